What follows belongs to an exercise in optimizing a design on an open flow for small area, a short achievable clock period and few clock cycles; a production flow would make more cautious choices. The RTL was checked by simulation tests, not by an equivalence proof against the original design. Order is by start time. A run may have started before the one above it ended, and the first run may already hold edits. The series may have gaps, and a smaller design here may also do less where the tests do not look.

`flow/run.sh`:
```
#!/bin/bash
# synth_recipe.tcl (not shown) runs the flow's synth.tcl, then flattens the netlist and writes it again
# the make line also repeats each setting of config.mk as NAME=value (left out here)
make -C /OpenROAD-flow-scripts/flow DESIGN_CONFIG=/design/flow/config.mk WORK_HOME=/design/flow/orfs CLKGATE_MAP_FILE= SYNTH_SCRIPT=/design/flow/synth_recipe.tcl finish
```
`flow/config.mk`:
```
export PLATFORM = sky130hd
export DESIGN_NAME = softmax
export DESIGN_NICKNAME = softmax
export VERILOG_FILES = /design/flow/design.v
export SDC_FILE = /design/flow/constraint.sdc
export NUM_CORES = 4
export LEC_CHECK = 0
export CAP_MARGIN = 20
export CORE_MARGIN = 2
export CORE_UTILIZATION = 40
export PLACE_DENSITY = 0.6
export SLEW_MARGIN = 20
```
`flow/constraint.sdc`:
```
create_clock -name core_clock -period 15.0 [get_ports {clk}]
set_input_delay 3.0000 -clock core_clock [delete_from_list [all_inputs] [get_ports {clk}]]
set_output_delay 3.0000 -clock core_clock [all_outputs]
set_load 0.01 [all_outputs]
```
`flow/design.v`:
```
module softmax #(parameter
	ARITH_TYPE = 1,
	DATA_WIDTH = 32,
	INTEGER = 10,
	FRACTION = 22,
    E=8,
    M=23 )
    (
input  wire                  clk,
input  wire                  reset,
input  wire                  softmax_enable,
input  wire [DATA_WIDTH-1:0] in1,
input  wire [DATA_WIDTH-1:0] in2,
input  wire [DATA_WIDTH-1:0] in3,
input  wire [DATA_WIDTH-1:0] in4,
input  wire [DATA_WIDTH-1:0] max_input,
output wire [DATA_WIDTH-1:0] softmax_out_1,
output wire [DATA_WIDTH-1:0] softmax_out_2,
output wire [DATA_WIDTH-1:0] softmax_out_3,
output wire [DATA_WIDTH-1:0] softmax_out_4,
output reg                   softmax_output_ready
    );
localparam [2:0] LAST = 3'd6;
reg [2:0] cnt;    
always @(posedge clk or posedge reset) begin
    if (reset) begin
        cnt <= 3'd0;
        softmax_output_ready <= 1'b0;
    end else begin
        if (softmax_enable)
            cnt <= 3'd1;
        else if (cnt != 3'd0 && cnt != LAST)
            cnt <= cnt + 3'd1;
        else
            cnt <= 3'd0;
        softmax_output_ready <= (cnt == LAST);
    end
end
reg [30:0] xin;
always @(*) begin
    case (cnt[1:0])
    2'd0: xin = in1[30:0];
    2'd1: xin = in2[30:0];
    2'd2: xin = in3[30:0];
    default: xin = in4[30:0];
    endcase
end
wire [30:0] x = max_input[30:0] - xin;
reg        s1_sat;
reg [6:0]  s1_idx;
reg [18:0] s1_r;
always @(posedge clk) begin
    s1_sat <= |x[30:26];
    s1_idx <= x[25:19];
    s1_r   <= x[18:0];
end
wire [37:0] sq_full = s1_r * s1_r;
reg        s2_sat;
reg [6:0]  s2_idx;
reg [18:0] s2_r;
reg [15:0] s2_sq;
always @(posedge clk) begin
    s2_sat <= s1_sat;
    s2_idx <= s1_idx;
    s2_r   <= s1_r;
    s2_sq  <= sq_full[37:22];
end
wire [34:0] cu_full = s2_r * s2_sq;
wire [12:0] cu = cu_full[34:22];
wire [15:0] cu5 = {cu, 2'b00} + cu;                  
wire [18:0] d = s2_r - {4'd0, s2_sq[15:1]} + {8'd0, cu5[15:5]};
reg        s3_sat;
reg [6:0]  s3_idx;
reg [18:0] s3_d;
always @(posedge clk) begin
    s3_sat <= s2_sat;
    s3_idx <= s2_idx;
    s3_d   <= d;
end
reg [22:0] p12;
always @(*) begin
    case ({s3_sat, s3_idx})
    8'd0: p12 = 23'h400000;
    8'd1: p12 = 23'h387ad4;
    8'd2: p12 = 23'h31d7df;
    8'd3: p12 = 23'h2bfc8c;
    8'd4: p12 = 23'h26d165;
    8'd5: p12 = 23'h2241b9;
    8'd6: p12 = 23'h1e3b40;
    8'd7: p12 = 23'h1aadde;
    8'd8: p12 = 23'h178b56;
    8'd9: p12 = 23'h14c71a;
    8'd10: p12 = 23'h125617;
    8'd11: p12 = 23'h102e85;
    8'd12: p12 = 23'h0e47c3;
    8'd13: p12 = 23'h0c9a33;
    8'd14: p12 = 23'h0b1f1c;
    8'd15: p12 = 23'h09d091;
    8'd16: p12 = 23'h08a955;
    8'd17: p12 = 23'h07a4c9;
    8'd18: p12 = 23'h06bedc;
    8'd19: p12 = 23'h05f3f2;
    8'd20: p12 = 23'h0540e1;
    8'd21: p12 = 23'h04a2da;
    8'd22: p12 = 23'h041764;
    8'd23: p12 = 23'h039c52;
    8'd24: p12 = 23'h032fb6;
    8'd25: p12 = 23'h02cfdc;
    8'd26: p12 = 23'h027b46;
    8'd27: p12 = 23'h0230a1;
    8'd28: p12 = 23'h01eec0;
    8'd29: p12 = 23'h01b49e;
    8'd30: p12 = 23'h018150;
    8'd31: p12 = 23'h015409;
    8'd32: p12 = 23'h012c15;
    8'd33: p12 = 23'h0108d2;
    8'd34: p12 = 23'h00e9b4;
    8'd35: p12 = 23'h00ce3e;
    8'd36: p12 = 23'h00b602;
    8'd37: p12 = 23'h00a09f;
    8'd38: p12 = 23'h008dbf;
    8'd39: p12 = 23'h007d17;
    8'd40: p12 = 23'h006e64;
    8'd41: p12 = 23'h00616b;
    8'd42: p12 = 23'h0055f8;
    8'd43: p12 = 23'h004bde;
    8'd44: p12 = 23'h0042f4;
    8'd45: p12 = 23'h003b16;
    8'd46: p12 = 23'h003425;
    8'd47: p12 = 23'h002e04;
    8'd48: p12 = 23'h00289c;
    8'd49: p12 = 23'h0023d6;
    8'd50: p12 = 23'h001fa0;
    8'd51: p12 = 23'h001be9;
    8'd52: p12 = 23'h0018a1;
    8'd53: p12 = 23'h0015bc;
    8'd54: p12 = 23'h00132e;
    8'd55: p12 = 23'h0010ed;
    8'd56: p12 = 23'h000ef0;
    8'd57: p12 = 23'h000d2e;
    8'd58: p12 = 23'h000ba2;
    8'd59: p12 = 23'h000a44;
    8'd60: p12 = 23'h00090f;
    8'd61: p12 = 23'h0007fe;
    8'd62: p12 = 23'h00070e;
    8'd63: p12 = 23'h00063a;
    8'd64: p12 = 23'h00057f;
    8'd65: p12 = 23'h0004d9;
    8'd66: p12 = 23'h000447;
    8'd67: p12 = 23'h0003c7;
    8'd68: p12 = 23'h000355;
    8'd69: p12 = 23'h0002f1;
    8'd70: p12 = 23'h000298;
    8'd71: p12 = 23'h00024a;
    8'd72: p12 = 23'h000205;
    8'd73: p12 = 23'h0001c8;
    8'd74: p12 = 23'h000192;
    8'd75: p12 = 23'h000163;
    8'd76: p12 = 23'h000139;
    8'd77: p12 = 23'h000114;
    8'd78: p12 = 23'h0000f4;
    8'd79: p12 = 23'h0000d7;
    8'd80: p12 = 23'h0000be;
    8'd81: p12 = 23'h0000a7;
    8'd82: p12 = 23'h000093;
    8'd83: p12 = 23'h000082;
    8'd84: p12 = 23'h000073;
    8'd85: p12 = 23'h000065;
    8'd86: p12 = 23'h000059;
    8'd87: p12 = 23'h00004f;
    8'd88: p12 = 23'h000046;
    8'd89: p12 = 23'h00003d;
    8'd90: p12 = 23'h000036;
    8'd91: p12 = 23'h000030;
    8'd92: p12 = 23'h00002a;
    8'd93: p12 = 23'h000025;
    8'd94: p12 = 23'h000021;
    8'd95: p12 = 23'h00001d;
    8'd96: p12 = 23'h000019;
    8'd97: p12 = 23'h000016;
    8'd98: p12 = 23'h000013;
    8'd99: p12 = 23'h000011;
    8'd100: p12 = 23'h00000f;
    8'd101: p12 = 23'h00000d;
    8'd102: p12 = 23'h00000b;
    8'd103: p12 = 23'h00000a;
    8'd104: p12 = 23'h000009;
    8'd105: p12 = 23'h000007;
    8'd106: p12 = 23'h000007;
    8'd107: p12 = 23'h000006;
    8'd108: p12 = 23'h000005;
    8'd109: p12 = 23'h000004;
    8'd110: p12 = 23'h000004;
    8'd111: p12 = 23'h000003;
    8'd112: p12 = 23'h000003;
    8'd113: p12 = 23'h000002;
    8'd114: p12 = 23'h000002;
    8'd115: p12 = 23'h000002;
    8'd116: p12 = 23'h000001;
    8'd117: p12 = 23'h000001;
    8'd118: p12 = 23'h000001;
    8'd119: p12 = 23'h000001;
    8'd120: p12 = 23'h000001;
    8'd121: p12 = 23'h000000;
    8'd122: p12 = 23'h000000;
    8'd123: p12 = 23'h000000;
    8'd124: p12 = 23'h000000;
    8'd125: p12 = 23'h000000;
    8'd126: p12 = 23'h000000;
    8'd127: p12 = 23'h000000;
    default: p12 = 23'd0;
    endcase
end
wire [22:0] oi = 23'h400000 - {4'd0, s3_d};
wire [45:0] res_full = p12 * oi;
reg [22:0] o1, o2, o3, o4;
always @(posedge clk) begin
    o4 <= res_full[44:22];
    o3 <= o4;
    o2 <= o3;
    o1 <= o2;
end
assign softmax_out_1 = {9'd0, o1};
assign softmax_out_2 = {9'd0, o2};
assign softmax_out_3 = {9'd0, o3};
assign softmax_out_4 = {9'd0, o4};
endmodule
```
==> results by group, run 1 <==
Yosys
  – Synth async-reset ratio: 0.0191
  – Post-synth EDFFs: 0
  – Avg Cell Area, Syn: 8.82 sq um
  – FF+latch count, synth: 209
  – Distinct cells, synth: 80
  – Yosys warning total: 1
  – Sequential area share after synthesis: 0.0912
  – Synth Flop Type: dfxtp_1
  – Mapped Cells: 5223
  – Mapped Area: 46100 sq um

STA
  – Final period util: 0.740
  – Max-slew headroom at the worst pin: 0.259
  – Unrepaired setup endpoints after global routing: false
  – TNS Setup: 0 ns
  – Final hold violation count: 0
  – Fmax: 90.1 MHz
  – Clk_skew: 0.0440 ns
  – Final Worst Setup Slack: 3.90 ns
  – Final setup vio count: 0
  – Post-layout min period: 11.10 ns
  – Worst hold slack: 0.320 ns
  – Max-slew violation count: 0
  – Worst-margin pin slew: 1.11 ns

Final layout
  – Final #Nets: 6926
  – Fraction of layout cells with a size suffix above 1: 0.0322
  – Area Growth Syn to Fin: 10.6%
  – Final core occ: 0.446

Worst setup path
  – FF-to-FF Start: s2_r[11]
  – Setup crit start kind: flip-flop
  – Worst path most repeated cell: fa_1
  – Crit-path slowest cell: dfxtp_1
  – Critical Path RT: 15.49 ns
  – Largest stage delay on the critical path: 0.99 ns
  – Crit end category: flip-flop
  – R2r endpoint: s3_d[18]
  – Crit path kind: reg2reg
  – R2R depth: 39
  – Worst-path maximum fanout: 17
  – Critical Path AT: 11.59 ns
  – R2R setup slack: 3.90 ns

Worst hold path
  – Hold Path Depth: 0
  – Hold Path Sink: s2_idx[5]
  – Hold_sp: s1_idx[5]
  – Min-Delay Path Class: reg2reg

GRT
  – Global-route wire length before repair: 200000 um
  – Initial antenna violation count: 2
  – Grt total ovfl: 0
  – Pin count of the biggest net entering global routing: 93
  – Vias in the first global route: 37300
  – Total Routing Usage GR: 0.214

Placement
  – IO buf count: 250
  – Setup WS pre-CTS: 4.05 ns
  – Detailed placer's ending HPWL: 96800 um
  – Gpl congestion: 0.914

Floorplanning
  – DIE HEIGHT: 343 um
  – # IOs: 292
  – Rows: 124
  – Core box area: 114000 sq um
  – Die span in x: 343 um
  – Die area: 118000 sq um
  – Initial Utilization: 0.403

Clocking
  – Hold_buf cts: 0
  – Skew-Pair Late Insertion Delay: 0.58 ns
  – CTS-repair resized insts: 0
  – Inserted Clock Buffers: 24
  – CTS HTree Levels: 1
  – Clk buf depth: 3
  – TritonCTS clock tree: done
  – CTS root buf: clkbuf_16
  – Postcts setup bufs: 0
  – Clk sinks: 209
  – Worst-path clk slew: 0.08 ns

Drt
  – Pre-Repair DR Iteration Count: 6
  – Vias post-DR: 34900
  – DRC: 0
  – Final wirelength: 124000 um
  – Routed wire length per instance: 18.0 um
  – Final ANT Viol Nets: 0
  – Via/cell ratio: 5.07
  – DR iter-0 viols: 2242

Flow run
  – Maxcap violations: 0

Outcome
  – Status: finished clean
[worst max-delay path, delay by kind of cell, from the launching register on]
family                     cells  cell delay, ns
xor gates and xnor gates       3            0.69
buffers and inverters          4            0.21
and+or+nand+nor                5            0.54
adders and majority gates     10            4.40
DFF                            1            0.99
AOI/OAI and AO/OA             17            4.20
[placed cells by master (no fill, tap or decap), types with 8 or more instances in the layout]
master / netlist / final
nand4_1: 13 / 13
a21o_1: 33 / 33
and3_1: 15 / 15
nor2b_1: 48 / 42
a21boi_0: 10 / 10
o31ai_1: 9 / 9
buf_4: 36 / 81
dfxtp_1: 205 / 202
o21ai_0: 139 / 139
o211ai_1: 20 / 20
nor3_1: 39 / 39
nand2_1: 702 / 702
nor4_1: 8 / 8
a311oi_1: 9 / 9
clkbuf_16: 0 / 25
fa_1: 930 / 930
conb_1: 1 / 36
nand3_1: 34 / 34
ha_1: 484 / 484
inv_1: 1150 / 1150
a31oi_1: 22 / 22
o21bai_1: 13 / 13
or2_2: 13 / 13
o21a_1: 24 / 24
a222oi_1: 32 / 32
xor2_1: 48 / 47
xnor2_1: 91 / 84
and2_1: 217 / 217
xnor2_2: 2 / 8
nor2_1: 295 / 295
a211oi_1: 31 / 31
a21oi_1: 137 / 137
clkdlybuf4s50_1: 0 / 250
nand2b_1: 49 / 49
[worst max path at each step]
| stage | slack [ns] | to | cells past startpoint | from |
|---|---|---|---|---|
| 2_1_floorplan | 5.53 | s3_d[18] | 43 | s2_sq[1] |
| 3_3_place_gp | 4.13 | s3_d[18] | 39 | s2_r[11] |
| 3_5_place_dp | 4.05 | s3_d[18] | 41 | s2_r[11] |
| 4_1_cts | 4.00 | s3_d[18] | 41 | s2_r[11] |
| 5_1_grt | 3.08 | s3_d[18] | 41 | s2_r[11] |
| 6_report | 3.90 | s3_d[18] | 39 | s2_r[11] |
[metrics by stage]
stage | cells | area (sq um)
2_1_floorplan | 5258 | 46200
3_3_place_gp | 6835 | 50200
3_5_place_dp | 6835 | 50200
4_1_cts | 6879 | 51000
5_1_grt | 6879 | 51000
6_report | 6881 | 51000
[final cells by class]
class / instances / area (sq um)
Antenna cell: 2 / 5.00
Sequential cell: 209 / 4210
Clock buffer: 29 / 661
Multi-Input combinational cell: 3626 / 36600
Inverter: 1157 / 4340
Timing Repair Buffer: 331 / 3110
Fill cell: 11200 / 63400
Clock inverter: 15 / 130
Tap cell: 1512 / 1890
[cells by family after synthesis]
logic type                 synth area share
and+or+nand+nor                       0.144
buffers and inverters                 0.119
adders and majority gates             0.535
AOI/OAI and AO/OA                    0.0796
DFF                                  0.0912
xor gates and xnor gates             0.0277
muxes                               0.00277
other                             0.0000814
[cell usage after synthesis (all sizes together), types with 49 or more instances]
| cell | count | area share |
|---|---|---|
| buf | 56 | 0.0078 |
| xor2 | 49 | 0.0097 |
| xnor2 | 93 | 0.018 |
| o21ai | 141 | 0.015 |
| and2 | 217 | 0.029 |
| dfxtp | 205 | 0.089 |
| clkbuf | 210 | 0.017 |
| a21oi | 137 | 0.015 |
| ha | 484 | 0.13 |
| fa | 930 | 0.40 |
| inv | 1151 | 0.094 |
| nor2 | 295 | 0.024 |
| nand2b | 49 | 0.0067 |
| nand2 | 702 | 0.057 |
[per-layer routing]
metal / vias to the layer above / track usage / wire length [um]
li1: 16100 / - / -
met5: - / 0 / 0
met3: 230 / 0.0298 / 8190
met2: 1253 / 0.360 / 58300
met1: 17300 / 0.288 / 53400
met4: 0 / 0.0582 / 3660
Testbench counts, summed over its fixed seeds: cycles 16,808.
Power of run 1 is not shown: default switching activity piles up to over one toggle a cycle in this logic, so the estimate is an artifact.
--- run 2: outline of the changes from run 1 ---
flow/design.v: 227 -> 2109 lines; modules unchanged: 0
  softmax: edited, 227 -> 2109 lines, shown in part
==> module softmax, changes in run 2, first 64 of 1987 lines <==
@@ -21,17 +21,17 @@
 output reg                   softmax_output_ready
     );
-localparam [2:0] LAST = 3'd6;
-reg [2:0] cnt;    
+localparam [3:0] LAST = 4'd6;
+reg [3:0] cnt;    
 always @(posedge clk or posedge reset) begin
     if (reset) begin
-        cnt <= 3'd0;
+        cnt <= 4'd0;
         softmax_output_ready <= 1'b0;
     end else begin
         if (softmax_enable)
-            cnt <= 3'd1;
-        else if (cnt != 3'd0 && cnt != LAST)
-            cnt <= cnt + 3'd1;
+            cnt <= 4'd1;
+        else if (cnt != 4'd0 && cnt != LAST)
+            cnt <= cnt + 4'd1;
         else
-            cnt <= 3'd0;
+            cnt <= 4'd0;
         softmax_output_ready <= (cnt == LAST);
     end
@@ -46,39 +46,1145 @@
     endcase
 end
-wire [30:0] x = max_input[30:0] - xin;
-reg        s1_sat;
+wire [26:0] x26 = {1'b0, max_input[25:0]} - {1'b0, xin[25:0]};
+reg        s1_bw;
+reg [4:0]  s1_xh;
 reg [6:0]  s1_idx;
 reg [18:0] s1_r;
 always @(posedge clk) begin
-    s1_sat <= |x[30:26];
-    s1_idx <= x[25:19];
-    s1_r   <= x[18:0];
+    s1_bw  <= x26[26];
+    s1_xh  <= max_input[30:26] - xin[30:26];
+    s1_idx <= x26[25:19];
+    s1_r   <= x26[18:0];
 end
-wire [37:0] sq_full = s1_r * s1_r;
-reg        s2_sat;
-reg [6:0]  s2_idx;
-reg [18:0] s2_r;
+wire s1_sat = (s1_xh != {4'd0, s1_bw});
+wire gp0 = s1_r[0] & s1_r[1];
+wire gp1 = s1_r[0] & s1_r[2];
+wire gp2 = s1_r[0] & s1_r[3];
+wire gp3 = s1_r[0] & s1_r[4];
+wire gp4 = s1_r[0] & s1_r[5];
+wire gp5 = s1_r[0] & s1_r[6];
+wire gp6 = s1_r[0] & s1_r[7];
+wire gp7 = s1_r[0] & s1_r[8];
+wire gp8 = s1_r[0] & s1_r[9];
+wire gp9 = s1_r[0] & s1_r[10];
+wire gp10 = s1_r[0] & s1_r[11];
+wire gp11 = s1_r[0] & s1_r[12];
+wire gp12 = s1_r[0] & s1_r[13];
+wire gp13 = s1_r[0] & s1_r[14];
+wire gp14 = s1_r[0] & s1_r[15];
==> run 2 against run 1 <==
First-iteration DRC count is 27% higher. Sequential share of layout area is 5.1 points higher. Clock skew fell by 0.015 ns. Die area fell by 21%. Non-clock buffer count shrank 2. Critical path depth decreased by 16. Maximum frequency increased by 38%. Critical endpoint is now s3_d[13]. Largest cell class unchanged.
==> results by group, run 2 <==
Flow run
  – Maxcap violations: 0 (unchanged)

Final layout
  – Area Growth Syn to Fin: 12.5%
  – Finished Cell Area: 41100 sq um (-19%)
  – Ant diodes: 0 (-2)
  – Fin cells: 5383 (-22%)
  – Final #Nets: 5109 (-26%)
  – Fraction of layout cells with a size suffix above 1: 0.0468 (+0.0146)
  – Commonest non-fill, non-tap cell in the layout: inv_1
  – Most frequent cells in the layout: inv_1 (644), fa_1 (495), xnor2_1 (414)

Placement
  – Setup WS pre-CTS: 6.92 ns (+2.87 ns)
  – Detailed placer's ending HPWL: 77200 um (-20%)
  – DP Area: 39800 sq um (-21%)
  – Placed Cells: 5318 (-22%)
  – IO buf count: 250 (unchanged)
  – Gpl congestion: 0.904 (-1.1%)

Worst setup path
  – Setup crit start kind: flip-flop
  – Critical Path AT: 8.52 ns (-3.07 ns)
  – Crit end category: flip-flop
  – Worst-path maximum fanout: 21 (+4)
  – Critical Path RT: 15.45 ns (-0.04 ns)
  – Crit path kind: reg2reg

STA
  – Unrepaired setup endpoints after global routing: false
  – Worst-margin pin slew: 1.22 ns (+0.109 ns)
  – Max-slew headroom at the worst pin: 0.185 (-0.0740)
  – Final hold violation count: 0 (unchanged)
  – Max-slew violation count: 0 (unchanged)
  – Final period util: 0.538 (-0.202)
  – Post-layout min period: 8.07 ns (-3.03 ns)
  – Final Worst Setup Slack: 6.93 ns (+3.03 ns)
  – Clk_skew: 0.0293 ns (-0.0147 ns)
  – Fmax: 124 MHz (+38%)
  – TNS Setup: 0 ns (unchanged)
  – Final setup vio count: 0 (unchanged)

Clocking
  – Worst-path clk slew: 0.06 ns (-0.02 ns)
  – CTS-repair resized insts: 0 (unchanged)
  – Clk buf depth: 3 (unchanged)
  – Skew-Pair Late Insertion Delay: 0.58 ns (about the same)
  – Clk sinks: 272 (+30%)
  – CTS HTree Levels: 2 (+1)
  – TritonCTS clock tree: done
  – CTS root buf: clkbuf_16
  – Hold_buf cts: 0 (unchanged)
  – Inserted Clock Buffers: 36 (+50%)
  – Postcts setup bufs: 0 (unchanged)

GRT
  – Initial antenna violation count: 0 (-2)
  – Vias in the first global route: 30000 (-20%)
  – Grt total ovfl: 0 (unchanged)
  – Total Routing Usage GR: 0.226 (+0.0121)
  – Global-route wire length before repair: 169000 um (-16%)
  – Pin count of the biggest net entering global routing: 90 (-3.2%)

Yosys
  – Most area-consuming cells after synthesis: fa_1 (27%), dfxtp_1 (15%), xnor2_1 (9.9%)
  – Post-synth top area share: 0.272 (-0.132)
  – FF+latch count, synth: 272 (+30%)
  – Top cell type by total area after synthesis: fa_1
  – Yosys warning total: 1 (unchanged)
  – Mapped Cells: 4108 (-21%)
  – Synth Flop Type: dfxtp_1
  – Mapped Area: 36500 sq um (-21%)
  – Sequential area share after synthesis: 0.150 (+0.0587)
  – Avg Cell Area, Syn: 8.88 sq um (+0.65%)
  – Most common cell in the netlist: inv_1
  – Synth async-reset ratio: 0.0184 (-0.000756)
  – Post-synth EDFFs: 0 (unchanged)
  – Distinct cells, synth: 86 (+7.5%)
  – Top cells by count, synth: inv_1 (644), fa_1 (495), xnor2_1 (414)

Floorplanning
  – Die area: 93600 sq um (-21%)
  – Die span in x: 306 um (-11%)
  – Initial Utilization: 0.405 (+0.00164)
  – Core box area: 90100 sq um (-21%)
  – DIE HEIGHT: 306 um (-11%)
  – Rows: 110 (-11%)
  – # IOs: 292 (unchanged)

Drt
  – Routed wire length per instance: 19.7 um (+9.9%)
  – Final ANT Viol Nets: 0 (unchanged)
  – Via/cell ratio: 5.44 (+7.2%)
  – Pre-Repair DR Iteration Count: 7 (+1)
  – Final wirelength: 106000 um (-14%)
  – DR iter-0 viols: 2844 (+27%)
  – Vias post-DR: 29300 (-16%)
  – DRC: 0 (unchanged)

Outcome
  – Status: finished clean

Worst hold path
  – Min-Delay Path Class: reg2reg
## run 2: changes by cell type in the layout (fill, tap and decap cells not counted), sizes merged, moves of 140 or more
| cell | previous run | this run |
|---|---|---|
| nor2 | 295 | 155 |
| ha | 484 | 270 |
| nand2 | 702 | 256 |
| inv | 1158 | 659 |
| xnor2 | 93 | 414 |
| a22oi | 5 | 343 |
| fa | 930 | 495 |
## run 2: layout make-up
cell class              count  area, sq um
clock buffers              42          963
clock inverters            22          279
fillers                  8725        49100
inverters                 661         2480
multi-input cells        2881        27300
flip-flops and latches    272         5470
well taps                1176         1470
repair buffers            329         3100
## run 2: through the flow
step           utilization  hold slack, ns
6_report             0.455           0.343
5_1_grt              0.455           0.351
4_1_cts              0.455           0.346
3_5_place_dp         0.441           0.335
3_3_place_gp         0.441           0.333
2_1_floorplan            -           0.354
## run 2: kinds of logic (layout without fill, tap and decap cells)
kind of cell	count (synthesis)	in the layout	synth area share
other cells	1	36	0.000103
mux	12	12	0.00370
buf+inv	990	1054	0.106
compound gates	910	910	0.175
fa+ha+maj	765	765	0.364
xor+xnor	458	458	0.110
flops	272	272	0.150
simple gates	700	700	0.0911
## run 2: worst max-delay path, stage by stage (launching register included)
cell and delay, ns:
dfxtp_1 1.01, a22oi_1 0.24, xnor2_1 0.21, fa_1 0.58, fa_1 0.55, inv_1 0.05
fa_1 0.48, fa_1 0.57, inv_1 0.05, ha_1 0.30, a21o_1 0.24, a211oi_1 0.22
nor4b_1 0.36, a31oi_1 0.34, or2_2 0.41, fa_1 0.49, ha_1 0.22, or3_1 0.34
o21ba_2 0.24, a211oi_4 0.36, a21oi_4 0.14, a21oi_1 0.28, o21ai_1 0.13, xor2_1 0.16
## run 2: final timing paths
kind / end / from / depth (start not counted) / slack (ns)
worst max-delay path: s3_d[13] / s2_sq[9] / 23 / 6.93
worst min-delay path: o2[2] / o3[2] / 0 / 0.34
worst max register to register: s3_d[13] / s2_sq[9] / 23 / 6.93
worst min register to register: o2[2] / o3[2] / 0 / 0.34
max in group asynchronous: cnt[1] / reset / 2 / 12.18
min in group asynchronous: cnt[2] / reset / 2 / 2.63
## run 2: metal layers
layer | routed length, um | global-route usage
met1 | 44500 | 0.294
met2 | 51100 | 0.385
met3 | 7390 | 0.0328
met4 | 3190 | 0.0725
met5 | 0 | 0
Testbench counts for the RTL of run 2, summed over its fixed seeds: cycles 16,808.
Power of run 2 is left out for the same reason.
==> run 3, diff against run 2 <==
--- a/flow/config.mk
+++ b/flow/config.mk
@@ -6,4 +6,5 @@
 export NUM_CORES = 4
 export LEC_CHECK = 0
+export ABC_AREA = 1
 export CAP_MARGIN = 20
 export CORE_MARGIN = 2
==> run 3 against run 2 <==
Global-route usage is 1.6 points higher. Synthesized cell count up 18%. Via count is 13% higher. Cell area increased by 3.9%. Critical endpoint is now s3_d[12]. Highest routed layer unchanged. Clock skew shrank 0.0095 ns.
==> results by group, run 3 <==
Worst setup path
  – R2R setup slack: 7.96 ns (+1.03 ns)
  – FF-to-FF Start: s2_sq[1]
  – Critical Path RT: 15.46 ns (about the same)
  – Critical Path AT: 7.49 ns (-1.03 ns)
  – Setup crit start kind: flip-flop
  – Crit end category: flip-flop
  – Worst-path maximum fanout: 19 (-9.5%)
  – Crit path kind: reg2reg
  – R2r endpoint: s3_d[12]
  – R2R depth: 26 (+13%)
  – Worst setup endpoint: s3_d[12]
  – Setup crit start: s2_sq[1]

STA
  – Worst-margin pin slew: 1.24 ns (+0.0196 ns)
  – Post-layout min period: 7.04 ns (-1.03 ns)
  – Final hold violation count: 0 (unchanged)
  – Max-slew headroom at the worst pin: 0.172 (-0.0129)
  – Fmax: 142 MHz (+15%)
  – Unrepaired setup endpoints after global routing: false
  – Clk_skew: 0.0198 ns (-0.00945 ns)
  – Max-slew violation count: 0 (unchanged)
  – Final setup vio count: 0 (unchanged)
  – Final period util: 0.469 (-0.0686)
  – TNS Setup: 0 ns (unchanged)

Clocking
  – Worst-path clk slew: 0.06 ns (about the same)
  – Clk sinks: 272 (unchanged)
  – TritonCTS clock tree: done
  – CTS-repair resized insts: 0 (unchanged)
  – Postcts setup bufs: 0 (unchanged)
  – Hold_buf cts: 0 (unchanged)
  – Clk buf depth: 3 (unchanged)
  – Inserted Clock Buffers: 30 (-17%)
  – CTS root buf: clkbuf_16
  – CTS HTree Levels: 1 (-1)
  – Skew-Pair Late Insertion Delay: 0.60 ns (+0.02 ns)

GRT
  – M1 GR Usage: 0.315 (+0.0215)
  – Total Routing Usage GR: 0.241 (+0.0156)
  – Met3 Use GR: 0.0409 (+0.00811)
  – GRT busiest layer: met2
  – Pin count of the biggest net entering global routing: 61 (-32%)
  – Met2 GRT Util: 0.402 (+0.0172)
  – Global-route wire length before repair: 188000 um (+12%)
  – Grt total ovfl: 0 (unchanged)
  – Initial antenna violation count: 0 (unchanged)
  – Vias in the first global route: 34000 (+13%)

Yosys
  – Post-synth top area share: 0.260 (-0.0112)
  – Distinct cells, synth: 62 (-28%)
  – FF+latch count, synth: 272 (unchanged)
  – Top cell type by total area after synthesis: fa_1
  – Post-synth EDFFs: 0 (unchanged)
  – Synth Flop Type: dfxtp_1
  – Avg Cell Area, Syn: 7.88 sq um (-11%)
  – Mapped Area: 38100 sq um (+4.3%)
  – Sequential area share after synthesis: 0.144 (-0.00620)
  – Mapped Cells: 4829 (+18%)
  – Yosys warning total: 1 (unchanged)
  – Synth async-reset ratio: 0.0184 (unchanged)
  – Most common cell in the netlist: inv_1
  – Top cells by count, synth: inv_1 (1007), nand2_1 (668), fa_1 (495)
  – Most area-consuming cells after synthesis: fa_1 (26%), dfxtp_1 (14%), xor2_1 (10%)

Floorplanning
  – DIE HEIGHT: 312 um (+2.1%)
  – # IOs: 292 (unchanged)
  – Die area: 97600 sq um (+4.3%)
  – Initial Utilization: 0.402 (-0.00235)
  – Die span in x: 312 um (+2.1%)
  – Core box area: 94600 sq um (+4.9%)
  – Rows: 113 (+2.7%)

Drt
  – Routed wire length per instance: 19.1 um (-3.4%)
  – Pre-Repair DR Iteration Count: 6 (-1)
  – Final wirelength: 119000 um (+12%)
  – Final ANT Viol Nets: 0 (unchanged)
  – DR iter-0 viols: 2714 (-4.6%)
  – Via/cell ratio: 5.30 (-2.6%)
  – DRC: 0 (unchanged)
  – Vias post-DR: 33000 (+13%)

Flow run
  – Maxcap violations: 0 (unchanged)

Placement
  – Detailed placer's ending HPWL: 91200 um (+18%)
  – Gpl congestion: 0.959 (+6.0%)
  – IO buf count: 250 (unchanged)

Outcome
  – Status: finished clean

Worst hold path
  – Min-Delay Path Class: reg2reg

Final layout
  – Commonest non-fill, non-tap cell in the layout: inv_1
  – Ant diodes: 0 (unchanged)
  – Most frequent cells in the layout: inv_1 (1007), nand2_1 (668), fa_1 (495)
  – Fraction of layout cells with a size suffix above 1: 0.0385 (-0.00837)
  – Final #Nets: 5873 (+15%)
  – Area Growth Syn to Fin: 12.1%
-- run 3: worst min-delay path by stage --
stage | from | cells past startpoint | end
after floorplan | s1_r[0] | 0 | s2_r[0]
after global placement | o4[2] | 0 | o3[2]
after detailed placement | o2[4] | 0 | o1[4]
after CTS | o2[4] | 0 | o1[4]
after global routing | o4[3] | 0 | o3[3]
final | o2[4] | 0 | o1[4]
-- run 3: logic make-up (layout without fill, tap and decap cells) --
kind of cell,after synthesis,count (layout),synth area share
simple gates,1101,1101,0.118
xor+xnor,454,454,0.104
other cells,1,36,0.0000985
buf+inv,1317,1420,0.135
compound gates,919,919,0.149
fa+ha+maj,765,765,0.349
flops,272,272,0.144
-- run 3: cell type report --
class	instances	area [sq um]
Clock buffer	37	838
Clock inverter	17	270
Fill cell	9465	51900
Inverter	1056	3970
Multi-Input combinational cell	3275	27600
Sequential cell	272	5470
Tap cell	1265	1580
Timing Repair Buffer	310	2950
-- run 3: metal layers --
metal  part of all wire  wire length [um]
met5                  0                 0
met2               0.46             54500
met4              0.039              4610
met3              0.086             10200
met1               0.42             49600
-- run 3: metrics by stage --
step           instances  utilization  setup slack, ns  instance area (sq um)  hold slack [ns]
2_1_floorplan       4864            -             9.09                  38200            0.346
3_3_place_gp        6178        0.439             8.08                  41500            0.333
3_5_place_dp        6178        0.439             8.01                  41500            0.334
4_1_cts             6232        0.451             7.96                  42700            0.348
5_1_grt             6232        0.451             7.57                  42700            0.352
6_report            6232        0.451             7.96                  42700            0.347
-- run 3: worst max-delay path, stage by stage (launching register included) --
cell	delay, ns
dfxtp_1	0.54
clkinv_1	0.63
o22ai_1	0.54
inv_1	0.11
fa_1	0.55
inv_1	0.06
fa_1	0.53
inv_1	0.05
fa_1	0.53
inv_1	0.05
fa_1	0.48
ha_1	0.33
nand2_1	0.11
inv_1	0.05
nand2_1	0.06
nand2_1	0.06
a21oi_1	0.15
nand3_2	0.20
fa_1	0.53
ha_1	0.36
a21oi_1	0.25
nor2_1	0.06
nor2_1	0.16
o21ai_0	0.10
a21oi_1	0.13
o21ai_0	0.11
xor2_1	0.17
Power of run 3 is left out for the same reason.
==> run 4, diff against run 3 <==
==> flow/flow/run.sh (new file) <==
#!/bin/bash
# Layout flow: the standard ORFS flow, unchanged, with its timing repair
# asked to leave extra setup slack (the design is signed off at the design's
# clock period as usual; the margin only makes repair_timing work harder on
# the critical register-to-register paths).
set -euo pipefail
MARGIN=$(cat flow/margin.txt 2>/dev/null || echo 8)
bash standard.sh SETUP_SLACK_MARGIN=$MARGIN finish > flow_make.log 2>&1
==> flow/flow/margin.txt (new file) <==
8
==> flow/standard.sh (new file) <==
#!/bin/bash
# synth_recipe.tcl (not shown) runs the flow's synth.tcl, then flattens the netlist and writes it again
# the make line also repeats each setting of config.mk as NAME=value (left out here)
make -C /OpenROAD-flow-scripts/flow DESIGN_CONFIG=/design/flow/config.mk WORK_HOME=/design/flow/orfs CLKGATE_MAP_FILE= SYNTH_SCRIPT=/design/flow/synth_recipe.tcl "${@:-finish}"
removed: flow/run.sh
==> run 4 against run 3 <==
Cell area grew 0.25%. Clock-buffer cell count is the same. First-iteration DRC count shrank 2.4%. Non-clock buffer count grew 12. Cell count grew 0.19%. Maximum frequency grew 5.3%. Via count is essentially flat.
==> results by group, run 4 <==
STA
  – Worst-margin pin slew: 1.21 ns (-0.0255 ns)
  – Final hold violation count: 0 (unchanged)
  – Final period util: 0.445 (-0.0238)
  – Fmax: 150 MHz (+5.3%)
  – Max-slew violation count: 0 (unchanged)
  – Max-slew headroom at the worst pin: 0.189 (+0.0171)
  – Unrepaired setup endpoints after global routing: false
  – Post-layout min period: 6.68 ns (-0.357 ns)
  – Final setup vio count: 0 (unchanged)
  – TNS Setup: 0 ns (unchanged)
  – Clk_skew: 0.0212 ns (+0.00136 ns)

Yosys
  – Avg Cell Area, Syn: 7.88 sq um (unchanged)
  – Most area-consuming cells after synthesis: fa_1 (26%), dfxtp_1 (14%), xor2_1 (10%)
  – Top cells by count, synth: inv_1 (1007), nand2_1 (668), fa_1 (495)
  – Distinct cells, synth: 62 (unchanged)
  – FF+latch count, synth: 272 (unchanged)
  – Most common cell in the netlist: inv_1
  – Mapped Area: 38100 sq um (unchanged)
  – Synth Flop Type: dfxtp_1
  – Post-synth top area share: 0.260 (unchanged)
  – Synth async-reset ratio: 0.0184 (unchanged)
  – Yosys warning total: 1 (unchanged)
  – Top cell type by total area after synthesis: fa_1
  – Mapped Cells: 4829 (unchanged)
  – Post-synth EDFFs: 0 (unchanged)
  – Sequential area share after synthesis: 0.144 (unchanged)

Worst setup path
  – Crit path kind: reg2reg
  – Critical Path RT: 15.48 ns (+0.02 ns)
  – Worst-path maximum fanout: 11 (-8)
  – Crit end category: flip-flop
  – R2R setup slack: 8.32 ns (+0.36 ns)
  – Setup crit start kind: flip-flop
  – Critical Path AT: 7.16 ns (-0.33 ns)

Floorplanning
  – # IOs: 292 (unchanged)
  – Rows: 113 (unchanged)
  – Die area: 97600 sq um (unchanged)
  – Core box area: 94600 sq um (unchanged)
  – Die span in x: 312 um (unchanged)
  – DIE HEIGHT: 312 um (unchanged)
  – Initial Utilization: 0.402 (unchanged)

Placement
  – IO buf count: 250 (unchanged)
  – Gpl congestion: 0.959 (unchanged)
  – Detailed placer's ending HPWL: 91200 um (unchanged)
  – Placed Cells: 6178 (unchanged)

Final layout
  – Final #Nets: 5885 (+0.20%)
  – Multi-input logic area: 27600 sq um (unchanged)
  – Sequential Area: 5470 sq um (about the same)
  – Fraction of layout cells with a size suffix above 1: 0.0420 (+0.00352)
  – Area Growth Syn to Fin: 12.3%
  – Filler instances: 9454 (-0.12%)
  – Ant diodes: 0 (unchanged)
  – Fin cells: 6244 (+0.19%)
  – Commonest non-fill, non-tap cell in the layout: inv_1
  – Most frequent cells in the layout: inv_1 (1005), nand2_1 (668), fa_1 (495)

GRT
  – Grt total ovfl: 0 (unchanged)
  – Global-route wire length before repair: 188000 um (unchanged)
  – Pin count of the biggest net entering global routing: 61 (unchanged)
  – Total Routing Usage GR: 0.241 (unchanged)
  – Initial antenna violation count: 0 (unchanged)
  – Vias in the first global route: 34000 (unchanged)

Clocking
  – Clk buf depth: 3 (unchanged)
  – Clk sinks: 272 (unchanged)
  – TritonCTS clock tree: done
  – Inserted Clock Buffers: 30 (unchanged)
  – Skew-Pair Late Insertion Delay: 0.60 ns (about the same)
  – CTS root buf: clkbuf_16
  – CTS HTree Levels: 1 (unchanged)
  – Worst-path clk slew: 0.06 ns (about the same)
  – Hold_buf cts: 0 (unchanged)

Drt
  – Routed wire length per instance: 19.1 um (-0.12%)
  – Via/cell ratio: 5.29 (-0.16%)
  – Final wirelength: 119000 um (about the same)
  – DR iter-0 viols: 2650 (-2.4%)
  – Vias post-DR: 33000 (+0.033%)
  – DRC: 0 (unchanged)
  – Pre-Repair DR Iteration Count: 5 (-1)
  – Final ANT Viol Nets: 0 (unchanged)

Flow run
  – Maxcap violations: 0 (unchanged)

Outcome
  – Status: finished clean

Worst hold path
  – Min-Delay Path Class: reg2reg
[run 4: through the flow]
step / cell area (sq um) / util / hold slack, ns / setup WS (ns)
global placement: 41500 / 0.439 / 0.333 / 8.08
detailed placement: 41500 / 0.439 / 0.334 / 8.01
floorplan: 38200 / - / 0.346 / 9.09
CTS: 42700 / 0.451 / 0.348 / 8.12
finish: 42800 / 0.452 / 0.347 / 8.32
global route: 42800 / 0.452 / 0.352 / 8.01
[run 4: final cells by class]
cell class | count | share of cell area
Inverter | 1056 | 0.0931
Clock buffer | 37 | 0.0196
Sequential cell | 272 | 0.128
Multi-Input combinational cell | 3275 | 0.645
Timing Repair Buffer | 322 | 0.0712
Clock inverter | 17 | 0.00632
Tap cell | 1265 | 0.0370
[run 4: what timing repair did]
action | 4_1_cts | 5_1_grt
setup endpoints to repair | 1 | 9
cloned | 0 | 0
resized for setup | 1 | 6
buffers inserted | 0 | 12
[run 4: logic make-up after synthesis]
family                     after synthesis  share of synthesized area
adders and majority gates              765                      0.349
and+or+nand+nor                       1101                      0.118
DFF                                    272                      0.144
other                                    1                  0.0000985
xor gates and xnor gates               454                      0.104
buffers and inverters                 1317                      0.135
AOI/OAI and AO/OA                      919                      0.149
[run 4: final timing paths]
kind,cells after the start,endpoint,startpoint
max,24,s3_d[18],s2_sq[15]
min,0,o1[4],o2[4]
max reg2reg,24,s3_d[18],s2_sq[15]
min reg2reg,0,o1[4],o2[4]
max in group asynchronous,2,cnt[0],reset
min in group asynchronous,2,cnt[1],reset
[run 4: worst max-delay path, stage by stage, from the launching register on]
cell	delay [ns]
dfxtp_1	0.61
clkinvlp_4	0.28
buf_4	0.20
o22ai_1	0.20
xor2_1	0.12
fa_1	0.51
inv_1	0.05
fa_1	0.45
fa_1	0.55
inv_1	0.05
fa_1	0.46
fa_1	0.39
inv_1	0.09
fa_1	0.41
fa_1	0.54
inv_1	0.04
ha_1	0.34
a21oi_1	0.17
inv_1	0.07
a31oi_1	0.32
o21ai_0	0.20
a31oi_1	0.30
nand2_1	0.09
nand2_1	0.06
nand2_1	0.05
[run 4: routing by layer]
| layer | share of wire | wire [um] | global-route usage |
|---|---|---|---|
| met1 | 0.42 | 49800 | 0.315 |
| met2 | 0.46 | 54700 | 0.402 |
| met3 | 0.082 | 9810 | 0.0409 |
| met4 | 0.038 | 4560 | 0.0849 |
| met5 | 0 | 0 | 0 |
Power of run 4 is left out for the same reason.
==> run 5, diff against run 4 <==
==> flow/flow/margin.txt (replaced) <==
10
==> run 5 against run 4 <==
Clock-buffer cell count grew 3. Via count grew 2.5%. Setup slack improved by 0.84 ns. Cell area up 4.8%. Sequential cell count unchanged. Global-route usage up 0.91 points. Cell count increased by 1.4%. Maximum frequency increased by 14%. Worst hold slack lost 0.00059 ns.
==> results by group, run 5 <==
Outcome
  – Status: finished clean

Yosys
  – Top cells by count, synth: inv_1 (1007), nand2_1 (668), fa_1 (495)
  – Yosys warning total: 1 (unchanged)
  – Synth async-reset ratio: 0.0184 (unchanged)
  – Post-synth top area share: 0.260 (unchanged)
  – Synth Flop Type: dfxtp_1
  – FF+latch count, synth: 272 (unchanged)
  – Top cell type by total area after synthesis: fa_1
  – Mapped Area: 38100 sq um (unchanged)
  – Mapped Cells: 4829 (unchanged)
  – Avg Cell Area, Syn: 7.88 sq um (unchanged)
  – Most area-consuming cells after synthesis: fa_1 (26%), dfxtp_1 (14%), xor2_1 (10%)
  – Post-synth EDFFs: 0 (unchanged)
  – Most common cell in the netlist: inv_1
  – Distinct cells, synth: 62 (unchanged)
  – Sequential area share after synthesis: 0.144 (unchanged)

Floorplanning
  – Initial Utilization: 0.402 (unchanged)
  – # IOs: 292 (unchanged)
  – Die span in x: 312 um (unchanged)
  – Core box area: 94600 sq um (unchanged)
  – Rows: 113 (unchanged)
  – Die area: 97600 sq um (unchanged)
  – DIE HEIGHT: 312 um (unchanged)

Clocking
  – CTS HTree Levels: 1 (unchanged)
  – Inserted Clock Buffers: 31 (+3.3%)
  – Worst-path clk slew: 0.06 ns (about the same)
  – TritonCTS clock tree: done
  – Clk sinks: 272 (unchanged)
  – CTS root buf: clkbuf_16
  – Skew-Pair Late Insertion Delay: 0.59 ns (about the same)
  – Clk buf depth: 3 (unchanged)

GRT
  – Pin count of the biggest net entering global routing: 61 (unchanged)
  – Global-route wire length before repair: 195000 um (+3.6%)
  – Total Routing Usage GR: 0.250 (+0.00906)
  – Initial antenna violation count: 0 (unchanged)
  – Grt total ovfl: 0 (unchanged)
  – Vias in the first global route: 34800 (+2.4%)

Drt
  – Routed wire length per instance: 19.6 um (+3.0%)
  – Pre-Repair DR Iteration Count: 6 (+1)
  – Final ANT Viol Nets: 0 (unchanged)
  – Final wirelength: 124000 um (+4.5%)
  – DR iter-0 viols: 2920 (+10%)
  – Vias post-DR: 33900 (+2.5%)
  – Via/cell ratio: 5.35 (+1.1%)
  – DRC: 0 (unchanged)

Final layout
  – Final #Nets: 5972 (+1.5%)
  – Area Growth Syn to Fin: 17.7%
  – Most frequent cells in the layout: inv_1 (962), nand2_1 (640), fa_1 (478)
  – Final core occ: 0.474 (+0.0215)
  – Commonest non-fill, non-tap cell in the layout: inv_1
  – Ant diodes: 0 (unchanged)
  – Fraction of layout cells with a size suffix above 1: 0.110 (+0.0675)

Worst setup path
  – Crit path kind: reg2reg
  – Worst path most repeated cell: fa_1
  – Setup crit start kind: flip-flop
  – Largest stage delay on the critical path: 0.56 ns (-0.05 ns)
  – Crit end category: flip-flop
  – Worst-path maximum fanout: 8 (-3)
  – Critical Path RT: 15.48 ns (about the same)
  – R2r endpoint: s3_d[18]
  – Crit-path slowest cell: fa_1
  – R2R depth: 30 (+25%)
  – FF-to-FF Start: s2_sq[13]
  – R2R setup slack: 9.16 ns (+0.84 ns)
  – Critical Path AT: 6.31 ns (-0.85 ns)

STA
  – Final period util: 0.389 (-0.0562)
  – Post-layout min period: 5.84 ns (-0.843 ns)
  – Fmax: 171 MHz (+14%)
  – TNS Setup: 0 ns (unchanged)
  – Max-slew violation count: 0 (unchanged)
  – Final setup vio count: 0 (unchanged)
  – Max-slew headroom at the worst pin: 0.382 (+0.193)
  – Final hold violation count: 0 (unchanged)
  – Worst-margin pin slew: 0.925 ns (-0.289 ns)
  – Unrepaired setup endpoints after global routing: true
  – Clk_skew: 0.0207 ns (-0.000459 ns)

Placement
  – Gpl congestion: 0.921 (-3.9%)
  – Detailed placer's ending HPWL: 92100 um (+0.97%)
  – IO buf count: 250 (unchanged)

Worst hold path
  – Hold Path Depth: 0 (unchanged)
  – Hold_sp: o2[0]
  – Min-Delay Path Class: reg2reg
  – Hold Path Sink: o1[0]

Flow run
  – Maxcap violations: 0 (unchanged)
run 5: cell counts after synthesis:
No cell type changed its count.
run 5: logic make-up (layout without fill, tap and decap cells):
kind of cell	Yosys count	in the layout	share of synthesized area
buffers and inverters	1317	1521	0.135
and+or+nand+nor	1101	1101	0.118
AOI/OAI and AO/OA	919	919	0.149
adders and majority gates	765	765	0.349
xor gates and xnor gates	454	454	0.104
DFF	272	272	0.144
other	1	36	0.0000985
run 5: worst max-delay path, delay by kind of cell, from the launching register on:
family / cells / cell delay (ns)
compound gates: 3 / 0.39
xor+xnor: 1 / 0.10
buf+inv: 7 / 0.85
fa+ha+maj: 7 / 3.07
simple gates: 12 / 0.96
flops: 1 / 0.37
run 5: stage by stage:
step / instances / setup WS, ns / hold WS, ns / cell area, sq um
final: 6333 / 9.16 / 0.347 / 44800
after detailed placement: 6171 / 8.49 / 0.335 / 41800
after CTS: 6302 / 9.27 / 0.349 / 44100
after global placement: 6171 / 8.50 / 0.332 / 41800
after floorplan: 4864 / 9.75 / 0.340 / 38900
after global routing: 6333 / 8.94 / 0.353 / 44800
run 5: layer usage:
metal  track usage  wire length [um]  vias up
met2         0.408             56100     1720
li1              -                 -    15600
met5             0                 0        -
met3        0.0449             11300      343
met4         0.104              5950        0
met1         0.328             50900    16200
run 5: worst max path at each step:
stage	from	to	slack (ns)
2_1_floorplan	s2_sq[1]	s3_d[12]	9.75
3_3_place_gp	s2_r[11]	s3_d[13]	8.50
3_5_place_dp	s2_r[11]	s3_d[12]	8.49
4_1_cts	s2_sq[9]	s3_d[12]	9.27
5_1_grt	s2_sq[13]	s3_d[12]	8.94
6_report	s2_sq[13]	s3_d[18]	9.16
run 5: final cells by class:
type                            count  area [sq um]
Fill cell                        9324         49800
Multi-Input combinational cell   3275         28500
Sequential cell                   272          5580
Inverter                         1056          4140
Timing Repair Buffer              398          3800
Tap cell                         1265          1580
Clock buffer                       40           900
Clock inverter                     17           243
Timing Repair inverter             10          70.1
run 5: timing repair:
item / in CTS / in global routing
endpoints found under the setup margin: 70 / 56
buffers inserted: 65 / 28
gates cloned: 9 / 3
hold buffers: 0 / 0
resized for setup: 174 / 109
pin swaps: 30 / 47
Power of run 5 is left out for the same reason.
--- run 6: outline of the changes from run 5 ---
flow/design.v: 2109 -> 2697 lines; modules unchanged: 0
  softmax: edited, 2109 -> 2689 lines, shown in part
  sm_fa: new, 4 lines
  sm_ha: new, 4 lines
==> module softmax as of run 6, first 66 of 2689 lines <==
module softmax #(parameter
	ARITH_TYPE = 1,
	DATA_WIDTH = 32,
	INTEGER = 10,
	FRACTION = 22,
    E=8,
    M=23 )
    (
input  wire                  clk,
input  wire                  reset,
input  wire                  softmax_enable,
input  wire [DATA_WIDTH-1:0] in1,
input  wire [DATA_WIDTH-1:0] in2,
input  wire [DATA_WIDTH-1:0] in3,
input  wire [DATA_WIDTH-1:0] in4,
input  wire [DATA_WIDTH-1:0] max_input,
output wire [DATA_WIDTH-1:0] softmax_out_1,
output wire [DATA_WIDTH-1:0] softmax_out_2,
output wire [DATA_WIDTH-1:0] softmax_out_3,
output wire [DATA_WIDTH-1:0] softmax_out_4,
output reg                   softmax_output_ready
    );
localparam [3:0] LAST = 4'd6;
reg [3:0] cnt;    
always @(posedge clk or posedge reset) begin
    if (reset) begin
        cnt <= 4'd0;
        softmax_output_ready <= 1'b0;
    end else begin
        if (softmax_enable)
            cnt <= 4'd1;
        else if (cnt != 4'd0 && cnt != LAST)
            cnt <= cnt + 4'd1;
        else
            cnt <= 4'd0;
        softmax_output_ready <= (cnt == LAST);
    end
end
reg [30:0] xin;
always @(*) begin
    case (cnt[1:0])
    2'd0: xin = in1[30:0];
    2'd1: xin = in2[30:0];
    2'd2: xin = in3[30:0];
    default: xin = in4[30:0];
    endcase
end
wire [26:0] x26 = {1'b0, max_input[25:0]} - {1'b0, xin[25:0]};
reg        s1_bw;
reg [4:0]  s1_xh;
reg [6:0]  s1_idx;
reg [18:0] s1_r;
always @(posedge clk) begin
    s1_bw  <= x26[26];
    s1_xh  <= max_input[30:26] - xin[30:26];
    s1_idx <= x26[25:19];
    s1_r   <= x26[18:0];
end
wire s1_sat = (s1_xh != {4'd0, s1_bw});
wire gp0 = s1_r[0] & s1_r[1];
wire gp1 = s1_r[0] & s1_r[2];
wire gp2 = s1_r[0] & s1_r[3];
wire gp3 = s1_r[0] & s1_r[4];
wire gp4 = s1_r[0] & s1_r[5];
wire gp5 = s1_r[0] & s1_r[6];
wire gp6 = s1_r[0] & s1_r[7];
==> module sm_fa as of run 6 <==
module sm_fa (input wire a, input wire b, input wire c, output wire s, output wire co);
assign s = a ^ b ^ c;
assign co = (a & b) | (c & (a ^ b));
endmodule
==> module sm_ha as of run 6 <==
module sm_ha (input wire a, input wire b, output wire s, output wire co);
assign s = a ^ b;
assign co = a & b;
endmodule
==> flow/flow/run.sh (replaced) <==
#!/bin/bash
# Layout flow: the standard ORFS flow (standard.sh, unchanged) with two
# settings passed on to make:
#  - BUFFER_PORTS_ARGS: every input and output port still gets its buffer, a
#    buf_1 (the smallest buffer) instead of the cell buffer_ports picks.
# make's full output goes to flow_make.log; ORFS keeps each step's log under
# orfs/logs.
set -euo pipefail
MARGIN=$(cat flow/margin.txt)
bash standard.sh "SETUP_SLACK_MARGIN=$MARGIN" \
  "BUFFER_PORTS_ARGS=-buffer_cell sky130_fd_sc_hd__buf_1" finish > flow_make.log 2>&1
--- a/flow/config.mk
+++ b/flow/config.mk
@@ -12,2 +12,4 @@
 export PLACE_DENSITY = 0.6
 export SLEW_MARGIN = 20
+export SYNTH_HIERARCHICAL = 1
+export SYNTH_MINIMUM_KEEP_SIZE = 0
==> run 6 against run 5 <==
Still clean. Maximum frequency up 3.9%. Via count down 3.4%. Synthesized cell count down 12%. Global-route usage up 0.98 points.
==> results by group, run 6 <==
Worst setup path
  – Critical Path AT: 6.07 ns (-0.24 ns)
  – Worst-path maximum fanout: 4 (-4)
  – Crit path kind: reg2reg
  – Setup crit start kind: flip-flop
  – R2R depth: 23 (-23%)
  – Critical Path RT: 15.46 ns (-0.02 ns)
  – Crit end category: flip-flop

Yosys
  – Synth Flop Type: dfxtp_1
  – Top cell type by total area after synthesis: fa_1
  – Mapped Cells: 4249 (-12%)
  – Sequential area share after synthesis: 0.133 (-0.0112)
  – Distinct cells, synth: 61 (-1.6%)
  – Post-synth EDFFs: 0 (unchanged)
  – Mapped Area: 35400 sq um (-7.0%)
  – Synth async-reset ratio: 0.0215 (+0.00308)
  – FF+latch count, synth: 233 (-14%)
  – Post-synth top area share: 0.290 (+0.0293)
  – Yosys warning total: 7 (+6)
  – Avg Cell Area, Syn: 8.33 sq um (+5.7%)
  – Most common cell in the netlist: nand2_1
  – Top cells by count, synth: nand2_1 (685), fa_1 (512), inv_1 (481)
  – Most area-consuming cells after synthesis: fa_1 (29%), dfxtp_1 (13%), xor2_1 (10%)

Drt
  – Pre-Repair DR Iteration Count: 8 (+2)
  – Via/cell ratio: 5.58 (+4.3%)
  – DR iter-0 viols: 3126 (+7.1%)
  – DRC: 0 (unchanged)
  – Final wirelength: 121000 um (-2.4%)
  – Vias post-DR: 32700 (-3.4%)
  – Routed wire length per instance: 20.7 um (+5.3%)
  – Final ANT Viol Nets: 0 (unchanged)

STA
  – Clk_skew: 0.0212 ns (+0.000470 ns)
  – Final period util: 0.375 (-0.0145)
  – Max-slew headroom at the worst pin: 0.402 (+0.0198)
  – Worst-margin pin slew: 0.893 ns (-0.0317 ns)
  – Unrepaired setup endpoints after global routing: true
  – Final hold violation count: 0 (unchanged)
  – Max-slew violation count: 0 (unchanged)
  – Fmax: 178 MHz (+3.9%)
  – Final setup vio count: 0 (unchanged)
  – Post-layout min period: 5.62 ns (-0.218 ns)
  – TNS Setup: 0 ns (unchanged)

Floorplanning
  – DIE HEIGHT: 301 um (-3.5%)
  – Die span in x: 301 um (-3.5%)
  – Core box area: 88000 sq um (-7.0%)
  – Initial Utilization: 0.402 (about the same)
  – Die area: 90900 sq um (-6.9%)
  – # IOs: 292 (unchanged)
  – Rows: 109 (-3.5%)

Placement
  – Detailed placer's ending HPWL: 85000 um (-7.7%)
  – IO buf count: 250 (unchanged)
  – DP Area: 37400 sq um (-11%)
  – Placed Cells: 5519 (-11%)
  – Gpl congestion: 0.930 (+1.0%)

GRT
  – Initial antenna violation count: 0 (unchanged)
  – Global-route wire length before repair: 186000 um (-4.6%)
  – Pin count of the biggest net entering global routing: 61 (unchanged)
  – Total Routing Usage GR: 0.260 (+0.00977)
  – Grt total ovfl: 0 (unchanged)
  – Vias in the first global route: 33100 (-5.0%)

Clocking
  – CTS HTree Levels: 1 (unchanged)
  – Clk buf depth: 3 (unchanged)
  – Hold_buf cts: 0 (unchanged)
  – Clk sinks: 233 (-14%)
  – Worst-path clk slew: 0.06 ns (about the same)
  – TritonCTS clock tree: done
  – Inserted Clock Buffers: 28 (-9.7%)
  – CTS root buf: clkbuf_16
  – Skew-Pair Late Insertion Delay: 0.59 ns (about the same)

Final layout
  – Finished Cell Area: 42900 sq um (-4.2%)
  – Most frequent cells in the layout: nand2_1 (646), fa_1 (468), inv_1 (422)
  – Multi-input logic area: 29700 sq um (+4.3%)
  – Commonest non-fill, non-tap cell in the layout: nand2_1
  – Area Growth Syn to Fin: 21.3%
  – Final #Nets: 5619 (-5.9%)
  – Filler instances: 8402 (-9.9%)
  – Sequential Area: 4830 sq um (-13%)
  – Final core occ: 0.488 (+0.0144)
  – Fraction of layout cells with a size suffix above 1: 0.186 (+0.0761)
  – Fin cells: 5869 (-7.3%)

Outcome
  – Status: finished clean

Worst hold path
  – Hold Path Depth: 0 (unchanged)
  – Min-Delay Path Class: reg2reg

Flow run
  – Maxcap violations: 0 (unchanged)
[run 6: changes by cell type in the layout (fill, tap and decap cells not counted), sizes merged, moves of 33 or more]
cell | before | now
buf | 146 | 572
clkdlybuf4s50 | 246 | 0
conb | 36 | 72
dfxtp | 267 | 228
inv | 1012 | 478
o21ai | 159 | 126
[run 6: area by class of cell]
class,count,share of cell area
diodes,1,0.0000583
clock inverters,19,0.00592
multi-input cells,3310,0.692
well taps,1165,0.0340
inverters,516,0.0501
repair inverters,20,0.00332
flip-flops and latches,233,0.113
repair buffers,572,0.0846
clock buffers,33,0.0175
[run 6: what timing repair did]
item / CTS / global route
buffers inserted: 179 / 97
endpoints found under the setup margin: 54 / 51
gates cloned: 20 / 1
gates resized for setup: 383 / 216
pin swaps: 93 / 126
[run 6: per-stage QoR]
| stage | setup slack [ns] | hold slack, ns |
|---|---|---|
| 5_1_grt | 9.13 | 0.333 |
| 3_5_place_dp | 8.44 | 0.313 |
| 4_1_cts | 9.33 | 0.327 |
| 6_report | 9.38 | 0.327 |
| 2_1_floorplan | 9.88 | 0.310 |
| 3_3_place_gp | 8.46 | 0.312 |
[run 6: kinds of logic after synthesis]
group	Yosys count	synth area share
compound gates	901	0.158
xor+xnor	444	0.110
fa+ha+maj	775	0.383
buf+inv	777	0.0898
flops	233	0.133
other cells	2	0.000212
simple gates	1117	0.126
[run 6: worst max-delay path, cell delays in order (launching register included)]
cell and delay, ns:
dfxtp_4 0.36, buf_4 0.13, nand2_1 0.14, xor2_2 0.19
fa_1 0.57, fa_1 0.45, fa_2 0.35, fa_1 0.51
fa_1 0.42, ha_1 0.32, a21oi_1 0.13, o21ai_1 0.09
nor2_2 0.16, nand3_4 0.12, fa_2 0.56, ha_4 0.22
a21oi_4 0.15, nor2_2 0.05, nor2_2 0.11, buf_4 0.13
o21ai_4 0.07, nand3_2 0.08, nand2_2 0.05, xor2_1 0.14
[run 6: path summary, 6_finish.rpt]
kind | slack, ns | startpoint | endpoint
max | 9.38 | s2_sq[15] | s3_d[16]
min reg2reg | 0.33 | s1_idx[5] | s2_si[5]
max reg2reg | 9.38 | s2_sq[15] | s3_d[16]
min | 0.33 | s1_idx[5] | s2_si[5]
max in group asynchronous | 12.46 | reset | cnt[1]
min in group asynchronous | 2.37 | reset | cnt[3]
[run 6: per-module statistics from Yosys (local to each module, per instance)]
module   flops+latches  cells  times used
softmax            233   3651           1
sm_ha                0      1          88
sm_fa                0      1         510
[run 6: metal layers]
| metal | up-vias | global-route usage | share of wire |
|---|---|---|---|
| li1 | 14800 | - | - |
| met1 | 15800 | 0.338 | 0.40 |
| met2 | 1753 | 0.424 | 0.46 |
| met3 | 404 | 0.0443 | 0.089 |
| met4 | 0 | 0.118 | 0.055 |
| met5 | - | 0 | 0 |
Testbench counts for the RTL of run 6, summed over its fixed seeds: cycles 16,808.
Power of run 6 is left out for the same reason.
==> run 7, diff against run 6 <==
==> flow/flow/margin.txt (replaced) <==
12
==> run 7 against run 6 <==
Still clean on timing, DRC and antenna. Global-route usage grew 0.82 points. Setup slack got worse by 0.061 ns. Clock-buffer cell count shrank 1. Critical path depth shrank 3. Routed wire length is 3.0% higher. Clock skew decreased by 0.00077 ns. Via count up 0.51%. Register-to-register slack got worse by 0.06 ns. Area after synthesis is the same. Sequential cell count did not move. Sequential share of layout area down 0.39 points. First-iteration DRC count shrank 13%. Critical endpoint is now s3_d[13].
==> results by group, run 7 <==
Worst setup path
  – Crit-path cells: clkinvlp_4 > buf_4 > buf_6 > o22ai_2 > xor2_1 > fa_1 > fa_2 > fa_1 > fa_2 > fa_2 > fa_2 > fa_2 > ha_4 > nand2_1 > nor2_1 > inv_1 > o21bai_1 > a21oi_2 > o21bai_1 > xor2_1
  – Worst path bufs/invs: 4 (+2)
  – Delay-heaviest family, CP: adder cells
  – FF-to-FF Start: s2_sq[15]
  – Critical Path RT: 15.49 ns (+0.03 ns)
  – Worst path most repeated cell: fa_2
  – Critical Path AT: 6.17 ns (+0.10 ns)
  – R2R setup slack: 9.32 ns (-0.06 ns)
  – Worst-path maximum fanout: 7 (+3)
  – Setup crit start kind: flip-flop
  – Largest stage delay on the critical path: 0.53 ns (-0.04 ns)
  – Crit end category: flip-flop
  – Crit-path slowest cell: fa_2
  – Crit path kind: reg2reg
  – R2R depth: 20 (-13%)
  – R2r endpoint: s3_d[13]

Floorplanning
  – Die area: 90900 sq um (unchanged)
  – # IOs: 292 (unchanged)
  – Rows: 109 (unchanged)
  – Die span in x: 301 um (unchanged)
  – Initial Utilization: 0.402 (unchanged)
  – Core box area: 88000 sq um (unchanged)
  – DIE HEIGHT: 301 um (unchanged)

STA
  – Worst hold slack: 0.323 ns (-0.00375 ns)
  – Final setup vio count: 0 (unchanged)
  – TNS Setup: 0 ns (unchanged)
  – Final hold violation count: 0 (unchanged)
  – Fmax: 176 MHz (-1.1%)
  – Max-slew headroom at the worst pin: 0.294 (-0.108)
  – Final period util: 0.379 (+0.00404)
  – Clk_skew: 0.0204 ns (-0.000770 ns)
  – Max-slew violation count: 0 (unchanged)
  – Worst-margin pin slew: 1.05 ns (+0.161 ns)
  – Unrepaired setup endpoints after global routing: true
  – Post-layout min period: 5.68 ns (+0.0605 ns)

Clocking
  – Hold_buf cts: 0 (unchanged)
  – Skew-Pair Late Insertion Delay: 0.58 ns (about the same)
  – TritonCTS clock tree: done
  – Clk buf depth: 3 (unchanged)
  – Worst-path clk slew: 0.07 ns (about the same)
  – Inserted Clock Buffers: 27 (-3.6%)
  – Clk sinks: 233 (unchanged)
  – CTS HTree Levels: 1 (unchanged)
  – CTS root buf: clkbuf_16

Yosys
  – Top cell type by total area after synthesis: fa_1
  – Most common cell in the netlist: nand2_1
  – Distinct cells, synth: 61 (unchanged)
  – Avg Cell Area, Syn: 8.33 sq um (unchanged)
  – Sequential area share after synthesis: 0.133 (unchanged)
  – Most area-consuming cells after synthesis: fa_1 (29%), dfxtp_1 (13%), xor2_1 (10%)
  – FF+latch count, synth: 233 (unchanged)
  – Top cells by count, synth: nand2_1 (685), fa_1 (512), inv_1 (481)
  – Post-synth top area share: 0.290 (unchanged)
  – Post-synth EDFFs: 0 (unchanged)
  – Mapped Cells: 4249 (unchanged)
  – Synth Flop Type: dfxtp_1
  – Synth async-reset ratio: 0.0215 (unchanged)
  – Yosys warning total: 7 (unchanged)
  – Mapped Area: 35400 sq um (unchanged)

Placement
  – Detailed placer's ending HPWL: 86000 um (+1.1%)
  – Gpl congestion: 0.940 (+1.1%)
  – IO buf count: 250 (unchanged)

Final layout
  – Final #Nets: 5638 (+0.34%)
  – Fraction of layout cells with a size suffix above 1: 0.276 (+0.0902)
  – Commonest non-fill, non-tap cell in the layout: nand2_1
  – Filler instances: 8040 (-4.3%)
  – Area Growth Syn to Fin: 29.1%
  – Most frequent cells in the layout: nand2_1 (610), fa_1 (440), inv_1 (410)
  – Final core occ: 0.519 (+0.0313)

GRT
  – Total Routing Usage GR: 0.268 (+0.00819)
  – Grt total ovfl: 0 (unchanged)
  – Initial antenna violation count: 0 (unchanged)
  – Pin count of the biggest net entering global routing: 61 (unchanged)
  – Vias in the first global route: 33900 (+2.6%)
  – Global-route wire length before repair: 191000 um (+2.7%)

Drt
  – Final ANT Viol Nets: 0 (unchanged)
  – Metal-1 WL: 49700 um (+2.9%)
  – Via/cell ratio: 5.59 (+0.20%)
  – Pre-Repair DR Iteration Count: 6 (-2)
  – Final wirelength: 125000 um (+3.0%)
  – DR WL met2: 58700 um (+5.7%)
  – Top sig layer: met4
  – DR iter-0 viols: 2730 (-13%)
  – Vias post-DR: 32900 (+0.51%)
  – Routed wire length per instance: 21.2 um (+2.7%)
  – Met3 Wirelength: 10200 um (-5.4%)
  – DRC: 0 (unchanged)

Worst hold path
  – Hold Path Sink: s2_si[4]
  – Min-Delay Path Class: reg2reg
  – Hold Path Depth: 0 (unchanged)
  – Hold_sp: s1_idx[4]

Outcome
  – Status: finished clean

Flow run
  – Maxcap violations: 0 (unchanged)
==> run 7: stage by stage <==
step                      setup WS, ns  std cells  cell area [sq um]
after floorplan                   9.88       4319              37300
after global placement            8.72       5514              38300
after detailed placement          8.70       5514              38300
after CTS                         9.32       5818              43900
after global routing              9.17       5886              45700
final                             9.32       5887              45700
==> run 7: cell families (layout without fill, tap and decap cells) <==
kind of cell | Yosys count | after routing | synth area share
flip-flops | 233 | 233 | 0.133
buffers and inverters | 777 | 1179 | 0.0898
XOR/XNOR | 444 | 444 | 0.110
other | 2 | 73 | 0.000212
adder cells (fa/ha/maj) | 775 | 775 | 0.383
AND/OR/NAND/NOR | 1117 | 1117 | 0.126
AO/OA/AOI/OAI | 901 | 901 | 0.158
==> run 7: final cells by class <==
type / count / area [sq um] / area share
well taps: 1165 / 1460 / 0.0319
diodes: 1 / 2.50 / 0.0000548
inverters: 516 / 2180 / 0.0476
clock inverters: 18 / 221 / 0.00485
repair buffers: 592 / 4850 / 0.106
flip-flops and latches: 233 / 4960 / 0.109
clock buffers: 32 / 714 / 0.0156
repair inverters: 21 / 146 / 0.00320
multi-input cells: 3309 / 31200 / 0.682
==> run 7: how the worst max path moves through the flow <==
| stage | endpoint | slack, ns | start | cells after the start |
|---|---|---|---|---|
| 3_3_place_gp | s3_d[13] | 8.72 | s2_sq[14] | 23 |
| 5_1_grt | s3_d[8] | 9.17 | s2_sq[15] | 24 |
| 4_1_cts | s3_d[12] | 9.32 | s2_rd[4] | 24 |
| 6_report | s3_d[13] | 9.32 | s2_sq[15] | 20 |
| 2_1_floorplan | s3_d[12] | 9.88 | s2_sq[0] | 24 |
| 3_5_place_dp | s3_d[13] | 8.70 | s2_sq[14] | 23 |
==> run 7: routing by layer <==
layer  up-vias  global-route usage
met3       396              0.0469
met2      1661               0.447
met5         -                   0
met4         0               0.117
li1      14800                   -
met1     16000               0.341
==> run 7: per-module statistics from Yosys, one instance, submodules excluded <==
module,flip-flops and latches,cell area (sq um),cells inside
sm_fa,0,20.0,1
sm_ha,0,12.5,1
softmax,233,24100,3651
==> run 7: repair_timing <==
item / 4_1_cts / 5_1_grt
hold endpoints to repair: 0 / 0
gates cloned: 23 / 0
pin swaps: 180 / 170
gates resized for setup: 652 / 280
setup buffers: 231 / 68
endpoints found under the setup margin: 192 / 187
Power of run 7 is left out for the same reason.
==> run 8, diff against run 7 <==
==> flow/flow/margin.txt (replaced) <==
9
==> run 8 against run 7 <==
Synthesized cell count is the same. Maximum frequency shrank 3.8%. Area after synthesis is the same. Highest routed layer is now met5. Global-route usage shrank 2.0 points. Routed wire length shrank 8.3%. Sequential share of layout area grew 1.2 points. Via count shrank 4.8%. First-iteration DRC count grew 6.6%. Largest cell class unchanged. Clock skew grew 0.016 ns. Die area is the same.
==> results by group, run 8 <==
Worst setup path
  – Worst path bufs/invs: 3 (-1)
  – Crit-path cells: clkinvlp_4 > buf_4 > o22ai_1 > xor2_1 > fa_1 > fa_1 > fa_1 > fa_1 > fa_1 > fa_1 > fa_1 > ha_2 > a21oi_1 > inv_1 > a31oi_4 > o21ai_0 > a31oi_1 > nand3b_1 > nand2_1
  – Worst-path maximum fanout: 5 (-2)
  – Critical Path AT: 6.37 ns (+0.20 ns)
  – Critical Path RT: 15.47 ns (-0.02 ns)
  – Worst path most repeated cell: fa_1
  – Crit end category: flip-flop
  – Setup crit start kind: flip-flop
  – Crit path kind: reg2reg
  – Largest stage delay on the critical path: 0.50 ns (-0.03 ns)
  – Delay-heaviest family, CP: adder cells
  – Crit-path slowest cell: fa_1

Final layout
  – Commonest non-fill, non-tap cell in the layout: nand2_1
  – Fin cells: 5668 (-3.7%)
  – Most frequent cells in the layout: nand2_1 (682), fa_1 (508), inv_1 (445)
  – Multi-input logic area: 28000 sq um (-10%)
  – Area Growth Syn to Fin: 11.4%
  – Filler instances: 8791 (+9.3%)
  – Finished Cell Area: 39400 sq um (-14%)
  – Sequential Area: 4760 sq um (-4.1%)
  – Fraction of layout cells with a size suffix above 1: 0.0822 (-0.194)
  – Final #Nets: 5420 (-3.9%)
  – Final core occ: 0.448 (-0.0714)
  – Ant diodes: 0 (-1)

Floorplanning
  – Core box area: 88000 sq um (unchanged)
  – Rows: 109 (unchanged)
  – Die area: 90900 sq um (unchanged)
  – # IOs: 292 (unchanged)
  – DIE HEIGHT: 301 um (unchanged)
  – Die span in x: 301 um (unchanged)
  – Initial Utilization: 0.402 (unchanged)

STA
  – Unrepaired setup endpoints after global routing: true
  – Max-slew violation count: 0 (unchanged)
  – Final period util: 0.394 (+0.0149)
  – Worst-margin pin slew: 1.14 ns (+0.0821 ns)
  – Final setup vio count: 0 (unchanged)
  – Max-slew headroom at the worst pin: 0.241 (-0.0531)
  – Post-layout min period: 5.90 ns (+0.223 ns)
  – Final hold violation count: 0 (unchanged)
  – Fmax: 169 MHz (-3.8%)
  – TNS Setup: 0 ns (unchanged)
  – Clk_skew: 0.0365 ns (+0.0161 ns)

Outcome
  – Status: finished clean

Yosys
  – Most area-consuming cells after synthesis: fa_1 (29%), dfxtp_1 (13%), xor2_1 (10%)
  – Synth Flop Type: dfxtp_1
  – Sequential area share after synthesis: 0.133 (unchanged)
  – Post-synth top area share: 0.290 (unchanged)
  – Yosys warning total: 7 (unchanged)
  – Mapped Cells: 4249 (unchanged)
  – Top cell type by total area after synthesis: fa_1
  – Most common cell in the netlist: nand2_1
  – Synth async-reset ratio: 0.0215 (unchanged)
  – Post-synth EDFFs: 0 (unchanged)
  – Avg Cell Area, Syn: 8.33 sq um (unchanged)
  – FF+latch count, synth: 233 (unchanged)
  – Distinct cells, synth: 61 (unchanged)
  – Top cells by count, synth: nand2_1 (685), fa_1 (512), inv_1 (481)
  – Mapped Area: 35400 sq um (unchanged)

GRT
  – GRT busiest layer: met2
  – Met3 Use GR: 0.0355 (-0.0114)
  – Pin count of the biggest net entering global routing: 61 (unchanged)
  – Grt total ovfl: 0 (unchanged)
  – Total Routing Usage GR: 0.248 (-0.0203)
  – M1 GR Usage: 0.325 (-0.0163)
  – Initial antenna violation count: 1 (+1)
  – Global-route wire length before repair: 179000 um (-6.6%)
  – Met2 GRT Util: 0.416 (-0.0307)
  – Vias in the first global route: 31900 (-6.0%)

Drt
  – Via/cell ratio: 5.53 (-1.1%)
  – Final ANT Viol Nets: 0 (unchanged)
  – Final wirelength: 115000 um (-8.3%)
  – DR iter-0 viols: 2909 (+6.6%)
  – DRC: 0 (unchanged)
  – Pre-Repair DR Iteration Count: 8 (+2)
  – Routed wire length per instance: 20.2 um (-4.8%)
  – Vias post-DR: 31300 (-4.8%)

Clocking
  – TritonCTS clock tree: done
  – Clk buf depth: 3 (unchanged)
  – CTS root buf: clkbuf_16
  – Skew-Pair Late Insertion Delay: 0.59 ns (about the same)
  – Clk sinks: 233 (unchanged)
  – CTS HTree Levels: 1 (unchanged)
  – Inserted Clock Buffers: 27 (unchanged)
  – Hold_buf cts: 0 (unchanged)
  – Worst-path clk slew: 0.06 ns (about the same)

Placement
  – Gpl congestion: 0.940 (unchanged)
  – Placed Cells: 5506 (-0.15%)
  – DP Area: 37100 sq um (-3.2%)
  – Detailed placer's ending HPWL: 85100 um (-1.1%)
  – IO buf count: 250 (unchanged)

Flow run
  – Maxcap violations: 0 (unchanged)

Worst hold path
  – Min-Delay Path Class: reg2reg
==> run 8: cell counts after synthesis <==
Identical to the previous run, type by type.
==> run 8: layer usage <==
metal  up-vias  part of all wire
li1      14400                 -
met1     15000              0.41
met2      1580              0.47
met3       287             0.084
met4         2             0.040
met5         -          0.000079
==> run 8: modules after synthesis (local to each module, per instance) <==
module   cells inside  area [sq um]  times used  flops+latches
sm_fa               1          20.0         510              0
sm_ha               1          12.5          88              0
softmax          3651         24100           1            233
==> run 8: layout make-up <==
type | count | share of cell area
timing repair inverter | 17 | 0.00286
sequential | 233 | 0.121
tap | 1165 | 0.0370
timing repair buffer | 378 | 0.0520
clock buffer | 31 | 0.0178
clock inverter | 19 | 0.00543
multi-input combinational | 3309 | 0.711
inverter | 516 | 0.0534
==> run 8: repair_timing <==
| item | 4_1_cts | 5_1_grt |
|---|---|---|
| setup endpoints to repair | 40 | 39 |
| gates cloned | 14 | 3 |
| pin swaps | 2 | 19 |
| setup buffers | 34 | 61 |
| resized for setup | 55 | 108 |
| hold endpoints to repair | 0 | 0 |
==> run 8: final timing paths <==
kind	start	end	slack [ns]	depth (start not counted)
min reg2reg	s1_idx[1]	s2_si[1]	0.32	0
max in group asynchronous	reset	cnt[3]	12.54	2
max	s2_sq[12]	s3_d[18]	9.10	19
min in group asynchronous	reset	cnt[2]	2.28	2
max reg2reg	s2_sq[12]	s3_d[18]	9.10	19
min	s1_idx[1]	s2_si[1]	0.32	0
==> run 8: cell families (layout without fill, tap and decap cells) <==
| family | after synthesis | count (layout) | synth area share |
|---|---|---|---|
| compound gates | 901 | 901 | 0.158 |
| xor+xnor | 444 | 444 | 0.110 |
| fa+ha+maj | 775 | 775 | 0.383 |
| buf+inv | 777 | 961 | 0.0898 |
| flops | 233 | 233 | 0.133 |
| other cells | 2 | 72 | 0.000212 |
| simple gates | 1117 | 1117 | 0.126 |
==> run 8: through the flow <==
stage,setup WS (ns),hold WS (ns)
floorplan,9.40,0.310
finish,9.10,0.325
global route,8.84,0.328
CTS,8.92,0.327
detailed placement,8.59,0.312
global placement,8.60,0.312
Power of run 8 is left out for the same reason.
==> run 9, diff against run 8 <==
==> flow/flow/margin.txt (replaced) <==
10
--- a/flow/config.mk
+++ b/flow/config.mk
@@ -9,6 +9,6 @@
 export CAP_MARGIN = 20
 export CORE_MARGIN = 2
-export CORE_UTILIZATION = 40
-export PLACE_DENSITY = 0.6
+export CORE_UTILIZATION = 60
+export PLACE_DENSITY = 0.75
 export SLEW_MARGIN = 20
 export SYNTH_HIERARCHICAL = 1
==> run 9 against run 8 <==
Area after synthesis unchanged. Core utilization increased by 27 points. Non-clock buffer count increased by 144. Setup slack got worse by 0.36 ns. First-iteration DRC count increased by 54%. Sequential cell count unchanged. Via count increased by 11%. Critical endpoint is now s3_d[16]. Largest cell class unchanged.
==> results by group, run 9 <==
Final layout
  – Commonest non-fill, non-tap cell in the layout: nand2_1
  – Finished Cell Area: 42400 sq um (+7.5%)
  – Area Growth Syn to Fin: 19.7%
  – Fraction of layout cells with a size suffix above 1: 0.187 (+0.104)
  – Most frequent cells in the layout: nand2_1 (634), fa_1 (472), inv_1 (420)
  – Ant diodes: 0 (unchanged)
  – Final #Nets: 5571 (+2.8%)

STA
  – Max-slew headroom at the worst pin: 0.428 (+0.187)
  – Worst hold slack: 0.326 ns (+0.000578 ns)
  – Worst-margin pin slew: 0.847 ns (-0.290 ns)
  – Final setup vio count: 0 (unchanged)
  – Unrepaired setup endpoints after global routing: true
  – Max-slew violation count: 0 (unchanged)
  – Final hold violation count: 0 (unchanged)
  – Post-layout min period: 6.26 ns (+0.360 ns)
  – Clk_skew: 0.0278 ns (-0.00877 ns)
  – TNS Setup: 0 ns (unchanged)
  – Fmax: 160 MHz (-5.7%)
  – Final period util: 0.418 (+0.0240)

Worst setup path
  – Setup crit start kind: flip-flop
  – Worst-path maximum fanout: 10 (+5)
  – Crit end category: flip-flop
  – Crit path kind: reg2reg
  – R2R depth: 18 (-1)
  – Critical Path AT: 6.71 ns (+0.34 ns)
  – Critical Path RT: 15.44 ns (-0.03 ns)

Yosys
  – Synth Area in XOR/XNOR: 0.110 (unchanged)
  – Sequential area share after synthesis: 0.133 (unchanged)
  – Compound-Gate Fraction of Synth Area: 0.158 (unchanged)
  – Top cell type by total area after synthesis: fa_1
  – Synth async-reset ratio: 0.0215 (unchanged)
  – Mapped Area: 35400 sq um (unchanged)
  – Mapped Cells: 4249 (unchanged)
  – Distinct cells, synth: 61 (unchanged)
  – Post-synth EDFFs: 0 (unchanged)
  – Synth Area in Simple Gates: 0.126 (unchanged)
  – FF+latch count, synth: 233 (unchanged)
  – Yosys warning total: 7 (unchanged)
  – Most area-consuming cells after synthesis: fa_1 (29%), dfxtp_1 (13%), xor2_1 (10%)
  – Synth Flop Type: dfxtp_1
  – Post-Synth Adder-Cell Area: 0.383 (unchanged)
  – Most common cell in the netlist: nand2_1
  – Avg Cell Area, Syn: 8.33 sq um (unchanged)
  – Post-synth top area share: 0.290 (unchanged)
  – Top cells by count, synth: nand2_1 (685), fa_1 (512), inv_1 (481)
  – Largest family of logic cells by synthesized area: adder cells
  – Mux contribution to synthesized area: 0 (unchanged)

Clocking
  – Inserted Clock Buffers: 27 (unchanged)
  – CTS root buf: clkbuf_16
  – Skew-Pair Late Insertion Delay: 0.58 ns (about the same)
  – Clk buf depth: 3 (unchanged)
  – TritonCTS clock tree: done
  – Clk sinks: 233 (unchanged)
  – CTS HTree Levels: 1 (unchanged)
  – Worst-path clk slew: 0.06 ns (about the same)
  – Hold_buf cts: 0 (unchanged)

Drt
  – DR iter-0 viols: 4476 (+54%)
  – Pre-Repair DR Iteration Count: 8 (unchanged)
  – Routed wire length per instance: 24.4 um (+21%)
  – Final wirelength: 132000 um (+15%)
  – Vias post-DR: 34700 (+11%)
  – Final ANT Viol Nets: 0 (unchanged)
  – Via/cell ratio: 6.39 (+16%)
  – DRC: 0 (unchanged)

GRT
  – Global-route wire length before repair: 183000 um (+2.3%)
  – Pin count of the biggest net entering global routing: 61 (unchanged)
  – Total Routing Usage GR: 0.388 (+0.140)
  – Vias in the first global route: 33500 (+5.2%)
  – Grt total ovfl: 0 (unchanged)
  – Initial antenna violation count: 2 (+1)

Placement
  – DP Area: 36900 sq um (-0.52%)
  – Detailed placer's ending HPWL: 82200 um (-3.3%)
  – Gpl congestion: 1.01 (+7.6%)
  – IO buf count: 250 (unchanged)

Floorplanning
  – DIE HEIGHT: 247 um (-18%)
  – # IOs: 292 (unchanged)
  – Die span in x: 247 um (-18%)
  – Rows: 89 (-18%)
  – Die area: 60900 sq um (-33%)
  – Core box area: 58700 sq um (-33%)
  – Initial Utilization: 0.603 (+0.201)

Worst hold path
  – Min-Delay Path Class: reg2reg
  – Hold Path Depth: 0 (unchanged)

Flow run
  – Maxcap violations: 0 (unchanged)

Outcome
  – Status: finished clean
-- run 9: cell count changes in the layout (fill, tap and decap cells not counted), moves of 28 or more --
| cell | delta |
|---|---|
| o22ai_1 | -34 |
| fa_2 | +36 |
| buf_6 | +34 |
| dfxtp_1 | -28 |
| nor2_4 | +34 |
| xor2_1 | -31 |
| buf_4 | +111 |
| nor2_1 | -55 |
| xor2_2 | +28 |
| fa_1 | -36 |
| nand2_1 | -48 |
-- run 9: area by class of cell --
class                      instances  area, sq um
multi-input combinational       3309        30000
fill                            4164        16300
sequential                       233         4820
timing repair buffer             522         3290
inverter                         516         2160
tap                              773          967
clock buffer                      34          742
timing repair inverter            24          174
clock inverter                    16          166
-- run 9: kinds of logic (layout without fill, tap and decap cells) --
| group | after synthesis | in the layout |
|---|---|---|
| simple gates | 1117 | 1117 |
| compound gates | 901 | 901 |
| buf+inv | 777 | 1112 |
| fa+ha+maj | 775 | 775 |
| xor+xnor | 444 | 444 |
| flops | 233 | 233 |
| other cells | 2 | 72 |
-- run 9: path summary, 6_finish.rpt --
path / from / slack, ns / to
max: s2_sq[11] / 8.74 / s3_d[16]
min: s1_idx[5] / 0.33 / s2_si[5]
max reg2reg: s2_sq[11] / 8.74 / s3_d[16]
min reg2reg: s1_idx[5] / 0.33 / s2_si[5]
max in group asynchronous: reset / 12.48 / cnt[0]
min in group asynchronous: reset / 2.34 / softmax_output_ready
-- run 9: metal layers --
metal  global-route usage  wire length [um]  vias up
met1                0.488             45000    16300
met4                0.228             11500        8
met5                    0               147        -
li1                     -                 -    14700
met3                0.103             17900      948
met2                0.603             57700     2739
-- run 9: repair_timing --
action                     4_1_cts  5_1_grt
gates cloned                    22        2
setup endpoints to repair       46       55
setup buffers                  148       86
pin swaps                       68      137
gates resized for setup        304      355
-- run 9: critical path, cell delays in order (launching register included) --
cell,delay (ns)
dfxtp_2,0.43
clkinvlp_4,0.32
o22ai_1,0.30
xor2_1,0.19
ha_1,0.28
fa_1,0.48
fa_1,0.47
fa_1,0.53
fa_1,0.41
fa_1,0.46
fa_1,0.57
ha_4,0.25
a21oi_1,0.41
inv_2,0.17
a31oi_4,0.23
o21ai_0,0.19
a21oi_1,0.18
nand2_1,0.11
xor2_1,0.16
-- run 9: stage by stage --
stage	instances	setup slack [ns]	util
6_report	5427	8.74	0.722
2_1_floorplan	4319	9.88	-
3_3_place_gp	5119	8.52	0.628
4_1_cts	5339	9.32	0.685
5_1_grt	5427	8.67	0.722
3_5_place_dp	5119	8.35	0.628
-- run 9: Yosys stat by module, one instance, submodules excluded --
module,flops+latches,cell area (sq um),cells,times used
sm_fa,0,20.0,1,510
sm_ha,0,12.5,1,88
softmax,233,24100,3651,1
Power of run 9 is left out for the same reason.
==> run 10, diff against run 9 <==
==> flow/flow/margin.txt (replaced) <==
8
--- a/flow/config.mk
+++ b/flow/config.mk
@@ -9,6 +9,6 @@
 export CAP_MARGIN = 20
 export CORE_MARGIN = 2
-export CORE_UTILIZATION = 60
-export PLACE_DENSITY = 0.75
+export CORE_UTILIZATION = 40
+export PLACE_DENSITY = 0.6
 export SLEW_MARGIN = 20
 export SYNTH_HIERARCHICAL = 1
==> run 10 against run 9 <==
Still clean on timing, DRC and antenna. Area after synthesis stayed put. Core utilization is 29 points lower. Cell count is 2.4% higher. Register-to-register slack worse by 0.36 ns.
==> results by group, run 10 <==
Drt
  – DRC: 0 (unchanged)
  – Routed wire length per instance: 19.8 um (-19%)
  – DR iter-0 viols: 2481 (-45%)
  – Final ANT Viol Nets: 0 (unchanged)
  – Via/cell ratio: 5.49 (-14%)
  – Pre-Repair DR Iteration Count: 5 (-3)
  – Vias post-DR: 30500 (-12%)
  – Final wirelength: 110000 um (-17%)

Placement
  – IO buf count: 250 (unchanged)
  – Gpl congestion: 0.940 (-7.1%)
  – Placed Cells: 5506 (+7.6%)
  – Detailed placer's ending HPWL: 85100 um (+3.4%)

Yosys
  – Post-synth top area share: 0.290 (unchanged)
  – Mapped Cells: 4249 (unchanged)
  – Synth Flop Type: dfxtp_1
  – Most common cell in the netlist: nand2_1
  – Most area-consuming cells after synthesis: fa_1 (29%), dfxtp_1 (13%), xor2_1 (10%)
  – Sequential area share after synthesis: 0.133 (unchanged)
  – Top cell type by total area after synthesis: fa_1
  – Mapped Area: 35400 sq um (unchanged)
  – Avg Cell Area, Syn: 8.33 sq um (unchanged)
  – Yosys warning total: 7 (unchanged)
  – Distinct cells, synth: 61 (unchanged)
  – Top cells by count, synth: nand2_1 (685), fa_1 (512), inv_1 (481)
  – FF+latch count, synth: 233 (unchanged)
  – Post-synth EDFFs: 0 (unchanged)
  – Synth async-reset ratio: 0.0215 (unchanged)

Clocking
  – Postcts setup bufs: 0 (-100%)
  – Clk sinks: 233 (unchanged)
  – Skew-Pair Late Insertion Delay: 0.58 ns (about the same)
  – CTS-repair resized insts: 0 (-100%)
  – Worst-path clk slew: 0.06 ns (about the same)
  – Clk buf depth: 3 (unchanged)
  – CTS HTree Levels: 1 (unchanged)
  – CTS root buf: clkbuf_16
  – Hold_buf cts: 0 (unchanged)
  – Inserted Clock Buffers: 27 (unchanged)
  – TritonCTS clock tree: done

Worst setup path
  – Critical Path AT: 7.08 ns (+0.37 ns)
  – Worst path bufs/invs: 1 (-1)
  – Setup crit start kind: flip-flop
  – Crit-path cells: nor2_1 > nor2_1 > clkinv_1 > o22ai_1 > xor2_1 > fa_1 > fa_1 > fa_1 > fa_1 > fa_1 > ha_1 > a21oi_1 > a21boi_0 > o21ai_0 > a221oi_1 > nand3_1 > nor2_1 > nor2_1
  – Largest stage delay on the critical path: 0.70 ns (+0.13 ns)
  – Worst-path maximum fanout: 18 (+8)
  – Worst path most repeated cell: fa_1
  – Critical Path RT: 15.46 ns (+0.02 ns)
  – Crit end category: flip-flop
  – Delay-heaviest family, CP: adder cells
  – Crit-path slowest cell: dfxtp_1
  – Crit path kind: reg2reg

STA
  – Clk_skew: 0.0332 ns (+0.00545 ns)
  – Max-slew violation count: 0 (unchanged)
  – TNS Setup: 0 ns (unchanged)
  – Post-layout min period: 6.62 ns (+0.357 ns)
  – Final hold violation count: 0 (unchanged)
  – Final setup vio count: 0 (unchanged)
  – Fmax: 151 MHz (-5.4%)
  – Unrepaired setup endpoints after global routing: false
  – Final period util: 0.441 (+0.0238)
  – Max-slew headroom at the worst pin: 0.188 (-0.240)
  – Worst-margin pin slew: 1.22 ns (+0.371 ns)

Worst hold path
  – Min-Delay Path Class: reg2reg

Floorplanning
  – Die area: 90900 sq um (+49%)
  – Die span in x: 301 um (+22%)
  – Initial Utilization: 0.402 (-0.201)
  – Core box area: 88000 sq um (+50%)
  – DIE HEIGHT: 301 um (+22%)
  – # IOs: 292 (unchanged)
  – Rows: 109 (+22%)

GRT
  – Total Routing Usage GR: 0.242 (-0.147)
  – Global-route wire length before repair: 175000 um (-4.3%)
  – Vias in the first global route: 31500 (-6.1%)
  – Pin count of the biggest net entering global routing: 61 (unchanged)
  – Initial antenna violation count: 1 (-1)
  – Grt total ovfl: 0 (unchanged)

Final layout
  – Commonest non-fill, non-tap cell in the layout: nand2_1
  – Final core occ: 0.432 (-0.290)
  – Area Growth Syn to Fin: 7.37%
  – Most frequent cells in the layout: nand2_1 (685), fa_1 (512), inv_1 (481)
  – Final #Nets: 5309 (-4.7%)
  – Filler instances: 8915 (+110%)
  – Ant diodes: 0 (unchanged)
  – Fin cells: 5557 (+2.4%)
  – Fraction of layout cells with a size suffix above 1: 0.0335 (-0.153)

Flow run
  – Maxcap violations: 0 (unchanged)

Outcome
  – Status: finished clean
[run 10: cell counts after synthesis]
Identical to the previous run, type by type.
[run 10: worst register-to-register path, cell delays in order (launching register included)]
cell and delay, ns:
dfxtp_1 0.70, nor2_1 0.17, nor2_1 0.19, clkinv_1 0.61, o22ai_1 0.46, xor2_1 0.23
fa_1 0.47, fa_1 0.54, fa_1 0.42, fa_1 0.51, fa_1 0.41, ha_1 0.37
a21oi_1 0.21, a21boi_0 0.34, o21ai_0 0.22, a221oi_1 0.35, nand3_1 0.15, nor2_1 0.11
nor2_1 0.05
[run 10: cells by family after synthesis]
| family | synth area share |
|---|---|
| buffers and inverters | 0.0898 |
| xor gates and xnor gates | 0.110 |
| DFF | 0.133 |
| and+or+nand+nor | 0.126 |
| AOI/OAI and AO/OA | 0.158 |
| adders and majority gates | 0.383 |
| other | 0.000212 |
[run 10: final timing paths]
kind                                 from       end  slack [ns]  depth (start not counted)
worst max-delay path            s3_p12[5]    o4[15]        8.38                         18
worst min-delay path            s1_idx[1]  s2_si[1]        0.32                          0
worst max register to register  s3_p12[5]    o4[15]        8.38                         18
worst min register to register  s1_idx[1]  s2_si[1]        0.32                          0
max in group asynchronous           reset    cnt[3]       12.54                          2
min in group asynchronous           reset    cnt[2]        2.28                          2
[run 10: layout make-up]
type	count	area [sq um]	area share
tap	1165	1460	0.0384
multi-input combinational	3309	27800	0.731
inverter	516	1940	0.0512
sequential	233	4690	0.123
clock inverter	19	214	0.00563
clock buffer	31	701	0.0184
timing repair buffer	284	1200	0.0315
[run 10: metal layers]
metal | up-vias | GRT usage | part of all wire
li1 | 14200 | - | -
met1 | 14800 | 0.322 | 0.43
met2 | 1346 | 0.406 | 0.47
met3 | 206 | 0.0300 | 0.072
met4 | 2 | 0.0790 | 0.033
met5 | - | 0 | 0.000082
[run 10: stage by stage]
stage | hold slack (ns) | setup WS (ns) | instance area, sq um
finish | 0.325 | 8.38 | 38000
global route | 0.328 | 8.06 | 38000
CTS | 0.327 | 8.56 | 38000
detailed placement | 0.312 | 8.59 | 37100
global placement | 0.312 | 8.60 | 37100
floorplan | 0.310 | 9.40 | 35600
[run 10: modules after synthesis, one instance, submodules excluded]
module / cell area [sq um] / copies in the design / flops+latches / cells inside
sm_fa: 20.0 / 510 / 0 / 1
sm_ha: 12.5 / 88 / 0 / 1
softmax: 24100 / 1 / 233 / 3651
Power of run 10 is left out for the same reason.
==> run 11: too many edits to list; what changed since run 10 <==
flow/design.v: 2697 -> 3014 lines; modules unchanged: 2
  softmax: edited, 2689 -> 3006 lines, shown in part
==> module softmax as of run 11, first 66 of 3006 lines <==
module softmax #(parameter
	ARITH_TYPE = 1,
	DATA_WIDTH = 32,
	INTEGER = 10,
	FRACTION = 22,
    E=8,
    M=23 )
    (
input  wire                  clk,
input  wire                  reset,
input  wire                  softmax_enable,
input  wire [DATA_WIDTH-1:0] in1,
input  wire [DATA_WIDTH-1:0] in2,
input  wire [DATA_WIDTH-1:0] in3,
input  wire [DATA_WIDTH-1:0] in4,
input  wire [DATA_WIDTH-1:0] max_input,
output wire [DATA_WIDTH-1:0] softmax_out_1,
output wire [DATA_WIDTH-1:0] softmax_out_2,
output wire [DATA_WIDTH-1:0] softmax_out_3,
output wire [DATA_WIDTH-1:0] softmax_out_4,
output reg                   softmax_output_ready
    );
localparam [3:0] LAST = 4'd6;
reg [3:0] cnt;    
always @(posedge clk or posedge reset) begin
    if (reset) begin
        cnt <= 4'd0;
        softmax_output_ready <= 1'b0;
    end else begin
        if (softmax_enable)
            cnt <= 4'd1;
        else if (cnt != 4'd0 && cnt != LAST)
            cnt <= cnt + 4'd1;
        else
            cnt <= 4'd0;
        softmax_output_ready <= (cnt == LAST);
    end
end
reg [30:0] xin;
always @(*) begin
    case (cnt[1:0])
    2'd0: xin = in1[30:0];
    2'd1: xin = in2[30:0];
    2'd2: xin = in3[30:0];
    default: xin = in4[30:0];
    endcase
end
wire [26:0] x26 = {1'b0, max_input[25:0]} - {1'b0, xin[25:0]};
reg        s1_bw;
reg [4:0]  s1_xh;
reg [6:0]  s1_idx;
reg [18:0] s1_r;
always @(posedge clk) begin
    s1_bw  <= x26[26];
    s1_xh  <= max_input[30:26] - xin[30:26];
    s1_idx <= x26[25:19];
    s1_r   <= x26[18:0];
end
wire s1_sat = (s1_xh != {4'd0, s1_bw});
wire gp0 = s1_r[0] & s1_r[1];
wire gp1 = s1_r[0] & s1_r[2];
wire gp2 = s1_r[0] & s1_r[3];
wire gp3 = s1_r[0] & s1_r[4];
wire gp4 = s1_r[0] & s1_r[5];
wire gp5 = s1_r[0] & s1_r[6];
wire gp6 = s1_r[0] & s1_r[7];
==> flow/flow/margin.txt (replaced) <==
9
==> run 11 against run 10 <==
Synthesized cell count down 6.9%. Global-route usage increased by 0.26 points. Area after synthesis shrank 3.9%. Cell area rose by 0.38%. Die area down 3.9%. Register-to-register slack better by 0.82 ns. Cell count is 4.0% lower. Sequential cell count stayed put. Setup slack gained 0.82 ns. Non-clock buffer count up 96. Critical path type unchanged. Still clean on timing, DRC and antenna. Critical path depth up 1.
==> results by group, run 11 <==
Outcome
  – Status: finished clean

Yosys
  – Top cells by count, synth: nand2_1 (569), fa_1 (516), inv_1 (431)
  – Mapped Cells: 3956 (-6.9%)
  – Avg Cell Area, Syn: 8.59 sq um (+3.2%)
  – Most area-consuming cells after synthesis: fa_1 (30%), dfxtp_1 (13%), xor2_1 (11%)
  – Synth Flop Type: dfxtp_1
  – Synth async-reset ratio: 0.0215 (unchanged)
  – Mapped Area: 34000 sq um (-3.9%)
  – Top cell type by total area after synthesis: fa_1
  – Distinct cells, synth: 68 (+11%)
  – Post-synth EDFFs: 0 (unchanged)
  – Yosys warning total: 7 (unchanged)
  – FF+latch count, synth: 233 (unchanged)
  – Post-synth top area share: 0.304 (+0.0142)
  – Most common cell in the netlist: nand2_1
  – Sequential area share after synthesis: 0.138 (+0.00540)

Final layout
  – Ant diodes: 0 (unchanged)
  – Final #Nets: 5121 (-3.5%)
  – Fraction of layout cells with a size suffix above 1: 0.0876 (+0.0541)
  – Most frequent cells in the layout: nand2_1 (564), fa_1 (510), xor2_1 (410)
  – Area Growth Syn to Fin: 12.2%
  – Commonest non-fill, non-tap cell in the layout: nand2_1

Drt
  – Via/cell ratio: 5.52 (+0.61%)
  – DR iter-0 viols: 2818 (+14%)
  – Final ANT Viol Nets: 0 (unchanged)
  – Top sig layer: met4
  – Pre-Repair DR Iteration Count: 6 (+1)
  – Metal-1 WL: 44400 um (-5.2%)
  – DR WL met2: 50500 um (-2.2%)
  – Routed wire length per instance: 20.4 um (+2.8%)
  – Vias post-DR: 29500 (-3.4%)
  – DRC: 0 (unchanged)
  – Final wirelength: 109000 um (-1.3%)
  – Met3 Wirelength: 9580 um (+21%)

STA
  – Final Worst Setup Slack: 9.20 ns (+0.821 ns)
  – Max-slew headroom at the worst pin: 0.331 (+0.143)
  – Clk_skew: 0.0444 ns (+0.0112 ns)
  – Final setup vio count: 0 (unchanged)
  – Post-layout min period: 5.80 ns (-0.821 ns)
  – Unrepaired setup endpoints after global routing: true
  – Final hold violation count: 0 (unchanged)
  – Worst-margin pin slew: 1.00 ns (-0.216 ns)
  – TNS Setup: 0 ns (unchanged)
  – Fmax: 172 MHz (+14%)
  – Max-slew violation count: 0 (unchanged)
  – Final period util: 0.387 (-0.0547)
  – Worst hold slack: 0.325 ns (+0.000349 ns)

Floorplanning
  – DIE HEIGHT: 296 um (-1.9%)
  – Die span in x: 296 um (-1.9%)
  – Core box area: 84000 sq um (-4.6%)
  – Die area: 87300 sq um (-3.9%)
  – Initial Utilization: 0.405 (+0.00273)
  – # IOs: 292 (unchanged)
  – Rows: 106 (-2.8%)

GRT
  – Initial antenna violation count: 0 (-1)
  – Total Routing Usage GR: 0.244 (+0.00257)
  – Grt total ovfl: 0 (unchanged)
  – Pin count of the biggest net entering global routing: 61 (unchanged)
  – Global-route wire length before repair: 167000 um (-4.4%)
  – Vias in the first global route: 29700 (-5.6%)

Worst setup path
  – Worst path most repeated cell: fa_1
  – Crit path kind: reg2reg
  – Crit end category: flip-flop
  – Critical Path RT: 15.50 ns (+0.04 ns)
  – Crit-path cells: clkinvlp_4 > buf_4 > o22ai_1 > xor2_1 > fa_1 > fa_1 > fa_1 > fa_2 > fa_1 > fa_1 > fa_1 > ha_4 > nand2_1 > o21a_1 > o221a_2 > nor2_1 > a211oi_1 > nand2_1 > xor2_1
  – Worst-path maximum fanout: 10 (-8)
  – Largest stage delay on the critical path: 0.53 ns (-0.17 ns)
  – Setup crit start kind: flip-flop
  – Crit-path slowest cell: fa_1
  – Critical Path AT: 6.30 ns (-0.78 ns)

Clocking
  – Skew-Pair Late Insertion Delay: 0.58 ns (about the same)
  – Clk sinks: 233 (unchanged)
  – CTS HTree Levels: 1 (unchanged)
  – CTS root buf: clkbuf_16
  – Clk buf depth: 3 (unchanged)
  – Worst-path clk slew: 0.07 ns (about the same)
  – Inserted Clock Buffers: 26 (-3.7%)
  – TritonCTS clock tree: done

Placement
  – IO buf count: 250 (unchanged)
  – Gpl congestion: 0.927 (-1.4%)
  – Detailed placer's ending HPWL: 79600 um (-6.4%)
  – Setup WS pre-CTS: 8.27 ns (-0.325 ns)

Worst hold path
  – Min-Delay Path Class: reg2reg

Flow run
  – Maxcap violations: 0 (unchanged)
==> run 11: cell types whose count changed after synthesis, sizes merged, moves of 10 or more <==
cell	before	now
buf	155	101
nor2	278	218
inv	502	449
xor2	424	414
a21oi	196	206
a21o	18	5
nand3	86	59
nand2	690	580
o21ai	126	113
clkbuf	106	172
==> run 11: through the flow <==
stage / util / cells / instance area [sq um]
6_report: 0.454 / 5334 / 38100
5_1_grt: 0.454 / 5334 / 38100
4_1_cts: 0.444 / 5277 / 37300
3_5_place_dp: 0.427 / 5190 / 35900
3_3_place_gp: 0.427 / 5189 / 35800
2_1_floorplan: - / 4026 / 34300
==> run 11: final timing paths <==
path	start	end	slack, ns	depth (start not counted)
worst max-delay path	s2_sq[15]	s3_d[16]	9.20	19
worst min-delay path	s1_idx[4]	s2_si[4]	0.33	0
worst max register to register	s2_sq[15]	s3_d[16]	9.20	19
worst min register to register	s1_idx[4]	s2_si[4]	0.33	0
max in group asynchronous	reset	cnt[2]	12.46	2
min in group asynchronous	reset	softmax_output_ready	2.31	2
==> run 11: layer usage <==
metal | GRT usage | up-vias
met1 | 0.322 | 14200
met4 | 0.0839 | 0
met3 | 0.0380 | 268
met2 | 0.407 | 1494
li1 | - | 13500
met5 | 0 | -
==> run 11: timing repair <==
action,4_1_cts,5_1_grt
endpoints found under the setup margin,42,40
hold buffers,0,0
resized for setup,52,119
setup buffers,28,49
cloned,11,8
pin swaps,7,13
==> run 11: worst max-delay path, delay by kind of cell (launching register included) <==
| kind | cells | cell delay, ns |
|---|---|---|
| adder cells (fa/ha/maj) | 8 | 3.55 |
| AND/OR/NAND/NOR | 3 | 0.36 |
| AO/OA/AOI/OAI | 4 | 0.74 |
| buffers and inverters | 2 | 0.33 |
| flip-flops | 1 | 0.39 |
| XOR/XNOR | 2 | 0.36 |
==> run 11: cells by family after synthesis <==
| kind of cell | after synthesis | share of synthesized area |
|---|---|---|
| AO/OA/AOI/OAI | 862 | 0.156 |
| XOR/XNOR | 433 | 0.112 |
| adder cells (fa/ha/maj) | 778 | 0.400 |
| buffers and inverters | 729 | 0.0849 |
| flip-flops | 233 | 0.138 |
| other | 2 | 0.000221 |
| AND/OR/NAND/NOR | 919 | 0.109 |
==> run 11: layout make-up <==
| class | instances | area, sq um |
|---|---|---|
| fillers | 8283 | 45800 |
| inverters | 456 | 1880 |
| repair buffers | 380 | 2080 |
| repair inverters | 19 | 115 |
| clock inverters | 14 | 151 |
| clock buffers | 34 | 751 |
| flip-flops and latches | 233 | 4750 |
| multi-input cells | 3064 | 27000 |
| well taps | 1134 | 1420 |
==> run 11: modules after synthesis, one instance, submodules excluded <==
module / times used / flip-flops and latches / cell area [sq um] / cells inside
sm_fa: 510 / 0 / 20.0 / 1
softmax: 1 / 233 / 22700 / 3358
sm_ha: 88 / 0 / 12.5 / 1
Testbench counts for the RTL of run 11, summed over its fixed seeds: cycles 16,808.
Power of run 11 is left out for the same reason.
==> run 12: too many edits to list; what changed since run 11 <==
flow/design.v: 3014 -> 2809 lines; modules unchanged: 2
  softmax: edited, 3006 -> 2801 lines, shown in part
==> module softmax as of run 12, first 66 of 2801 lines <==
module softmax #(parameter
	ARITH_TYPE = 1,
	DATA_WIDTH = 32,
	INTEGER = 10,
	FRACTION = 22,
    E=8,
    M=23 )
    (
input  wire                  clk,
input  wire                  reset,
input  wire                  softmax_enable,
input  wire [DATA_WIDTH-1:0] in1,
input  wire [DATA_WIDTH-1:0] in2,
input  wire [DATA_WIDTH-1:0] in3,
input  wire [DATA_WIDTH-1:0] in4,
input  wire [DATA_WIDTH-1:0] max_input,
output wire [DATA_WIDTH-1:0] softmax_out_1,
output wire [DATA_WIDTH-1:0] softmax_out_2,
output wire [DATA_WIDTH-1:0] softmax_out_3,
output wire [DATA_WIDTH-1:0] softmax_out_4,
output reg                   softmax_output_ready
    );
localparam [3:0] LAST = 4'd6;
reg [3:0] cnt;    
always @(posedge clk or posedge reset) begin
    if (reset) begin
        cnt <= 4'd0;
        softmax_output_ready <= 1'b0;
    end else begin
        if (softmax_enable)
            cnt <= 4'd1;
        else if (cnt != 4'd0 && cnt != LAST)
            cnt <= cnt + 4'd1;
        else
            cnt <= 4'd0;
        softmax_output_ready <= (cnt == LAST);
    end
end
reg [30:0] xin;
always @(*) begin
    case (cnt[1:0])
    2'd0: xin = in1[30:0];
    2'd1: xin = in2[30:0];
    2'd2: xin = in3[30:0];
    default: xin = in4[30:0];
    endcase
end
wire [26:0] x26 = {1'b0, max_input[25:0]} - {1'b0, xin[25:0]};
reg        s1_bw;
reg [4:0]  s1_xh;
reg [6:0]  s1_idx;
reg [18:0] s1_r;
always @(posedge clk) begin
    s1_bw  <= x26[26];
    s1_xh  <= max_input[30:26] - xin[30:26];
    s1_idx <= x26[25:19];
    s1_r   <= x26[18:0];
end
wire s1_sat = (s1_xh != {4'd0, s1_bw});
wire gp0 = s1_r[0] & s1_r[1];
wire gp1 = s1_r[0] & s1_r[2];
wire gp2 = s1_r[0] & s1_r[3];
wire gp3 = s1_r[0] & s1_r[4];
wire gp4 = s1_r[0] & s1_r[5];
wire gp5 = s1_r[0] & s1_r[6];
wire gp6 = s1_r[0] & s1_r[7];
==> run 12 against run 11 <==
Die area rose by 2.7%. Global-route usage barely moved. Routed wire length rose by 3.7%. Clock-buffer cell count fell by 5. First-iteration DRC count rose by 9.9%. Register-to-register slack got worse by 0.04 ns. Maximum frequency fell by 0.62%. Critical path type unchanged.
==> results by group, run 12 <==
Clocking
  – Clk buf depth: 3 (unchanged)
  – TritonCTS clock tree: done
  – Skew-Pair Late Insertion Delay: 0.58 ns (about the same)
  – Worst-path clk slew: 0.06 ns (about the same)
  – CTS root buf: clkbuf_16
  – CTS HTree Levels: 1 (unchanged)
  – Clk sinks: 229 (-1.7%)
  – Inserted Clock Buffers: 26 (unchanged)
  – Hold_buf cts: 0 (unchanged)

STA
  – Post-layout min period: 5.83 ns (+0.0360 ns)
  – Final period util: 0.389 (+0.00240)
  – Max-slew headroom at the worst pin: 0.275 (-0.0561)
  – Fmax: 171 MHz (-0.62%)
  – Worst-margin pin slew: 1.09 ns (+0.0837 ns)
  – Max-slew violation count: 0 (unchanged)
  – Unrepaired setup endpoints after global routing: true
  – TNS Setup: 0 ns (unchanged)
  – Clk_skew: 0.0419 ns (-0.00256 ns)
  – Final Worst Setup Slack: 9.17 ns (-0.0360 ns)
  – Final setup vio count: 0 (unchanged)
  – Final hold violation count: 0 (unchanged)

Final layout
  – Fraction of layout cells with a size suffix above 1: 0.0915 (+0.00384)
  – Area Growth Syn to Fin: 12.5%
  – Commonest non-fill, non-tap cell in the layout: nand2_1
  – Final #Nets: 5351 (+4.5%)
  – Most frequent cells in the layout: nand2_1 (642), fa_1 (504), inv_1 (436)
  – Fin cells: 5595 (+4.9%)
  – Finished Cell Area: 39300 sq um (+3.0%)

Yosys
  – Yosys warning total: 7 (unchanged)
  – Top cells by count, synth: nand2_1 (650), fa_1 (517), inv_1 (470)
  – Post-synth EDFFs: 0 (unchanged)
  – Avg Cell Area, Syn: 8.38 sq um (-2.5%)
  – Mapped Area: 34900 sq um (+2.7%)
  – Top cell type by total area after synthesis: fa_1
  – Most common cell in the netlist: nand2_1
  – Post-synth top area share: 0.296 (-0.00739)
  – Distinct cells, synth: 64 (-5.9%)
  – Synth Flop Type: dfxtp_1
  – Sequential area share after synthesis: 0.132 (-0.00591)
  – Synth async-reset ratio: 0.0218 (+0.000375)
  – Mapped Cells: 4168 (+5.4%)
  – FF+latch count, synth: 229 (-1.7%)
  – Most area-consuming cells after synthesis: fa_1 (30%), dfxtp_1 (13%), xor2_1 (11%)

Floorplanning
  – Die span in x: 299 um (+1.3%)
  – Rows: 108 (+1.9%)
  – DIE HEIGHT: 299 um (+1.3%)
  – # IOs: 292 (unchanged)
  – Initial Utilization: 0.403 (-0.00190)
  – Core box area: 86600 sq um (+3.2%)
  – Die area: 89700 sq um (+2.7%)

Worst setup path
  – Worst-path maximum fanout: 5 (-5)
  – Critical Path RT: 15.46 ns (-0.04 ns)
  – Crit path kind: reg2reg
  – Worst path most repeated cell: nand2_1
  – Crit end category: flip-flop
  – Critical Path AT: 6.29 ns (about the same)
  – Crit-path slowest cell: fa_1
  – Setup crit start kind: flip-flop
  – Largest stage delay on the critical path: 0.58 ns (+0.05 ns)

Placement
  – Detailed placer's ending HPWL: 83500 um (+4.9%)
  – Setup WS pre-CTS: 8.50 ns (+0.233 ns)
  – IO buf count: 250 (unchanged)
  – DP Area: 36800 sq um (+2.5%)
  – Gpl congestion: 0.931 (+0.41%)
  – Placed Cells: 5426 (+4.5%)

GRT
  – Total Routing Usage GR: 0.245 (+0.000365)
  – Global-route wire length before repair: 175000 um (+4.9%)
  – Met3 Use GR: 0.0398 (+0.00175)
  – GRT busiest layer: met2
  – Met2 GRT Util: 0.411 (+0.00442)
  – Pin count of the biggest net entering global routing: 61 (unchanged)
  – M1 GR Usage: 0.320 (-0.00217)
  – Initial antenna violation count: 0 (unchanged)
  – Grt total ovfl: 0 (unchanged)
  – Vias in the first global route: 31500 (+6.1%)

Drt
  – DR iter-0 viols: 3097 (+9.9%)
  – DRC: 0 (unchanged)
  – Final wirelength: 113000 um (+3.7%)
  – Routed wire length per instance: 20.1 um (-1.1%)
  – Via/cell ratio: 5.54 (+0.30%)
  – Pre-Repair DR Iteration Count: 6 (unchanged)
  – Final ANT Viol Nets: 0 (unchanged)
  – Vias post-DR: 31000 (+5.2%)

Worst hold path
  – Min-Delay Path Class: reg2reg

Outcome
  – Status: finished clean

Flow run
  – Maxcap violations: 0 (unchanged)
run 12: cell types whose count changed after synthesis, moves of 14 or more:
cell / before / now
o21ai_0: 97 / 120
nand2_1: 569 / 650
nand3_1: 58 / 74
nor3_1: 20 / 35
inv_1: 431 / 470
xor2_1: 414 / 429
clkbuf_1: 172 / 158
nor2_1: 217 / 239
clkinv_1: 7 / 23
a21oi_1: 199 / 216
run 12: final timing paths:
kind | start | depth (start not counted) | slack, ns | endpoint
max | s2_r[8] | 26 | 9.17 | s3_d[12]
min | s1_idx[3] | 0 | 0.33 | s2_si[3]
max reg2reg | s2_r[8] | 26 | 9.17 | s3_d[12]
min reg2reg | s1_idx[3] | 0 | 0.33 | s2_si[3]
max in group asynchronous | reset | 2 | 12.54 | cnt[3]
min in group asynchronous | reset | 2 | 2.28 | softmax_output_ready
run 12: per-module statistics from Yosys, one instance, submodules excluded:
module   flops+latches  area, sq um  times used
softmax            229        23600           1
sm_ha                0         12.5          84
sm_fa                0         20.0         515
run 12: cell families (layout without fill, tap and decap cells):
family	Yosys count	count (layout)	synth area share
AND/OR/NAND/NOR	1051	1051	0.122
AO/OA/AOI/OAI	906	906	0.159
adder cells (fa/ha/maj)	766	766	0.386
buffers and inverters	761	966	0.0863
XOR/XNOR	453	453	0.115
flip-flops	229	229	0.132
other	2	69	0.000215
run 12: metrics by stage:
step,utilization,hold WS [ns]
global placement,0.424,0.310
finish,0.454,0.326
detailed placement,0.424,0.312
floorplan,-,0.310
global route,0.454,0.335
CTS,0.442,0.325
run 12: area by class of cell:
type,count,area (sq um)
well taps,1155,1450
clock buffers,29,672
clock inverters,16,206
repair inverters,11,55.1
inverters,506,2100
fillers,8611,47300
multi-input cells,3244,27900
flip-flops and latches,229,4700
diodes,1,2.50
repair buffers,404,2190
run 12: per-layer routing:
metal,vias up,wire [um]
met4,0,4320
met5,-,0
li1,14200,-
met3,293,9940
met2,1603,52800
met1,14900,45700
run 12: timing repair:
action,4_1_cts,5_1_grt
setup endpoints to repair,41,35
pin swaps,2,27
gates cloned,5,6
gates resized for setup,68,152
buffers inserted,54,58
run 12: critical path: cells and delay by family (launching register included):
| kind | cells | cell delay [ns] |
|---|---|---|
| AOI/OAI and AO/OA | 5 | 0.58 |
| xor gates and xnor gates | 2 | 0.36 |
| adders and majority gates | 7 | 2.89 |
| buffers and inverters | 3 | 0.56 |
| DFF | 1 | 0.38 |
| and+or+nand+nor | 9 | 0.91 |
Testbench counts for the RTL of run 12, summed over its fixed seeds: cycles 16,808.
Power of run 12 is left out for the same reason.
==> run 13, diff against run 12 <==
--- a/flow/design.v
+++ b/flow/design.v
@@ -1769,294 +1769,296 @@
     endcase
 end
+wire gbt1562 = (p12[1] & ~p12[0] & ~1'b0) | (~p12[1] & p12[0] & 1'b0);
+wire gbo1563 = p12[2] ^ p12[1];
+wire gbt1564 = (p12[3] & ~p12[2] & ~p12[1]) | (~p12[3] & p12[2] & p12[1]);
+wire gbo1565 = p12[4] ^ p12[3];
+wire gbt1566 = (p12[5] & ~p12[4] & ~p12[3]) | (~p12[5] & p12[4] & p12[3]);
+wire gbo1567 = p12[6] ^ p12[5];
+wire gbt1568 = (p12[7] & ~p12[6] & ~p12[5]) | (~p12[7] & p12[6] & p12[5]);
+wire gbo1569 = p12[8] ^ p12[7];
+wire gbt1570 = (p12[9] & ~p12[8] & ~p12[7]) | (~p12[9] & p12[8] & p12[7]);
+wire gbo1571 = p12[10] ^ p12[9];
+wire gbt1572 = (p12[11] & ~p12[10] & ~p12[9]) | (~p12[11] & p12[10] & p12[9]);
+wire gbo1573 = p12[12] ^ p12[11];
+wire gbt1574 = (p12[13] & ~p12[12] & ~p12[11]) | (~p12[13] & p12[12] & p12[11]);
+wire gbo1575 = p12[14] ^ p12[13];
+wire gbt1576 = (p12[15] & ~p12[14] & ~p12[13]) | (~p12[15] & p12[14] & p12[13]);
+wire gbo1577 = p12[16] ^ p12[15];
+wire gbt1578 = (p12[17] & ~p12[16] & ~p12[15]) | (~p12[17] & p12[16] & p12[15]);
+wire gbo1579 = p12[18] ^ p12[17];
+wire gbt1580 = (p12[19] & ~p12[18] & ~p12[17]) | (~p12[19] & p12[18] & p12[17]);
+wire gbo1581 = p12[20] ^ p12[19];
+wire gbt1582 = (p12[21] & ~p12[20] & ~p12[19]) | (~p12[21] & p12[20] & p12[19]);
+wire gbo1583 = p12[22] ^ p12[21];
+wire gbt1584 = p12[22] & p12[21];
+reg [35:0] s3_pd;
+always @(posedge clk) s3_pd <= {gbt1584, gbo1583, 1'b0, gbt1582, gbo1581, p12[21], gbt1580, gbo1579, p12[19], gbt1578, gbo1577, p12[17], gbt1576, gbo1575, p12[15], gbt1574, gbo1573, p12[13], gbt1572, gbo1571, p12[11], gbt1570, gbo1569, p12[9], gbt1568, gbo1567, p12[7], gbt1566, gbo1565, p12[5], gbt1564, gbo1563, p12[3], gbt1562, p12[0], p12[1]};
 reg [22:0] s3_p12;
 always @(posedge clk) s3_p12 <= {p12[22], p12[21], p12[20], p12[19], p12[18], p12[17], p12[16], p12[15], p12[14], p12[13], p12[12], p12[11], p12[10], p12[9], p12[8], p12[7], p12[6], p12[5], p12[4], p12[3], p12[2], p12[1], p12[0]};
-wire gbt1562 = (s3_p12[1] & ~s3_p12[0] & ~1'b0) | (~s3_p12[1] & s3_p12[0] & 1'b0);
-wire gbo1563 = s3_p12[2] ^ s3_p12[1];
-wire gbt1564 = (s3_p12[3] & ~s3_p12[2] & ~s3_p12[1]) | (~s3_p12[3] & s3_p12[2] & s3_p12[1]);
-wire gbo1565 = s3_p12[4] ^ s3_p12[3];
-wire gbt1566 = (s3_p12[5] & ~s3_p12[4] & ~s3_p12[3]) | (~s3_p12[5] & s3_p12[4] & s3_p12[3]);
-wire gbo1567 = s3_p12[6] ^ s3_p12[5];
-wire gbt1568 = (s3_p12[7] & ~s3_p12[6] & ~s3_p12[5]) | (~s3_p12[7] & s3_p12[6] & s3_p12[5]);
-wire gbo1569 = s3_p12[8] ^ s3_p12[7];
-wire gbt1570 = (s3_p12[9] & ~s3_p12[8] & ~s3_p12[7]) | (~s3_p12[9] & s3_p12[8] & s3_p12[7]);
-wire gbo1571 = s3_p12[10] ^ s3_p12[9];
-wire gbt1572 = (s3_p12[11] & ~s3_p12[10] & ~s3_p12[9]) | (~s3_p12[11] & s3_p12[10] & s3_p12[9]);
-wire gbo1573 = s3_p12[12] ^ s3_p12[11];
-wire gbt1574 = (s3_p12[13] & ~s3_p12[12] & ~s3_p12[11]) | (~s3_p12[13] & s3_p12[12] & s3_p12[11]);
-wire gbo1575 = s3_p12[14] ^ s3_p12[13];
-wire gbt1576 = (s3_p12[15] & ~s3_p12[14] & ~s3_p12[13]) | (~s3_p12[15] & s3_p12[14] & s3_p12[13]);
-wire gbo1577 = s3_p12[16] ^ s3_p12[15];
-wire gbt1578 = (s3_p12[17] & ~s3_p12[16] & ~s3_p12[15]) | (~s3_p12[17] & s3_p12[16] & s3_p12[15]);
-wire gbo1579 = s3_p12[18] ^ s3_p12[17];
-wire gbt1580 = (s3_p12[19] & ~s3_p12[18] & ~s3_p12[17]) | (~s3_p12[19] & s3_p12[18] & s3_p12[17]);
-wire gbo1581 = s3_p12[20] ^ s3_p12[19];
-wire gbt1582 = (s3_p12[21] & ~s3_p12[20] & ~s3_p12[19]) | (~s3_p12[21] & s3_p12[20] & s3_p12[19]);
-wire gbo1583 = s3_p12[22] ^ s3_p12[21];
-wire gbt1584 = s3_p12[22] & s3_p12[21];
-wire gn1585 = ~s3_p12[1];
-wire gn1586 = ~s3_p12[3];
-wire gn1587 = ~s3_p12[5];
-wire gn1588 = ~s3_p12[7];
-wire gn1589 = ~s3_p12[9];
-wire gn1590 = ~s3_p12[11];
-wire gn1591 = ~s3_p12[13];
-wire gn1592 = ~s3_p12[15];
-wire gn1593 = ~s3_p12[17];
-wire gn1594 = ~s3_p12[19];
-wire gn1595 = ~s3_p12[21];
-wire gp1596 = ((s3_p12[0] & s3_d[0])) ^ gn1585;
-wire gp1597 = ((s3_p12[0] & s3_d[1]) | (gbt1562 & s3_d[0])) ^ gn1585;
-wire gp1598 = ((s3_p12[0] & s3_d[2]) | (gbt1562 & s3_d[1])) ^ gn1585;
-wire gp1599 = ((s3_p12[0] & s3_d[3]) | (gbt1562 & s3_d[2])) ^ gn1585;
-wire gp1600 = ((s3_p12[0] & s3_d[4]) | (gbt1562 & s3_d[3])) ^ gn1585;
-wire gp1601 = ((s3_p12[0] & s3_d[5]) | (gbt1562 & s3_d[4])) ^ gn1585;
-wire gp1602 = ((s3_p12[0] & s3_d[6]) | (gbt1562 & s3_d[5])) ^ gn1585;
-wire gp1603 = ((s3_p12[0] & s3_d[7]) | (gbt1562 & s3_d[6])) ^ gn1585;
-wire gp1604 = ((s3_p12[0] & s3_d[8]) | (gbt1562 & s3_d[7])) ^ gn1585;
-wire gp1605 = ((s3_p12[0] & s3_d[9]) | (gbt1562 & s3_d[8])) ^ gn1585;
-wire gp1606 = ((s3_p12[0] & s3_d[10]) | (gbt1562 & s3_d[9])) ^ gn1585;
-wire gp1607 = ((s3_p12[0] & s3_d[11]) | (gbt1562 & s3_d[10])) ^ gn1585;
-wire gp1608 = ((s3_p12[0] & s3_d[12]) | (gbt1562 & s3_d[11])) ^ gn1585;
-wire gp1609 = ((s3_p12[0] & s3_d[13]) | (gbt1562 & s3_d[12])) ^ gn1585;
-wire gp1610 = ((s3_p12[0] & s3_d[14]) | (gbt1562 & s3_d[13])) ^ gn1585;
-wire gp1611 = ((s3_p12[0] & s3_d[15]) | (gbt1562 & s3_d[14])) ^ gn1585;
-wire gp1612 = ((s3_p12[0] & s3_d[16]) | (gbt1562 & s3_d[15])) ^ gn1585;
-wire gp1613 = ((s3_p12[0] & s3_d[17]) | (gbt1562 & s3_d[16])) ^ gn1585;
-wire gp1614 = ((s3_p12[0] & s3_d[18]) | (gbt1562 & s3_d[17])) ^ gn1585;
-wire gp1615 = ((gbt1562 & s3_d[18])) ^ gn1585;
+wire gn1585 = ~s3_pd[0];
+wire gn1586 = ~s3_pd[3];
+wire gn1587 = ~s3_pd[6];
+wire gn1588 = ~s3_pd[9];
+wire gn1589 = ~s3_pd[12];
+wire gn1590 = ~s3_pd[15];
+wire gn1591 = ~s3_pd[18];
+wire gn1592 = ~s3_pd[21];
+wire gn1593 = ~s3_pd[24];
+wire gn1594 = ~s3_pd[27];
+wire gn1595 = ~s3_pd[30];
+wire gp1596 = ((s3_pd[1] & s3_d[0])) ^ gn1585;
+wire gp1597 = ((s3_pd[1] & s3_d[1]) | (s3_pd[2] & s3_d[0])) ^ gn1585;
+wire gp1598 = ((s3_pd[1] & s3_d[2]) | (s3_pd[2] & s3_d[1])) ^ gn1585;
+wire gp1599 = ((s3_pd[1] & s3_d[3]) | (s3_pd[2] & s3_d[2])) ^ gn1585;
+wire gp1600 = ((s3_pd[1] & s3_d[4]) | (s3_pd[2] & s3_d[3])) ^ gn1585;
+wire gp1601 = ((s3_pd[1] & s3_d[5]) | (s3_pd[2] & s3_d[4])) ^ gn1585;
+wire gp1602 = ((s3_pd[1] & s3_d[6]) | (s3_pd[2] & s3_d[5])) ^ gn1585;
+wire gp1603 = ((s3_pd[1] & s3_d[7]) | (s3_pd[2] & s3_d[6])) ^ gn1585;
+wire gp1604 = ((s3_pd[1] & s3_d[8]) | (s3_pd[2] & s3_d[7])) ^ gn1585;
+wire gp1605 = ((s3_pd[1] & s3_d[9]) | (s3_pd[2] & s3_d[8])) ^ gn1585;
+wire gp1606 = ((s3_pd[1] & s3_d[10]) | (s3_pd[2] & s3_d[9])) ^ gn1585;
+wire gp1607 = ((s3_pd[1] & s3_d[11]) | (s3_pd[2] & s3_d[10])) ^ gn1585;
+wire gp1608 = ((s3_pd[1] & s3_d[12]) | (s3_pd[2] & s3_d[11])) ^ gn1585;
+wire gp1609 = ((s3_pd[1] & s3_d[13]) | (s3_pd[2] & s3_d[12])) ^ gn1585;
+wire gp1610 = ((s3_pd[1] & s3_d[14]) | (s3_pd[2] & s3_d[13])) ^ gn1585;
+wire gp1611 = ((s3_pd[1] & s3_d[15]) | (s3_pd[2] & s3_d[14])) ^ gn1585;
+wire gp1612 = ((s3_pd[1] & s3_d[16]) | (s3_pd[2] & s3_d[15])) ^ gn1585;
+wire gp1613 = ((s3_pd[1] & s3_d[17]) | (s3_pd[2] & s3_d[16])) ^ gn1585;
+wire gp1614 = ((s3_pd[1] & s3_d[18]) | (s3_pd[2] & s3_d[17])) ^ gn1585;
+wire gp1615 = ((s3_pd[2] & s3_d[18])) ^ gn1585;
 wire gn1616 = ~gn1585;
-wire gp1617 = ((gbo1563 & s3_d[0])) ^ gn1586;
-wire gp1618 = ((gbo1563 & s3_d[1]) | (gbt1564 & s3_d[0])) ^ gn1586;
-wire gp1619 = ((gbo1563 & s3_d[2]) | (gbt1564 & s3_d[1])) ^ gn1586;
-wire gp1620 = ((gbo1563 & s3_d[3]) | (gbt1564 & s3_d[2])) ^ gn1586;
-wire gp1621 = ((gbo1563 & s3_d[4]) | (gbt1564 & s3_d[3])) ^ gn1586;
-wire gp1622 = ((gbo1563 & s3_d[5]) | (gbt1564 & s3_d[4])) ^ gn1586;
-wire gp1623 = ((gbo1563 & s3_d[6]) | (gbt1564 & s3_d[5])) ^ gn1586;
-wire gp1624 = ((gbo1563 & s3_d[7]) | (gbt1564 & s3_d[6])) ^ gn1586;
-wire gp1625 = ((gbo1563 & s3_d[8]) | (gbt1564 & s3_d[7])) ^ gn1586;
-wire gp1626 = ((gbo1563 & s3_d[9]) | (gbt1564 & s3_d[8])) ^ gn1586;
-wire gp1627 = ((gbo1563 & s3_d[10]) | (gbt1564 & s3_d[9])) ^ gn1586;
-wire gp1628 = ((gbo1563 & s3_d[11]) | (gbt1564 & s3_d[10])) ^ gn1586;
-wire gp1629 = ((gbo1563 & s3_d[12]) | (gbt1564 & s3_d[11])) ^ gn1586;
-wire gp1630 = ((gbo1563 & s3_d[13]) | (gbt1564 & s3_d[12])) ^ gn1586;
-wire gp1631 = ((gbo1563 & s3_d[14]) | (gbt1564 & s3_d[13])) ^ gn1586;
-wire gp1632 = ((gbo1563 & s3_d[15]) | (gbt1564 & s3_d[14])) ^ gn1586;
-wire gp1633 = ((gbo1563 & s3_d[16]) | (gbt1564 & s3_d[15])) ^ gn1586;
-wire gp1634 = ((gbo1563 & s3_d[17]) | (gbt1564 & s3_d[16])) ^ gn1586;
-wire gp1635 = ((gbo1563 & s3_d[18]) | (gbt1564 & s3_d[17])) ^ gn1586;
-wire gp1636 = ((gbt1564 & s3_d[18])) ^ gn1586;
+wire gp1617 = ((s3_pd[4] & s3_d[0])) ^ gn1586;
+wire gp1618 = ((s3_pd[4] & s3_d[1]) | (s3_pd[5] & s3_d[0])) ^ gn1586;
+wire gp1619 = ((s3_pd[4] & s3_d[2]) | (s3_pd[5] & s3_d[1])) ^ gn1586;
+wire gp1620 = ((s3_pd[4] & s3_d[3]) | (s3_pd[5] & s3_d[2])) ^ gn1586;
+wire gp1621 = ((s3_pd[4] & s3_d[4]) | (s3_pd[5] & s3_d[3])) ^ gn1586;
+wire gp1622 = ((s3_pd[4] & s3_d[5]) | (s3_pd[5] & s3_d[4])) ^ gn1586;
+wire gp1623 = ((s3_pd[4] & s3_d[6]) | (s3_pd[5] & s3_d[5])) ^ gn1586;
+wire gp1624 = ((s3_pd[4] & s3_d[7]) | (s3_pd[5] & s3_d[6])) ^ gn1586;
+wire gp1625 = ((s3_pd[4] & s3_d[8]) | (s3_pd[5] & s3_d[7])) ^ gn1586;
+wire gp1626 = ((s3_pd[4] & s3_d[9]) | (s3_pd[5] & s3_d[8])) ^ gn1586;
+wire gp1627 = ((s3_pd[4] & s3_d[10]) | (s3_pd[5] & s3_d[9])) ^ gn1586;
+wire gp1628 = ((s3_pd[4] & s3_d[11]) | (s3_pd[5] & s3_d[10])) ^ gn1586;
+wire gp1629 = ((s3_pd[4] & s3_d[12]) | (s3_pd[5] & s3_d[11])) ^ gn1586;
+wire gp1630 = ((s3_pd[4] & s3_d[13]) | (s3_pd[5] & s3_d[12])) ^ gn1586;
+wire gp1631 = ((s3_pd[4] & s3_d[14]) | (s3_pd[5] & s3_d[13])) ^ gn1586;
+wire gp1632 = ((s3_pd[4] & s3_d[15]) | (s3_pd[5] & s3_d[14])) ^ gn1586;
+wire gp1633 = ((s3_pd[4] & s3_d[16]) | (s3_pd[5] & s3_d[15])) ^ gn1586;
+wire gp1634 = ((s3_pd[4] & s3_d[17]) | (s3_pd[5] & s3_d[16])) ^ gn1586;
+wire gp1635 = ((s3_pd[4] & s3_d[18]) | (s3_pd[5] & s3_d[17])) ^ gn1586;
+wire gp1636 = ((s3_pd[5] & s3_d[18])) ^ gn1586;
 wire gn1637 = ~gn1586;
-wire gp1638 = ((gbo1565 & s3_d[0])) ^ gn1587;
-wire gp1639 = ((gbo1565 & s3_d[1]) | (gbt1566 & s3_d[0])) ^ gn1587;
-wire gp1640 = ((gbo1565 & s3_d[2]) | (gbt1566 & s3_d[1])) ^ gn1587;
-wire gp1641 = ((gbo1565 & s3_d[3]) | (gbt1566 & s3_d[2])) ^ gn1587;
-wire gp1642 = ((gbo1565 & s3_d[4]) | (gbt1566 & s3_d[3])) ^ gn1587;
-wire gp1643 = ((gbo1565 & s3_d[5]) | (gbt1566 & s3_d[4])) ^ gn1587;
-wire gp1644 = ((gbo1565 & s3_d[6]) | (gbt1566 & s3_d[5])) ^ gn1587;
-wire gp1645 = ((gbo1565 & s3_d[7]) | (gbt1566 & s3_d[6])) ^ gn1587;
-wire gp1646 = ((gbo1565 & s3_d[8]) | (gbt1566 & s3_d[7])) ^ gn1587;
-wire gp1647 = ((gbo1565 & s3_d[9]) | (gbt1566 & s3_d[8])) ^ gn1587;
-wire gp1648 = ((gbo1565 & s3_d[10]) | (gbt1566 & s3_d[9])) ^ gn1587;
-wire gp1649 = ((gbo1565 & s3_d[11]) | (gbt1566 & s3_d[10])) ^ gn1587;
-wire gp1650 = ((gbo1565 & s3_d[12]) | (gbt1566 & s3_d[11])) ^ gn1587;
-wire gp1651 = ((gbo1565 & s3_d[13]) | (gbt1566 & s3_d[12])) ^ gn1587;
-wire gp1652 = ((gbo1565 & s3_d[14]) | (gbt1566 & s3_d[13])) ^ gn1587;
-wire gp1653 = ((gbo1565 & s3_d[15]) | (gbt1566 & s3_d[14])) ^ gn1587;
-wire gp1654 = ((gbo1565 & s3_d[16]) | (gbt1566 & s3_d[15])) ^ gn1587;
-wire gp1655 = ((gbo1565 & s3_d[17]) | (gbt1566 & s3_d[16])) ^ gn1587;
-wire gp1656 = ((gbo1565 & s3_d[18]) | (gbt1566 & s3_d[17])) ^ gn1587;
-wire gp1657 = ((gbt1566 & s3_d[18])) ^ gn1587;
+wire gp1638 = ((s3_pd[7] & s3_d[0])) ^ gn1587;
+wire gp1639 = ((s3_pd[7] & s3_d[1]) | (s3_pd[8] & s3_d[0])) ^ gn1587;
+wire gp1640 = ((s3_pd[7] & s3_d[2]) | (s3_pd[8] & s3_d[1])) ^ gn1587;
+wire gp1641 = ((s3_pd[7] & s3_d[3]) | (s3_pd[8] & s3_d[2])) ^ gn1587;
+wire gp1642 = ((s3_pd[7] & s3_d[4]) | (s3_pd[8] & s3_d[3])) ^ gn1587;
+wire gp1643 = ((s3_pd[7] & s3_d[5]) | (s3_pd[8] & s3_d[4])) ^ gn1587;
+wire gp1644 = ((s3_pd[7] & s3_d[6]) | (s3_pd[8] & s3_d[5])) ^ gn1587;
+wire gp1645 = ((s3_pd[7] & s3_d[7]) | (s3_pd[8] & s3_d[6])) ^ gn1587;
+wire gp1646 = ((s3_pd[7] & s3_d[8]) | (s3_pd[8] & s3_d[7])) ^ gn1587;
+wire gp1647 = ((s3_pd[7] & s3_d[9]) | (s3_pd[8] & s3_d[8])) ^ gn1587;
+wire gp1648 = ((s3_pd[7] & s3_d[10]) | (s3_pd[8] & s3_d[9])) ^ gn1587;
+wire gp1649 = ((s3_pd[7] & s3_d[11]) | (s3_pd[8] & s3_d[10])) ^ gn1587;
+wire gp1650 = ((s3_pd[7] & s3_d[12]) | (s3_pd[8] & s3_d[11])) ^ gn1587;
+wire gp1651 = ((s3_pd[7] & s3_d[13]) | (s3_pd[8] & s3_d[12])) ^ gn1587;
+wire gp1652 = ((s3_pd[7] & s3_d[14]) | (s3_pd[8] & s3_d[13])) ^ gn1587;
+wire gp1653 = ((s3_pd[7] & s3_d[15]) | (s3_pd[8] & s3_d[14])) ^ gn1587;
+wire gp1654 = ((s3_pd[7] & s3_d[16]) | (s3_pd[8] & s3_d[15])) ^ gn1587;
+wire gp1655 = ((s3_pd[7] & s3_d[17]) | (s3_pd[8] & s3_d[16])) ^ gn1587;
+wire gp1656 = ((s3_pd[7] & s3_d[18]) | (s3_pd[8] & s3_d[17])) ^ gn1587;
+wire gp1657 = ((s3_pd[8] & s3_d[18])) ^ gn1587;
 wire gn1658 = ~gn1587;
-wire gp1659 = ((gbo1567 & s3_d[0])) ^ gn1588;
-wire gp1660 = ((gbo1567 & s3_d[1]) | (gbt1568 & s3_d[0])) ^ gn1588;
-wire gp1661 = ((gbo1567 & s3_d[2]) | (gbt1568 & s3_d[1])) ^ gn1588;
-wire gp1662 = ((gbo1567 & s3_d[3]) | (gbt1568 & s3_d[2])) ^ gn1588;
-wire gp1663 = ((gbo1567 & s3_d[4]) | (gbt1568 & s3_d[3])) ^ gn1588;
-wire gp1664 = ((gbo1567 & s3_d[5]) | (gbt1568 & s3_d[4])) ^ gn1588;
-wire gp1665 = ((gbo1567 & s3_d[6]) | (gbt1568 & s3_d[5])) ^ gn1588;
-wire gp1666 = ((gbo1567 & s3_d[7]) | (gbt1568 & s3_d[6])) ^ gn1588;
-wire gp1667 = ((gbo1567 & s3_d[8]) | (gbt1568 & s3_d[7])) ^ gn1588;
-wire gp1668 = ((gbo1567 & s3_d[9]) | (gbt1568 & s3_d[8])) ^ gn1588;
-wire gp1669 = ((gbo1567 & s3_d[10]) | (gbt1568 & s3_d[9])) ^ gn1588;
-wire gp1670 = ((gbo1567 & s3_d[11]) | (gbt1568 & s3_d[10])) ^ gn1588;
-wire gp1671 = ((gbo1567 & s3_d[12]) | (gbt1568 & s3_d[11])) ^ gn1588;
-wire gp1672 = ((gbo1567 & s3_d[13]) | (gbt1568 & s3_d[12])) ^ gn1588;
-wire gp1673 = ((gbo1567 & s3_d[14]) | (gbt1568 & s3_d[13])) ^ gn1588;
-wire gp1674 = ((gbo1567 & s3_d[15]) | (gbt1568 & s3_d[14])) ^ gn1588;
-wire gp1675 = ((gbo1567 & s3_d[16]) | (gbt1568 & s3_d[15])) ^ gn1588;
-wire gp1676 = ((gbo1567 & s3_d[17]) | (gbt1568 & s3_d[16])) ^ gn1588;
-wire gp1677 = ((gbo1567 & s3_d[18]) | (gbt1568 & s3_d[17])) ^ gn1588;
-wire gp1678 = ((gbt1568 & s3_d[18])) ^ gn1588;
+wire gp1659 = ((s3_pd[10] & s3_d[0])) ^ gn1588;
+wire gp1660 = ((s3_pd[10] & s3_d[1]) | (s3_pd[11] & s3_d[0])) ^ gn1588;
+wire gp1661 = ((s3_pd[10] & s3_d[2]) | (s3_pd[11] & s3_d[1])) ^ gn1588;
+wire gp1662 = ((s3_pd[10] & s3_d[3]) | (s3_pd[11] & s3_d[2])) ^ gn1588;
+wire gp1663 = ((s3_pd[10] & s3_d[4]) | (s3_pd[11] & s3_d[3])) ^ gn1588;
+wire gp1664 = ((s3_pd[10] & s3_d[5]) | (s3_pd[11] & s3_d[4])) ^ gn1588;
+wire gp1665 = ((s3_pd[10] & s3_d[6]) | (s3_pd[11] & s3_d[5])) ^ gn1588;
+wire gp1666 = ((s3_pd[10] & s3_d[7]) | (s3_pd[11] & s3_d[6])) ^ gn1588;
+wire gp1667 = ((s3_pd[10] & s3_d[8]) | (s3_pd[11] & s3_d[7])) ^ gn1588;
+wire gp1668 = ((s3_pd[10] & s3_d[9]) | (s3_pd[11] & s3_d[8])) ^ gn1588;
+wire gp1669 = ((s3_pd[10] & s3_d[10]) | (s3_pd[11] & s3_d[9])) ^ gn1588;
+wire gp1670 = ((s3_pd[10] & s3_d[11]) | (s3_pd[11] & s3_d[10])) ^ gn1588;
+wire gp1671 = ((s3_pd[10] & s3_d[12]) | (s3_pd[11] & s3_d[11])) ^ gn1588;
+wire gp1672 = ((s3_pd[10] & s3_d[13]) | (s3_pd[11] & s3_d[12])) ^ gn1588;
+wire gp1673 = ((s3_pd[10] & s3_d[14]) | (s3_pd[11] & s3_d[13])) ^ gn1588;
+wire gp1674 = ((s3_pd[10] & s3_d[15]) | (s3_pd[11] & s3_d[14])) ^ gn1588;
+wire gp1675 = ((s3_pd[10] & s3_d[16]) | (s3_pd[11] & s3_d[15])) ^ gn1588;
+wire gp1676 = ((s3_pd[10] & s3_d[17]) | (s3_pd[11] & s3_d[16])) ^ gn1588;
+wire gp1677 = ((s3_pd[10] & s3_d[18]) | (s3_pd[11] & s3_d[17])) ^ gn1588;
+wire gp1678 = ((s3_pd[11] & s3_d[18])) ^ gn1588;
 wire gn1679 = ~gn1588;
-wire gp1680 = ((gbo1569 & s3_d[0])) ^ gn1589;
-wire gp1681 = ((gbo1569 & s3_d[1]) | (gbt1570 & s3_d[0])) ^ gn1589;
-wire gp1682 = ((gbo1569 & s3_d[2]) | (gbt1570 & s3_d[1])) ^ gn1589;
-wire gp1683 = ((gbo1569 & s3_d[3]) | (gbt1570 & s3_d[2])) ^ gn1589;
-wire gp1684 = ((gbo1569 & s3_d[4]) | (gbt1570 & s3_d[3])) ^ gn1589;
-wire gp1685 = ((gbo1569 & s3_d[5]) | (gbt1570 & s3_d[4])) ^ gn1589;
-wire gp1686 = ((gbo1569 & s3_d[6]) | (gbt1570 & s3_d[5])) ^ gn1589;
-wire gp1687 = ((gbo1569 & s3_d[7]) | (gbt1570 & s3_d[6])) ^ gn1589;
-wire gp1688 = ((gbo1569 & s3_d[8]) | (gbt1570 & s3_d[7])) ^ gn1589;
-wire gp1689 = ((gbo1569 & s3_d[9]) | (gbt1570 & s3_d[8])) ^ gn1589;
-wire gp1690 = ((gbo1569 & s3_d[10]) | (gbt1570 & s3_d[9])) ^ gn1589;
-wire gp1691 = ((gbo1569 & s3_d[11]) | (gbt1570 & s3_d[10])) ^ gn1589;
-wire gp1692 = ((gbo1569 & s3_d[12]) | (gbt1570 & s3_d[11])) ^ gn1589;
-wire gp1693 = ((gbo1569 & s3_d[13]) | (gbt1570 & s3_d[12])) ^ gn1589;
-wire gp1694 = ((gbo1569 & s3_d[14]) | (gbt1570 & s3_d[13])) ^ gn1589;
-wire gp1695 = ((gbo1569 & s3_d[15]) | (gbt1570 & s3_d[14])) ^ gn1589;
-wire gp1696 = ((gbo1569 & s3_d[16]) | (gbt1570 & s3_d[15])) ^ gn1589;
-wire gp1697 = ((gbo1569 & s3_d[17]) | (gbt1570 & s3_d[16])) ^ gn1589;
-wire gp1698 = ((gbo1569 & s3_d[18]) | (gbt1570 & s3_d[17])) ^ gn1589;
-wire gp1699 = ((gbt1570 & s3_d[18])) ^ gn1589;
+wire gp1680 = ((s3_pd[13] & s3_d[0])) ^ gn1589;
+wire gp1681 = ((s3_pd[13] & s3_d[1]) | (s3_pd[14] & s3_d[0])) ^ gn1589;
+wire gp1682 = ((s3_pd[13] & s3_d[2]) | (s3_pd[14] & s3_d[1])) ^ gn1589;
+wire gp1683 = ((s3_pd[13] & s3_d[3]) | (s3_pd[14] & s3_d[2])) ^ gn1589;
+wire gp1684 = ((s3_pd[13] & s3_d[4]) | (s3_pd[14] & s3_d[3])) ^ gn1589;
+wire gp1685 = ((s3_pd[13] & s3_d[5]) | (s3_pd[14] & s3_d[4])) ^ gn1589;
+wire gp1686 = ((s3_pd[13] & s3_d[6]) | (s3_pd[14] & s3_d[5])) ^ gn1589;
+wire gp1687 = ((s3_pd[13] & s3_d[7]) | (s3_pd[14] & s3_d[6])) ^ gn1589;
+wire gp1688 = ((s3_pd[13] & s3_d[8]) | (s3_pd[14] & s3_d[7])) ^ gn1589;
+wire gp1689 = ((s3_pd[13] & s3_d[9]) | (s3_pd[14] & s3_d[8])) ^ gn1589;
+wire gp1690 = ((s3_pd[13] & s3_d[10]) | (s3_pd[14] & s3_d[9])) ^ gn1589;
+wire gp1691 = ((s3_pd[13] & s3_d[11]) | (s3_pd[14] & s3_d[10])) ^ gn1589;
+wire gp1692 = ((s3_pd[13] & s3_d[12]) | (s3_pd[14] & s3_d[11])) ^ gn1589;
+wire gp1693 = ((s3_pd[13] & s3_d[13]) | (s3_pd[14] & s3_d[12])) ^ gn1589;
+wire gp1694 = ((s3_pd[13] & s3_d[14]) | (s3_pd[14] & s3_d[13])) ^ gn1589;
+wire gp1695 = ((s3_pd[13] & s3_d[15]) | (s3_pd[14] & s3_d[14])) ^ gn1589;
+wire gp1696 = ((s3_pd[13] & s3_d[16]) | (s3_pd[14] & s3_d[15])) ^ gn1589;
+wire gp1697 = ((s3_pd[13] & s3_d[17]) | (s3_pd[14] & s3_d[16])) ^ gn1589;
+wire gp1698 = ((s3_pd[13] & s3_d[18]) | (s3_pd[14] & s3_d[17])) ^ gn1589;
+wire gp1699 = ((s3_pd[14] & s3_d[18])) ^ gn1589;
 wire gn1700 = ~gn1589;
-wire gp1701 = ((gbo1571 & s3_d[0])) ^ gn1590;
-wire gp1702 = ((gbo1571 & s3_d[1]) | (gbt1572 & s3_d[0])) ^ gn1590;
-wire gp1703 = ((gbo1571 & s3_d[2]) | (gbt1572 & s3_d[1])) ^ gn1590;
-wire gp1704 = ((gbo1571 & s3_d[3]) | (gbt1572 & s3_d[2])) ^ gn1590;
-wire gp1705 = ((gbo1571 & s3_d[4]) | (gbt1572 & s3_d[3])) ^ gn1590;
-wire gp1706 = ((gbo1571 & s3_d[5]) | (gbt1572 & s3_d[4])) ^ gn1590;
-wire gp1707 = ((gbo1571 & s3_d[6]) | (gbt1572 & s3_d[5])) ^ gn1590;
-wire gp1708 = ((gbo1571 & s3_d[7]) | (gbt1572 & s3_d[6])) ^ gn1590;
-wire gp1709 = ((gbo1571 & s3_d[8]) | (gbt1572 & s3_d[7])) ^ gn1590;
-wire gp1710 = ((gbo1571 & s3_d[9]) | (gbt1572 & s3_d[8])) ^ gn1590;
-wire gp1711 = ((gbo1571 & s3_d[10]) | (gbt1572 & s3_d[9])) ^ gn1590;
-wire gp1712 = ((gbo1571 & s3_d[11]) | (gbt1572 & s3_d[10])) ^ gn1590;
-wire gp1713 = ((gbo1571 & s3_d[12]) | (gbt1572 & s3_d[11])) ^ gn1590;
-wire gp1714 = ((gbo1571 & s3_d[13]) | (gbt1572 & s3_d[12])) ^ gn1590;
-wire gp1715 = ((gbo1571 & s3_d[14]) | (gbt1572 & s3_d[13])) ^ gn1590;
-wire gp1716 = ((gbo1571 & s3_d[15]) | (gbt1572 & s3_d[14])) ^ gn1590;
-wire gp1717 = ((gbo1571 & s3_d[16]) | (gbt1572 & s3_d[15])) ^ gn1590;
-wire gp1718 = ((gbo1571 & s3_d[17]) | (gbt1572 & s3_d[16])) ^ gn1590;
-wire gp1719 = ((gbo1571 & s3_d[18]) | (gbt1572 & s3_d[17])) ^ gn1590;
-wire gp1720 = ((gbt1572 & s3_d[18])) ^ gn1590;
+wire gp1701 = ((s3_pd[16] & s3_d[0])) ^ gn1590;
+wire gp1702 = ((s3_pd[16] & s3_d[1]) | (s3_pd[17] & s3_d[0])) ^ gn1590;
+wire gp1703 = ((s3_pd[16] & s3_d[2]) | (s3_pd[17] & s3_d[1])) ^ gn1590;
+wire gp1704 = ((s3_pd[16] & s3_d[3]) | (s3_pd[17] & s3_d[2])) ^ gn1590;
+wire gp1705 = ((s3_pd[16] & s3_d[4]) | (s3_pd[17] & s3_d[3])) ^ gn1590;
+wire gp1706 = ((s3_pd[16] & s3_d[5]) | (s3_pd[17] & s3_d[4])) ^ gn1590;
+wire gp1707 = ((s3_pd[16] & s3_d[6]) | (s3_pd[17] & s3_d[5])) ^ gn1590;
+wire gp1708 = ((s3_pd[16] & s3_d[7]) | (s3_pd[17] & s3_d[6])) ^ gn1590;
+wire gp1709 = ((s3_pd[16] & s3_d[8]) | (s3_pd[17] & s3_d[7])) ^ gn1590;
+wire gp1710 = ((s3_pd[16] & s3_d[9]) | (s3_pd[17] & s3_d[8])) ^ gn1590;
+wire gp1711 = ((s3_pd[16] & s3_d[10]) | (s3_pd[17] & s3_d[9])) ^ gn1590;
+wire gp1712 = ((s3_pd[16] & s3_d[11]) | (s3_pd[17] & s3_d[10])) ^ gn1590;
+wire gp1713 = ((s3_pd[16] & s3_d[12]) | (s3_pd[17] & s3_d[11])) ^ gn1590;
+wire gp1714 = ((s3_pd[16] & s3_d[13]) | (s3_pd[17] & s3_d[12])) ^ gn1590;
+wire gp1715 = ((s3_pd[16] & s3_d[14]) | (s3_pd[17] & s3_d[13])) ^ gn1590;
+wire gp1716 = ((s3_pd[16] & s3_d[15]) | (s3_pd[17] & s3_d[14])) ^ gn1590;
+wire gp1717 = ((s3_pd[16] & s3_d[16]) | (s3_pd[17] & s3_d[15])) ^ gn1590;
+wire gp1718 = ((s3_pd[16] & s3_d[17]) | (s3_pd[17] & s3_d[16])) ^ gn1590;
+wire gp1719 = ((s3_pd[16] & s3_d[18]) | (s3_pd[17] & s3_d[17])) ^ gn1590;
+wire gp1720 = ((s3_pd[17] & s3_d[18])) ^ gn1590;
 wire gn1721 = ~gn1590;
-wire gp1722 = ((gbo1573 & s3_d[0])) ^ gn1591;
-wire gp1723 = ((gbo1573 & s3_d[1]) | (gbt1574 & s3_d[0])) ^ gn1591;
-wire gp1724 = ((gbo1573 & s3_d[2]) | (gbt1574 & s3_d[1])) ^ gn1591;
-wire gp1725 = ((gbo1573 & s3_d[3]) | (gbt1574 & s3_d[2])) ^ gn1591;
-wire gp1726 = ((gbo1573 & s3_d[4]) | (gbt1574 & s3_d[3])) ^ gn1591;
-wire gp1727 = ((gbo1573 & s3_d[5]) | (gbt1574 & s3_d[4])) ^ gn1591;
-wire gp1728 = ((gbo1573 & s3_d[6]) | (gbt1574 & s3_d[5])) ^ gn1591;
-wire gp1729 = ((gbo1573 & s3_d[7]) | (gbt1574 & s3_d[6])) ^ gn1591;
-wire gp1730 = ((gbo1573 & s3_d[8]) | (gbt1574 & s3_d[7])) ^ gn1591;
-wire gp1731 = ((gbo1573 & s3_d[9]) | (gbt1574 & s3_d[8])) ^ gn1591;
-wire gp1732 = ((gbo1573 & s3_d[10]) | (gbt1574 & s3_d[9])) ^ gn1591;
-wire gp1733 = ((gbo1573 & s3_d[11]) | (gbt1574 & s3_d[10])) ^ gn1591;
-wire gp1734 = ((gbo1573 & s3_d[12]) | (gbt1574 & s3_d[11])) ^ gn1591;
-wire gp1735 = ((gbo1573 & s3_d[13]) | (gbt1574 & s3_d[12])) ^ gn1591;
-wire gp1736 = ((gbo1573 & s3_d[14]) | (gbt1574 & s3_d[13])) ^ gn1591;
-wire gp1737 = ((gbo1573 & s3_d[15]) | (gbt1574 & s3_d[14])) ^ gn1591;
-wire gp1738 = ((gbo1573 & s3_d[16]) | (gbt1574 & s3_d[15])) ^ gn1591;
-wire gp1739 = ((gbo1573 & s3_d[17]) | (gbt1574 & s3_d[16])) ^ gn1591;
-wire gp1740 = ((gbo1573 & s3_d[18]) | (gbt1574 & s3_d[17])) ^ gn1591;
-wire gp1741 = ((gbt1574 & s3_d[18])) ^ gn1591;
+wire gp1722 = ((s3_pd[19] & s3_d[0])) ^ gn1591;
+wire gp1723 = ((s3_pd[19] & s3_d[1]) | (s3_pd[20] & s3_d[0])) ^ gn1591;
+wire gp1724 = ((s3_pd[19] & s3_d[2]) | (s3_pd[20] & s3_d[1])) ^ gn1591;
+wire gp1725 = ((s3_pd[19] & s3_d[3]) | (s3_pd[20] & s3_d[2])) ^ gn1591;
+wire gp1726 = ((s3_pd[19] & s3_d[4]) | (s3_pd[20] & s3_d[3])) ^ gn1591;
+wire gp1727 = ((s3_pd[19] & s3_d[5]) | (s3_pd[20] & s3_d[4])) ^ gn1591;
+wire gp1728 = ((s3_pd[19] & s3_d[6]) | (s3_pd[20] & s3_d[5])) ^ gn1591;
+wire gp1729 = ((s3_pd[19] & s3_d[7]) | (s3_pd[20] & s3_d[6])) ^ gn1591;
+wire gp1730 = ((s3_pd[19] & s3_d[8]) | (s3_pd[20] & s3_d[7])) ^ gn1591;
+wire gp1731 = ((s3_pd[19] & s3_d[9]) | (s3_pd[20] & s3_d[8])) ^ gn1591;
+wire gp1732 = ((s3_pd[19] & s3_d[10]) | (s3_pd[20] & s3_d[9])) ^ gn1591;
+wire gp1733 = ((s3_pd[19] & s3_d[11]) | (s3_pd[20] & s3_d[10])) ^ gn1591;
+wire gp1734 = ((s3_pd[19] & s3_d[12]) | (s3_pd[20] & s3_d[11])) ^ gn1591;
+wire gp1735 = ((s3_pd[19] & s3_d[13]) | (s3_pd[20] & s3_d[12])) ^ gn1591;
+wire gp1736 = ((s3_pd[19] & s3_d[14]) | (s3_pd[20] & s3_d[13])) ^ gn1591;
+wire gp1737 = ((s3_pd[19] & s3_d[15]) | (s3_pd[20] & s3_d[14])) ^ gn1591;
+wire gp1738 = ((s3_pd[19] & s3_d[16]) | (s3_pd[20] & s3_d[15])) ^ gn1591;
+wire gp1739 = ((s3_pd[19] & s3_d[17]) | (s3_pd[20] & s3_d[16])) ^ gn1591;
+wire gp1740 = ((s3_pd[19] & s3_d[18]) | (s3_pd[20] & s3_d[17])) ^ gn1591;
+wire gp1741 = ((s3_pd[20] & s3_d[18])) ^ gn1591;
 wire gn1742 = ~gn1591;
-wire gp1743 = ((gbo1575 & s3_d[0])) ^ gn1592;
-wire gp1744 = ((gbo1575 & s3_d[1]) | (gbt1576 & s3_d[0])) ^ gn1592;
-wire gp1745 = ((gbo1575 & s3_d[2]) | (gbt1576 & s3_d[1])) ^ gn1592;
-wire gp1746 = ((gbo1575 & s3_d[3]) | (gbt1576 & s3_d[2])) ^ gn1592;
-wire gp1747 = ((gbo1575 & s3_d[4]) | (gbt1576 & s3_d[3])) ^ gn1592;
-wire gp1748 = ((gbo1575 & s3_d[5]) | (gbt1576 & s3_d[4])) ^ gn1592;
-wire gp1749 = ((gbo1575 & s3_d[6]) | (gbt1576 & s3_d[5])) ^ gn1592;
-wire gp1750 = ((gbo1575 & s3_d[7]) | (gbt1576 & s3_d[6])) ^ gn1592;
-wire gp1751 = ((gbo1575 & s3_d[8]) | (gbt1576 & s3_d[7])) ^ gn1592;
-wire gp1752 = ((gbo1575 & s3_d[9]) | (gbt1576 & s3_d[8])) ^ gn1592;
-wire gp1753 = ((gbo1575 & s3_d[10]) | (gbt1576 & s3_d[9])) ^ gn1592;
-wire gp1754 = ((gbo1575 & s3_d[11]) | (gbt1576 & s3_d[10])) ^ gn1592;
-wire gp1755 = ((gbo1575 & s3_d[12]) | (gbt1576 & s3_d[11])) ^ gn1592;
-wire gp1756 = ((gbo1575 & s3_d[13]) | (gbt1576 & s3_d[12])) ^ gn1592;
-wire gp1757 = ((gbo1575 & s3_d[14]) | (gbt1576 & s3_d[13])) ^ gn1592;
-wire gp1758 = ((gbo1575 & s3_d[15]) | (gbt1576 & s3_d[14])) ^ gn1592;
-wire gp1759 = ((gbo1575 & s3_d[16]) | (gbt1576 & s3_d[15])) ^ gn1592;
-wire gp1760 = ((gbo1575 & s3_d[17]) | (gbt1576 & s3_d[16])) ^ gn1592;
-wire gp1761 = ((gbo1575 & s3_d[18]) | (gbt1576 & s3_d[17])) ^ gn1592;
-wire gp1762 = ((gbt1576 & s3_d[18])) ^ gn1592;
+wire gp1743 = ((s3_pd[22] & s3_d[0])) ^ gn1592;
+wire gp1744 = ((s3_pd[22] & s3_d[1]) | (s3_pd[23] & s3_d[0])) ^ gn1592;
+wire gp1745 = ((s3_pd[22] & s3_d[2]) | (s3_pd[23] & s3_d[1])) ^ gn1592;
+wire gp1746 = ((s3_pd[22] & s3_d[3]) | (s3_pd[23] & s3_d[2])) ^ gn1592;
+wire gp1747 = ((s3_pd[22] & s3_d[4]) | (s3_pd[23] & s3_d[3])) ^ gn1592;
+wire gp1748 = ((s3_pd[22] & s3_d[5]) | (s3_pd[23] & s3_d[4])) ^ gn1592;
+wire gp1749 = ((s3_pd[22] & s3_d[6]) | (s3_pd[23] & s3_d[5])) ^ gn1592;
+wire gp1750 = ((s3_pd[22] & s3_d[7]) | (s3_pd[23] & s3_d[6])) ^ gn1592;
+wire gp1751 = ((s3_pd[22] & s3_d[8]) | (s3_pd[23] & s3_d[7])) ^ gn1592;
+wire gp1752 = ((s3_pd[22] & s3_d[9]) | (s3_pd[23] & s3_d[8])) ^ gn1592;
+wire gp1753 = ((s3_pd[22] & s3_d[10]) | (s3_pd[23] & s3_d[9])) ^ gn1592;
+wire gp1754 = ((s3_pd[22] & s3_d[11]) | (s3_pd[23] & s3_d[10])) ^ gn1592;
+wire gp1755 = ((s3_pd[22] & s3_d[12]) | (s3_pd[23] & s3_d[11])) ^ gn1592;
+wire gp1756 = ((s3_pd[22] & s3_d[13]) | (s3_pd[23] & s3_d[12])) ^ gn1592;
+wire gp1757 = ((s3_pd[22] & s3_d[14]) | (s3_pd[23] & s3_d[13])) ^ gn1592;
+wire gp1758 = ((s3_pd[22] & s3_d[15]) | (s3_pd[23] & s3_d[14])) ^ gn1592;
+wire gp1759 = ((s3_pd[22] & s3_d[16]) | (s3_pd[23] & s3_d[15])) ^ gn1592;
+wire gp1760 = ((s3_pd[22] & s3_d[17]) | (s3_pd[23] & s3_d[16])) ^ gn1592;
+wire gp1761 = ((s3_pd[22] & s3_d[18]) | (s3_pd[23] & s3_d[17])) ^ gn1592;
+wire gp1762 = ((s3_pd[23] & s3_d[18])) ^ gn1592;
 wire gn1763 = ~gn1592;
-wire gp1764 = ((gbo1577 & s3_d[0])) ^ gn1593;
-wire gp1765 = ((gbo1577 & s3_d[1]) | (gbt1578 & s3_d[0])) ^ gn1593;
-wire gp1766 = ((gbo1577 & s3_d[2]) | (gbt1578 & s3_d[1])) ^ gn1593;
-wire gp1767 = ((gbo1577 & s3_d[3]) | (gbt1578 & s3_d[2])) ^ gn1593;
-wire gp1768 = ((gbo1577 & s3_d[4]) | (gbt1578 & s3_d[3])) ^ gn1593;
-wire gp1769 = ((gbo1577 & s3_d[5]) | (gbt1578 & s3_d[4])) ^ gn1593;
-wire gp1770 = ((gbo1577 & s3_d[6]) | (gbt1578 & s3_d[5])) ^ gn1593;
-wire gp1771 = ((gbo1577 & s3_d[7]) | (gbt1578 & s3_d[6])) ^ gn1593;
-wire gp1772 = ((gbo1577 & s3_d[8]) | (gbt1578 & s3_d[7])) ^ gn1593;
-wire gp1773 = ((gbo1577 & s3_d[9]) | (gbt1578 & s3_d[8])) ^ gn1593;
-wire gp1774 = ((gbo1577 & s3_d[10]) | (gbt1578 & s3_d[9])) ^ gn1593;
-wire gp1775 = ((gbo1577 & s3_d[11]) | (gbt1578 & s3_d[10])) ^ gn1593;
-wire gp1776 = ((gbo1577 & s3_d[12]) | (gbt1578 & s3_d[11])) ^ gn1593;
-wire gp1777 = ((gbo1577 & s3_d[13]) | (gbt1578 & s3_d[12])) ^ gn1593;
-wire gp1778 = ((gbo1577 & s3_d[14]) | (gbt1578 & s3_d[13])) ^ gn1593;
-wire gp1779 = ((gbo1577 & s3_d[15]) | (gbt1578 & s3_d[14])) ^ gn1593;
-wire gp1780 = ((gbo1577 & s3_d[16]) | (gbt1578 & s3_d[15])) ^ gn1593;
-wire gp1781 = ((gbo1577 & s3_d[17]) | (gbt1578 & s3_d[16])) ^ gn1593;
-wire gp1782 = ((gbo1577 & s3_d[18]) | (gbt1578 & s3_d[17])) ^ gn1593;
-wire gp1783 = ((gbt1578 & s3_d[18])) ^ gn1593;
+wire gp1764 = ((s3_pd[25] & s3_d[0])) ^ gn1593;
+wire gp1765 = ((s3_pd[25] & s3_d[1]) | (s3_pd[26] & s3_d[0])) ^ gn1593;
+wire gp1766 = ((s3_pd[25] & s3_d[2]) | (s3_pd[26] & s3_d[1])) ^ gn1593;
+wire gp1767 = ((s3_pd[25] & s3_d[3]) | (s3_pd[26] & s3_d[2])) ^ gn1593;
+wire gp1768 = ((s3_pd[25] & s3_d[4]) | (s3_pd[26] & s3_d[3])) ^ gn1593;
+wire gp1769 = ((s3_pd[25] & s3_d[5]) | (s3_pd[26] & s3_d[4])) ^ gn1593;
+wire gp1770 = ((s3_pd[25] & s3_d[6]) | (s3_pd[26] & s3_d[5])) ^ gn1593;
+wire gp1771 = ((s3_pd[25] & s3_d[7]) | (s3_pd[26] & s3_d[6])) ^ gn1593;
+wire gp1772 = ((s3_pd[25] & s3_d[8]) | (s3_pd[26] & s3_d[7])) ^ gn1593;
+wire gp1773 = ((s3_pd[25] & s3_d[9]) | (s3_pd[26] & s3_d[8])) ^ gn1593;
+wire gp1774 = ((s3_pd[25] & s3_d[10]) | (s3_pd[26] & s3_d[9])) ^ gn1593;
+wire gp1775 = ((s3_pd[25] & s3_d[11]) | (s3_pd[26] & s3_d[10])) ^ gn1593;
+wire gp1776 = ((s3_pd[25] & s3_d[12]) | (s3_pd[26] & s3_d[11])) ^ gn1593;
+wire gp1777 = ((s3_pd[25] & s3_d[13]) | (s3_pd[26] & s3_d[12])) ^ gn1593;
+wire gp1778 = ((s3_pd[25] & s3_d[14]) | (s3_pd[26] & s3_d[13])) ^ gn1593;
+wire gp1779 = ((s3_pd[25] & s3_d[15]) | (s3_pd[26] & s3_d[14])) ^ gn1593;
+wire gp1780 = ((s3_pd[25] & s3_d[16]) | (s3_pd[26] & s3_d[15])) ^ gn1593;
+wire gp1781 = ((s3_pd[25] & s3_d[17]) | (s3_pd[26] & s3_d[16])) ^ gn1593;
+wire gp1782 = ((s3_pd[25] & s3_d[18]) | (s3_pd[26] & s3_d[17])) ^ gn1593;
+wire gp1783 = ((s3_pd[26] & s3_d[18])) ^ gn1593;
 wire gn1784 = ~gn1593;
-wire gp1785 = ((gbo1579 & s3_d[0])) ^ gn1594;
-wire gp1786 = ((gbo1579 & s3_d[1]) | (gbt1580 & s3_d[0])) ^ gn1594;
-wire gp1787 = ((gbo1579 & s3_d[2]) | (gbt1580 & s3_d[1])) ^ gn1594;
-wire gp1788 = ((gbo1579 & s3_d[3]) | (gbt1580 & s3_d[2])) ^ gn1594;
-wire gp1789 = ((gbo1579 & s3_d[4]) | (gbt1580 & s3_d[3])) ^ gn1594;
-wire gp1790 = ((gbo1579 & s3_d[5]) | (gbt1580 & s3_d[4])) ^ gn1594;
-wire gp1791 = ((gbo1579 & s3_d[6]) | (gbt1580 & s3_d[5])) ^ gn1594;
-wire gp1792 = ((gbo1579 & s3_d[7]) | (gbt1580 & s3_d[6])) ^ gn1594;
-wire gp1793 = ((gbo1579 & s3_d[8]) | (gbt1580 & s3_d[7])) ^ gn1594;
-wire gp1794 = ((gbo1579 & s3_d[9]) | (gbt1580 & s3_d[8])) ^ gn1594;
-wire gp1795 = ((gbo1579 & s3_d[10]) | (gbt1580 & s3_d[9])) ^ gn1594;
-wire gp1796 = ((gbo1579 & s3_d[11]) | (gbt1580 & s3_d[10])) ^ gn1594;
-wire gp1797 = ((gbo1579 & s3_d[12]) | (gbt1580 & s3_d[11])) ^ gn1594;
-wire gp1798 = ((gbo1579 & s3_d[13]) | (gbt1580 & s3_d[12])) ^ gn1594;
-wire gp1799 = ((gbo1579 & s3_d[14]) | (gbt1580 & s3_d[13])) ^ gn1594;
-wire gp1800 = ((gbo1579 & s3_d[15]) | (gbt1580 & s3_d[14])) ^ gn1594;
-wire gp1801 = ((gbo1579 & s3_d[16]) | (gbt1580 & s3_d[15])) ^ gn1594;
-wire gp1802 = ((gbo1579 & s3_d[17]) | (gbt1580 & s3_d[16])) ^ gn1594;
-wire gp1803 = ((gbo1579 & s3_d[18]) | (gbt1580 & s3_d[17])) ^ gn1594;
-wire gp1804 = ((gbt1580 & s3_d[18])) ^ gn1594;
+wire gp1785 = ((s3_pd[28] & s3_d[0])) ^ gn1594;
+wire gp1786 = ((s3_pd[28] & s3_d[1]) | (s3_pd[29] & s3_d[0])) ^ gn1594;
+wire gp1787 = ((s3_pd[28] & s3_d[2]) | (s3_pd[29] & s3_d[1])) ^ gn1594;
+wire gp1788 = ((s3_pd[28] & s3_d[3]) | (s3_pd[29] & s3_d[2])) ^ gn1594;
+wire gp1789 = ((s3_pd[28] & s3_d[4]) | (s3_pd[29] & s3_d[3])) ^ gn1594;
+wire gp1790 = ((s3_pd[28] & s3_d[5]) | (s3_pd[29] & s3_d[4])) ^ gn1594;
+wire gp1791 = ((s3_pd[28] & s3_d[6]) | (s3_pd[29] & s3_d[5])) ^ gn1594;
+wire gp1792 = ((s3_pd[28] & s3_d[7]) | (s3_pd[29] & s3_d[6])) ^ gn1594;
+wire gp1793 = ((s3_pd[28] & s3_d[8]) | (s3_pd[29] & s3_d[7])) ^ gn1594;
+wire gp1794 = ((s3_pd[28] & s3_d[9]) | (s3_pd[29] & s3_d[8])) ^ gn1594;
+wire gp1795 = ((s3_pd[28] & s3_d[10]) | (s3_pd[29] & s3_d[9])) ^ gn1594;
+wire gp1796 = ((s3_pd[28] & s3_d[11]) | (s3_pd[29] & s3_d[10])) ^ gn1594;
+wire gp1797 = ((s3_pd[28] & s3_d[12]) | (s3_pd[29] & s3_d[11])) ^ gn1594;
+wire gp1798 = ((s3_pd[28] & s3_d[13]) | (s3_pd[29] & s3_d[12])) ^ gn1594;
+wire gp1799 = ((s3_pd[28] & s3_d[14]) | (s3_pd[29] & s3_d[13])) ^ gn1594;
+wire gp1800 = ((s3_pd[28] & s3_d[15]) | (s3_pd[29] & s3_d[14])) ^ gn1594;
+wire gp1801 = ((s3_pd[28] & s3_d[16]) | (s3_pd[29] & s3_d[15])) ^ gn1594;
+wire gp1802 = ((s3_pd[28] & s3_d[17]) | (s3_pd[29] & s3_d[16])) ^ gn1594;
+wire gp1803 = ((s3_pd[28] & s3_d[18]) | (s3_pd[29] & s3_d[17])) ^ gn1594;
+wire gp1804 = ((s3_pd[29] & s3_d[18])) ^ gn1594;
 wire gn1805 = ~gn1594;
-wire gp1806 = ((gbo1581 & s3_d[0])) ^ gn1595;
-wire gp1807 = ((gbo1581 & s3_d[1]) | (gbt1582 & s3_d[0])) ^ gn1595;
-wire gp1808 = ((gbo1581 & s3_d[2]) | (gbt1582 & s3_d[1])) ^ gn1595;
-wire gp1809 = ((gbo1581 & s3_d[3]) | (gbt1582 & s3_d[2])) ^ gn1595;
-wire gp1810 = ((gbo1581 & s3_d[4]) | (gbt1582 & s3_d[3])) ^ gn1595;
-wire gp1811 = ((gbo1581 & s3_d[5]) | (gbt1582 & s3_d[4])) ^ gn1595;
-wire gp1812 = ((gbo1581 & s3_d[6]) | (gbt1582 & s3_d[5])) ^ gn1595;
-wire gp1813 = ((gbo1581 & s3_d[7]) | (gbt1582 & s3_d[6])) ^ gn1595;
-wire gp1814 = ((gbo1581 & s3_d[8]) | (gbt1582 & s3_d[7])) ^ gn1595;
-wire gp1815 = ((gbo1581 & s3_d[9]) | (gbt1582 & s3_d[8])) ^ gn1595;
-wire gp1816 = ((gbo1581 & s3_d[10]) | (gbt1582 & s3_d[9])) ^ gn1595;
-wire gp1817 = ((gbo1581 & s3_d[11]) | (gbt1582 & s3_d[10])) ^ gn1595;
-wire gp1818 = ((gbo1581 & s3_d[12]) | (gbt1582 & s3_d[11])) ^ gn1595;
-wire gp1819 = ((gbo1581 & s3_d[13]) | (gbt1582 & s3_d[12])) ^ gn1595;
-wire gp1820 = ((gbo1581 & s3_d[14]) | (gbt1582 & s3_d[13])) ^ gn1595;
-wire gp1821 = ((gbo1581 & s3_d[15]) | (gbt1582 & s3_d[14])) ^ gn1595;
-wire gp1822 = ((gbo1581 & s3_d[16]) | (gbt1582 & s3_d[15])) ^ gn1595;
-wire gp1823 = ((gbo1581 & s3_d[17]) | (gbt1582 & s3_d[16])) ^ gn1595;
-wire gp1824 = ((gbo1581 & s3_d[18]) | (gbt1582 & s3_d[17])) ^ gn1595;
-wire gp1825 = ((gbt1582 & s3_d[18])) ^ gn1595;
+wire gp1806 = ((s3_pd[31] & s3_d[0])) ^ gn1595;
+wire gp1807 = ((s3_pd[31] & s3_d[1]) | (s3_pd[32] & s3_d[0])) ^ gn1595;
+wire gp1808 = ((s3_pd[31] & s3_d[2]) | (s3_pd[32] & s3_d[1])) ^ gn1595;
+wire gp1809 = ((s3_pd[31] & s3_d[3]) | (s3_pd[32] & s3_d[2])) ^ gn1595;
+wire gp1810 = ((s3_pd[31] & s3_d[4]) | (s3_pd[32] & s3_d[3])) ^ gn1595;
+wire gp1811 = ((s3_pd[31] & s3_d[5]) | (s3_pd[32] & s3_d[4])) ^ gn1595;
+wire gp1812 = ((s3_pd[31] & s3_d[6]) | (s3_pd[32] & s3_d[5])) ^ gn1595;
+wire gp1813 = ((s3_pd[31] & s3_d[7]) | (s3_pd[32] & s3_d[6])) ^ gn1595;
+wire gp1814 = ((s3_pd[31] & s3_d[8]) | (s3_pd[32] & s3_d[7])) ^ gn1595;
+wire gp1815 = ((s3_pd[31] & s3_d[9]) | (s3_pd[32] & s3_d[8])) ^ gn1595;
+wire gp1816 = ((s3_pd[31] & s3_d[10]) | (s3_pd[32] & s3_d[9])) ^ gn1595;
+wire gp1817 = ((s3_pd[31] & s3_d[11]) | (s3_pd[32] & s3_d[10])) ^ gn1595;
+wire gp1818 = ((s3_pd[31] & s3_d[12]) | (s3_pd[32] & s3_d[11])) ^ gn1595;
+wire gp1819 = ((s3_pd[31] & s3_d[13]) | (s3_pd[32] & s3_d[12])) ^ gn1595;
+wire gp1820 = ((s3_pd[31] & s3_d[14]) | (s3_pd[32] & s3_d[13])) ^ gn1595;
+wire gp1821 = ((s3_pd[31] & s3_d[15]) | (s3_pd[32] & s3_d[14])) ^ gn1595;
+wire gp1822 = ((s3_pd[31] & s3_d[16]) | (s3_pd[32] & s3_d[15])) ^ gn1595;
+wire gp1823 = ((s3_pd[31] & s3_d[17]) | (s3_pd[32] & s3_d[16])) ^ gn1595;
+wire gp1824 = ((s3_pd[31] & s3_d[18]) | (s3_pd[32] & s3_d[17])) ^ gn1595;
+wire gp1825 = ((s3_pd[32] & s3_d[18])) ^ gn1595;
 wire gn1826 = ~gn1595;
-wire gp1827 = ~((gbo1583 & s3_d[0]));
-wire gp1828 = ~((gbo1583 & s3_d[1]) | (gbt1584 & s3_d[0]));
-wire gp1829 = ~((gbo1583 & s3_d[2]) | (gbt1584 & s3_d[1]));
-wire gp1830 = ~((gbo1583 & s3_d[3]) | (gbt1584 & s3_d[2]));
-wire gp1831 = ~((gbo1583 & s3_d[4]) | (gbt1584 & s3_d[3]));
-wire gp1832 = ~((gbo1583 & s3_d[5]) | (gbt1584 & s3_d[4]));
-wire gp1833 = ~((gbo1583 & s3_d[6]) | (gbt1584 & s3_d[5]));
-wire gp1834 = ~((gbo1583 & s3_d[7]) | (gbt1584 & s3_d[6]));
-wire gp1835 = ~((gbo1583 & s3_d[8]) | (gbt1584 & s3_d[7]));
-wire gp1836 = ~((gbo1583 & s3_d[9]) | (gbt1584 & s3_d[8]));
-wire gp1837 = ~((gbo1583 & s3_d[10]) | (gbt1584 & s3_d[9]));
-wire gp1838 = ~((gbo1583 & s3_d[11]) | (gbt1584 & s3_d[10]));
-wire gp1839 = ~((gbo1583 & s3_d[12]) | (gbt1584 & s3_d[11]));
-wire gp1840 = ~((gbo1583 & s3_d[13]) | (gbt1584 & s3_d[12]));
-wire gp1841 = ~((gbo1583 & s3_d[14]) | (gbt1584 & s3_d[13]));
-wire gp1842 = ~((gbo1583 & s3_d[15]) | (gbt1584 & s3_d[14]));
-wire gp1843 = ~((gbo1583 & s3_d[16]) | (gbt1584 & s3_d[15]));
-wire gp1844 = ~((gbo1583 & s3_d[17]) | (gbt1584 & s3_d[16]));
-wire gp1845 = ~((gbo1583 & s3_d[18]) | (gbt1584 & s3_d[17]));
-wire gp1846 = ~((gbt1584 & s3_d[18]));
+wire gp1827 = ~((s3_pd[34] & s3_d[0]));
+wire gp1828 = ~((s3_pd[34] & s3_d[1]) | (s3_pd[35] & s3_d[0]));
+wire gp1829 = ~((s3_pd[34] & s3_d[2]) | (s3_pd[35] & s3_d[1]));
+wire gp1830 = ~((s3_pd[34] & s3_d[3]) | (s3_pd[35] & s3_d[2]));
+wire gp1831 = ~((s3_pd[34] & s3_d[4]) | (s3_pd[35] & s3_d[3]));
+wire gp1832 = ~((s3_pd[34] & s3_d[5]) | (s3_pd[35] & s3_d[4]));
+wire gp1833 = ~((s3_pd[34] & s3_d[6]) | (s3_pd[35] & s3_d[5]));
+wire gp1834 = ~((s3_pd[34] & s3_d[7]) | (s3_pd[35] & s3_d[6]));
+wire gp1835 = ~((s3_pd[34] & s3_d[8]) | (s3_pd[35] & s3_d[7]));
+wire gp1836 = ~((s3_pd[34] & s3_d[9]) | (s3_pd[35] & s3_d[8]));
+wire gp1837 = ~((s3_pd[34] & s3_d[10]) | (s3_pd[35] & s3_d[9]));
+wire gp1838 = ~((s3_pd[34] & s3_d[11]) | (s3_pd[35] & s3_d[10]));
+wire gp1839 = ~((s3_pd[34] & s3_d[12]) | (s3_pd[35] & s3_d[11]));
+wire gp1840 = ~((s3_pd[34] & s3_d[13]) | (s3_pd[35] & s3_d[12]));
+wire gp1841 = ~((s3_pd[34] & s3_d[14]) | (s3_pd[35] & s3_d[13]));
+wire gp1842 = ~((s3_pd[34] & s3_d[15]) | (s3_pd[35] & s3_d[14]));
+wire gp1843 = ~((s3_pd[34] & s3_d[16]) | (s3_pd[35] & s3_d[15]));
+wire gp1844 = ~((s3_pd[34] & s3_d[17]) | (s3_pd[35] & s3_d[16]));
+wire gp1845 = ~((s3_pd[34] & s3_d[18]) | (s3_pd[35] & s3_d[17]));
+wire gp1846 = ~((s3_pd[35] & s3_d[18]));
 wire gs1847;
 wire gco1848;
-sm_ha u1849 (.a(gn1593), .b(gp1764), .s(gs1847), .co(gco1848));
+sm_ha u1849 (.a(gn1593), .b(gp1612), .s(gs1847), .co(gco1848));
 wire gs1850;
 wire gco1851;
@@ -2064,8 +2066,8 @@
 wire gs1853;
 wire gco1854;
-sm_fa u1855 (.a(gn1594), .b(gp1785), .c(gp1614), .s(gs1853), .co(gco1854));
+sm_fa u1855 (.a(gn1594), .b(gp1614), .c(gp1633), .s(gs1853), .co(gco1854));
 wire gs1856;
 wire gco1857;
-sm_ha u1858 (.a(gp1633), .b(gp1652), .s(gs1856), .co(gco1857));
+sm_ha u1858 (.a(gp1652), .b(gp1671), .s(gs1856), .co(gco1857));
 wire gs1859;
 wire gco1860;
@@ -2079,8 +2081,8 @@
 wire gs1868;
 wire gco1869;
-sm_fa u1870 (.a(gp1806), .b(gp1635), .c(gp1654), .s(gs1868), .co(gco1869));
+sm_fa u1870 (.a(gp1635), .b(gp1654), .c(gp1673), .s(gs1868), .co(gco1869));
 wire gs1871;
 wire gco1872;
-sm_fa u1873 (.a(gp1673), .b(gp1692), .c(gp1711), .s(gs1871), .co(gco1872));
+sm_fa u1873 (.a(gp1692), .b(gp1711), .c(gp1730), .s(gs1871), .co(gco1872));
 wire gs1874;
 wire gco1875;
@@ -2154,5 +2156,5 @@
 wire gs1943;
 wire gco1944;
-sm_ha u1945 (.a(gn1590), .b(gp1701), .s(gs1943), .co(gco1944));
+sm_ha u1945 (.a(gn1590), .b(gp1606), .s(gs1943), .co(gco1944));
 wire gs1946;
 wire gco1947;
@@ -2160,8 +2162,8 @@
 wire gs1949;
 wire gco1950;
-sm_fa u1951 (.a(gn1591), .b(gp1722), .c(gp1608), .s(gs1949), .co(gco1950));
+sm_fa u1951 (.a(gn1591), .b(gp1608), .c(gp1627), .s(gs1949), .co(gco1950));
 wire gs1952;
 wire gco1953;
-sm_ha u1954 (.a(gp1627), .b(gp1646), .s(gs1952), .co(gco1953));
+sm_ha u1954 (.a(gp1646), .b(gp1665), .s(gs1952), .co(gco1953));
 wire gs1955;
 wire gco1956;
@@ -2172,11 +2174,11 @@
 wire gs1961;
 wire gco1962;
-sm_fa u1963 (.a(gn1592), .b(gp1743), .c(gp1610), .s(gs1961), .co(gco1962));
+sm_fa u1963 (.a(gn1592), .b(gp1610), .c(gp1629), .s(gs1961), .co(gco1962));
 wire gs1964;
 wire gco1965;
-sm_fa u1966 (.a(gp1629), .b(gp1648), .c(gp1667), .s(gs1964), .co(gco1965));
+sm_fa u1966 (.a(gp1648), .b(gp1667), .c(gp1686), .s(gs1964), .co(gco1965));
 wire gs1967;
 wire gco1968;
-sm_ha u1969 (.a(gp1686), .b(gp1705), .s(gs1967), .co(gco1968));
+sm_ha u1969 (.a(gp1705), .b(gp1724), .s(gs1967), .co(gco1968));
 wire gs1970;
 wire gco1971;
@@ -2190,11 +2192,11 @@
 wire gs1979;
 wire gco1980;
-sm_fa u1981 (.a(gp1612), .b(gp1631), .c(gp1650), .s(gs1979), .co(gco1980));
+sm_fa u1981 (.a(gp1631), .b(gp1650), .c(gp1669), .s(gs1979), .co(gco1980));
 wire gs1982;
 wire gco1983;
-sm_fa u1984 (.a(gp1669), .b(gp1688), .c(gp1707), .s(gs1982), .co(gco1983));
+sm_fa u1984 (.a(gp1688), .b(gp1707), .c(gp1726), .s(gs1982), .co(gco1983));
 wire gs1985;
 wire gco1986;
-sm_fa u1987 (.a(gp1726), .b(gp1745), .c(gs1847), .s(gs1985), .co(gco1986));
+sm_fa u1987 (.a(gp1745), .b(gp1764), .c(gs1847), .s(gs1985), .co(gco1986));
 wire gs1988;
 wire gco1989;
@@ -2208,8 +2210,8 @@
 wire gs1997;
 wire gco1998;
-sm_fa u1999 (.a(gp1671), .b(gp1690), .c(gp1709), .s(gs1997), .co(gco1998));
+sm_fa u1999 (.a(gp1690), .b(gp1709), .c(gp1728), .s(gs1997), .co(gco1998));
 wire gs2000;
 wire gco2001;
-sm_fa u2002 (.a(gp1728), .b(gp1747), .c(gp1766), .s(gs2000), .co(gco2001));
+sm_fa u2002 (.a(gp1747), .b(gp1766), .c(gp1785), .s(gs2000), .co(gco2001));
 wire gs2003;
 wire gco2004;
@@ -2226,8 +2228,8 @@
 wire gs2015;
 wire gco2016;
-sm_fa u2017 (.a(gs1865), .b(gp1730), .c(gp1749), .s(gs2015), .co(gco2016));
+sm_fa u2017 (.a(gp1749), .b(gp1768), .c(gp1787), .s(gs2015), .co(gco2016));
 wire gs2018;
 wire gco2019;
-sm_fa u2020 (.a(gp1768), .b(gp1787), .c(gco1863), .s(gs2018), .co(gco2019));
+sm_fa u2020 (.a(gp1806), .b(gs1865), .c(gco1863), .s(gs2018), .co(gco2019));
 wire gs2021;
 wire gco2022;
@@ -2235,8 +2237,8 @@
 wire gs2024;
 wire gco2025;
-sm_fa u2026 (.a(gco1866), .b(gp1769), .c(gp1788), .s(gs2024), .co(gco2025));
+sm_fa u2026 (.a(gp1769), .b(gp1788), .c(gp1807), .s(gs2024), .co(gco2025));
 wire gs2027;
 wire gco2028;
-sm_fa u2029 (.a(gp1807), .b(gs1880), .c(gco1869), .s(gs2027), .co(gco2028));
+sm_fa u2029 (.a(gco1866), .b(gs1880), .c(gco1869), .s(gs2027), .co(gco2028));
 wire gs2030;
 wire gco2031;
@@ -2244,5 +2246,5 @@
 wire gs2033;
 wire gco2034;
-sm_fa u2035 (.a(gs1883), .b(gp1789), .c(gp1808), .s(gs2033), .co(gco2034));
+sm_fa u2035 (.a(gp1789), .b(gp1808), .c(gs1883), .s(gs2033), .co(gco2034));
 wire gs2036;
 wire gco2037;
@@ -2253,5 +2255,5 @@
 wire gs2042;
 wire gco2043;
-sm_fa u2044 (.a(gco1884), .b(gp1809), .c(gco1893), .s(gs2042), .co(gco2043));
+sm_fa u2044 (.a(gp1809), .b(gco1884), .c(gco1893), .s(gs2042), .co(gco2043));
 wire gs2045;
 wire gco2046;
@@ -2307,5 +2309,5 @@
 wire gs2096;
 wire gco2097;
-sm_fa u2098 (.a(gs1940), .b(gp1834), .c(gp1720), .s(gs2096), .co(gco2097));
+sm_fa u2098 (.a(gp1834), .b(gs1940), .c(gp1720), .s(gs2096), .co(gco2097));
 wire gs2099;
 wire gco2100;
@@ -2352,5 +2354,5 @@
 wire gs2141;
 wire gco2142;
-sm_ha u2143 (.a(gn1588), .b(gp1659), .s(gs2141), .co(gco2142));
+sm_ha u2143 (.a(gn1588), .b(gp1602), .s(gs2141), .co(gco2142));
 wire gs2144;
 wire gco2145;
@@ -2358,8 +2360,8 @@
 wire gs2147;
 wire gco2148;
-sm_fa u2149 (.a(gn1589), .b(gp1680), .c(gp1604), .s(gs2147), .co(gco2148));
+sm_fa u2149 (.a(gn1589), .b(gp1604), .c(gp1623), .s(gs2147), .co(gco2148));
 wire gs2150;
 wire gco2151;
-sm_ha u2152 (.a(gp1623), .b(gp1642), .s(gs2150), .co(gco2151));
+sm_ha u2152 (.a(gp1642), .b(gp1661), .s(gs2150), .co(gco2151));
 wire gs2153;
 wire gco2154;
@@ -2370,8 +2372,8 @@
 wire gs2159;
 wire gco2160;
-sm_fa u2161 (.a(gp1606), .b(gp1625), .c(gp1644), .s(gs2159), .co(gco2160));
+sm_fa u2161 (.a(gp1625), .b(gp1644), .c(gp1663), .s(gs2159), .co(gco2160));
 wire gs2162;
 wire gco2163;
-sm_fa u2164 (.a(gp1663), .b(gp1682), .c(gs1943), .s(gs2162), .co(gco2163));
+sm_fa u2164 (.a(gp1682), .b(gp1701), .c(gs1943), .s(gs2162), .co(gco2163));
 wire gs2165;
 wire gco2166;
@@ -2382,5 +2384,5 @@
 wire gs2171;
 wire gco2172;
-sm_fa u2173 (.a(gp1665), .b(gp1684), .c(gp1703), .s(gs2171), .co(gco2172));
+sm_fa u2173 (.a(gp1684), .b(gp1703), .c(gp1722), .s(gs2171), .co(gco2172));
 wire gs2174;
 wire gco2175;
@@ -2394,5 +2396,5 @@
 wire gs2183;
 wire gco2184;
-sm_fa u2185 (.a(gp1724), .b(gco1959), .c(gs1967), .s(gs2183), .co(gco2184));
+sm_fa u2185 (.a(gp1743), .b(gco1959), .c(gs1967), .s(gs2183), .co(gco2184));
 wire gs2186;
 wire gco2187;
@@ -2466,8 +2468,8 @@
 wire gs2255;
 wire gco2256;
-sm_fa u2257 (.a(gco2061), .b(gs2069), .c(gco2064), .s(gs2255), .co(gco2256));
+sm_fa u2257 (.a(gco2061), .b(gs2069), .c(gs2072), .s(gs2255), .co(gco2256));
 wire gs2258;
 wire gco2259;
-sm_fa u2260 (.a(gs2072), .b(gco2067), .c(gs2075), .s(gs2258), .co(gco2259));
+sm_fa u2260 (.a(gco2064), .b(gco2067), .c(gs2075), .s(gs2258), .co(gco2259));
 wire gs2261;
 wire gco2262;
@@ -2487,5 +2489,5 @@
 wire gs2276;
 wire gco2277;
-sm_fa u2278 (.a(gs2099), .b(gco2094), .c(gs2102), .s(gs2276), .co(gco2277));
+sm_fa u2278 (.a(gs2099), .b(gs2102), .c(gco2094), .s(gs2276), .co(gco2277));
 wire gs2279;
 wire gco2280;
@@ -2520,5 +2522,5 @@
 wire gs2309;
 wire gco2310;
-sm_fa u2311 (.a(gs2138), .b(gp1840), .c(gp1783), .s(gs2309), .co(gco2310));
+sm_fa u2311 (.a(gp1840), .b(gs2138), .c(gp1783), .s(gs2309), .co(gco2310));
 wire gs2312;
 wire gco2313;
@@ -2544,5 +2546,5 @@
 wire gs2333;
 wire gco2334;
-sm_ha u2335 (.a(gn1587), .b(gp1638), .s(gs2333), .co(gco2334));
+sm_ha u2335 (.a(gn1587), .b(gp1600), .s(gs2333), .co(gco2334));
 wire gs2336;
 wire gco2337;
@@ -2550,5 +2552,5 @@
 wire gs2339;
 wire gco2340;
-sm_fa u2341 (.a(gp1602), .b(gp1621), .c(gp1640), .s(gs2339), .co(gco2340));
+sm_fa u2341 (.a(gp1621), .b(gp1640), .c(gp1659), .s(gs2339), .co(gco2340));
 wire gs2342;
 wire gco2343;
@@ -2556,5 +2558,5 @@
 wire gs2345;
 wire gco2346;
-sm_fa u2347 (.a(gp1661), .b(gco2145), .c(gs2150), .s(gs2345), .co(gco2346));
+sm_fa u2347 (.a(gp1680), .b(gco2145), .c(gs2150), .s(gs2345), .co(gco2346));
 wire gs2348;
 wire gco2349;
@@ -2613,8 +2615,8 @@
 wire gs2402;
 wire gco2403;
-sm_fa u2404 (.a(gco2256), .b(gs2261), .c(gco2259), .s(gs2402), .co(gco2403));
+sm_fa u2404 (.a(gs2261), .b(gco2256), .c(gco2259), .s(gs2402), .co(gco2403));
 wire gs2405;
 wire gco2406;
-sm_fa u2407 (.a(gs2267), .b(gco2262), .c(gco2265), .s(gs2405), .co(gco2406));
+sm_fa u2407 (.a(gs2267), .b(gco2262), .c(gs2270), .s(gs2405), .co(gco2406));
 wire gs2408;
 wire gco2409;
@@ -2622,5 +2624,5 @@
 wire gs2411;
 wire gco2412;
-sm_fa u2413 (.a(gs2279), .b(gco2274), .c(gco2277), .s(gs2411), .co(gco2412));
+sm_fa u2413 (.a(gs2279), .b(gco2274), .c(gs2282), .s(gs2411), .co(gco2412));
 wire gs2414;
 wire gco2415;
@@ -2628,5 +2630,5 @@
 wire gs2417;
 wire gco2418;
-sm_fa u2419 (.a(gco2286), .b(gs2291), .c(gco2289), .s(gs2417), .co(gco2418));
+sm_fa u2419 (.a(gs2291), .b(gco2286), .c(gco2289), .s(gs2417), .co(gco2418));
 wire gs2420;
 wire gco2421;
@@ -2637,5 +2639,5 @@
 wire gs2426;
 wire gco2427;
-sm_fa u2428 (.a(gco2304), .b(gs2309), .c(gco2307), .s(gs2426), .co(gco2427));
+sm_fa u2428 (.a(gco2304), .b(gs2309), .c(gs2312), .s(gs2426), .co(gco2427));
 wire gs2429;
 wire gco2430;
@@ -2649,5 +2651,5 @@
 wire gs2438;
 wire gco2439;
-sm_fa u2440 (.a(gs2330), .b(gp1844), .c(gp1825), .s(gs2438), .co(gco2439));
+sm_fa u2440 (.a(gp1844), .b(gs2330), .c(gp1825), .s(gs2438), .co(gco2439));
 wire gs2441;
 wire gco2442;
@@ -2658,5 +2660,5 @@
 wire gs2447;
 wire gco2448;
-sm_ha u2449 (.a(gn1586), .b(gp1617), .s(gs2447), .co(gco2448));
+sm_ha u2449 (.a(gn1586), .b(gp1598), .s(gs2447), .co(gco2448));
 wire gs2450;
 wire gco2451;
@@ -2664,5 +2666,5 @@
 wire gs2453;
 wire gco2454;
-sm_fa u2455 (.a(gp1600), .b(gp1619), .c(gs2333), .s(gs2453), .co(gco2454));
+sm_fa u2455 (.a(gp1619), .b(gp1638), .c(gs2333), .s(gs2453), .co(gco2454));
 wire gs2456;
 wire gco2457;
@@ -2670,5 +2672,5 @@
 wire gs2459;
 wire gco2460;
-sm_fa u2461 (.a(gs2141), .b(gco2337), .c(gs2339), .s(gs2459), .co(gco2460));
+sm_fa u2461 (.a(gco2337), .b(gs2141), .c(gs2339), .s(gs2459), .co(gco2460));
 wire gs2462;
 wire gco2463;
@@ -2736,5 +2738,5 @@
 wire gs2525;
 wire gco2526;
-sm_fa u2527 (.a(gs2270), .b(gco2403), .c(gs2405), .s(gs2525), .co(gco2526));
+sm_fa u2527 (.a(gco2265), .b(gco2403), .c(gs2405), .s(gs2525), .co(gco2526));
 wire gs2528;
 wire gco2529;
@@ -2742,5 +2744,5 @@
 wire gs2531;
 wire gco2532;
-sm_fa u2533 (.a(gs2282), .b(gco2409), .c(gs2411), .s(gs2531), .co(gco2532));
+sm_fa u2533 (.a(gco2277), .b(gs2411), .c(gco2409), .s(gs2531), .co(gco2532));
 wire gs2534;
 wire gco2535;
@@ -2757,5 +2759,5 @@
 wire gs2546;
 wire gco2547;
-sm_fa u2548 (.a(gs2312), .b(gco2424), .c(gs2426), .s(gs2546), .co(gco2547));
+sm_fa u2548 (.a(gco2307), .b(gco2424), .c(gs2426), .s(gs2546), .co(gco2547));
 wire gs2549;
 wire gco2550;
@@ -2766,5 +2768,5 @@
 wire gs2555;
 wire gco2556;
-sm_fa u2557 (.a(gs2327), .b(gco2433), .c(gs2435), .s(gs2555), .co(gco2556));
+sm_fa u2557 (.a(gs2327), .b(gs2435), .c(gco2433), .s(gs2555), .co(gco2556));
 wire gs2558;
 wire gco2559;
@@ -2775,5 +2777,5 @@
 wire gs2564;
 wire gco2565;
-sm_fa u2566 (.a(gs2444), .b(gp1846), .c(gco2442), .s(gs2564), .co(gco2565));
+sm_fa u2566 (.a(gp1846), .b(gs2444), .c(gco2442), .s(gs2564), .co(gco2565));
 wire gs2567;
 wire gco2568;
@@ -2786,5 +2788,5 @@
 sm_ha u2575 (.a(1'b1), .b(s3_p12[22]), .s(gs2573), .co(gco2574));
 wire [44:0] res_sum_a = {gco2571, gco2568, gco2565, gco2562, gco2559, gco2556, gco2553, gco2550, gco2547, gco2544, gco2541, gco2538, gco2535, gco2532, gco2529, gco2526, gco2523, gco2520, gco2517, gco2514, gco2511, gco2508, gco2505, gco2502, gco2499, gco2496, gco2493, gco2490, gco2487, gco2484, gco2481, gco2478, gco2475, gco2472, gco2469, gco2466, gco2463, gco2460, gco2457, gco2454, gco2451, gco2448, gs2447, gp1597, gn1585};
-wire [44:0] res_sum_b = {gs2573, gs2570, gs2567, gs2564, gs2561, gs2558, gs2555, gs2552, gs2549, gs2546, gs2543, gs2540, gs2537, gs2534, gs2531, gs2528, gs2525, gs2522, gs2519, gs2516, gs2513, gs2510, gs2507, gs2504, gs2501, gs2498, gs2495, gs2492, gs2489, gs2486, gs2483, gs2480, gs2477, gs2474, gs2471, gs2468, gs2465, gs2462, gs2459, gs2456, gs2453, gs2450, gp1598, 1'b0, gp1596};
+wire [44:0] res_sum_b = {gs2573, gs2570, gs2567, gs2564, gs2561, gs2558, gs2555, gs2552, gs2549, gs2546, gs2543, gs2540, gs2537, gs2534, gs2531, gs2528, gs2525, gs2522, gs2519, gs2516, gs2513, gs2510, gs2507, gs2504, gs2501, gs2498, gs2495, gs2492, gs2489, gs2486, gs2483, gs2480, gs2477, gs2474, gs2471, gs2468, gs2465, gs2462, gs2459, gs2456, gs2453, gs2450, gp1617, 1'b0, gp1596};
 wire [44:0] res_sum = res_sum_a + res_sum_b;
 reg [22:0] o1, o2, o3, o4;
==> run 13 against run 12 <==
Highest routed layer is now met5. Largest cell class unchanged. Sequential share of layout area increased by 1.7 points. Still clean. Setup slack better by 0.032 ns. Maximum frequency increased by 0.55%. Critical endpoint is now s3_d[10]. Routed wire length is 2.4% higher. Clock-buffer cell count is 11 higher.
==> results by group, run 13 <==
Yosys
  – Post-synth top area share: 0.288 (-0.00829)
  – Sequential area share after synthesis: 0.150 (+0.0180)
  – Most area-consuming cells after synthesis: fa_1 (29%), dfxtp_1 (15%), xor2_1 (11%)
  – Synth async-reset ratio: 0.0187 (-0.00318)
  – Yosys warning total: 7 (unchanged)
  – Most common cell in the netlist: nand2_1
  – Mapped Cells: 4246 (+1.9%)
  – Post-synth EDFFs: 0 (unchanged)
  – Distinct cells, synth: 66 (+3.1%)
  – Synth Flop Type: dfxtp_1
  – Mapped Area: 35900 sq um (+2.9%)
  – Top cell type by total area after synthesis: fa_1
  – Top cells by count, synth: nand2_1 (647), fa_1 (517), inv_1 (494)
  – Avg Cell Area, Syn: 8.46 sq um (+0.99%)
  – FF+latch count, synth: 268 (+17%)

Clocking
  – TritonCTS clock tree: done
  – CTS HTree Levels: 1 (unchanged)
  – Skew-Pair Late Insertion Delay: 0.60 ns (+0.02 ns)
  – Clk sinks: 268 (+17%)
  – Inserted Clock Buffers: 30 (+15%)
  – CTS root buf: clkbuf_16
  – Worst-path clk slew: 0.06 ns (about the same)
  – Clk buf depth: 3 (unchanged)

STA
  – Post-layout min period: 5.80 ns (-0.0318 ns)
  – Unrepaired setup endpoints after global routing: true
  – Clk_skew: 0.0143 ns (-0.0275 ns)
  – Final hold violation count: 0 (unchanged)
  – Final period util: 0.387 (-0.00212)
  – Max-slew violation count: 0 (unchanged)
  – Worst-margin pin slew: 1.04 ns (-0.0424 ns)
  – TNS Setup: 0 ns (unchanged)
  – Max-slew headroom at the worst pin: 0.303 (+0.0283)
  – Fmax: 172 MHz (+0.55%)
  – Final setup vio count: 0 (unchanged)

Drt
  – Final wirelength: 115000 um (+2.4%)
  – Vias post-DR: 31500 (+1.6%)
  – Routed wire length per instance: 20.4 um (+1.3%)
  – DRC: 0 (unchanged)
  – Via/cell ratio: 5.56 (+0.47%)
  – Final ANT Viol Nets: 0 (unchanged)
  – DR iter-0 viols: 2440 (-21%)
  – Pre-Repair DR Iteration Count: 6 (unchanged)

Placement
  – Gpl congestion: 0.946 (+1.6%)
  – Placed Cells: 5518 (+1.7%)
  – DP Area: 37700 sq um (+2.7%)
  – Detailed placer's ending HPWL: 84700 um (+1.4%)
  – IO buf count: 250 (unchanged)

GRT
  – Global-route wire length before repair: 179000 um (+2.3%)
  – Pin count of the biggest net entering global routing: 61 (unchanged)
  – Vias in the first global route: 32300 (+2.6%)
  – Grt total ovfl: 0 (unchanged)
  – Initial antenna violation count: 2 (+2)
  – Total Routing Usage GR: 0.242 (-0.00263)

Final layout
  – Area Growth Syn to Fin: 11.5%
  – Fraction of layout cells with a size suffix above 1: 0.0780 (-0.0135)
  – Filler instances: 8786 (+2.0%)
  – Most frequent cells in the layout: nand2_1 (640), fa_1 (503), inv_1 (461)
  – Fin cells: 5656 (+1.1%)
  – Finished Cell Area: 40000 sq um (+1.9%)
  – Commonest non-fill, non-tap cell in the layout: nand2_1
  – Final core occ: 0.452 (-0.00177)
  – Final #Nets: 5396 (+0.84%)

Floorplanning
  – Core box area: 88600 sq um (+2.3%)
  – Initial Utilization: 0.405 (+0.00211)
  – DIE HEIGHT: 304 um (+1.4%)
  – # IOs: 292 (unchanged)
  – Die area: 92200 sq um (+2.8%)
  – Rows: 109 (+0.93%)
  – Die span in x: 304 um (+1.4%)

Worst setup path
  – Setup crit start: s2_r[17]
  – Crit-path cells: clkinvlp_4 > o22ai_1 > xor2_1 > fa_1 > fa_1 > fa_1 > fa_1 > fa_1 > fa_1 > fa_1 > ha_2 > a21oi_1 > inv_1 > a31oi_1 > o21ai_0 > inv_1 > nand2_1 > nand2_1 > nand2_1 > nand2_1 > nand2_1
  – Crit-path slowest cell: fa_1
  – Critical Path RT: 15.49 ns (+0.03 ns)
  – Worst-path maximum fanout: 5 (unchanged)
  – Crit end category: flip-flop
  – Crit path kind: reg2reg
  – Setup crit start kind: flip-flop
  – FF-to-FF Start: s2_r[17]
  – Worst path most repeated cell: fa_1
  – Critical Path AT: 6.29 ns (about the same)
  – Largest stage delay on the critical path: 0.52 ns (-0.06 ns)

Outcome
  – Status: finished clean

Worst hold path
  – Min-Delay Path Class: reg2reg
  – Hold_sp: o4[22]

Flow run
  – Maxcap violations: 0 (unchanged)
-- run 13: kinds of logic after synthesis --
logic type,synth area share
other cells,0.000209
compound gates,0.157
buf+inv,0.0869
flops,0.150
xor+xnor,0.116
fa+ha+maj,0.375
simple gates,0.115
-- run 13: what timing repair did --
item / 4_1_cts / 5_1_grt
buffers inserted: 44 / 26
setup endpoints to repair: 29 / 38
hold buffers: 0 / 0
cloned: 3 / 9
gates resized for setup: 74 / 123
pin swaps: 0 / 20
-- run 13: Yosys stat by module (local to each module, per instance) --
module | cells inside | area, sq um
sm_ha | 1 | 12.5
softmax | 3647 | 24600
sm_fa | 1 | 20.0
-- run 13: final timing paths --
check                                  endpoint  slack [ns]  cells past startpoint
hold / removal                           o3[22]        0.34                      0
setup / recovery                       s3_d[10]        9.20                     21
max in group asynchronous                cnt[0]       12.52                      2
hold reg to reg                          o3[22]        0.34                      0
setup reg to reg                       s3_d[10]        9.20                     21
min in group asynchronous  softmax_output_ready        2.30                      2
-- run 13: metrics by stage --
step	setup WS [ns]	hold slack [ns]
after floorplan	9.19	0.329
after CTS	9.01	0.346
final	9.20	0.345
after global placement	8.44	0.331
after detailed placement	8.37	0.333
after global routing	8.95	0.356
-- run 13: area by class of cell --
class / instances / area (sq um) / area share
Timing Repair Buffer: 349 / 1740 / 0.0436
Clock inverter: 15 / 170 / 0.00425
Sequential cell: 268 / 5460 / 0.136
Clock buffer: 40 / 880 / 0.0220
Multi-Input combinational cell: 3254 / 28000 / 0.698
Antenna cell: 1 / 2.50 / 0.0000625
Inverter: 552 / 2310 / 0.0577
Tap cell: 1165 / 1460 / 0.0364
Timing Repair inverter: 12 / 70.1 / 0.00175
-- run 13: layer usage --
layer | share of wire | track usage | up-vias
met2 | 0.47 | 0.407 | 1608
met3 | 0.090 | 0.0441 | 277
met1 | 0.40 | 0.311 | 15300
met5 | 0.00010 | 0 | -
li1 | - | - | 14300
met4 | 0.038 | 0.0865 | 2
-- run 13: critical path: cells and delay by family (launching register included) --
family                   cells  cell delay, ns
adder cells (fa/ha/maj)      8            3.58
AND/OR/NAND/NOR              5            0.32
XOR/XNOR                     1            0.21
flip-flops                   1            0.42
buffers and inverters        3            0.36
AO/OA/AOI/OAI                4            0.79
Testbench counts for the RTL of run 13, summed over its fixed seeds: cycles 16,808.
Power of run 13 is left out for the same reason.
--- run 14: outline of the changes from run 13 ---
flow/design.v: 2811 -> 3018 lines; modules unchanged: 2
  softmax: edited, 2803 -> 3010 lines, shown in part
==> module softmax as of run 14, first 66 of 3010 lines <==
module softmax #(parameter
	ARITH_TYPE = 1,
	DATA_WIDTH = 32,
	INTEGER = 10,
	FRACTION = 22,
    E=8,
    M=23 )
    (
input  wire                  clk,
input  wire                  reset,
input  wire                  softmax_enable,
input  wire [DATA_WIDTH-1:0] in1,
input  wire [DATA_WIDTH-1:0] in2,
input  wire [DATA_WIDTH-1:0] in3,
input  wire [DATA_WIDTH-1:0] in4,
input  wire [DATA_WIDTH-1:0] max_input,
output wire [DATA_WIDTH-1:0] softmax_out_1,
output wire [DATA_WIDTH-1:0] softmax_out_2,
output wire [DATA_WIDTH-1:0] softmax_out_3,
output wire [DATA_WIDTH-1:0] softmax_out_4,
output reg                   softmax_output_ready
    );
localparam [3:0] LAST = 4'd6;
reg [3:0] cnt;    
always @(posedge clk or posedge reset) begin
    if (reset) begin
        cnt <= 4'd0;
        softmax_output_ready <= 1'b0;
    end else begin
        if (softmax_enable)
            cnt <= 4'd1;
        else if (cnt != 4'd0 && cnt != LAST)
            cnt <= cnt + 4'd1;
        else
            cnt <= 4'd0;
        softmax_output_ready <= (cnt == LAST);
    end
end
reg [30:0] xin;
always @(*) begin
    case (cnt[1:0])
    2'd0: xin = in1[30:0];
    2'd1: xin = in2[30:0];
    2'd2: xin = in3[30:0];
    default: xin = in4[30:0];
    endcase
end
wire [26:0] x26 = {1'b0, max_input[25:0]} - {1'b0, xin[25:0]};
reg        s1_bw;
reg [4:0]  s1_xh;
reg [6:0]  s1_idx;
reg [18:0] s1_r;
always @(posedge clk) begin
    s1_bw  <= x26[26];
    s1_xh  <= max_input[30:26] - xin[30:26];
    s1_idx <= x26[25:19];
    s1_r   <= x26[18:0];
end
wire s1_sat = (s1_xh != {4'd0, s1_bw});
wire gp0 = s1_r[0] & s1_r[1];
wire gp1 = s1_r[0] & s1_r[2];
wire gp2 = s1_r[0] & s1_r[3];
wire gp3 = s1_r[0] & s1_r[4];
wire gp4 = s1_r[0] & s1_r[5];
wire gp5 = s1_r[0] & s1_r[6];
wire gp6 = s1_r[0] & s1_r[7];
==> run 14 against run 13 <==
Via count down 2.3%. Sequential cell count unchanged. Register-to-register slack worse by 0.08 ns. First-iteration DRC count up 17%. Cell area down 1.5%. Worst hold slack worse by 0.019 ns. Cell count down 3.2%. Critical endpoint is now s3_d[12]. Routed wire length down 1.0%.
==> results by group, run 14 <==
Floorplanning
  – DIE HEIGHT: 300 um (-1.2%)
  – Initial Utilization: 0.404 (-0.00139)
  – Rows: 108 (-0.92%)
  – # IOs: 292 (unchanged)
  – Die span in x: 300 um (-1.2%)
  – Die area: 90000 sq um (-2.4%)
  – Core box area: 86800 sq um (-2.1%)

Clocking
  – Clk sinks: 268 (unchanged)
  – TritonCTS clock tree: done
  – Skew-Pair Late Insertion Delay: 0.58 ns (-0.02 ns)
  – Worst-path clk slew: 0.06 ns (about the same)
  – CTS HTree Levels: 1 (unchanged)
  – Inserted Clock Buffers: 29 (-3.3%)
  – CTS root buf: clkbuf_16
  – Clk buf depth: 3 (unchanged)
  – Hold_buf cts: 0 (unchanged)

Worst setup path
  – Critical Path RT: 15.46 ns (-0.03 ns)
  – Crit path kind: reg2reg
  – Worst-path maximum fanout: 4 (-1)
  – Crit end category: flip-flop
  – Largest stage delay on the critical path: 0.58 ns (+0.06 ns)
  – Critical Path AT: 6.34 ns (+0.05 ns)
  – Crit-path cells: clkinvlp_4 > o22ai_4 > xor2_2 > fa_2 > fa_2 > fa_2 > fa_2 > fa_1 > ha_1 > nand2_1 > o21bai_4 > a21oi_2 > nor3b_2 > nand2_2 > fa_1 > ha_4 > a21oi_4 > nor2_1 > nor2_2 > o21ai_1 > a21oi_1 > o21ai_2 > xnor2_1 > inv_1
  – Crit-path slowest cell: fa_2
  – Setup crit start kind: flip-flop
  – Worst path most repeated cell: fa_2
  – R2R depth: 24 (+14%)

Drt
  – Vias post-DR: 30800 (-2.3%)
  – Final ANT Viol Nets: 0 (unchanged)
  – Via/cell ratio: 5.62 (+0.94%)
  – Final wirelength: 114000 um (-1.0%)
  – DRC: 0 (unchanged)
  – Routed wire length per instance: 20.9 um (+2.2%)
  – Pre-Repair DR Iteration Count: 7 (+1)
  – DR iter-0 viols: 2847 (+17%)

STA
  – Max-slew violation count: 0 (unchanged)
  – Final setup vio count: 0 (unchanged)
  – Worst-margin pin slew: 1.01 ns (-0.0293 ns)
  – Post-layout min period: 5.89 ns (+0.0828 ns)
  – Unrepaired setup endpoints after global routing: true
  – Max-slew headroom at the worst pin: 0.321 (+0.0180)
  – Fmax: 170 MHz (-1.4%)
  – Final period util: 0.392 (+0.00552)
  – Clk_skew: 0.0177 ns (+0.00338 ns)
  – TNS Setup: 0 ns (unchanged)
  – Final hold violation count: 0 (unchanged)

Final layout
  – Fraction of layout cells with a size suffix above 1: 0.0947 (+0.0167)
  – Most frequent cells in the layout: nand2_1 (571), fa_1 (503), inv_1 (462)
  – Filler instances: 8589 (-2.2%)
  – Area Growth Syn to Fin: 12.6%
  – Commonest non-fill, non-tap cell in the layout: nand2_1
  – Final #Nets: 5237 (-2.9%)

Yosys
  – Sequential area share after synthesis: 0.154 (+0.00381)
  – Top cells by count, synth: nand2_1 (577), fa_1 (516), inv_1 (494)
  – Post-synth EDFFs: 0 (unchanged)
  – Yosys warning total: 7 (unchanged)
  – Most area-consuming cells after synthesis: fa_1 (29%), dfxtp_1 (15%), xor2_1 (10%)
  – Top cell type by total area after synthesis: fa_1
  – Synth Flop Type: dfxtp_1
  – Distinct cells, synth: 60 (-9.1%)
  – Most common cell in the netlist: nand2_1
  – Avg Cell Area, Syn: 8.61 sq um (+1.8%)
  – Mapped Area: 35000 sq um (-2.5%)
  – Mapped Cells: 4067 (-4.2%)
  – FF+latch count, synth: 268 (unchanged)
  – Synth async-reset ratio: 0.0187 (unchanged)
  – Post-synth top area share: 0.295 (+0.00674)

Placement
  – Gpl congestion: 0.970 (+2.5%)
  – Detailed placer's ending HPWL: 86000 um (+1.6%)
  – IO buf count: 250 (unchanged)

Worst hold path
  – Hold Path Depth: 0 (unchanged)
  – Min-Delay Path Class: reg2reg

GRT
  – Global-route wire length before repair: 176000 um (-1.7%)
  – Initial antenna violation count: 3 (+1)
  – Pin count of the biggest net entering global routing: 61 (unchanged)
  – Total Routing Usage GR: 0.249 (+0.00737)
  – Vias in the first global route: 30800 (-4.6%)
  – Grt total ovfl: 0 (unchanged)

Outcome
  – Status: finished clean

Flow run
  – Maxcap violations: 0 (unchanged)
run 14: changes by cell type after synthesis, moves of 10 or more:
cell	previous run	this run
nand2_1	647	577
clkbuf_1	120	177
clkinv_1	46	6
nor2_1	248	208
xor2_1	440	402
buf_1	74	41
o21ai_0	140	109
ha_1	249	262
nand2_2	1	13
a21o_1	17	7
run 14: kinds of logic after synthesis:
| group | count (synthesis) | share of synthesized area |
|---|---|---|
| AOI/OAI and AO/OA | 874 | 0.153 |
| and+or+nand+nor | 936 | 0.109 |
| DFF | 268 | 0.154 |
| other | 2 | 0.000214 |
| buffers and inverters | 780 | 0.0879 |
| adders and majority gates | 778 | 0.388 |
| xor gates and xnor gates | 429 | 0.108 |
run 14: Yosys stat by module, one instance, submodules excluded:
module	cell area, sq um	cells	flip-flops and latches	copies in the design
sm_ha	12.5	1	0	88
softmax	23700	3469	268	1
sm_fa	20.0	1	0	510
run 14: layout make-up:
type	instances	area, sq um	area share
Timing Repair Buffer	389	2080	0.0527
Antenna cell	2	5.00	0.000127
Multi-Input combinational cell	3089	27300	0.692
Tap cell	1155	1450	0.0366
Sequential cell	268	5490	0.139
Clock buffer	38	830	0.0210
Timing Repair inverter	5	32.5	0.000825
Inverter	514	2070	0.0524
Clock inverter	16	191	0.00485
run 14: worst max-delay path: cells and delay by family, from the launching register on:
family	cells	cell delay [ns]
fa+ha+maj	8	3.38
buf+inv	2	0.19
xor+xnor	2	0.29
simple gates	5	0.61
flops	1	0.37
compound gates	7	0.91
run 14: layer usage:
layer | wire (um) | GRT usage | vias to the layer above | share of wire
li1 | - | - | 13800 | -
met1 | 44900 | 0.321 | 14900 | 0.39
met2 | 52500 | 0.408 | 1715 | 0.46
met3 | 9970 | 0.0386 | 379 | 0.087
met4 | 6840 | 0.124 | 0 | 0.060
met5 | 0 | 0 | - | 0
run 14: final timing paths:
kind	start	to	slack, ns
worst max register to register	s2_rd[5]	s3_d[12]	9.11
min in group asynchronous	reset	softmax_output_ready	2.30
max in group asynchronous	reset	cnt[1]	12.53
worst max-delay path	s2_rd[5]	s3_d[12]	9.11
worst min-delay path	s1_idx[4]	s2_si[4]	0.33
worst min register to register	s1_idx[4]	s2_si[4]	0.33
run 14: repair_timing:
action                     CTS  global route
hold endpoints to repair     0             0
setup endpoints to repair   71            62
resized for setup           68           144
gates cloned                 1             4
setup buffers               53            42
pin swaps                    4            29
run 14: stage by stage:
stage / area (sq um) / instances / utilization / setup WS, ns / hold slack [ns]
after floorplan: 35300 / 4137 / - / 9.09 / 0.310
after global placement: 36900 / 5319 / 0.425 / 8.49 / 0.310
after detailed placement: 36900 / 5320 / 0.425 / 8.50 / 0.312
after CTS: 38600 / 5428 / 0.445 / 9.03 / 0.327
after global routing: 39500 / 5476 / 0.455 / 8.87 / 0.334
final: 39500 / 5476 / 0.455 / 9.11 / 0.326
Testbench counts for the RTL of run 14, summed over its fixed seeds: cycles 16,808.
Power of run 14 is left out for the same reason.
==> run 15, diff against run 14 <==
==> flow/design.v: back to that of run 11 <==
--- a/flow/config.mk
+++ b/flow/config.mk
@@ -10,4 +10,5 @@
 export CORE_MARGIN = 2
 export CORE_UTILIZATION = 40
+export CTS_BUF_LIST = sky130_fd_sc_hd__clkbuf_4 sky130_fd_sc_hd__clkbuf_8
 export PLACE_DENSITY = 0.6
 export SLEW_MARGIN = 20
==> run 15 against run 14 <==
Still clean on timing, DRC and antenna. Worst hold slack lost 0.014 ns. Cell count decreased by 2.0%. Non-clock buffer count shrank 1. Cell area down 3.3%. Sequential cell count down 35. Critical path depth fell by 9. Core utilization about the same. Die area down 2.9%. Sequential share of layout area is 1.4 points lower. Critical path type unchanged.
==> results by group, run 15 <==
Clocking
  – Inserted Clock Buffers: 39 (+34%)
  – Clk sinks: 233 (-13%)
  – Worst-path clk slew: 0.06 ns (about the same)
  – Hold_buf cts: 0 (unchanged)
  – CTS HTree Levels: 2 (+1)
  – Skew-Pair Late Insertion Delay: 0.61 ns (+0.03 ns)
  – TritonCTS clock tree: done
  – CTS root buf: clkbuf_8
  – Clk buf depth: 3 (unchanged)

STA
  – Worst-margin pin slew: 1.00 ns (-0.0142 ns)
  – Max-slew headroom at the worst pin: 0.332 (+0.0112)
  – Post-layout min period: 5.85 ns (-0.0404 ns)
  – Final hold violation count: 0 (unchanged)
  – Final Worst Setup Slack: 9.15 ns (+0.0404 ns)
  – Final setup vio count: 0 (unchanged)
  – Final period util: 0.390 (-0.00269)
  – Clk_skew: 0.0577 ns (+0.0399 ns)
  – Fmax: 171 MHz (+0.69%)
  – TNS Setup: 0 ns (unchanged)
  – Max-slew violation count: 0 (unchanged)
  – Unrepaired setup endpoints after global routing: true

Yosys
  – Top cells by count, synth: nand2_1 (569), fa_1 (516), inv_1 (431)
  – Synth async-reset ratio: 0.0215 (+0.00280)
  – Most area-consuming cells after synthesis: fa_1 (30%), dfxtp_1 (13%), xor2_1 (11%)
  – Synth Flop Type: dfxtp_1
  – Mapped Cells: 3956 (-2.7%)
  – Mapped Area: 34000 sq um (-2.9%)
  – Most common cell in the netlist: nand2_1
  – Avg Cell Area, Syn: 8.59 sq um (-0.22%)
  – Distinct cells, synth: 68 (+13%)
  – FF+latch count, synth: 233 (-13%)
  – Post-synth EDFFs: 0 (unchanged)
  – Yosys warning total: 7 (unchanged)
  – Post-synth top area share: 0.304 (+0.00894)
  – Top cell type by total area after synthesis: fa_1
  – Sequential area share after synthesis: 0.138 (-0.0159)

Worst hold path
  – Min-Delay Path Class: reg2reg

Final layout
  – Final #Nets: 5144 (-1.8%)
  – Filler instances: 8279 (-3.6%)
  – Multi-input logic area: 27000 sq um (-1.3%)
  – Area Growth Syn to Fin: 12.2%
  – Commonest non-fill, non-tap cell in the layout: nand2_1
  – Most frequent cells in the layout: nand2_1 (566), fa_1 (508), xor2_1 (409)
  – Fraction of layout cells with a size suffix above 1: 0.0966 (+0.00192)
  – Sequential Area: 4760 sq um (-13%)

Drt
  – Final ANT Viol Nets: 0 (unchanged)
  – Routed wire length per instance: 20.3 um (-2.7%)
  – Vias post-DR: 29600 (-3.7%)
  – Via/cell ratio: 5.52 (-1.8%)
  – Final wirelength: 109000 um (-4.6%)
  – Pre-Repair DR Iteration Count: 6 (-1)
  – DR iter-0 viols: 2658 (-6.6%)
  – DRC: 0 (unchanged)

Worst setup path
  – Worst-path maximum fanout: 12 (+8)
  – Crit end category: flip-flop
  – Crit path kind: reg2reg
  – Setup crit start kind: flip-flop
  – Critical Path AT: 6.29 ns (-0.05 ns)
  – Critical Path RT: 15.45 ns (about the same)

GRT
  – Global-route wire length before repair: 167000 um (-5.1%)
  – Pin count of the biggest net entering global routing: 61 (unchanged)
  – Vias in the first global route: 29900 (-3.2%)
  – Grt total ovfl: 0 (unchanged)
  – Initial antenna violation count: 1 (-2)
  – Total Routing Usage GR: 0.245 (-0.00419)

Placement
  – Gpl congestion: 0.927 (-4.4%)
  – Detailed placer's ending HPWL: 79600 um (-7.5%)
  – IO buf count: 250 (unchanged)
  – Setup WS pre-CTS: 8.27 ns (-0.227 ns)

Floorplanning
  – # IOs: 292 (unchanged)
  – Core box area: 84000 sq um (-3.2%)
  – Die span in x: 296 um (-1.5%)
  – Die area: 87300 sq um (-2.9%)
  – Initial Utilization: 0.405 (+0.00119)
  – DIE HEIGHT: 296 um (-1.5%)
  – Rows: 106 (-1.9%)

Outcome
  – Status: finished clean

Flow run
  – Maxcap violations: 0 (unchanged)
-- run 15: cell count changes after synthesis, sizes merged, moves of 7 or more --
cell,change
nand3,-14
inv,-59
nor2,+10
o311ai,-7
nand2,-14
xor2,+9
dfxtp,-35
buf,+12
-- run 15: kinds of logic (layout without fill, tap and decap cells) --
| family | Yosys count | count (layout) | share of synthesized area |
|---|---|---|---|
| AOI/OAI and AO/OA | 862 | 862 | 0.156 |
| xor gates and xnor gates | 433 | 433 | 0.112 |
| adders and majority gates | 778 | 778 | 0.400 |
| buffers and inverters | 729 | 936 | 0.0849 |
| DFF | 233 | 233 | 0.138 |
| other | 2 | 73 | 0.000221 |
| and+or+nand+nor | 919 | 919 | 0.109 |
-- run 15: what timing repair did --
| action | 4_1_cts | 5_1_grt |
|---|---|---|
| pin swaps | 7 | 14 |
| setup endpoints to repair | 41 | 38 |
| endpoints found under the hold margin | 0 | 0 |
| cloned | 10 | 11 |
| gates resized for setup | 52 | 125 |
| setup buffers | 28 | 57 |
-- run 15: through the flow --
| stage | util | hold WS [ns] | area, sq um | instances |
|---|---|---|---|---|
| after global placement | 0.427 | 0.310 | 35800 | 5189 |
| after floorplan | - | 0.310 | 34300 | 4026 |
| after global routing | 0.455 | 0.318 | 38200 | 5368 |
| after CTS | 0.443 | 0.297 | 37200 | 5299 |
| final | 0.455 | 0.311 | 38200 | 5368 |
| after detailed placement | 0.427 | 0.312 | 35900 | 5190 |
-- run 15: Yosys stat by module (local to each module, per instance) --
module   cells inside  area, sq um  times used
sm_fa               1         20.0         510
softmax          3358        22700           1
sm_ha               1         12.5          88
-- run 15: routing by layer --
metal | track usage | part of all wire | up-vias
li1 | - | - | 13500
met1 | 0.323 | 0.41 | 14300
met2 | 0.407 | 0.46 | 1518
met3 | 0.0368 | 0.090 | 277
met4 | 0.0914 | 0.039 | 0
met5 | 0 | 0 | -
-- run 15: layout make-up --
type                    count  area share
diodes                      1   0.0000656
clock buffers              59      0.0195
clock inverters            12     0.00325
inverters                 456      0.0497
multi-input cells        3064       0.707
flip-flops and latches    233       0.125
well taps                1134      0.0372
repair buffers            388      0.0555
repair inverters           21     0.00328
-- run 15: worst max-delay path, cell delays in order, from the launching register on --
cell	delay, ns
dfxtp_1	0.52
clkinvlp_2	0.80
o22ai_1	0.38
xor2_1	0.23
fa_1	0.49
fa_1	0.57
fa_1	0.45
fa_1	0.46
ha_1	0.45
nand2_1	0.13
nor2_1	0.26
and3_1	0.26
nand4_1	0.14
nand4_1	0.26
a21oi_1	0.15
xnor2_1	0.15
-- run 15: path summary, 6_finish.rpt --
path | from | end | slack (ns) | cells after the start
setup / recovery | s3_d[14] | o4[21] | 9.15 | 15
hold / removal | o4[16] | o3[16] | 0.31 | 0
setup reg to reg | s3_d[14] | o4[21] | 9.15 | 15
hold reg to reg | o4[16] | o3[16] | 0.31 | 0
max in group asynchronous | reset | softmax_output_ready | 12.47 | 2
min in group asynchronous | reset | cnt[3] | 2.28 | 2
Testbench counts for the RTL of run 15, summed over its fixed seeds: cycles 16,808.
Power of run 15 is left out for the same reason.
## Run 16: large edit since run 15, in outline
flow/design.v: 3014 -> 3236 lines; modules unchanged: 2
  softmax: edited, 3006 -> 3228 lines, shown in part
==> module softmax, changes in run 16, first 61 of 5716 lines <==
@@ -46,5 +46,262 @@
     endcase
 end
-wire [26:0] x26 = {1'b0, max_input[25:0]} - {1'b0, xin[25:0]};
+wire gnx0 = ~xin[0];
+wire gnx1 = ~xin[1];
+wire gnx2 = ~xin[2];
+wire gnx3 = ~xin[3];
+wire gnx4 = ~xin[4];
+wire gnx5 = ~xin[5];
+wire gnx6 = ~xin[6];
+wire gnx7 = ~xin[7];
+wire gnx8 = ~xin[8];
+wire gnx9 = ~xin[9];
+wire gnx10 = ~xin[10];
+wire gnx11 = ~xin[11];
+wire gnx12 = ~xin[12];
+wire gnx13 = ~xin[13];
+wire gnx14 = ~xin[14];
+wire gnx15 = ~xin[15];
+wire gnx16 = ~xin[16];
+wire gnx17 = ~xin[17];
+wire gnx18 = ~xin[18];
+wire gnx19 = ~xin[19];
+wire gnx20 = ~xin[20];
+wire gnx21 = ~xin[21];
+wire gnx22 = ~xin[22];
+wire gnx23 = ~xin[23];
+wire gnx24 = ~xin[24];
+wire gnx25 = ~xin[25];
+wire ga26 = max_input[0] & gnx0;
+wire gx27 = max_input[0] ^ gnx0;
+wire ga28 = max_input[1] & gnx1;
+wire gx29 = max_input[1] ^ gnx1;
+wire ga30 = max_input[2] & gnx2;
+wire gx31 = max_input[2] ^ gnx2;
+wire ga32 = max_input[3] & gnx3;
+wire gx33 = max_input[3] ^ gnx3;
+wire ga34 = max_input[4] & gnx4;
+wire gx35 = max_input[4] ^ gnx4;
+wire ga36 = max_input[5] & gnx5;
+wire gx37 = max_input[5] ^ gnx5;
+wire ga38 = max_input[6] & gnx6;
+wire gx39 = max_input[6] ^ gnx6;
+wire ga40 = max_input[7] & gnx7;
+wire gx41 = max_input[7] ^ gnx7;
+wire ga42 = max_input[8] & gnx8;
+wire gx43 = max_input[8] ^ gnx8;
+wire ga44 = max_input[9] & gnx9;
+wire gx45 = max_input[9] ^ gnx9;
+wire ga46 = max_input[10] & gnx10;
+wire gx47 = max_input[10] ^ gnx10;
+wire ga48 = max_input[11] & gnx11;
+wire gx49 = max_input[11] ^ gnx11;
+wire ga50 = max_input[12] & gnx12;
+wire gx51 = max_input[12] ^ gnx12;
+wire ga52 = max_input[13] & gnx13;
+wire gx53 = max_input[13] ^ gnx13;
+wire ga54 = max_input[14] & gnx14;
+wire gx55 = max_input[14] ^ gnx14;
+wire ga56 = max_input[15] & gnx15;
--- a/flow/config.mk
+++ b/flow/config.mk
@@ -10,5 +10,4 @@
 export CORE_MARGIN = 2
 export CORE_UTILIZATION = 40
-export CTS_BUF_LIST = sky130_fd_sc_hd__clkbuf_4 sky130_fd_sc_hd__clkbuf_8
 export PLACE_DENSITY = 0.6
 export SLEW_MARGIN = 20
==> run 16 against run 15 <==
Clock skew decreased by 0.031 ns. Register-to-register slack improved by 0.07 ns. Synthesized cell count shrank 1.5%. Routed wire length fell by 2.1%. Still clean on timing, DRC and antenna. Maximum frequency is 1.3% higher. Non-clock buffer count grew 22. Area after synthesis shrank 1.5%. Worst hold slack improved by 0.015 ns. Via count is 2.6% lower. Die area decreased by 1.5%. Critical path depth grew 5. Critical path type unchanged.
==> results by group, run 16 <==
STA
  – Clk_skew: 0.0265 ns (-0.0312 ns)
  – Max-slew violation count: 0 (unchanged)
  – Worst hold slack: 0.326 ns (+0.0148 ns)
  – Final setup vio count: 0 (unchanged)
  – Max-slew headroom at the worst pin: 0.313 (-0.0191)
  – Worst-margin pin slew: 1.03 ns (+0.0287 ns)
  – TNS Setup: 0 ns (unchanged)
  – Unrepaired setup endpoints after global routing: true
  – Post-layout min period: 5.77 ns (-0.0723 ns)
  – Fmax: 173 MHz (+1.3%)
  – Final period util: 0.385 (-0.00482)
  – Final hold violation count: 0 (unchanged)

Floorplanning
  – Die span in x: 293 um (-0.76%)
  – # IOs: 292 (unchanged)
  – Initial Utilization: 0.402 (-0.00304)
  – Die area: 86000 sq um (-1.5%)
  – DIE HEIGHT: 293 um (-0.76%)
  – Core box area: 83300 sq um (-0.79%)
  – Rows: 106 (unchanged)

Drt
  – Via/cell ratio: 5.53 (+0.16%)
  – Final wirelength: 107000 um (-2.1%)
  – Vias post-DR: 28800 (-2.6%)
  – Final ANT Viol Nets: 0 (unchanged)
  – Pre-Repair DR Iteration Count: 6 (unchanged)
  – DRC: 0 (unchanged)
  – Routed wire length per instance: 20.5 um (+0.67%)
  – DR iter-0 viols: 2414 (-9.2%)

Worst setup path
  – R2R depth: 20 (+5)
  – R2R setup slack: 9.23 ns (+0.07 ns)
  – Worst-path maximum fanout: 4 (-8)
  – Critical Path AT: 6.23 ns (-0.06 ns)
  – R2r endpoint: s3_d[17]
  – Crit end category: flip-flop
  – Critical Path RT: 15.45 ns (about the same)
  – Crit path kind: reg2reg
  – FF-to-FF Start: s2_sq[14]
  – Setup crit start kind: flip-flop

Flow run
  – Maxcap violations: 0 (unchanged)

Clocking
  – TritonCTS clock tree: done
  – Worst-path clk slew: 0.06 ns (about the same)
  – CTS HTree Levels: 1 (-1)
  – Skew-Pair Late Insertion Delay: 0.58 ns (-0.03 ns)
  – Hold_buf cts: 0 (unchanged)
  – CTS root buf: clkbuf_16
  – Clk buf depth: 3 (unchanged)
  – Clk sinks: 233 (unchanged)
  – Inserted Clock Buffers: 28 (-28%)

Final layout
  – Ant diodes: 0 (-1)
  – Area Growth Syn to Fin: 12.4%
  – Finished Cell Area: 37600 sq um (-1.4%)
  – Fraction of layout cells with a size suffix above 1: 0.0942 (-0.00240)
  – Most frequent cells in the layout: nand2_1 (555), fa_1 (493), inv_1 (427)
  – Final #Nets: 5043 (-2.0%)
  – Filler instances: 8244 (-0.42%)
  – Commonest non-fill, non-tap cell in the layout: nand2_1

Yosys
  – Most common cell in the netlist: nand2_1
  – Largest family of logic cells by synthesized area: adder cells
  – Post-synth EDFFs: 0 (unchanged)
  – Sequential area share after synthesis: 0.140 (+0.00215)
  – Synth Flop Type: dfxtp_1
  – Synth Area in Simple Gates: 0.106 (-0.00282)
  – Distinct cells, synth: 66 (-2.9%)
  – Mapped Area: 33500 sq um (-1.5%)
  – Most area-consuming cells after synthesis: fa_1 (30%), dfxtp_1 (14%), xor2_1 (11%)
  – Mux contribution to synthesized area: 0 (unchanged)
  – Post-synth top area share: 0.300 (-0.00423)
  – Compound-Gate Fraction of Synth Area: 0.153 (-0.00280)
  – Top cell type by total area after synthesis: fa_1
  – Yosys warning total: 7 (unchanged)
  – Synth async-reset ratio: 0.0215 (unchanged)
  – Synth Area in XOR/XNOR: 0.113 (+0.00174)
  – FF+latch count, synth: 233 (unchanged)
  – Avg Cell Area, Syn: 8.60 sq um (about the same)
  – Post-Synth Adder-Cell Area: 0.398 (-0.00273)
  – Mapped Cells: 3895 (-1.5%)
  – Top cells by count, synth: nand2_1 (558), fa_1 (501), inv_1 (461)

GRT
  – Met3 Use GR: 0.0322 (-0.00461)
  – Pin count of the biggest net entering global routing: 44 (-28%)
  – GRT busiest layer: met2
  – Met2 GRT Util: 0.409 (+0.00166)
  – Initial antenna violation count: 0 (-1)
  – Total Routing Usage GR: 0.239 (-0.00578)
  – M1 GR Usage: 0.303 (-0.0196)
  – Vias in the first global route: 29100 (-2.5%)
  – Global-route wire length before repair: 163000 um (-2.5%)
  – Grt total ovfl: 0 (unchanged)

Placement
  – DP Area: 35200 sq um (-1.8%)
  – Detailed placer's ending HPWL: 77500 um (-2.6%)
  – IO buf count: 250 (unchanged)
  – Gpl congestion: 0.909 (-2.0%)

Worst hold path
  – Hold Path Sink: s2_si[5]
  – Hold_sp: s1_idx[5]
  – Hold Path Depth: 0 (unchanged)
  – Min-Delay Path Class: reg2reg

Outcome
  – Status: finished clean
[run 16: cell types whose count changed in the layout (fill, tap and decap cells not counted), moves of 15 or more]
cell,delta
a21oi_1,-27
clkbuf_16,+29
inv_1,+39
clkbuf_8,-43
buf_4,+28
conb_1,-35
nor2_1,-21
clkinvlp_4,-16
fa_1,-15
[run 16: per-stage QoR]
| stage | utilization | std cells | setup slack (ns) |
|---|---|---|---|
| floorplan | - | 3930 | 9.26 |
| global placement | 0.423 | 5053 | 8.27 |
| detailed placement | 0.423 | 5053 | 8.20 |
| CTS | 0.438 | 5126 | 8.97 |
| global route | 0.452 | 5219 | 8.95 |
| finish | 0.452 | 5219 | 9.23 |
[run 16: kinds of logic after synthesis]
kind of cell,after synthesis
fa+ha+maj,763
simple gates,881
other cells,2
flops,233
xor+xnor,433
buf+inv,752
compound gates,831
[run 16: worst max-delay path: stages (launching register included)]
cell        delay, ns
dfxtp_4          0.38
clkinvlp_4       0.20
buf_4            0.20
o22ai_1          0.15
xor2_1           0.20
fa_1             0.46
fa_1             0.40
fa_1             0.54
fa_2             0.47
fa_1             0.40
fa_1             0.46
fa_1             0.50
ha_2             0.30
a21oi_1          0.18
o21ai_0          0.16
a21oi_1          0.22
nor2_1           0.08
a211oi_2         0.17
nand2_1          0.08
nand2_1          0.06
nand2_1          0.04
[run 16: layer usage]
layer | part of all wire | vias to the layer above
met2 | 0.47 | 1382
met4 | 0.048 | 0
li1 | - | 13200
met5 | 0 | -
met1 | 0.40 | 14000
met3 | 0.076 | 277
[run 16: worst max-delay path by stage]
stage,endpoint,cells past startpoint,slack [ns],from
2_1_floorplan,s3_d[13],18,9.26,s2_r[15]
3_3_place_gp,o4[21],23,8.27,s3_p12[5]
3_5_place_dp,o4[21],25,8.20,s3_p12[3]
4_1_cts,s3_d[13],21,8.97,s2_sq[14]
5_1_grt,s2_sq[14],25,8.95,s1_r[18]
6_report,s3_d[17],20,9.23,s2_sq[14]
[run 16: what timing repair did]
item | CTS | global route
buffers inserted | 16 | 82
cloned | 5 | 11
pin swaps | 0 | 16
resized for setup | 31 | 126
hold endpoints to repair | 0 | 0
setup endpoints to repair | 41 | 36
[run 16: layout make-up]
type,count,area [sq um],share of cell area
multi-input cells,2945,26200,0.695
flip-flops and latches,233,4750,0.126
repair buffers,410,2230,0.0592
inverters,483,1970,0.0523
well taps,1080,1350,0.0359
clock buffers,35,798,0.0212
clock inverters,17,275,0.00732
repair inverters,16,90.1,0.00239
[run 16: Yosys stat by module, one instance, submodules excluded]
module	area (sq um)	copies in the design	cells	flops+latches
sm_fa	20.0	492	1	0
sm_ha	12.5	71	1	0
softmax	22700	1	3332	233
Testbench counts for the RTL of run 16, summed over its fixed seeds: cycles 16,808.
Power of run 16 is left out for the same reason.
==> run 17, diff against run 16 <==
==> flow/flow/margin.txt (replaced) <==
9.5
==> run 17 against run 16 <==
Clock-buffer cell count rose by 2. Non-clock buffer count grew 80. First-iteration DRC count fell by 3.1%. Still clean on timing, DRC and antenna. Synthesized cell count unchanged. Register-to-register slack improved by 0.08 ns. Sequential cell count unchanged. Worst hold slack worse by 0.0018 ns. Via count grew 3.2%. Largest cell class unchanged. Area after synthesis did not move. Critical path depth grew 4. Die area stayed put. Highest routed layer unchanged.
==> results by group, run 17 <==
Worst setup path
  – Crit path kind: reg2reg
  – Worst path bufs/invs: 3 (+1)
  – Worst-path maximum fanout: 5 (+1)
  – Crit-path cells: clkinvlp_4 > buf_6 > o22ai_1 > xor2_1 > fa_1 > fa_2 > fa_2 > fa_1 > ha_1 > nand2_1 > o21bai_1 > a21oi_1 > nor3b_2 > nand2_4 > fa_2 > ha_4 > a21oi_4 > nor2_1 > nor2_2 > o21ai_4 > nand2_2 > nand2_2 > buf_4 > xor2_2
  – Largest stage delay on the critical path: 0.61 ns (+0.07 ns)
  – Delay-heaviest family, CP: adder cells
  – Critical Path RT: 15.45 ns (about the same)
  – Worst path most repeated cell: fa_2
  – Critical Path AT: 6.14 ns (-0.09 ns)
  – Crit-path slowest cell: fa_1
  – Crit end category: flip-flop
  – Setup crit start kind: flip-flop

STA
  – Final setup vio count: 0 (unchanged)
  – Final period util: 0.380 (-0.00516)
  – Max-slew violation count: 0 (unchanged)
  – Max-slew headroom at the worst pin: 0.421 (+0.108)
  – Final hold violation count: 0 (unchanged)
  – Worst-margin pin slew: 0.867 ns (-0.162 ns)
  – Fmax: 176 MHz (+1.4%)
  – Unrepaired setup endpoints after global routing: true
  – TNS Setup: 0 ns (unchanged)
  – Clk_skew: 0.0204 ns (-0.00612 ns)
  – Post-layout min period: 5.70 ns (-0.0773 ns)

GRT
  – Total Routing Usage GR: 0.248 (+0.00904)
  – Initial antenna violation count: 0 (unchanged)
  – Grt total ovfl: 0 (unchanged)
  – Vias in the first global route: 29700 (+2.0%)
  – Pin count of the biggest net entering global routing: 40 (-9.1%)
  – Global-route wire length before repair: 168000 um (+3.2%)

Yosys
  – Sequential area share after synthesis: 0.140 (unchanged)
  – Yosys warning total: 7 (unchanged)
  – Most area-consuming cells after synthesis: fa_1 (30%), dfxtp_1 (14%), xor2_1 (11%)
  – Distinct cells, synth: 66 (unchanged)
  – Avg Cell Area, Syn: 8.60 sq um (unchanged)
  – Synth Flop Type: dfxtp_1
  – Synth async-reset ratio: 0.0215 (unchanged)
  – Most common cell in the netlist: nand2_1
  – Mapped Area: 33500 sq um (unchanged)
  – Mapped Cells: 3895 (unchanged)
  – Post-synth EDFFs: 0 (unchanged)
  – FF+latch count, synth: 233 (unchanged)
  – Post-synth top area share: 0.300 (unchanged)
  – Top cells by count, synth: nand2_1 (558), fa_1 (501), inv_1 (461)
  – Top cell type by total area after synthesis: fa_1

Drt
  – Routed wire length per instance: 20.8 um (+1.8%)
  – Final wirelength: 110000 um (+3.4%)
  – DR iter-0 viols: 2339 (-3.1%)
  – Via/cell ratio: 5.62 (+1.6%)
  – Pre-Repair DR Iteration Count: 5 (-1)
  – DRC: 0 (unchanged)
  – Vias post-DR: 29800 (+3.2%)
  – Final ANT Viol Nets: 0 (unchanged)

Clocking
  – Worst-path clk slew: 0.06 ns (about the same)
  – CTS HTree Levels: 1 (unchanged)
  – CTS root buf: clkbuf_16
  – Inserted Clock Buffers: 28 (unchanged)
  – TritonCTS clock tree: done
  – Skew-Pair Late Insertion Delay: 0.58 ns (about the same)
  – Clk sinks: 233 (unchanged)
  – Clk buf depth: 3 (unchanged)

Final layout
  – Ant diodes: 0 (unchanged)
  – Final core occ: 0.472 (+0.0198)
  – Most frequent cells in the layout: nand2_1 (531), fa_1 (466), inv_1 (419)
  – Final #Nets: 5123 (+1.6%)
  – Commonest non-fill, non-tap cell in the layout: nand2_1
  – Finished Cell Area: 39300 sq um (+4.4%)
  – Fraction of layout cells with a size suffix above 1: 0.148 (+0.0539)
  – Area Growth Syn to Fin: 17.3%

Floorplanning
  – Rows: 106 (unchanged)
  – Initial Utilization: 0.402 (unchanged)
  – Die span in x: 293 um (unchanged)
  – Core box area: 83300 sq um (unchanged)
  – # IOs: 292 (unchanged)
  – Die area: 86000 sq um (unchanged)
  – DIE HEIGHT: 293 um (unchanged)

Worst hold path
  – Min-Delay Path Class: reg2reg

Placement
  – DP Area: 35200 sq um (about the same)
  – Detailed placer's ending HPWL: 77400 um (-0.20%)
  – Gpl congestion: 0.911 (+0.14%)
  – IO buf count: 250 (unchanged)

Outcome
  – Status: finished clean

Flow run
  – Maxcap violations: 0 (unchanged)
==> run 17: cell counts after synthesis <==
Identical to the previous run, type by type.
==> run 17: layout make-up <==
class | count | area [sq um]
multi-input cells | 2945 | 26900
repair buffers | 490 | 3070
well taps | 1080 | 1350
repair inverters | 16 | 113
flip-flops and latches | 233 | 4800
clock inverters | 15 | 216
inverters | 483 | 2000
clock buffers | 37 | 806
fillers | 8013 | 44000
==> run 17: Yosys stat by module (local to each module, per instance) <==
module   cell area (sq um)  flip-flops and latches
sm_ha                 12.5                       0
softmax              22700                     233
sm_fa                 20.0                       0
==> run 17: path summary, 6_finish.rpt <==
kind	end	cells past startpoint	start	slack (ns)
setup / recovery	s3_d[8]	24	s2_sq[14]	9.30
hold / removal	s2_si[6]	0	s1_idx[6]	0.32
setup reg to reg	s3_d[8]	24	s2_sq[14]	9.30
hold reg to reg	s2_si[6]	0	s1_idx[6]	0.32
max in group asynchronous	softmax_output_ready	2	reset	12.53
min in group asynchronous	cnt[0]	2	reset	2.29
==> run 17: cell families after synthesis <==
group / count (synthesis) / synth area share
and+or+nand+nor: 881 / 0.106
AOI/OAI and AO/OA: 831 / 0.153
adders and majority gates: 763 / 0.398
buffers and inverters: 752 / 0.0893
xor gates and xnor gates: 433 / 0.113
DFF: 233 / 0.140
other: 2 / 0.000224
==> run 17: what timing repair did <==
item,in CTS,in global routing
gates resized for setup,242,144
hold buffers,0,0
gates cloned,17,5
pin swaps,46,57
endpoints found under the setup margin,49,44
setup buffers,115,54
==> run 17: metrics by stage <==
| step | hold WS, ns | cells | worst slack (ns) |
|---|---|---|---|
| 2_1_floorplan | 0.310 | 3930 | 9.50 |
| 3_3_place_gp | 0.310 | 5056 | 8.23 |
| 3_5_place_dp | 0.314 | 5056 | 8.16 |
| 4_1_cts | 0.326 | 5240 | 9.34 |
| 5_1_grt | 0.333 | 5299 | 9.12 |
| 6_report | 0.324 | 5299 | 9.30 |
==> run 17: metal layers <==
metal / routed length (um) / up-vias / track usage
li1: - / 13400 / -
met1: 43100 / 14400 / 0.310
met2: 52000 / 1582 / 0.417
met3: 9090 / 338 / 0.0390
met4: 6130 / 0 / 0.124
met5: 0 / - / 0
Power of run 17 is left out for the same reason.
==> run 18, diff against run 17 <==
==> flow/flow/margin.txt (replaced) <==
9
--- a/flow/config.mk
+++ b/flow/config.mk
@@ -9,6 +9,6 @@
 export CAP_MARGIN = 20
 export CORE_MARGIN = 2
-export CORE_UTILIZATION = 40
-export PLACE_DENSITY = 0.6
+export CORE_UTILIZATION = 30
+export PLACE_DENSITY = 0.5
 export SLEW_MARGIN = 20
 export SYNTH_HIERARCHICAL = 1
==> run 18 against run 17 <==
Worst hold slack improved by 0.0022 ns. Routed wire length rose by 2.8%. Cell count rose by 6.3%. Critical path depth rose by 2. Highest routed layer is now met5. Maximum frequency fell by 1.8%. Die area rose by 33%. Setup slack got worse by 0.11 ns. Cell area fell by 2.4%. Clock-buffer cell count fell by 4. Still clean on timing, DRC and antenna.
==> results by group, run 18 <==
Worst setup path
  – Crit path kind: reg2reg
  – R2R setup slack: 9.20 ns (-0.11 ns)
  – Largest stage delay on the critical path: 0.53 ns (-0.08 ns)
  – Crit-path slowest cell: fa_1
  – R2R depth: 26 (+8.3%)
  – Worst-path maximum fanout: 4 (-1)
  – Setup crit start: s2_sq[14]
  – Worst setup endpoint: s3_d[12]
  – FF-to-FF Start: s2_sq[14]
  – Setup crit start kind: flip-flop
  – Critical Path AT: 6.25 ns (+0.11 ns)
  – Critical Path RT: 15.45 ns (about the same)
  – Crit end category: flip-flop
  – R2r endpoint: s3_d[12]

Clocking
  – Inserted Clock Buffers: 28 (unchanged)
  – CTS root buf: clkbuf_16
  – Worst-path clk slew: 0.06 ns (about the same)
  – Clk sinks: 233 (unchanged)
  – CTS HTree Levels: 1 (unchanged)
  – TritonCTS clock tree: done
  – Skew-Pair Late Insertion Delay: 0.58 ns (about the same)
  – Clk buf depth: 3 (unchanged)
  – Hold_buf cts: 0 (unchanged)

STA
  – Worst-margin pin slew: 1.11 ns (+0.245 ns)
  – Max-slew violation count: 0 (unchanged)
  – Worst hold slack: 0.327 ns (+0.00222 ns)
  – Clk_skew: 0.00992 ns (-0.0104 ns)
  – Unrepaired setup endpoints after global routing: true
  – Post-layout min period: 5.80 ns (+0.106 ns)
  – Final period util: 0.387 (+0.00706)
  – TNS Setup: 0 ns (unchanged)
  – Final hold violation count: 0 (unchanged)
  – Fmax: 172 MHz (-1.8%)
  – Max-slew headroom at the worst pin: 0.258 (-0.163)
  – Final setup vio count: 0 (unchanged)

Drt
  – Vias post-DR: 28600 (-3.7%)
  – Routed wire length per instance: 20.1 um (-3.3%)
  – DRC: 0 (unchanged)
  – Final ANT Viol Nets: 0 (unchanged)
  – Pre-Repair DR Iteration Count: 5 (unchanged)
  – Final wirelength: 113000 um (+2.8%)
  – Via/cell ratio: 5.08 (-9.4%)
  – DR iter-0 viols: 2203 (-5.8%)

Yosys
  – Sequential area share after synthesis: 0.140 (unchanged)
  – Most area-consuming cells after synthesis: fa_1 (30%), dfxtp_1 (14%), xor2_1 (11%)
  – Yosys warning total: 7 (unchanged)
  – Top cell type by total area after synthesis: fa_1
  – Top cells by count, synth: nand2_1 (558), fa_1 (501), inv_1 (461)
  – Most common cell in the netlist: nand2_1
  – Synth async-reset ratio: 0.0215 (unchanged)
  – Synth Flop Type: dfxtp_1
  – Post-synth EDFFs: 0 (unchanged)
  – FF+latch count, synth: 233 (unchanged)
  – Avg Cell Area, Syn: 8.60 sq um (unchanged)
  – Distinct cells, synth: 66 (unchanged)
  – Post-synth top area share: 0.300 (unchanged)
  – Mapped Area: 33500 sq um (unchanged)
  – Mapped Cells: 3895 (unchanged)

Floorplanning
  – # IOs: 292 (unchanged)
  – Die span in x: 338 um (+15%)
  – Die area: 114000 sq um (+33%)
  – Initial Utilization: 0.303 (-0.0994)
  – Core box area: 111000 sq um (+33%)
  – DIE HEIGHT: 338 um (+15%)
  – Rows: 122 (+15%)

Final layout
  – Final #Nets: 5049 (-1.4%)
  – Commonest non-fill, non-tap cell in the layout: nand2_1
  – Fraction of layout cells with a size suffix above 1: 0.0984 (-0.0497)
  – Most frequent cells in the layout: nand2_1 (551), fa_1 (493), inv_1 (432)
  – Finished Cell Area: 38300 sq um (-2.4%)
  – Ant diodes: 0 (unchanged)
  – Filler instances: 11500 (+43%)
  – Area Growth Syn to Fin: 14.5%

Placement
  – IO buf count: 250 (unchanged)
  – Gpl congestion: 0.888 (-2.4%)
  – Detailed placer's ending HPWL: 82300 um (+6.4%)
  – DP Area: 35700 sq um (+1.5%)

GRT
  – Vias in the first global route: 29300 (-1.5%)
  – Met3 Use GR: 0.0227 (-0.0163)
  – Global-route wire length before repair: 172000 um (+2.2%)
  – Pin count of the biggest net entering global routing: 45 (+13%)
  – Total Routing Usage GR: 0.192 (-0.0560)
  – GRT busiest layer: met2
  – M1 GR Usage: 0.253 (-0.0577)
  – Grt total ovfl: 0 (unchanged)
  – Initial antenna violation count: 1 (+1)
  – Met2 GRT Util: 0.329 (-0.0882)

Worst hold path
  – Min-Delay Path Class: reg2reg

Flow run
  – Maxcap violations: 0 (unchanged)

Outcome
  – Status: finished clean
==> run 18: Yosys stat by module, one instance, submodules excluded <==
module	area, sq um	cells
softmax	22700	3332
sm_ha	12.5	1
sm_fa	20.0	1
==> run 18: metal layers <==
metal	share of wire	up-vias
li1	-	13300
met1	0.43	13900
met2	0.47	1242
met3	0.066	211
met4	0.035	2
met5	0.00017	-
==> run 18: worst min-delay path by stage <==
stage	startpoint	end	slack, ns	cells past startpoint
finish	s1_idx[4]	s2_si[4]	0.33	0
global route	s1_idx[6]	s2_si[6]	0.33	0
CTS	s1_idx[3]	s2_si[3]	0.33	0
detailed placement	s1_idx[3]	s2_si[3]	0.31	0
global placement	s1_idx[4]	s2_si[4]	0.31	0
floorplan	s1_idx[0]	s2_si[0]	0.31	0
==> run 18: what timing repair did <==
item | CTS | global route
gates cloned | 6 | 11
pin swaps | 0 | 19
gates resized for setup | 53 | 123
endpoints found under the setup margin | 42 | 40
hold endpoints to repair | 0 | 0
buffers inserted | 30 | 68
==> run 18: worst max-delay path: cells and delay by family (launching register included) <==
| kind | cells | cell delay, ns |
|---|---|---|
| simple gates | 10 | 0.89 |
| compound gates | 5 | 0.73 |
| flops | 1 | 0.38 |
| buf+inv | 2 | 0.30 |
| xor+xnor | 2 | 0.38 |
| fa+ha+maj | 7 | 2.99 |
==> run 18: cells by family (layout without fill, tap and decap cells) <==
group / Yosys count / in the layout / synth area share
buf+inv: 752 / 967 / 0.0893
simple gates: 881 / 881 / 0.106
fa+ha+maj: 763 / 763 / 0.398
other cells: 2 / 37 / 0.000224
compound gates: 831 / 831 / 0.153
flops: 233 / 233 / 0.140
xor+xnor: 433 / 433 / 0.113
==> run 18: metrics by stage <==
| stage | cells | util | worst slack, ns |
|---|---|---|---|
| after floorplan | 3930 | - | 9.26 |
| after global placement | 5466 | 0.323 | 8.18 |
| after detailed placement | 5466 | 0.323 | 8.10 |
| after CTS | 5554 | 0.337 | 8.95 |
| after global routing | 5633 | 0.346 | 8.96 |
| final | 5633 | 0.346 | 9.20 |
==> run 18: area by class of cell <==
| type | instances | area (sq um) | area share |
|---|---|---|---|
| clock buffers | 33 | 761 | 0.0198 |
| clock inverters | 19 | 333 | 0.00868 |
| repair buffers | 415 | 2260 | 0.0589 |
| multi-input cells | 2945 | 26300 | 0.686 |
| flip-flops and latches | 233 | 4750 | 0.124 |
| well taps | 1488 | 1860 | 0.0486 |
| repair inverters | 17 | 100 | 0.00261 |
| inverters | 483 | 1960 | 0.0510 |
Power of run 18 is left out for the same reason.
==> run 19, diff against run 18 <==
--- a/flow/config.mk
+++ b/flow/config.mk
@@ -6,9 +6,8 @@
 export NUM_CORES = 4
 export LEC_CHECK = 0
-export ABC_AREA = 1
 export CAP_MARGIN = 20
 export CORE_MARGIN = 2
-export CORE_UTILIZATION = 30
-export PLACE_DENSITY = 0.5
+export CORE_UTILIZATION = 40
+export PLACE_DENSITY = 0.6
 export SLEW_MARGIN = 20
 export SYNTH_HIERARCHICAL = 1
==> run 19 against run 18 <==
Worst hold slack hardly changed. Register-to-register slack worse by 0.97 ns. Non-clock buffer count is 62 higher. Setup slack worse by 0.97 ns. Core utilization is 12 points higher. Via count is 18% higher. Cell area is 12% higher.
==> results by group, run 19 <==
Worst setup path
  – Setup crit start kind: flip-flop
  – Critical Path RT: 15.51 ns (+0.06 ns)
  – Crit path kind: reg2reg
  – Critical Path AT: 7.28 ns (+1.03 ns)
  – R2R setup slack: 8.23 ns (-0.97 ns)
  – Worst-path maximum fanout: 11 (+7)
  – Crit end category: flip-flop

Drt
  – Via/cell ratio: 5.99 (+18%)
  – Final ANT Viol Nets: 0 (unchanged)
  – Routed wire length per instance: 21.4 um (+6.4%)
  – DRC: 0 (unchanged)
  – Final wirelength: 121000 um (+6.5%)
  – Vias post-DR: 33800 (+18%)
  – DR iter-0 viols: 3473 (+58%)
  – Pre-Repair DR Iteration Count: 9 (+4)

Clocking
  – Inserted Clock Buffers: 26 (-7.1%)
  – Clk buf depth: 3 (unchanged)
  – CTS root buf: clkbuf_16
  – TritonCTS clock tree: done
  – Clk sinks: 233 (unchanged)
  – CTS HTree Levels: 1 (unchanged)
  – Skew-Pair Late Insertion Delay: 0.58 ns (about the same)
  – Worst-path clk slew: 0.07 ns (about the same)
  – Hold_buf cts: 0 (unchanged)

STA
  – Final period util: 0.451 (+0.0646)
  – TNS Setup: 0 ns (unchanged)
  – Final setup vio count: 0 (unchanged)
  – Worst-margin pin slew: 1.08 ns (-0.0354 ns)
  – Final hold violation count: 0 (unchanged)
  – Unrepaired setup endpoints after global routing: true
  – Max-slew headroom at the worst pin: 0.275 (+0.0169)
  – Fmax: 148 MHz (-14%)
  – Max-slew violation count: 0 (unchanged)
  – Post-layout min period: 6.77 ns (+0.969 ns)
  – Worst hold slack: 0.326 ns (-0.000493 ns)
  – Clk_skew: 0.0205 ns (+0.0106 ns)

Final layout
  – Filler instances: 8958 (-22%)
  – Fraction of layout cells with a size suffix above 1: 0.119 (+0.0203)
  – Commonest non-fill, non-tap cell in the layout: fa_1
  – Final #Nets: 5295 (+4.9%)
  – Ant diodes: 0 (unchanged)
  – Most frequent cells in the layout: fa_1 (474), nand2_1 (337), a21oi_1 (264)
  – Fin cells: 5643 (+0.18%)
  – Area Growth Syn to Fin: 14.7%

Yosys
  – Compound-Gate Fraction of Synth Area: 0.243 (+0.0895)
  – Synth async-reset ratio: 0.0215 (unchanged)
  – Top cells by count, synth: fa_1 (501), clkbuf_1 (377), nand2_1 (344)
  – FF+latch count, synth: 233 (unchanged)
  – Post-synth top area share: 0.267 (-0.0322)
  – Distinct cells, synth: 82 (+24%)
  – Mapped Area: 37500 sq um (+12%)
  – Synth Flop Type: dfxtp_1
  – Largest family of logic cells by synthesized area: adder cells
  – Post-Synth Adder-Cell Area: 0.377 (-0.0208)
  – Most common cell in the netlist: fa_1
  – Synth Area in XOR/XNOR: 0.0584 (-0.0549)
  – Sequential area share after synthesis: 0.125 (-0.0151)
  – Mapped Cells: 4316 (+11%)
  – Yosys warning total: 7 (unchanged)
  – Top cell type by total area after synthesis: fa_1
  – Avg Cell Area, Syn: 8.69 sq um (+1.1%)
  – Post-synth EDFFs: 0 (unchanged)
  – Synth Area in Simple Gates: 0.128 (+0.0217)
  – Mux contribution to synthesized area: 0.00280 (+0.00280)
  – Most area-consuming cells after synthesis: fa_1 (27%), dfxtp_1 (12%), ha_1 (8.7%)

GRT
  – Total Routing Usage GR: 0.240 (+0.0480)
  – Grt total ovfl: 0 (unchanged)
  – Pin count of the biggest net entering global routing: 112 (+150%)
  – Vias in the first global route: 32200 (+10%)
  – Global-route wire length before repair: 185000 um (+7.6%)
  – Initial antenna violation count: 0 (-1)

Worst hold path
  – Min-Delay Path Class: reg2reg

Placement
  – Gpl congestion: 0.915 (+3.0%)
  – Placed Cells: 5463 (-0.055%)
  – Detailed placer's ending HPWL: 80100 um (-2.8%)
  – IO buf count: 250 (unchanged)

Floorplanning
  – Die span in x: 310 um (-8.2%)
  – Core box area: 93200 sq um (-16%)
  – Initial Utilization: 0.403 (+0.100)
  – DIE HEIGHT: 310 um (-8.2%)
  – Die area: 96200 sq um (-16%)
  – Rows: 112 (-8.2%)
  – # IOs: 292 (unchanged)

Flow run
  – Maxcap violations: 0 (unchanged)

Outcome
  – Status: finished clean
[run 19: worst paths after layout]
kind	endpoint	depth (start not counted)	startpoint
min in group asynchronous	cnt[1]	2	reset
min reg2reg	s2_si[1]	0	s1_idx[1]
min	s2_si[1]	0	s1_idx[1]
max reg2reg	s3_d[12]	22	s2_sq[10]
max	s3_d[12]	22	s2_sq[10]
max in group asynchronous	softmax_output_ready	2	reset
[run 19: worst max-delay path: stages, from the launching register on]
cell and delay, ns:
dfxtp_2 0.35, buf_12 0.15, a22oi_1 0.20, xnor2_1 0.17, fa_2 0.48, fa_2 0.54, fa_1 0.44, fa_1 0.45
ha_1 0.29, and3_4 0.18, and4_4 0.19, or3_4 0.37, or3_4 0.40, fa_2 0.45, ha_4 0.19, a2111oi_4 0.29
nand2_1 0.11, or4_4 0.44, a221oi_4 0.25, or2_4 0.20, o2111ai_4 0.16, a41oi_2 0.24, xnor2_1 0.13
[run 19: routing by layer]
| metal | vias up | GRT usage | share of wire |
|---|---|---|---|
| met4 | 0 | 0.0664 | 0.030 |
| met2 | 1528 | 0.403 | 0.48 |
| met3 | 210 | 0.0283 | 0.076 |
| met1 | 16700 | 0.327 | 0.42 |
| li1 | 15400 | - | - |
| met5 | - | 0 | 0 |
[run 19: kinds of logic (layout without fill, tap and decap cells)]
kind of cell,after synthesis,in the layout
compound gates,1355,1355
simple gates,1000,1000
fa+ha+maj,845,845
buf+inv,623,661
xor+xnor,250,250
flops,233,233
mux,8,8
other cells,2,37
[run 19: final cells by class]
class	instances	area [sq um]	area share
Inverter	133	541	0.0126
Timing Repair Buffer	477	3840	0.0892
Sequential cell	233	4920	0.114
Timing Repair inverter	3	20.0	0.000465
Clock buffer	34	742	0.0172
Clock inverter	14	176	0.00410
Tap cell	1254	1570	0.0365
Multi-Input combinational cell	3495	31200	0.726
[run 19: metrics by stage]
step                      cell area, sq um  setup WS (ns)  utilization
after CTS                            41800           8.21        0.448
after detailed placement             39000           7.18        0.418
after global placement               39000           7.20        0.418
after floorplan                      37800           8.49            -
after global routing                 43000           7.95        0.462
final                                43000           8.23        0.462
[run 19: modules after synthesis (local to each module, per instance)]
| module | times used | cells | flip-flops and latches | cell area [sq um] |
|---|---|---|---|---|
| sm_ha | 71 | 1 | 0 | 12.5 |
| softmax | 1 | 3753 | 233 | 26800 |
| sm_fa | 492 | 1 | 0 | 20.0 |
[run 19: what timing repair did]
| item | CTS | global route |
|---|---|---|
| pin swaps | 37 | 49 |
| gates cloned | 17 | 12 |
| endpoints found under the setup margin | 52 | 36 |
| gates resized for setup | 285 | 147 |
| buffers inserted | 57 | 46 |
Power of run 19 is left out for the same reason.
==> run 20, diff against run 19 <==
==> flow/flow/margin.txt (replaced) <==
8.5
--- a/flow/config.mk
+++ b/flow/config.mk
@@ -6,4 +6,5 @@
 export NUM_CORES = 4
 export LEC_CHECK = 0
+export ABC_AREA = 1
 export CAP_MARGIN = 20
 export CORE_MARGIN = 2
==> run 20 against run 19 <==
Still clean. First-iteration DRC count is 43% lower. Clock-buffer cell count up 1. Global-route usage shrank 0.37 points. Worst hold slack about the same. Non-clock buffer count shrank 154. Synthesized cell count fell by 9.8%. Critical endpoint unchanged.
==> results by group, run 20 <==
Yosys
  – Largest family of logic cells by synthesized area: adder cells
  – Top cells by count, synth: nand2_1 (558), fa_1 (501), inv_1 (461)
  – Synth Area in XOR/XNOR: 0.113 (+0.0549)
  – Post-synth EDFFs: 0 (unchanged)
  – Top cell type by total area after synthesis: fa_1
  – Compound-Gate Fraction of Synth Area: 0.153 (-0.0895)
  – Sequential area share after synthesis: 0.140 (+0.0151)
  – FF+latch count, synth: 233 (unchanged)
  – Mux contribution to synthesized area: 0 (-0.00280)
  – Synth Area in Simple Gates: 0.106 (-0.0217)
  – Post-Synth Adder-Cell Area: 0.398 (+0.0208)
  – Most area-consuming cells after synthesis: fa_1 (30%), dfxtp_1 (14%), xor2_1 (11%)
  – Synth Flop Type: dfxtp_1
  – Yosys warning total: 7 (unchanged)
  – Post-synth top area share: 0.300 (+0.0322)
  – Synth async-reset ratio: 0.0215 (unchanged)
  – Mapped Cells: 3895 (-9.8%)
  – Avg Cell Area, Syn: 8.60 sq um (-1.1%)
  – Mapped Area: 33500 sq um (-11%)
  – Distinct cells, synth: 66 (-20%)
  – Most common cell in the netlist: nand2_1

Worst setup path
  – Delay-heaviest family, CP: adder cells
  – Worst-path maximum fanout: 20 (+9)
  – R2R setup slack: 8.80 ns (+0.57 ns)
  – Setup crit start kind: flip-flop
  – R2r endpoint: s3_d[12]
  – Largest stage delay on the critical path: 0.66 ns (+0.12 ns)
  – Worst path bufs/invs: 1 (unchanged)
  – Crit-path slowest cell: inv_1
  – FF-to-FF Start: s2_sq[1]
  – Crit end category: flip-flop
  – Critical Path RT: 15.46 ns (-0.05 ns)
  – R2R depth: 25 (+14%)
  – Crit path kind: reg2reg
  – Critical Path AT: 6.66 ns (-0.62 ns)

GRT
  – Total Routing Usage GR: 0.237 (-0.00372)
  – Pin count of the biggest net entering global routing: 44 (-61%)
  – Global-route wire length before repair: 162000 um (-13%)
  – Vias in the first global route: 28900 (-10%)
  – Grt total ovfl: 0 (unchanged)
  – Initial antenna violation count: 0 (unchanged)

Outcome
  – Status: finished clean

Drt
  – Vias post-DR: 28200 (-17%)
  – Final wirelength: 103000 um (-15%)
  – DR iter-0 viols: 1992 (-43%)
  – Via/cell ratio: 5.50 (-8.1%)
  – DRC: 0 (unchanged)
  – Final ANT Viol Nets: 0 (unchanged)
  – Pre-Repair DR Iteration Count: 6 (-3)
  – Routed wire length per instance: 20.2 um (-5.8%)

Floorplanning
  – Die span in x: 293 um (-5.5%)
  – DIE HEIGHT: 293 um (-5.5%)
  – Core box area: 83300 sq um (-11%)
  – Die area: 86000 sq um (-11%)
  – # IOs: 292 (unchanged)
  – Initial Utilization: 0.402 (-0.000561)
  – Rows: 106 (-5.4%)

STA
  – Final hold violation count: 0 (unchanged)
  – Max-slew violation count: 0 (unchanged)
  – Clk_skew: 0.0290 ns (+0.00850 ns)
  – Post-layout min period: 6.20 ns (-0.571 ns)
  – Unrepaired setup endpoints after global routing: false
  – Final period util: 0.413 (-0.0381)
  – TNS Setup: 0 ns (unchanged)
  – Worst-margin pin slew: 1.16 ns (+0.0806 ns)
  – Fmax: 161 MHz (+9.2%)
  – Max-slew headroom at the worst pin: 0.228 (-0.0470)
  – Final setup vio count: 0 (unchanged)

Worst hold path
  – Hold_sp: s1_idx[5]
  – Min-Delay Path Class: reg2reg
  – Hold Path Depth: 0 (unchanged)
  – Hold Path Sink: s2_si[5]

Final layout
  – Final #Nets: 4942 (-6.7%)
  – Finished Cell Area: 36400 sq um (-15%)
  – Final core occ: 0.438 (-0.0242)
  – Ant diodes: 0 (unchanged)
  – Fraction of layout cells with a size suffix above 1: 0.0483 (-0.0704)
  – Area Growth Syn to Fin: 8.86%
  – Commonest non-fill, non-tap cell in the layout: nand2_1
  – Most frequent cells in the layout: nand2_1 (557), fa_1 (501), inv_1 (456)

Clocking
  – Hold_buf cts: 0 (unchanged)
  – Worst-path clk slew: 0.07 ns (about the same)
  – Inserted Clock Buffers: 28 (+7.7%)
  – TritonCTS clock tree: done
  – CTS HTree Levels: 1 (unchanged)
  – Skew-Pair Late Insertion Delay: 0.58 ns (about the same)
  – Clk sinks: 233 (unchanged)
  – CTS root buf: clkbuf_16
  – Clk buf depth: 3 (unchanged)

Placement
  – IO buf count: 250 (unchanged)
  – Detailed placer's ending HPWL: 77500 um (-3.2%)
  – Gpl congestion: 0.909 (-0.58%)
  – DP Area: 35200 sq um (-9.7%)

Flow run
  – Maxcap violations: 0 (unchanged)
## run 20: cell count changes after synthesis, sizes merged, moves of 99 or more
cell / delta
xor2: +368
inv: +346
o22ai: +269
a22oi: -249
clkbuf: -226
nand2: +223
xnor2: -185
and2: -175
o21ai: -170
nor2b: -99
## run 20: worst max path at each step
stage          slack [ns]  startpoint  cells past startpoint       end
2_1_floorplan        9.26    s2_r[15]                     18  s3_d[13]
3_3_place_gp         8.27   s3_p12[5]                     23    o4[21]
3_5_place_dp         8.20   s3_p12[3]                     25    o4[21]
4_1_cts              8.59   s3_p12[1]                     18    o4[16]
5_1_grt              8.49   s3_p12[5]                     23    o4[21]
6_report             8.80    s2_sq[1]                     25  s3_d[12]
## run 20: layout make-up
class	instances	area (sq um)
Tap cell	1080	1350
Multi-Input combinational cell	2945	26000
Fill cell	8369	46800
Timing Repair inverter	2	10.0
Sequential cell	233	4700
Clock inverter	17	275
Timing Repair Buffer	323	1490
Inverter	483	1860
Clock buffer	35	798
## run 20: cells by family after synthesis
| group | Yosys count |
|---|---|
| fa+ha+maj | 763 |
| other cells | 2 |
| flops | 233 |
| simple gates | 881 |
| compound gates | 831 |
| buf+inv | 752 |
| xor+xnor | 433 |
## run 20: through the flow
stage | hold WS, ns | instances | setup slack (ns)
3_5_place_dp | 0.313 | 5053 | 8.20
3_3_place_gp | 0.310 | 5053 | 8.27
5_1_grt | 0.331 | 5118 | 8.49
6_report | 0.326 | 5118 | 8.80
4_1_cts | 0.327 | 5105 | 8.59
2_1_floorplan | 0.310 | 3930 | 9.26
## run 20: metal layers
layer,track usage,share of wire
met1,0.302,0.41
met2,0.404,0.48
met3,0.0328,0.072
met4,0.0938,0.041
met5,0,0
## run 20: repair_timing
item / 4_1_cts / 5_1_grt
setup endpoints to repair: 7 / 18
gates cloned: 0 / 2
setup buffers: 0 / 11
resized for setup: 3 / 19
## run 20: worst register-to-register path: stages (launching register included)
cell and delay [ns]:
dfxtp_1 0.31, inv_1 0.66, o22ai_1 0.24, xor2_1 0.21, ha_1 0.31, fa_1 0.54
fa_1 0.43, fa_1 0.48, ha_1 0.33, nand4_1 0.21, a21oi_1 0.24, nor2_1 0.08
nand2_1 0.14, nand2_1 0.09, nand2_2 0.11, fa_1 0.42, ha_1 0.33, a21oi_1 0.22
nor2_1 0.07, nor2_1 0.17, o21ai_4 0.12, nand2_2 0.08, nand2_2 0.05, nand2_1 0.05
nand2_1 0.05, xor2_1 0.15
## run 20: per-module statistics from Yosys, one instance, submodules excluded
| module | area [sq um] | flip-flops and latches |
|---|---|---|
| sm_ha | 12.5 | 0 |
| sm_fa | 20.0 | 0 |
| softmax | 22700 | 233 |
Power of run 20 is left out for the same reason.

afterwards: timing with drivers on the ports:
The results above use ideal ports. As a check the final layouts listed here were re-extracted and re-timed, cells and wires unchanged.
Step 1, drivers: a clkbuf_16 drives clk and a buf_2 each remaining input, both assumed.
Step 2 adds t to the input delays and takes it off the output delays; t is the mean of the earliest and latest rising clock arrival at the registers after step 1. Input paths then give back, and output paths get back, about the clock's delay inside the block.
Slacks: ideal / step 1 / step 2; pairs: ideal / step 1.
run	t (ns)	slack for setup (ns)	worst hold slack (ns)	worst setup path after step 2	clock arrival spread, ns
run 1	0.623	3.900 / 3.900 / 3.900	0.320 / 0.320 / 0.320	register to register	0.045 / 0.045
run 2	0.629	6.934 / 6.934 / 6.934	0.343 / 0.343 / 0.343	register to register	0.029 / 0.030
run 3	0.659	7.963 / 7.963 / 7.963	0.347 / 0.347 / 0.347	register to register	0.021 / 0.020
run 4	0.655	8.320 / 8.320 / 8.320	0.347 / 0.347 / 0.347	register to register	0.021 / 0.022
run 5	0.653	9.163 / 9.163 / 9.163	0.347 / 0.347 / 0.347	register to register	0.023 / 0.024
run 6	0.649	9.381 / 9.381 / 9.381	0.327 / 0.327 / 0.327	register to register	0.023 / 0.023
run 7	0.639	9.321 / 9.321 / 9.321	0.323 / 0.323 / 0.323	register to register	0.026 / 0.025
run 8	0.637	9.097 / 9.097 / 9.097	0.325 / 0.325 / 0.325	register to register	0.039 / 0.039
run 9	0.627	8.737 / 8.737 / 8.737	0.326 / 0.326 / 0.326	register to register	0.030 / 0.031
run 10	0.635	8.380 / 8.380 / 8.380	0.325 / 0.325 / 0.325	register to register	0.035 / 0.035
run 11	0.629	9.201 / 9.201 / 9.201	0.325 / 0.325 / 0.325	register to register	0.046 / 0.046
run 12	0.627	9.165 / 9.165 / 9.165	0.326 / 0.326 / 0.326	register to register	0.044 / 0.044
run 13	0.663	9.197 / 9.197 / 9.161	0.345 / 0.345 / 0.345	input to register	0.017 / 0.018
run 14	0.628	9.114 / 9.114 / 9.114	0.326 / 0.326 / 0.326	register to register	0.022 / 0.022
run 15	0.653	9.154 / 9.154 / 9.154	0.311 / 0.311 / 0.311	register to register	0.064 / 0.064
run 16	0.633	9.227 / 9.227 / 9.135	0.326 / 0.326 / 0.326	input to register	0.027 / 0.027
run 17	0.632	9.304 / 9.304 / 9.059	0.324 / 0.324 / 0.324	input to register	0.022 / 0.022
run 18	0.649	9.198 / 9.198 / 9.056	0.327 / 0.327 / 0.327	input to register	0.012 / 0.013
run 19	0.641	8.229 / 8.229 / 8.229	0.326 / 0.326 / 0.326	register to register	0.023 / 0.024
run 20	0.631	8.800 / 8.800 / 8.800	0.326 / 0.326 / 0.326	register to register	0.029 / 0.030
After both steps setup and hold are still met in every run listed. For run 17, which loses most, drivers alone change the setup slack by 0.000 ns; drivers and shift together by -0.245 ns.
